What follows belongs to an exercise in optimizing a design on an open flow for small area; a production flow would make more cautious choices. In this exercise RTL edits were held to simulation tests only and were not proved equivalent to the original. The runs stand in the order in which they began. Some may have run side by side, so a run need not build on the results above it, and the first need not be the original design. The series may have gaps, and a smaller design here may also do less where the tests do not look. The clock cells of runs 11 to 16 come from the design's own scripts or RTL, not from TritonCTS. The clock input has no modelled driver; a real chip could not lean on it and would need a root buffer or a full tree. Power is estimated from default activity; no workload was simulated.

**design/flow/run.sh**
```bash
#!/bin/bash
# synth_recipe.tcl (not shown) runs the flow's synth.tcl, then flattens the netlist and writes it again
# the make line also repeats each setting of config.mk as NAME=value (left out here)
make -C /OpenROAD-flow-scripts/flow DESIGN_CONFIG=/design/flow/config.mk WORK_HOME=/design/flow/orfs CLKGATE_MAP_FILE= SYNTH_SCRIPT=/design/flow/synth_recipe.tcl finish
```
**design/flow/config.mk**
```make
export PLATFORM = sky130hd
export DESIGN_NAME = motor_controle
export DESIGN_NICKNAME = motor_controle
export VERILOG_FILES = /design/flow/design.v
export SDC_FILE = /design/flow/constraint.sdc
export NUM_CORES = 4
export LEC_CHECK = 0
export CAP_MARGIN = 20
export CORE_MARGIN = 2
export CORE_UTILIZATION = 40
export SLEW_MARGIN = 20
```
**design/flow/constraint.sdc**
```tcl
create_clock -name core_clock -period 10.0 [get_ports {clk}]
set_input_delay 2.0000 -clock core_clock [delete_from_list [all_inputs] [get_ports {clk}]]
set_output_delay 2.0000 -clock core_clock [all_outputs]
set_load 0.01 [all_outputs]
```
**design/flow/design.v**
```verilog
module motor_controle (
    input  logic clk,              
    input  logic rst,              
    input  logic sensor,           
    output logic led_red,led_green,
    output logic pino_buzzer,      
    output logic pino_in1,
    output logic pino_in2,
    output logic pino_in3,
    output logic pino_in4,
    output logic seg_a,
    output logic seg_b,
    output logic seg_c,
    output logic seg_d,
    output logic seg_e,
    output logic seg_f,
    output logic seg_g
);
    localparam CLK_FREQ_HZ = 200_000;  
    localparam TEMPO_MOTOR = 10;
    localparam integer VELOCIDADE_HZ = 1000;
    localparam integer CONTAGEM_VELOCIDADE = CLK_FREQ_HZ / VELOCIDADE_HZ;
    localparam DEBOUNCE_MS  = 20;
    localparam DEBOUNCE_MAX = (CLK_FREQ_HZ / 1000) * DEBOUNCE_MS;
    localparam DEBOUNCE_BITS = $clog2(DEBOUNCE_MAX);
    localparam TOM_FREQ_HZ = 2000;  
    localparam TOM_MEIO_PERIODO = CLK_FREQ_HZ / (TOM_FREQ_HZ * 2);
    localparam PULSO_FREQ_HZ = 1;  
    localparam PULSO_MEIO_PERIODO = CLK_FREQ_HZ / (PULSO_FREQ_HZ * 2);
    typedef enum logic [1:0] { IDLE, CONTANDO, MOTOR_ON } state_t;
    state_t state, next_state;
    logic [2:0] cont_objetos;
    logic [31:0] tempo_motor;
    logic [$clog2(CONTAGEM_VELOCIDADE)-1:0] passo_cnt;
    logic [2:0] passo_idx;
    logic [DEBOUNCE_BITS-1:0] debounce_cnt;
    logic sensor_filtrado;
    logic sensor_antigo_filtrado;
    logic pulso_limpo;
    logic [$clog2(TOM_MEIO_PERIODO)-1:0] tom_cnt;
    logic tom_onda;
    logic [$clog2(PULSO_MEIO_PERIODO)-1:0] pulso_cnt;
    logic pulso_onda;
    always_ff @(posedge clk) begin
        if (rst) begin
            debounce_cnt <= 0;
            sensor_filtrado <= 0;
            sensor_antigo_filtrado <= 0;
        end else begin
        if (sensor != sensor_filtrado) begin
            debounce_cnt <= 0;
        end 
        else if (debounce_cnt < DEBOUNCE_MAX) begin
            debounce_cnt <= debounce_cnt + 1;
        end
        if (debounce_cnt == DEBOUNCE_MAX) begin
            sensor_filtrado <= sensor;
        end
        sensor_antigo_filtrado <= sensor_filtrado;
        end
    end
    assign pulso_limpo = sensor_filtrado & ~sensor_antigo_filtrado;
    logic [3:0] passo_atual;
    always_comb begin
        case (passo_idx)
            3'd0: passo_atual = 4'b1000;
            3'd1: passo_atual = 4'b1100;
            3'd2: passo_atual = 4'b0100;
            3'd3: passo_atual = 4'b0110;
            3'd4: passo_atual = 4'b0010;
            3'd5: passo_atual = 4'b0011;
            3'd6: passo_atual = 4'b0001;
            default: passo_atual = 4'b1001;
        endcase
    end
    always_ff @(posedge clk) begin
        if (rst) begin
            tom_cnt <= 0;
            tom_onda <= 0;
        end else if (tom_cnt == TOM_MEIO_PERIODO - 1) begin
            tom_cnt <= 0;
            tom_onda <= ~tom_onda;
        end else begin
            tom_cnt <= tom_cnt + 1;
        end
    end
    always_ff @(posedge clk) begin
        if (rst) begin
            pulso_cnt <= 0;
            pulso_onda <= 0;
        end else if (pulso_cnt == PULSO_MEIO_PERIODO - 1) begin
            pulso_cnt <= 0;
            pulso_onda <= ~pulso_onda;
        end else begin
            pulso_cnt <= pulso_cnt + 1;
        end
    end
    always_ff @(posedge clk) begin
        if (rst) begin
            state <= IDLE;
            cont_objetos <= 0;
            tempo_motor <= 0;
            passo_cnt <= 0;
            passo_idx <= 0;
        end else begin
        state <= next_state;
        if (state != MOTOR_ON && pulso_limpo) begin
            if (cont_objetos < 5)
                cont_objetos <= cont_objetos + 1;
        end
        if (state == MOTOR_ON)
            tempo_motor <= tempo_motor + 1;
        else
            tempo_motor <= 0;
        if (state == MOTOR_ON) begin
            if (passo_cnt == CONTAGEM_VELOCIDADE - 1) begin 
                passo_cnt <= 0;
                passo_idx <= passo_idx + 1;
            end else
                passo_cnt <= passo_cnt + 1;
        end else begin
            passo_idx <= 0;
            passo_cnt <= 0;
        end
        if (state == MOTOR_ON && next_state == IDLE)
            cont_objetos <= 0;
        end
    end
    always_comb begin
        next_state = state;
        case (state)
            IDLE: begin
                if (cont_objetos > 0)
                    next_state = CONTANDO;
            end
            CONTANDO: begin
                if (cont_objetos == 5)
                    next_state = MOTOR_ON;
            end
            MOTOR_ON: begin
                if (tempo_motor >= (TEMPO_MOTOR * CLK_FREQ_HZ))
                    next_state = IDLE;
            end
        endcase
    end
    assign led_red   = (state == MOTOR_ON);
    assign led_green = ~(state == MOTOR_ON);
    assign pino_buzzer = tom_onda & pulso_onda & (state == MOTOR_ON);
    logic [3:0] padrao_motor;
    assign padrao_motor = (state == MOTOR_ON) ? passo_atual : 4'b0000;
    assign pino_in1 = padrao_motor[3];
    assign pino_in2 = padrao_motor[2];
    assign pino_in3 = padrao_motor[1];
    assign pino_in4 = padrao_motor[0];
    logic [6:0] seg_vetor;
    always_comb begin
        case (cont_objetos)
            0: seg_vetor = 7'b1000000;  
            1: seg_vetor = 7'b1111001;  
            2: seg_vetor = 7'b0100100;  
            3: seg_vetor = 7'b0110000;  
            4: seg_vetor = 7'b0011001;  
            5: seg_vetor = 7'b0010010;  
            default: seg_vetor = 7'b1111111;  
        endcase
    end
    assign seg_a = seg_vetor[0];
    assign seg_b = seg_vetor[1];
    assign seg_c = seg_vetor[2];
    assign seg_d = seg_vetor[3];
    assign seg_e = seg_vetor[4];
    assign seg_f = seg_vetor[5];
    assign seg_g = seg_vetor[6];
endmodule
```
==> results.tsv, run 1 <==
stage	metric	value	unit
worst_setup_path	Reg2Reg Depth	4	
worst_setup_path	crit path launch type	flop	
floorplanning	Die Height	108	um
power	Cell Pwr Density	126	nW/um^2
routing	Vias	3527	
layout	fraction of layout cells with a size suffix above 1	4.80	%
worst_setup_path	CP Capture Type	output port	
yosys	Ys Warns	1	
yosys	Main synth FF type	dfxtp_1	
power	peak supply drop	0.0000871	V
clock_tree	CTS tree	yes	
timing	Clock Skew	0.00847	ns
power	switching part of the total power	21.2	%
clock_tree	Clk Latency, worst-skew pair	0.36	ns
layout	number of diodes	0	
yosys	Distinct cells, synth	52	
worst_setup_path	crit path capture	seg_e	
power	Psw	127	uW
power	Pint	470	uW
yosys	number of synthesized register bits	87	
global_route	vias in the first global route	3356	
min_path	Hold WC Path Type	flop to flop	
floorplanning	width of the die	108	um
layout	final net count	537	
power	combinational share of power	1.6	%
timing	Final Hold Viols	0	
routing	DRC	0	
yosys	top cell type's share of synthesized area	40.3	%
power	Clock Power Share	39.6	%
place	DPL Wire Length	5790	um
floorplanning	initial core utilization	41.5	%
global_route	initial antenna violation count	0	
worst_setup_path	crit path from	cont_objetos[2]	
yosys	Synth area leader	dfxtp_1	
worst_setup_path	critical path required time	8.00	ns
power	Leak	0.00152	uW
floorplanning	cell row count	37	
global_route	first-pass GRT wire length	14700	um
yosys	mapped cell area	4320	sq um
worst_setup_path	r2r startpoint	tempo_motor[2]	
timing	fin crit period	4.65	ns
worst_setup_path	CP max FO	11	
yosys	EDFF count, synth	0	
floorplanning	core box area	10400	sq um
floorplanning	Die Footprint	11700	sq um
outcome	status	timing/DRC/antenna clean	
global_route	total overflow reported by the global router	0	
clock_tree	setup bufs post-CTS	0	
timing	RSZ-0062 raised after global routing	false	
yosys	ys async rst share	0	%
timing	Final Cycle Share	46.5	%
global_route	largest net degree at the start of global routing	36	
yosys	syn_nets	531	
routing	initial drt markers	173	
timing	Slew Viols, Final	0	
yosys	Avg Cell Area, Syn	8.48	sq um
timing	Peak Freq	0.215	GHz
power	Flop pwr share	58.8	%
clock_tree	Hold-fix buffers, CTS	0	
place	gp weighted congestion	0.840	
timing	Post-Route Setup TNS	0	ns
routing	Via-to-Cell Ratio	5.37	
global_route	Overall Global Routing Usage	15.5	%
worst_setup_path	Reg2Reg Setup Slack	7.59	ns
layout	Layout area overhead	9.32	%
run	Max-Cap Viols	0	
timing	Worst-Margin Slew	0.817	ns
routing	Routed Antenna Nets	0	
place	port bufs	16	
clock_tree	clock sinks	87	
layout	filler cell count in the final layout	1048	
clock_tree	Root Driver	clkbuf_8	
clock_tree	post-CTS sizing	0	
clock_tree	clk buf depth	2	
routing	DRT Pass-1 Iters	4	
timing	Setup Viol. Count Final	0	
yosys	Cells after Synth	510	
yosys	post-synthesis sequential area ratio	40.3	%
worst_setup_path	r2r endpoint	tempo_motor[18]	
floorplanning	# IOs	17	
timing	Slew HR	45.4	%
clock_tree	number of buffers created by CTS	9	
worst_setup_path	Critical Path AT	2.65	ns
clock_tree	H-tree lvl count	3	
routing	WL/cell	12.7	um
routing	Total Wirelength	8330	um
worst_setup_path	worst setup path category	flop to output port	
timing	hold_ws	0.462	ns
clock_tree	Reg clk slew, reported paths	0.08	ns
yosys	dominant cells by area after synthesis	dfxtp_1 40%, nor2_1 6.4%, ha_1 5.2%, xnor2_1 4.9%, a21oi_1 3.4%	
metal layers:
metal	part of all wire, %	vias to the layer above	track usage, %
met2	48	46	26.9
met3	3.3	12	3.80
met5	0	-	0
met4	1.4	0	5.31
li1	-	1825	-
met1	48	1644	18.9
cells by family after synthesis:
group,synth area share [%]
compound gates,13.1
xor+xnor,8.10
fa+ha+maj,5.21
buf+inv,5.27
flops,40.3
mux,0.926
simple gates,27.1
worst min path at each step:
stage,startpoint,endpoint,slack [ns],depth (start not counted)
after floorplan,passo_cnt[0],passo_cnt[0],0.41,1
after global placement,passo_cnt[0],passo_cnt[0],0.42,1
after detailed placement,passo_cnt[0],passo_cnt[0],0.45,1
after CTS,passo_cnt[0],passo_cnt[0],0.46,1
after global routing,tempo_motor[0],tempo_motor[0],0.50,1
final,passo_cnt[0],passo_cnt[0],0.46,1
registers in the layout (all words and copies together) (netlist names):
| signal | cells |
|---|---|
| tempo_motor | 32 |
| pulso_cnt | 17 |
| debounce_cnt | 12 |
| passo_cnt | 8 |
| tom_cnt | 6 |
| cont_objetos | 3 |
| passo_idx | 3 |
| state | 2 |
| pulso_onda | 1 |
| sensor_antigo_filtrado | 1 |
| sensor_filtrado | 1 |
| tom_onda | 1 |
metrics by stage:
step	total power [uW]	setup WS [ns]	utilization, %	instance area [sq um]	instances
final	597	5.35	45.4	4730	657
after global routing	623	5.18	45.4	4730	657
after CTS	608	5.34	45.3	4720	657
after detailed placement	369	5.74	43.5	4530	641
after global placement	369	5.80	43.5	4530	641
after floorplan	366	6.47	-	4320	510
synthesized netlist by cell type, drive strengths merged, types with 2 or more instances:
library cell	count
nor3	11
or2	2
mux2i	4
a221oi	4
nor4	7
xnor2	24
nand3	26
a21oi	29
xor2	16
a31oi	9
or4	19
o31ai	17
nor2	74
o311a	2
a211oi	3
clkbuf	17
o22ai	2
ha	18
or3	12
nand2b	7
and4	4
nor2b	2
and3	9
nand2	29
inv	24
o211ai	2
o21ai	14
and2	3
nand4	15
dfxtp	87
buf	5
layout make-up:
type / instances / area, sq um / area share, %
clock buffer: 14 / 183 / 3.86
clock inverter: 2 / 12.5 / 0.265
inverter: 25 / 93.8 / 1.99
multi-input combinational: 376 / 2360 / 49.9
sequential: 87 / 1740 / 36.8
tap: 136 / 170 / 3.60
timing repair buffer: 17 / 168 / 3.55
worst max-delay path, stage by stage (launching register included):
cell and delay, ns:
dfxtp_1 0.51, inv_1 0.17, ha_1 0.29, or3_1 0.43, nor2_1 0.12, nor3_1 0.05, a31oi_1 0.16, clkdlybuf4s50_1 0.56
power groups by stage:
stage | clock network [uW] | registers [uW] | logic [uW]
after floorplan | 0 | 359 | 7.33
after CTS | 247 | 351 | 9.81
after global routing | 259 | 352 | 11.5
final | 236 | 351 | 9.56
after detailed placement | 0 | 359 | 9.77
after global placement | 0 | 359 | 9.45
cells in the final DEF (no fill, tap or decap), types with 3 or more instances in the layout:
cell	count
nor2_1	74
o21ai_0	14
inv_1	24
a31oi_1	9
xnor2_1	24
and4_1	4
nor3_1	11
mux2i_1	4
or4_1	18
a21oi_1	29
nand2b_1	7
dfxtp_1	87
clkdlybuf4s50_1	16
o31ai_1	17
nand2_1	29
clkbuf_8	13
a211oi_1	3
a221oi_1	4
or3_1	11
nand3_1	25
and3_1	9
xor2_1	16
nand4_1	14
ha_1	18
nor4_1	7
and2_1	3
==> run 2: changes to the inputs <==
==> design/flow/design.v (replaced) <==
module motor_controle (
    input  logic clk,
    input  logic rst,
    input  logic sensor,
    output logic led_red, led_green,
    output logic pino_buzzer,
    output logic pino_in1,
    output logic pino_in2,
    output logic pino_in3,
    output logic pino_in4,
    output logic seg_a,
    output logic seg_b,
    output logic seg_c,
    output logic seg_d,
    output logic seg_e,
    output logic seg_f,
    output logic seg_g
);
    logic [11:0] deb;
    logic sensor_filtrado, sensor_antigo_filtrado;
    wire deb_sat = deb[0] & ~deb[1] & deb[2] & deb[4] & ~deb[5] & deb[6] & ~deb[7] & deb[8] & ~deb[9] & deb[10] & ~deb[11];
    wire deb_hold = deb[0] & ~deb[1] & deb[2] & deb[4] & ~deb[5] & deb[6] & ~deb[7] & deb[8] & ~deb[9] & deb[10];
    wire deb_fb = deb_hold ? 1'b1 : ~(deb[11] ^ (deb[3] | ~deb[6]));
    wire deb_clr = rst | (sensor ^ sensor_filtrado);
    always_ff @(posedge clk) begin
        deb <= deb_clr ? 12'b100010010010 : {~deb[10:0], deb_fb};
        if (rst) sensor_filtrado <= 1'b0;
        else if (deb_sat) sensor_filtrado <= sensor;
        sensor_antigo_filtrado <= sensor_filtrado;
    end
    wire pulso_limpo = sensor_filtrado & ~sensor_antigo_filtrado;
    logic [5:0] a;        
    logic tom_onda;
    wire a_end = a[0] & ~a[2] & ~a[3] & a[5];
    always_ff @(posedge clk) begin
        a <= (rst | a_end) ? 6'b011100 : {~a[4:0], a[0] ^ a[5]};
        tom_onda <= ~rst & (tom_onda ^ a_end);
    end
    logic [9:0] b;        
    logic pulso_onda;
    wire b_end = b[0] & b[1] & b[2] & b[4] & b[5] & b[6] & b[7] & b[8];
    wire b_en = a_end & tom_onda;
    always_ff @(posedge clk) begin
        if (rst | (b_en & b_end)) b <= 10'b1111110110;
        else if (b_en) b <= {b[8:0], ~(b[2] ^ b[9])};
        pulso_onda <= ~rst & (pulso_onda ^ (b_en & b_end));
    end
    logic [2:0] st;
    localparam logic [2:0] ST_0 = 3'd0, ST_1 = 3'd1, ST_2 = 3'd2, ST_3 = 3'd3,
                           ST_4 = 3'd4, ST_5 = 3'd5, ST_M = 3'd6;
    wire motor = (st == ST_M);
    logic motor_end;
    logic [2:0] st_next;
    always_comb begin
        case (st)
            ST_0: st_next = pulso_limpo ? ST_1 : ST_0;
            ST_1: st_next = pulso_limpo ? ST_2 : ST_1;
            ST_2: st_next = pulso_limpo ? ST_3 : ST_2;
            ST_3: st_next = pulso_limpo ? ST_4 : ST_3;
            ST_4: st_next = pulso_limpo ? ST_5 : ST_4;
            ST_5: st_next = ST_M;
            ST_M: st_next = motor_end ? ST_0 : ST_M;
            default: st_next = ST_0;
        endcase
    end
    always_ff @(posedge clk) begin
        if (rst) st <= ST_0;
        else st <= st_next;
    end
    logic [7:0] c;
    logic [2:0] idx;
    wire c_end = c[0] & c[1] & c[2] & c[4] & c[5] & c[7];
    always_ff @(posedge clk) begin
        c <= (~motor | c_end) ? 8'b00001011 : {~c[6:0], c[2] ^ c[7]};
        if (~motor) idx <= 3'd0;
        else if (c_end) idx <= idx + 3'd1;
    end
    logic [10:0] u;
    wire u_end = u[0] & u[2] & ~u[3] & ~u[5] & ~u[6] & ~u[7] & ~u[9] & ~u[10];
    always_ff @(posedge clk) begin
        if (~motor) u <= 11'b10001011100;
        else if (c_end & (idx == 3'd7)) u <= {u[9:0], ~(u[0] ^ u[10])};
    end
    assign motor_end = u_end;
    logic [3:0] passo_atual;
    always_comb begin
        case (idx)
            3'd0: passo_atual = 4'b1000;
            3'd1: passo_atual = 4'b1100;
            3'd2: passo_atual = 4'b0100;
            3'd3: passo_atual = 4'b0110;
            3'd4: passo_atual = 4'b0010;
            3'd5: passo_atual = 4'b0011;
            3'd6: passo_atual = 4'b0001;
            default: passo_atual = 4'b1001;
        endcase
    end
    assign led_red = motor;
    assign led_green = ~motor;
    assign pino_buzzer = tom_onda & pulso_onda & motor;
    assign {pino_in1, pino_in2, pino_in3, pino_in4} = motor ? passo_atual : 4'b0000;
    logic [6:0] seg_vetor;
    always_comb begin
        case (st)
            ST_0: seg_vetor = 7'b1000000;
            ST_1: seg_vetor = 7'b1111001;
            ST_2: seg_vetor = 7'b0100100;
            ST_3: seg_vetor = 7'b0110000;
            ST_4: seg_vetor = 7'b0011001;
            default: seg_vetor = 7'b0010010;
        endcase
    end
    assign {seg_g, seg_f, seg_e, seg_d, seg_c, seg_b, seg_a} = seg_vetor;
endmodule
==> results.tsv, run 2 <==
stage	metric	value	unit	change
clock_tree	clk buf depth	2		unchanged
timing	RSZ-0062 raised after global routing	false		
timing	fin crit period	4.24	ns	-0.412 ns
clock_tree	H-tree lvl count	3		unchanged
yosys	ys async rst share	0	%	unchanged
layout	max FFs per register	12		-63%
yosys	top-count cell post-synth	dfxtp_1		
worst_setup_path	Reg2Reg Setup Slack	7.88	ns	+0.29 ns
clock_tree	Root Driver	clkbuf_8		
routing	Vias	1586		-55%
timing	Post-Route Setup TNS	0	ns	unchanged
yosys	Compound-Gate Fraction of Synth Area	8.36	%	-4.8 points
run	Max-Cap Viols	0		unchanged
yosys	Synth area leader	dfxtp_1		
yosys	post-synthesis sequential area ratio	52.2	%	+12 points
worst_setup_path	WP depth	5		-2
worst_setup_path	Worst path max stage delay	0.53	ns	-0.03 ns
routing	Total Wirelength	3620	um	-57%
yosys	Main synth FF type	dfxtp_1		
yosys	Avg Cell Area, Syn	9.26	sq um	+9.2%
floorplanning	width of the die	77.9	um	-28%
layout	filler cell count in the final layout	527		-50%
yosys	largest family of logic cells by synthesized area	simple AND/OR/NAND/NOR gates		
power	Cell Pwr Density	184	nW/um^2	+45%
timing	hold_ws	0.372	ns	-0.0901 ns
global_route	initial antenna violation count	0		unchanged
worst_setup_path	Critical Path AT	2.24	ns	-0.41 ns
worst_setup_path	Critical Path, Cell by Cell	nand3b_1, buf_4, inv_1, o311a_1, clkdlybuf4s50_1		
yosys	Cells after Synth	236		-54%
floorplanning	# IOs	17		unchanged
power	Leak	0.000924	uW	-39%
clock_tree	Reg clk slew, reported paths	0.07	ns	about the same
clock_tree	Clk Latency, worst-skew pair	0.33	ns	-0.03 ns
yosys	dominant cells by area after synthesis	dfxtp_1 52%, nor2_1 6.2%, nand2_1 4.1%, ha_1 4.0%, xnor2_1 3.6%		
layout	Layout area overhead	19.0	%	
timing	Clock Skew	0.00941	ns	+0.000938 ns
worst_setup_path	crit path launch type	flop		
worst_setup_path	CP max FO	25		+14
clock_tree	number of buffers created by CTS	9		unchanged
floorplanning	Die Height	77.9	um	-28%
floorplanning	core box area	5200	sq um	-50%
layout	most frequent cells in the layout	57 x dfxtp_1, 36 x nor2_1, 24 x nand2_1		
yosys	top cell type's share of synthesized area	52.2	%	+12 points
global_route	total overflow reported by the global router	0		unchanged
worst_setup_path	worst setup path category	flop to output port		
global_route	largest net degree at the start of global routing	26		-28%
clock_tree	Hold-fix buffers, CTS	0		unchanged
timing	Worst-Margin Slew	0.700	ns	-0.117 ns
floorplanning	cell row count	26		-30%
yosys	Distinct cells, synth	39		-25%
timing	Final Cycle Share	42.4	%	-4.1 points
worst_setup_path	slowest CP cell	clkdlybuf4s50_1		
routing	Via-to-Cell Ratio	4.87		-9.4%
timing	Peak Freq	0.236	GHz	+9.7%
timing	Slew HR	53.2	%	+7.8 points
yosys	XOR/XNOR Fraction of Synth Area	4.01	%	-4.1 points
layout	final net count	261		-51%
floorplanning	initial core utilization	42.0	%	+0.46 points
clock_tree	clock sinks	57		-34%
layout	number of diodes	0		unchanged
place	port bufs	16		unchanged
power	switching part of the total power	20.1	%	-1.1 points
routing	DRC	0		unchanged
power	Tot Pwr	477	uW	-20%
power	Psw	96.1	uW	-24%
worst_setup_path	crit path from	st[2]		
layout	largest registers	deb x12, u x11, b x10		
power	Clock Power Share	50.0	%	+10 points
worst_setup_path	Reg2Reg Depth	7		+3
clock_tree	CTS tree	yes		
timing	Final Hold Viols	0		unchanged
yosys	Post-Synth Adder-Cell Area	4.01	%	-1.2 points
timing	Setup Viol. Count Final	0		unchanged
yosys	Simple-Gate Fraction of Synth Area	24.0	%	-3.1 points
min_path	Hold WC Path Type	flop to flop		
clock_tree	setup bufs post-CTS	0		unchanged
layout	Final Core Density	49.9	%	+4.5 points
yosys	syn_nets	246		-54%
yosys	Ys Warns	1		unchanged
layout	most common cell after layout, fill and taps aside	dfxtp_1		
power	combinational share of power	1.3	%	-0.3 points
power	Flop pwr share	48.6	%	-10 points
routing	WL/cell	11.1	um	-12%
global_route	first-pass GRT wire length	6260	um	-57%
routing	initial drt markers	39		-77%
min_path	min-delay src	a[1]		
routing	Routed Antenna Nets	0		unchanged
yosys	number of synthesized register bits	57		-34%
floorplanning	Die Footprint	6070	sq um	-48%
place	gp weighted congestion	0.718		-15%
routing	DRT Pass-1 Iters	4		unchanged
clock_tree	post-CTS sizing	0		unchanged
yosys	post-synthesis mux area share	3.21	%	+2.3 points
outcome	status	timing/DRC/antenna clean		
timing	Slew Viols, Final	0		unchanged
worst_setup_path	CP bufs+invs	3		+1
layout	multi-input logic area	952	sq um	-60%
yosys	list of most frequent post-synthesis cells	57 x dfxtp_1, 36 x nor2_1, 24 x nand2_1		
layout	fraction of layout cells with a size suffix above 1	8.59	%	+3.8 points
power	peak supply drop	0.000107	V	+23%
yosys	EDFF count, synth	0		unchanged
layout	most flop-heavy register	deb		
worst_setup_path	CP Capture Type	output port		
layout	Sequential Area	1140	sq um	-34%
worst_setup_path	r2r startpoint	a[0]		
place	DPL Wire Length	2410	um	-58%
worst_setup_path	top cell family by delay on the critical path	buffers and inverters		
global_route	vias in the first global route	1453		-57%
yosys	mapped cell area	2180	sq um	-49%
worst_setup_path	crit path capture	pino_in1		
global_route	Overall Global Routing Usage	13.3	%	-2.3 points
worst_setup_path	r2r endpoint	pulso_onda		
power	Pint	381	uW	-19%
worst_setup_path	critical path required time	8.00	ns	about the same
## run 2: worst min path at each step
stage,to,cells past startpoint
after global routing,a[2],1
after detailed placement,a[2],1
after floorplan,a[2],1
final,a[2],1
after global placement,a[2],1
after CTS,a[2],1
## run 2: cell type report
class                   count  area share [%]
flip-flops and latches     57            43.9
multi-input cells         160            36.6
repair buffers             17            6.45
clock buffers              10            5.30
clock inverters             6            3.47
well taps                  70            3.37
inverters                   6           0.867
## run 2: per-stage QoR
step,cell area (sq um),cells,setup slack (ns)
6_report,2600,326,5.76
5_1_grt,2600,326,5.58
4_1_cts,2600,326,5.74
3_5_place_dp,2370,310,6.13
3_3_place_gp,2370,310,6.16
2_1_floorplan,2180,236,6.63
## run 2: power by group through the flow
stage	Clock (uW)	Sequential (uW)	Combinational, uW
floorplan	0	237	4.89
global placement	0	237	6.44
detailed placement	0	237	6.53
CTS	248	232	6.58
global route	257	232	7.34
finish	239	232	6.44
## run 2: logic make-up after synthesis
family,Yosys count
AND/OR/NAND/NOR,106
XOR/XNOR,10
buffers and inverters,19
adder cells (fa/ha/maj),7
AO/OA/AOI/OAI,30
multiplexers,7
flip-flops,57
## run 2: routing by layer
metal	vias up	share of wire [%]	track usage, %
met5	-	0	0
met4	0	0.72	5.79
met3	2	3.7	6.63
met2	21	48	21.8
met1	747	48	14.4
li1	816	-	-
==> run 3: changes to the inputs <==
--- a/design/flow/config.mk
+++ b/design/flow/config.mk
@@ -7,5 +7,8 @@
 export LEC_CHECK = 0
 export CAP_MARGIN = 20
 export CORE_MARGIN = 2
-export CORE_UTILIZATION = 40
+export CORE_UTILIZATION = 60
+export CTS_BUF_LIST = sky130_fd_sc_hd__clkbuf_2 sky130_fd_sc_hd__clkbuf_4
+export CTS_CLUSTER_DIAMETER = 100
+export CTS_CLUSTER_SIZE = 30
 export SLEW_MARGIN = 20
==> results.tsv, run 3 <==
stage	metric	value	unit	change
clock_tree	Reg clk slew, reported paths	0.09	ns	+0.02 ns
layout	most frequent cells in the layout	57 x dfxtp_1, 36 x nor2_1, 24 x nand2_1		
timing	Setup Viol. Count Final	0		unchanged
floorplanning	core box area	3420	sq um	-34%
min_path	Hold WC Path Type	flop to flop		
yosys	EDFF count, synth	0		unchanged
routing	Total Wirelength	3680	um	+1.9%
layout	fraction of layout cells with a size suffix above 1	7.42	%	-1.2 points
clock_tree	post-CTS sizing	0		unchanged
global_route	largest net degree at the start of global routing	26		unchanged
routing	initial drt markers	69		+77%
place	port bufs	16		unchanged
worst_setup_path	crit path launch type	flop		
layout	number of diodes	0		unchanged
worst_setup_path	CP max FO	25		unchanged
routing	Via-to-Cell Ratio	5.37		+10%
yosys	ys async rst share	0	%	unchanged
yosys	Ys Warns	1		unchanged
worst_setup_path	r2r startpoint	a[0]		
power	Leak	0.000885	uW	-4.3%
routing	DRC	0		unchanged
global_route	initial antenna violation count	0		unchanged
floorplanning	initial core utilization	64.0	%	+22 points
floorplanning	Die Footprint	4140	sq um	-32%
clock_tree	clk buf depth	2		unchanged
routing	WL/cell	12.2	um	+9.9%
yosys	Avg Cell Area, Syn	9.26	sq um	unchanged
timing	fin crit period	4.29	ns	+0.0471 ns
power	peak supply drop	0.000132	V	+23%
yosys	Synth area leader	dfxtp_1		
timing	Final Cycle Share	42.9	%	+0.47 points
clock_tree	Root Driver	clkbuf_4		
yosys	top cell type's share of synthesized area	52.2	%	unchanged
clock_tree	Clk Latency, worst-skew pair	0.37	ns	+0.04 ns
min_path	min-delay src	c[0]		
layout	most flop-heavy register	deb		
timing	RSZ-0062 raised after global routing	false		
routing	Routed Antenna Nets	0		unchanged
layout	final net count	261		unchanged
worst_setup_path	CP Capture Type	output port		
yosys	Cells after Synth	236		unchanged
yosys	mapped cell area	2180	sq um	unchanged
layout	max FFs per register	12		unchanged
global_route	total overflow reported by the global router	0		unchanged
clock_tree	setup bufs post-CTS	0		unchanged
global_route	vias in the first global route	1615		+11%
place	DPL Wire Length	2640	um	+9.6%
timing	Final Hold Viols	0		unchanged
timing	hold_ws	0.380	ns	+0.00716 ns
layout	Final Core Density	72.3	%	+22 points
layout	Layout area overhead	13.1	%	
run	Max-Cap Viols	0		unchanged
clock_tree	Hold-fix buffers, CTS	0		unchanged
floorplanning	width of the die	64.3	um	-17%
power	Cell Pwr Density	159	nW/um^2	-14%
global_route	Overall Global Routing Usage	20.7	%	+7.4 points
global_route	first-pass GRT wire length	6620	um	+5.8%
floorplanning	Die Height	64.3	um	-17%
worst_setup_path	Critical Path AT	2.29	ns	+0.05 ns
clock_tree	CTS tree	yes		
routing	Vias	1621		+2.2%
yosys	list of most frequent post-synthesis cells	57 x dfxtp_1, 36 x nor2_1, 24 x nand2_1		
yosys	syn_nets	246		unchanged
timing	Slew Viols, Final	0		unchanged
power	Tot Pwr	391	uW	-18%
timing	Clock Skew	0.0112	ns	+0.00176 ns
worst_setup_path	crit path from	st[2]		
timing	Post-Route Setup TNS	0	ns	unchanged
yosys	top-count cell post-synth	dfxtp_1		
worst_setup_path	critical path required time	8.00	ns	about the same
worst_setup_path	Reg2Reg Setup Slack	7.97	ns	+0.09 ns
timing	Peak Freq	0.233	GHz	-1.1%
yosys	number of synthesized register bits	57		unchanged
timing	Slew HR	56.5	%	+3.3 points
clock_tree	clock sinks	57		unchanged
clock_tree	H-tree lvl count	3		unchanged
clock_tree	number of buffers created by CTS	9		unchanged
timing	Worst-Margin Slew	0.651	ns	-0.0493 ns
yosys	dominant cells by area after synthesis	dfxtp_1 52%, nor2_1 6.2%, nand2_1 4.1%, ha_1 4.0%, xnor2_1 3.6%		
yosys	post-synthesis sequential area ratio	52.2	%	unchanged
routing	DRT Pass-1 Iters	6		+2
worst_setup_path	worst setup path category	flop to output port		
layout	most common cell after layout, fill and taps aside	dfxtp_1		
yosys	Distinct cells, synth	39		unchanged
outcome	status	timing/DRC/antenna clean		
floorplanning	# IOs	17		unchanged
yosys	Main synth FF type	dfxtp_1		
floorplanning	cell row count	21		-19%
place	gp weighted congestion	0.755		+5.1%
layout	largest registers	deb x12, u x11, b x10		
==> run 3: report_power, final <==
part | leakage [uW] | internal [uW] | switching, uW | total (uW)
logic | 0.000348 | 2.96 | 3.42 | 6.39
clock network | 0.0000734 | 79.2 | 74.0 | 153
registers | 0.000463 | 230 | 1.76 | 232
==> run 3: cell families (layout without fill, tap and decap cells) <==
family                   count (synthesis)  in the layout  share of synthesized area, %
AND/OR/NAND/NOR                        106            106                          24.0
flip-flops                              57             57                          52.2
AO/OA/AOI/OAI                           30             30                          8.36
buffers and inverters                   19             39                          4.18
XOR/XNOR                                10             10                          4.01
adder cells (fa/ha/maj)                  7              7                          4.01
multiplexers                             7              7                          3.21
==> run 3: metal layers <==
layer  GRT usage [%]  vias to the layer above  wire [um]
met5               0                        -          0
met4            10.6                        0         84
met3            5.81                       10         89
met2            35.3                       23       1830
met1            23.5                      760       1680
li1                -                      828          -
==> run 3: critical path, stage by stage, from the launching register on <==
cell and delay [ns]:
dfxtp_1 0.51, nand3b_1 0.11, buf_4 0.23, inv_1 0.28
o311a_1 0.24, clkdlybuf4s50_1 0.53
==> run 3: stage by stage <==
step	setup WS, ns	instance area, sq um	cells
final	5.71	2470	302
after detailed placement	6.13	2340	286
after global routing	5.58	2470	302
after global placement	6.20	2340	286
after floorplan	6.63	2180	236
after CTS	5.71	2470	302
==> run 3: cell type report <==
class	instances	area [sq um]
flip-flops and latches	57	1140
multi-input cells	160	952
fillers	253	946
repair buffers	17	168
clock buffers	11	82.6
well taps	46	57.6
clock inverters	5	46.3
inverters	6	22.5
==> run 3: final timing paths <==
kind / to / depth (start not counted)
worst max-delay path: pino_in1 / 5
worst min-delay path: c[1] / 1
worst max register to register: b[7] / 7
worst min register to register: c[1] / 1
==> run 4: changes to the inputs <==
==> design/flow/config.mk (replaced) <==
export PLATFORM = sky130hd
export DESIGN_NAME = motor_controle
export DESIGN_NICKNAME = motor_controle
export VERILOG_FILES = /design/flow/design.v
export SDC_FILE = /design/flow/constraint.sdc
export NUM_CORES = 4
export LEC_CHECK = 0
export CAP_MARGIN = 20
export CORE_MARGIN = 2
export CORE_UTILIZATION = 40
export CTS_CLUSTER_DIAMETER = 200
export CTS_CLUSTER_SIZE = 60
export SLEW_MARGIN = 20
==> results.tsv, run 4 <==
stage	metric	value	unit	change
timing	Final Hold Viols	0		unchanged
worst_setup_path	CP Capture Type	output port		
routing	WL/cell	11.1	um	-9.0%
floorplanning	Die Height	77.9	um	+21%
yosys	top-count cell post-synth	dfxtp_1		
worst_setup_path	Worst path max stage delay	0.53	ns	about the same
power	peak supply drop	0.000107	V	-19%
layout	final net count	261		unchanged
layout	most flop-heavy register	deb		
worst_setup_path	r2r endpoint	pulso_onda		
layout	Final Core Density	49.9	%	-22 points
floorplanning	# IOs	17		unchanged
layout	Layout area overhead	19.0	%	
place	gp weighted congestion	0.718		-4.9%
worst_setup_path	slowest CP cell	clkdlybuf4s50_1		
layout	most common cell after layout, fill and taps aside	dfxtp_1		
timing	Worst-Margin Slew	0.700	ns	+0.0493 ns
timing	Setup Viol. Count Final	0		unchanged
layout	largest registers	deb x12, u x11, b x10		
clock_tree	H-tree lvl count	3		unchanged
timing	RSZ-0062 raised after global routing	false		
worst_setup_path	Reg2Reg Setup Slack	7.88	ns	-0.09 ns
outcome	status	timing/DRC/antenna clean		
layout	Final Non-Filler Cells	326		+7.9%
layout	most frequent cells in the layout	57 x dfxtp_1, 36 x nor2_1, 24 x nand2_1		
routing	initial drt markers	39		-43%
place	port bufs	16		unchanged
layout	fraction of layout cells with a size suffix above 1	8.59	%	+1.2 points
min_path	Hold WC Path Type	flop to flop		
worst_setup_path	Critical Path AT	2.24	ns	-0.05 ns
timing	Final Cycle Share	42.4	%	-0.47 points
layout	filler cell count in the final layout	527		+110%
global_route	initial antenna violation count	0		unchanged
timing	fin crit period	4.24	ns	-0.0471 ns
place	DPL Wire Length	2410	um	-8.8%
floorplanning	Die Footprint	6070	sq um	+47%
routing	DRT Pass-1 Iters	4		-2
power	Leak	0.000924	uW	+4.5%
worst_setup_path	Reg2Reg Depth	7		unchanged
worst_setup_path	r2r startpoint	a[0]		
clock_tree	Reg clk slew, reported paths	0.07	ns	-0.02 ns
worst_setup_path	crit path from	st[2]		
yosys	mapped cell area	2180	sq um	unchanged
yosys	number of synthesized register bits	57		unchanged
place	Post-Place Cells	310		+8.4%
yosys	ys async rst share	0	%	unchanged
global_route	vias in the first global route	1453		-10%
worst_setup_path	crit path launch type	flop		
clock_tree	setup bufs post-CTS	0		unchanged
yosys	Ys Warns	1		unchanged
run	Max-Cap Viols	0		unchanged
min_path	min-delay src	a[1]		
yosys	top cell type's share of synthesized area	52.2	%	unchanged
power	Cell Pwr Density	184	nW/um^2	+16%
layout	max FFs per register	12		unchanged
global_route	total overflow reported by the global router	0		unchanged
floorplanning	core box area	5200	sq um	+52%
layout	number of diodes	0		unchanged
yosys	Avg Cell Area, Syn	9.26	sq um	unchanged
yosys	Cells after Synth	236		unchanged
yosys	Distinct cells, synth	39		unchanged
global_route	largest net degree at the start of global routing	26		unchanged
clock_tree	CTS tree	yes		
global_route	Overall Global Routing Usage	13.3	%	-7.4 points
clock_tree	Clk Latency, worst-skew pair	0.33	ns	-0.04 ns
yosys	post-synthesis sequential area ratio	52.2	%	unchanged
yosys	syn_nets	246		unchanged
yosys	EDFF count, synth	0		unchanged
routing	Routed Antenna Nets	0		unchanged
floorplanning	initial core utilization	42.0	%	-22 points
timing	Peak Freq	0.236	GHz	+1.1%
routing	DRC	0		unchanged
clock_tree	Root Driver	clkbuf_8		
clock_tree	clk buf depth	2		unchanged
worst_setup_path	worst setup path category	flop to output port		
worst_setup_path	Critical Path, Cell by Cell	nand3b_1, buf_4, inv_1, o311a_1, clkdlybuf4s50_1		
clock_tree	post-CTS sizing	0		unchanged
min_path	WHS Path Cells	1		unchanged
routing	Total Wirelength	3620	um	-1.8%
yosys	Synth area leader	dfxtp_1		
clock_tree	number of buffers created by CTS	9		unchanged
yosys	dominant cells by area after synthesis	dfxtp_1 52%, nor2_1 6.2%, nand2_1 4.1%, ha_1 4.0%, xnor2_1 3.6%		
worst_setup_path	critical path required time	8.00	ns	about the same
worst_setup_path	CP max FO	25		unchanged
timing	Slew HR	53.2	%	-3.3 points
floorplanning	cell row count	26		+24%
min_path	hold path endpoint	a[2]		
global_route	first-pass GRT wire length	6260	um	-5.5%
timing	Post-Route Setup TNS	0	ns	unchanged
routing	Vias	1586		-2.2%
floorplanning	width of the die	77.9	um	+21%
timing	Clock Skew	0.00941	ns	-0.00176 ns
yosys	Main synth FF type	dfxtp_1		
routing	Via-to-Cell Ratio	4.87		-9.4%
yosys	list of most frequent post-synthesis cells	57 x dfxtp_1, 36 x nor2_1, 24 x nand2_1		
clock_tree	clock sinks	57		unchanged
clock_tree	Hold-fix buffers, CTS	0		unchanged
timing	Slew Viols, Final	0		unchanged
-- run 4: cell counts after synthesis --
No cell type changed its count.
-- run 4: metrics by stage --
stage               power (uW)  hold slack [ns]  cell area (sq um)  setup WS (ns)
floorplan                  242            0.343               2180           6.63
global placement           244            0.352               2370           6.16
detailed placement         244            0.357               2370           6.13
CTS                        487            0.381               2600           5.74
global route               497            0.389               2600           5.58
finish                     477            0.372               2600           5.76
-- run 4: layout make-up --
type	instances	area (sq um)	area share [%]
tap	70	87.6	3.37
clock buffer	10	138	5.30
multi-input combinational	160	952	36.6
inverter	6	22.5	0.867
timing repair buffer	17	168	6.45
clock inverter	6	90.1	3.47
sequential	57	1140	43.9
-- run 4: power by group --
group          internal (uW)  leakage [uW]  switching [uW]  total (uW)
logic                   2.96      0.000348            3.47        6.44
registers                230      0.000463            1.68         232
clock network            148      0.000113            90.9         239
total                    381      0.000924            96.1         477
-- run 4: critical path, delay by kind of cell, from the launching register on --
family	cells	cell delay, ns
simple gates	1	0.11
flops	1	0.50
compound gates	1	0.24
buf+inv	3	1.06
-- run 4: cells by family after synthesis --
kind of cell / Yosys count / share of synthesized area [%]
muxes: 7 / 3.21
adders and majority gates: 7 / 4.01
buffers and inverters: 19 / 4.18
and+or+nand+nor: 106 / 24.0
xor gates and xnor gates: 10 / 4.01
AOI/OAI and AO/OA: 30 / 8.36
DFF: 57 / 52.2
-- run 4: worst max-delay path by stage --
stage / depth (start not counted) / to
3_3_place_gp: 5 / pino_in1
3_5_place_dp: 5 / pino_in1
6_report: 5 / pino_in1
4_1_cts: 5 / pino_in1
2_1_floorplan: 4 / pino_in4
5_1_grt: 5 / pino_in1
-- run 4: metal layers --
metal / global-route usage (%) / up-vias / share of wire, %
met5: 0 / - / 0
met4: 5.79 / 0 / 0.72
met3: 6.63 / 2 / 3.7
met2: 21.8 / 21 / 48
met1: 14.4 / 747 / 48
li1: - / 816 / -
==> run 5: changes to the inputs <==
--- a/design/flow/config.mk
+++ b/design/flow/config.mk
@@ -8,6 +8,7 @@
 export CAP_MARGIN = 20
 export CORE_MARGIN = 2
 export CORE_UTILIZATION = 40
+export CTS_BUF_LIST = sky130_fd_sc_hd__clkbuf_4
 export CTS_CLUSTER_DIAMETER = 200
 export CTS_CLUSTER_SIZE = 60
 export SLEW_MARGIN = 20
==> results.tsv, run 5 <==
stage	metric	value	unit	change
routing	WL/cell	11.0	um	-0.97%
floorplanning	Die Height	77.9	um	unchanged
layout	most flop-heavy register	deb		
timing	Peak Freq	0.233	GHz	-1.2%
min_path	Hold WC Path Type	flop to flop		
yosys	Avg Cell Area, Syn	9.26	sq um	unchanged
worst_setup_path	worst setup path category	flop to output port		
layout	Layout area overhead	15.9	%	
routing	DRT Pass-1 Iters	4		unchanged
clock_tree	CTS tree	yes		
timing	Slew Viols, Final	0		unchanged
yosys	Distinct cells, synth	39		unchanged
power	peak supply drop	0.000119	V	+11%
timing	RSZ-0062 raised after global routing	false		
worst_setup_path	r2r endpoint	pulso_onda		
global_route	first-pass GRT wire length	6220	um	-0.56%
timing	Final Hold Viols	0		unchanged
power	Cell Pwr Density	168	nW/um^2	-8.6%
yosys	Post-Synth Adder-Cell Area	4.01	%	unchanged
floorplanning	# IOs	17		unchanged
worst_setup_path	Reg2Reg Depth	7		unchanged
layout	filler cell count in the final layout	530		+0.57%
global_route	total overflow reported by the global router	0		unchanged
layout	most frequent cells in the layout	57 x dfxtp_1, 36 x nor2_1, 24 x nand2_1		
place	gp weighted congestion	0.718		unchanged
outcome	status	timing/DRC/antenna clean		
worst_setup_path	crit path from	st[2]		
floorplanning	initial core utilization	42.0	%	unchanged
place	port bufs	16		unchanged
global_route	vias in the first global route	1448		-0.34%
clock_tree	Hold-fix buffers, CTS	0		unchanged
yosys	Compound-Gate Fraction of Synth Area	8.36	%	unchanged
yosys	largest family of logic cells by synthesized area	simple AND/OR/NAND/NOR gates		
worst_setup_path	crit path capture	pino_in1		
worst_setup_path	crit path launch type	flop		
worst_setup_path	Critical Path AT	2.29	ns	+0.05 ns
worst_setup_path	Reg2Reg Setup Slack	7.87	ns	about the same
timing	fin crit period	4.29	ns	+0.0510 ns
clock_tree	clk buf depth	2		unchanged
yosys	top cell type's share of synthesized area	52.2	%	unchanged
timing	Worst-Margin Slew	0.681	ns	-0.0191 ns
global_route	initial antenna violation count	0		unchanged
yosys	syn_nets	246		unchanged
yosys	Synth area leader	dfxtp_1		
yosys	XOR/XNOR Fraction of Synth Area	4.01	%	unchanged
yosys	post-synthesis mux area share	3.21	%	unchanged
routing	DRC	0		unchanged
routing	Vias	1589		+0.19%
power	Leak	0.000896	uW	-3.1%
place	DPL Wire Length	2410	um	unchanged
yosys	Cells after Synth	236		unchanged
layout	largest registers	deb x12, u x11, b x10		
yosys	EDFF count, synth	0		unchanged
timing	Post-Route Setup TNS	0	ns	unchanged
yosys	list of most frequent post-synthesis cells	57 x dfxtp_1, 36 x nor2_1, 24 x nand2_1		
timing	Slew HR	54.4	%	+1.3 points
yosys	post-synthesis sequential area ratio	52.2	%	unchanged
worst_setup_path	CP max FO	25		unchanged
layout	max FFs per register	12		unchanged
yosys	Ys Warns	1		unchanged
clock_tree	Clk Latency, worst-skew pair	0.38	ns	+0.05 ns
timing	Clock Skew	0.0108	ns	+0.00144 ns
clock_tree	setup bufs post-CTS	0		unchanged
routing	Routed Antenna Nets	0		unchanged
worst_setup_path	CP Capture Type	output port		
clock_tree	number of buffers created by CTS	9		unchanged
timing	Final Cycle Share	42.9	%	+0.51 points
floorplanning	Die Footprint	6070	sq um	unchanged
clock_tree	Root Driver	clkbuf_4		
yosys	Main synth FF type	dfxtp_1		
clock_tree	H-tree lvl count	3		unchanged
worst_setup_path	critical path required time	8.00	ns	about the same
yosys	top-count cell post-synth	dfxtp_1		
yosys	ys async rst share	0	%	unchanged
run	Max-Cap Viols	0		unchanged
layout	most common cell after layout, fill and taps aside	dfxtp_1		
timing	Setup Viol. Count Final	0		unchanged
yosys	number of synthesized register bits	57		unchanged
floorplanning	cell row count	26		unchanged
routing	Via-to-Cell Ratio	4.87		+0.19%
floorplanning	width of the die	77.9	um	unchanged
worst_setup_path	r2r startpoint	a[0]		
yosys	Simple-Gate Fraction of Synth Area	24.0	%	unchanged
routing	Total Wirelength	3580	um	-0.97%
clock_tree	clock sinks	57		unchanged
yosys	mapped cell area	2180	sq um	unchanged
timing	hold_ws	0.384	ns	+0.0117 ns
yosys	dominant cells by area after synthesis	dfxtp_1 52%, nor2_1 6.2%, nand2_1 4.1%, ha_1 4.0%, xnor2_1 3.6%		
global_route	Overall Global Routing Usage	13.2	%	-0.046 points
layout	Sequential Area	1140	sq um	unchanged
clock_tree	Reg clk slew, reported paths	0.10	ns	+0.03 ns
clock_tree	post-CTS sizing	0		unchanged
layout	fraction of layout cells with a size suffix above 1	8.20	%	-0.39 points
global_route	largest net degree at the start of global routing	26		unchanged
routing	initial drt markers	41		+5.1%
layout	multi-input logic area	952	sq um	unchanged
layout	number of diodes	0		unchanged
layout	final net count	261		unchanged
floorplanning	core box area	5200	sq um	unchanged
run 5: worst min-delay path by stage:
stage	startpoint	to	slack (ns)	cells past startpoint
2_1_floorplan	a[1]	a[2]	0.34	1
3_3_place_gp	a[1]	a[2]	0.35	1
3_5_place_dp	a[1]	a[2]	0.36	1
4_1_cts	a[1]	a[2]	0.40	1
5_1_grt	a[1]	a[2]	0.41	1
6_report	a[1]	a[2]	0.38	1
run 5: stage by stage:
step	cells	worst slack [ns]	total power, uW	instance area, sq um	util [%]
global route	326	5.49	443	2530	48.7
floorplan	236	6.63	242	2180	-
detailed placement	310	6.13	244	2370	45.6
finish	326	5.71	425	2530	48.7
CTS	326	5.67	433	2530	48.7
global placement	310	6.16	244	2370	45.6
run 5: cell type report:
cell class / count / area share, %
inverter: 6 / 0.889
clock buffer: 9 / 2.67
clock inverter: 7 / 3.71
sequential: 57 / 45.1
tap: 70 / 3.46
timing repair buffer: 17 / 6.62
multi-input combinational: 160 / 37.6
run 5: cells by family after synthesis:
kind of cell,count (synthesis)
AO/OA/AOI/OAI,30
XOR/XNOR,10
adder cells (fa/ha/maj),7
buffers and inverters,19
flip-flops,57
multiplexers,7
AND/OR/NAND/NOR,106
run 5: routing by layer:
layer  part of all wire (%)  vias to the layer above  track usage, %
met3                    3.3                        7            6.63
met2                     46                       16            21.5
met1                     49                      745            14.4
met5                      0                        -               0
li1                       -                      821               -
met4                    1.7                        0            6.32
run 5: critical path: stages (launching register included):
cell and delay (ns):
dfxtp_1 0.51, nand3b_1 0.11, buf_4 0.22, inv_1 0.31, o311a_1 0.24, clkdlybuf4s50_1 0.53
run 5: report_power, final:
group	leakage (uW)	switching, uW	internal, uW	total, uW
logic	0.000348	3.47	2.96	6.44
clock network	0.0000839	85.1	101	186
registers	0.000463	1.66	230	232
==> run 6: changes to the inputs <==
==> design/flow/flow/run.sh (new file) <==
#!/bin/bash
set -euo pipefail
export BUFFER_PORTS_ARGS="-buffer_cell sky130_fd_sc_hd__buf_1"
export CTS_ARGS="-sink_clustering_enable -repair_clock_nets -dont_use_dummy_load -sink_clustering_size 30 -sink_clustering_max_diameter 100 -buf_list {sky130_fd_sc_hd__clkbuf_2 sky130_fd_sc_hd__clkbuf_4}"
bash standard.sh "BUFFER_PORTS_ARGS=$BUFFER_PORTS_ARGS" "CTS_ARGS=$CTS_ARGS" finish > standard.log 2>&1
==> design/flow/standard.sh (new file) <==
#!/bin/bash
# synth_recipe.tcl (not shown) runs the flow's synth.tcl, then flattens the netlist and writes it again
# the make line also repeats each setting of config.mk as NAME=value (left out here)
make -C /OpenROAD-flow-scripts/flow DESIGN_CONFIG=/design/flow/config.mk WORK_HOME=/design/flow/orfs CLKGATE_MAP_FILE= SYNTH_SCRIPT=/design/flow/synth_recipe.tcl "${@:-finish}"
==> design/flow/config.mk (replaced) <==
export PLATFORM = sky130hd
export DESIGN_NAME = motor_controle
export DESIGN_NICKNAME = motor_controle
export VERILOG_FILES = /design/flow/design.v
export SDC_FILE = /design/flow/constraint.sdc
export NUM_CORES = 4
export LEC_CHECK = 0
export CAP_MARGIN = 20
export CORE_MARGIN = 2
export CORE_UTILIZATION = 60
export SLEW_MARGIN = 20
removed: design/flow/run.sh
==> results.tsv, run 6 <==
stage	metric	value	unit	change
outcome	status	timing/DRC/antenna clean		
global_route	first-pass GRT wire length	6330	um	+1.8%
yosys	list of most frequent post-synthesis cells	57 x dfxtp_1, 36 x nor2_1, 24 x nand2_1		
floorplanning	width of the die	64.3	um	-17%
clock_tree	Reg clk slew, reported paths	0.08	ns	-0.02 ns
global_route	initial antenna violation count	0		unchanged
timing	Setup Viol. Count Final	0		unchanged
worst_setup_path	worst setup path category	flop to output port		
yosys	EDFF count, synth	0		unchanged
clock_tree	setup bufs post-CTS	0		unchanged
power	Leak	0.000815	uW	-9.0%
yosys	Ys Warns	1		unchanged
global_route	largest net degree at the start of global routing	26		unchanged
timing	fin crit period	3.86	ns	-0.435 ns
floorplanning	Die Footprint	4140	sq um	-32%
layout	largest registers	deb x12, u x11, b x10		
worst_setup_path	Critical Path AT	1.86	ns	-0.43 ns
routing	Total Wirelength	3630	um	+1.3%
clock_tree	number of buffers created by CTS	9		unchanged
yosys	top-count cell post-synth	dfxtp_1		
clock_tree	Hold-fix buffers, CTS	0		unchanged
clock_tree	post-CTS sizing	0		unchanged
floorplanning	Die Height	64.3	um	-17%
routing	Routed Antenna Nets	0		unchanged
routing	DRT Pass-1 Iters	4		unchanged
yosys	syn_nets	246		unchanged
routing	Vias	1602		+0.82%
routing	DRC	0		unchanged
floorplanning	cell row count	21		-19%
run	Max-Cap Viols	0		unchanged
clock_tree	CTS tree	yes		
power	Tot Pwr	344	uW	-19%
clock_tree	Clk Latency, worst-skew pair	0.39	ns	about the same
worst_setup_path	Critical Path, Cell by Cell	nand3b_1, buf_4, inv_1, o311a_1, buf_1		
timing	Post-Route Setup TNS	0	ns	unchanged
layout	max FFs per register	12		unchanged
worst_setup_path	CP max FO	25		unchanged
worst_setup_path	slowest CP cell	dfxtp_1		
min_path	Hold WC Path Type	flop to flop		
place	DPL Wire Length	2660	um	+10%
worst_setup_path	crit path launch type	flop		
global_route	total overflow reported by the global router	0		unchanged
place	gp weighted congestion	0.775		+8.0%
place	DP Area	2240	sq um	-5.5%
clock_tree	Root Driver	clkbuf_4		
power	Cell Pwr Density	149	nW/um^2	-11%
yosys	number of synthesized register bits	57		unchanged
yosys	Synth area leader	dfxtp_1		
floorplanning	initial core utilization	64.0	%	+22 points
layout	final design instance area without fill	2310	sq um	-8.8%
layout	Final Core Density	67.6	%	+19 points
timing	hold_ws	0.385	ns	+0.00127 ns
layout	most flop-heavy register	deb		
layout	most common cell after layout, fill and taps aside	dfxtp_1		
floorplanning	# IOs	17		unchanged
timing	Slew Viols, Final	0		unchanged
timing	Peak Freq	0.259	GHz	+11%
clock_tree	clock sinks	57		unchanged
clock_tree	H-tree lvl count	3		unchanged
worst_setup_path	critical path required time	8.00	ns	about the same
power	peak supply drop	0.000102	V	-14%
worst_setup_path	CP Capture Type	output port		
routing	initial drt markers	99		+140%
place	port bufs	16		unchanged
yosys	top cell type's share of synthesized area	52.2	%	unchanged
layout	number of diodes	0		unchanged
worst_setup_path	Worst path max stage delay	0.50	ns	-0.03 ns
layout	Layout area overhead	5.67	%	
yosys	ys async rst share	0	%	unchanged
yosys	Distinct cells, synth	39		unchanged
layout	final net count	261		unchanged
timing	RSZ-0062 raised after global routing	false		
timing	Slew HR	45.6	%	-8.8 points
routing	Via-to-Cell Ratio	5.43		+11%
timing	Final Cycle Share	38.6	%	-4.3 points
clock_tree	clk buf depth	2		unchanged
routing	WL/cell	12.3	um	+12%
timing	Final Hold Viols	0		unchanged
layout	fraction of layout cells with a size suffix above 1	6.02	%	-2.2 points
timing	Worst-Margin Slew	0.816	ns	+0.134 ns
timing	Clock Skew	0.0333	ns	+0.0224 ns
layout	most frequent cells in the layout	57 x dfxtp_1, 36 x nor2_1, 24 x nand2_1		
yosys	Cells after Synth	236		unchanged
yosys	dominant cells by area after synthesis	dfxtp_1 52%, nor2_1 6.2%, nand2_1 4.1%, ha_1 4.0%, xnor2_1 3.6%		
yosys	post-synthesis sequential area ratio	52.2	%	unchanged
global_route	Overall Global Routing Usage	20.4	%	+7.2 points
yosys	Avg Cell Area, Syn	9.26	sq um	unchanged
yosys	mapped cell area	2180	sq um	unchanged
global_route	vias in the first global route	1490		+2.9%
yosys	Main synth FF type	dfxtp_1		
floorplanning	core box area	3420	sq um	-34%
[run 6: cell counts after synthesis]
Identical to the previous run, type by type.
[run 6: through the flow]
step	worst slack (ns)	std cells
floorplan	6.63	236
global placement	6.57	286
detailed placement	6.53	286
CTS	6.10	295
global route	5.94	295
finish	6.14	295
[run 6: final cells by class]
cell class	instances	area [sq um]
sequential	57	1140
fill	272	1110
multi-input combinational	160	952
clock buffer	9	67.6
timing repair buffer	17	67.6
tap	46	57.6
inverter	6	22.5
[run 6: logic make-up (layout without fill, tap and decap cells)]
group                    Yosys count  in the layout  synth area share (%)
adder cells (fa/ha/maj)            7              7                  4.01
AO/OA/AOI/OAI                     30             30                  8.36
flip-flops                        57             57                  52.2
AND/OR/NAND/NOR                  106            106                  24.0
buffers and inverters             19             32                  4.18
XOR/XNOR                          10             10                  4.01
multiplexers                       7              7                  3.21
[run 6: path summary, 6_finish.rpt]
kind,startpoint,end,slack [ns],cells after the start
worst max-delay path,st[2],pino_in1,6.14,5
worst min-delay path,deb[0],deb[1],0.39,1
worst max register to register,a[5],pulso_onda,7.86,7
worst min register to register,deb[0],deb[1],0.39,1
[run 6: worst max-delay path: cells and delay by family (launching register included)]
family | cells | cell delay, ns
buf+inv | 3 | 0.65
flops | 1 | 0.50
compound gates | 1 | 0.23
simple gates | 1 | 0.11
[run 6: routing by layer]
metal | global-route usage [%] | part of all wire [%] | vias to the layer above
met3 | 10.7 | 3.9 | 7
met1 | 21.5 | 43 | 751
li1 | - | - | 816
met5 | 0 | 0 | -
met4 | 6.91 | 1.7 | 0
met2 | 34.9 | 52 | 28
[run 6: power breakdown]
| part | switching [uW] | internal (uW) |
|---|---|---|
| clock | 64.2 | 41.6 |
| sequential | 1.72 | 230 |
| combinational | 3.62 | 2.45 |
| total | 69.5 | 274 |
==> run 7: changes to the inputs <==
==> design/flow/flow/run.sh (replaced) <==
#!/bin/bash
set -euo pipefail
export BUFFER_PORTS_ARGS="-buffer_cell sky130_fd_sc_hd__buf_1"
export CTS_ARGS="-sink_clustering_enable -repair_clock_nets -dont_use_dummy_load -sink_clustering_size 60 -sink_clustering_max_diameter 300 -buf_list sky130_fd_sc_hd__clkbuf_8"
bash standard.sh "BUFFER_PORTS_ARGS=$BUFFER_PORTS_ARGS" "CTS_ARGS=$CTS_ARGS" finish > standard.log 2>&1
==> results.tsv, run 7 <==
stage	metric	value	unit	change
clock_tree	setup bufs post-CTS	0		unchanged
timing	Final Cycle Share	38.1	%	-0.49 points
yosys	post-synthesis sequential area ratio	52.2	%	unchanged
routing	initial drt markers	79		-20%
yosys	Synth area leader	dfxtp_1		
clock_tree	post-CTS sizing	0		unchanged
floorplanning	cell row count	21		unchanged
timing	Slew HR	45.3	%	-0.35 points
min_path	Hold WC Path Type	flop to flop		
layout	max FFs per register	12		unchanged
power	peak supply drop	0.000127	V	+25%
layout	largest registers	deb x12, u x11, b x10		
floorplanning	Die Height	64.3	um	unchanged
power	Leak	0.000838	uW	+2.9%
timing	fin crit period	3.81	ns	-0.0495 ns
clock_tree	number of buffers created by CTS	9		unchanged
worst_setup_path	Critical Path, Cell by Cell	nand3b_1, buf_4, inv_1, o311a_1, buf_1		
floorplanning	# IOs	17		unchanged
power	Pint	313	uW	+14%
global_route	Overall Global Routing Usage	20.7	%	+0.25 points
floorplanning	initial core utilization	64.0	%	unchanged
routing	Via-to-Cell Ratio	5.42		-0.12%
yosys	ys async rst share	0	%	unchanged
clock_tree	Root Driver	clkbuf_8		
place	gp weighted congestion	0.775		unchanged
global_route	initial antenna violation count	0		unchanged
timing	Final Hold Viols	0		unchanged
worst_setup_path	worst setup path category	flop to output port		
yosys	top-count cell post-synth	dfxtp_1		
worst_setup_path	Worst path max stage delay	0.50	ns	about the same
floorplanning	core box area	3420	sq um	unchanged
routing	Vias	1600		-0.12%
layout	fraction of layout cells with a size suffix above 1	6.02	%	unchanged
layout	most frequent cells in the layout	57 x dfxtp_1, 36 x nor2_1, 24 x nand2_1		
yosys	number of synthesized register bits	57		unchanged
timing	RSZ-0062 raised after global routing	false		
routing	Routed Antenna Nets	0		unchanged
routing	WL/cell	12.5	um	+2.0%
worst_setup_path	crit path launch type	flop		
clock_tree	CTS tree	yes		
worst_setup_path	CP max FO	25		unchanged
yosys	Avg Cell Area, Syn	9.26	sq um	unchanged
layout	Final Core Density	69.2	%	+1.6 points
yosys	Cells after Synth	236		unchanged
timing	Setup Viol. Count Final	0		unchanged
timing	Slew Viols, Final	0		unchanged
clock_tree	Hold-fix buffers, CTS	0		unchanged
routing	Total Wirelength	3700	um	+2.0%
clock_tree	Clk Latency, worst-skew pair	0.33	ns	-0.06 ns
global_route	vias in the first global route	1508		+1.2%
layout	final net count	261		unchanged
outcome	status	timing/DRC/antenna clean		
layout	filler cell count in the final layout	273		+0.37%
yosys	Ys Warns	1		unchanged
place	port bufs	16		unchanged
worst_setup_path	Critical Path AT	1.81	ns	-0.05 ns
power	Psw	75.3	uW	+8.3%
yosys	top cell type's share of synthesized area	52.2	%	unchanged
yosys	Distinct cells, synth	39		unchanged
worst_setup_path	top cell family by delay on the critical path	buffers and inverters		
worst_setup_path	CP bufs+invs	3		unchanged
floorplanning	Die Footprint	4140	sq um	unchanged
clock_tree	clk buf depth	2		unchanged
timing	Clock Skew	0.0219	ns	-0.0114 ns
worst_setup_path	critical path required time	8.00	ns	about the same
layout	Layout area overhead	8.25	%	
power	Cell Pwr Density	164	nW/um^2	+10%
worst_setup_path	slowest CP cell	dfxtp_1		
global_route	total overflow reported by the global router	0		unchanged
power	switching part of the total power	19.4	%	-0.81 points
clock_tree	H-tree lvl count	3		unchanged
yosys	syn_nets	246		unchanged
power	Clock Power Share	38.5	%	+7.7 points
timing	Worst-Margin Slew	0.821	ns	+0.00531 ns
layout	number of diodes	0		unchanged
yosys	Main synth FF type	dfxtp_1		
global_route	largest net degree at the start of global routing	26		unchanged
yosys	list of most frequent post-synthesis cells	57 x dfxtp_1, 36 x nor2_1, 24 x nand2_1		
power	Flop pwr share	60.0	%	-7.5 points
worst_setup_path	CP Capture Type	output port		
layout	most common cell after layout, fill and taps aside	dfxtp_1		
yosys	mapped cell area	2180	sq um	unchanged
yosys	dominant cells by area after synthesis	dfxtp_1 52%, nor2_1 6.2%, nand2_1 4.1%, ha_1 4.0%, xnor2_1 3.6%		
run	Max-Cap Viols	0		unchanged
place	DPL Wire Length	2660	um	unchanged
routing	DRC	0		unchanged
global_route	first-pass GRT wire length	6400	um	+0.98%
routing	DRT Pass-1 Iters	4		unchanged
layout	most flop-heavy register	deb		
power	combinational share of power	1.6	%	-0.2 points
clock_tree	clock sinks	57		unchanged
yosys	EDFF count, synth	0		unchanged
timing	Post-Route Setup TNS	0	ns	unchanged
floorplanning	width of the die	64.3	um	unchanged
timing	Peak Freq	0.263	GHz	+1.3%
clock_tree	Reg clk slew, reported paths	0.06	ns	-0.02 ns
[run 7: cell counts after synthesis]
Identical to the previous run, type by type.
[run 7: final cells by class]
class / instances / area (sq um) / area share, %
flip-flops and latches: 57 / 1140 / 48.3
multi-input cells: 160 / 952 / 40.3
clock buffers: 9 / 124 / 5.24
repair buffers: 17 / 67.6 / 2.86
well taps: 46 / 57.6 / 2.43
inverters: 6 / 22.5 / 0.952
[run 7: worst paths after layout]
check          endpoint  cells after the start  slack [ns]  startpoint
min reg2reg      deb[1]                      1        0.38      deb[0]
max reg2reg  pulso_onda                      7        7.85        a[5]
min              deb[1]                      1        0.38      deb[0]
max            pino_in1                      5        6.19       st[2]
[run 7: stage by stage]
| step | hold WS (ns) | setup WS [ns] | total power (uW) | cells | cell area, sq um |
|---|---|---|---|---|---|
| floorplan | 0.343 | 6.63 | 242 | 236 | 2180 |
| global placement | 0.350 | 6.57 | 243 | 286 | 2240 |
| detailed placement | 0.368 | 6.53 | 243 | 286 | 2240 |
| CTS | 0.383 | 6.18 | 393 | 295 | 2360 |
| global route | 0.394 | 6.02 | 407 | 295 | 2360 |
| finish | 0.379 | 6.19 | 388 | 295 | 2360 |
[run 7: routing by layer]
metal	share of wire (%)	track usage (%)	vias up
met5	0	0	-
met4	1.2	8.51	0
met3	4.7	10.2	4
met2	50	35.2	31
met1	44	21.7	750
li1	-	-	815
[run 7: cells by family (layout without fill, tap and decap cells)]
kind of cell | Yosys count | in the layout | share of synthesized area [%]
compound gates | 30 | 30 | 8.36
buf+inv | 19 | 32 | 4.18
xor+xnor | 10 | 10 | 4.01
mux | 7 | 7 | 3.21
simple gates | 106 | 106 | 24.0
fa+ha+maj | 7 | 7 | 4.01
flops | 57 | 57 | 52.2
[run 7: power groups by stage]
stage | clock, uW | sequential, uW | combinational (uW)
2_1_floorplan | 0 | 237 | 4.89
3_3_place_gp | 0 | 237 | 5.68
3_5_place_dp | 0 | 237 | 6.08
4_1_cts | 155 | 232 | 6.13
5_1_grt | 167 | 233 | 6.85
6_report | 149 | 233 | 6.09
[run 7: worst register-to-register path, cell delays in order (launching register included)]
cell and delay (ns):
dfxtp_1 0.35, nand2_1 0.06, nor3_1 0.29, ha_1 0.53, nand2_1 0.19, nor3_2 0.37, xnor2_1 0.16, nor2_1 0.06
==> run 8: changes to the inputs <==
==> design/flow/flow/run.sh (replaced) <==
#!/bin/bash
set -euo pipefail
here=$(pwd)
cat flow/abc_head.tcl synth_recipe.tcl > my_synth.tcl
export FLOW_ABC_SCRIPT=$here/flow/area.abc
ports="-buffer_cell sky130_fd_sc_hd__buf_1"
cts="-sink_clustering_enable -repair_clock_nets -dont_use_dummy_load -buf_list sky130_fd_sc_hd__clkbuf_4"
export BUFFER_PORTS_ARGS="$ports" CTS_ARGS="$cts"
bash standard.sh "SYNTH_SCRIPT=$here/my_synth.tcl" "ADDER_MAP_FILE=" \
  "BUFFER_PORTS_ARGS=$ports" "CTS_ARGS=$cts" finish > standard.log 2>&1
==> design/flow/flow/abc_head.tcl (new file) <==
# Map the logic with an area-oriented ABC script ($::env(FLOW_ABC_SCRIPT)) in place of
# ORFS's speed script; everything else is the standard synthesis.
proc abc {args} {
  set i [lsearch -exact $args -script]
  if {$i >= 0} { lset args [expr {$i + 1}] $::env(FLOW_ABC_SCRIPT) }
  yosys abc {*}$args
}
==> design/flow/flow/area.abc (new file) <==
strash
dch -f
amap
==> results.tsv, run 8 <==
stage	metric	value	unit	change
outcome	status	timing/DRC/antenna clean		
power	Leak	0.000737	uW	-12%
timing	Slew Viols, Final	0		unchanged
yosys	list of most frequent post-synthesis cells	57 x dfxtp_1, 50 x nor2_1, 20 x clkinv_1		
layout	most frequent cells in the layout	57 x dfxtp_1, 50 x nor2_1, 20 x clkinv_1		
timing	Final Cycle Share	43.1	%	+5.0 points
min_path	Hold WC Path Type	flop to flop		
power	Cell Pwr Density	164	nW/um^2	-0.17%
routing	initial drt markers	101		+28%
floorplanning	Die Height	60.6	um	-5.8%
yosys	post-synthesis sequential area ratio	59.4	%	+7.1 points
layout	Layout area overhead	9.51	%	
floorplanning	Die Footprint	3670	sq um	-11%
min_path	min-delay src	sensor_filtrado		
global_route	initial antenna violation count	0		unchanged
yosys	EDFF count, synth	0		unchanged
clock_tree	H-tree lvl count	3		unchanged
timing	Worst-Margin Slew	0.424	ns	-0.397 ns
routing	DRT Pass-1 Iters	4		unchanged
routing	Routed Antenna Nets	0		unchanged
worst_setup_path	most frequent CP cell	clkinv_1		
yosys	ys async rst share	0	%	unchanged
timing	hold_ws	0.359	ns	-0.0205 ns
timing	Final Hold Viols	0		unchanged
timing	RSZ-0062 raised after global routing	false		
place	port bufs	16		unchanged
yosys	dominant cells by area after synthesis	dfxtp_1 59%, nor2_1 9.8%, a221o_1 6.3%, clkinv_1 3.9%, nand2_1 2.9%		
timing	Post-Route Setup TNS	0	ns	unchanged
yosys	Avg Cell Area, Syn	9.37	sq um	+1.3%
timing	Slew HR	71.5	%	+26 points
run	Max-Cap Viols	0		unchanged
clock_tree	setup bufs post-CTS	0		unchanged
routing	DRC	0		unchanged
worst_setup_path	worst setup path category	flop to output port		
layout	most flop-heavy register	deb		
routing	WL/cell	12.2	um	-2.6%
clock_tree	Hold-fix buffers, CTS	0		unchanged
power	peak supply drop	0.0000982	V	-23%
clock_tree	CTS tree	yes		
yosys	Cells after Synth	205		-13%
yosys	Synth area leader	dfxtp_1		
place	gp weighted congestion	0.774		-0.19%
worst_setup_path	Critical Path, Cell by Cell	clkinv_1, nor2_1, clkinv_1, a221oi_1, buf_1		
worst_setup_path	CP bufs+invs	3		unchanged
global_route	largest net degree at the start of global routing	18		-31%
worst_setup_path	Worst path max stage delay	0.45	ns	-0.05 ns
floorplanning	width of the die	60.6	um	-5.8%
worst_setup_path	slowest CP cell	clkinv_1		
worst_setup_path	Critical Path AT	2.31	ns	+0.50 ns
global_route	vias in the first global route	1238		-18%
layout	final net count	235		-10%
place	DP Area	2040	sq um	-9.1%
layout	max FFs per register	12		unchanged
clock_tree	Clk Latency, worst-skew pair	0.38	ns	+0.05 ns
yosys	top-count cell post-synth	dfxtp_1		
yosys	number of synthesized register bits	57		unchanged
worst_setup_path	top cell family by delay on the critical path	buffers and inverters		
worst_setup_path	CP Capture Type	output port		
power	Tot Pwr	345	uW	-11%
floorplanning	# IOs	17		unchanged
yosys	Distinct cells, synth	28		-28%
routing	Vias	1483		-7.3%
worst_setup_path	r2r startpoint	st[2]		
floorplanning	initial core utilization	63.0	%	-1.0 points
clock_tree	Reg clk slew, reported paths	0.08	ns	+0.02 ns
global_route	total overflow reported by the global router	0		unchanged
yosys	Main synth FF type	dfxtp_1		
routing	Total Wirelength	3350	um	-9.5%
clock_tree	number of buffers created by CTS	9		unchanged
layout	final design instance area without fill	2100	sq um	-11%
timing	Peak Freq	0.232	GHz	-12%
yosys	syn_nets	208		-15%
yosys	mapped cell area	1920	sq um	-12%
layout	Final Core Density	68.9	%	-0.30 points
worst_setup_path	critical path required time	8.00	ns	about the same
yosys	top cell type's share of synthesized area	59.4	%	+7.1 points
worst_setup_path	crit path from	st[2]		
floorplanning	cell row count	20		-4.8%
routing	Via-to-Cell Ratio	5.41		-0.21%
clock_tree	Root Driver	clkbuf_4		
layout	largest registers	deb x12, u x11, b x10		
timing	Setup Viol. Count Final	0		unchanged
worst_setup_path	CP max FO	17		-32%
layout	fraction of layout cells with a size suffix above 1	4.35	%	-1.7 points
global_route	Overall Global Routing Usage	20.8	%	+0.16 points
clock_tree	clk buf depth	2		unchanged
clock_tree	clock sinks	57		unchanged
place	DPL Wire Length	2410	um	-9.5%
yosys	Ys Warns	1		unchanged
global_route	first-pass GRT wire length	5380	um	-16%
layout	number of diodes	0		unchanged
clock_tree	post-CTS sizing	0		unchanged
worst_setup_path	crit path launch type	flop		
layout	most common cell after layout, fill and taps aside	dfxtp_1		
timing	Clock Skew	0.0223	ns	+0.000404 ns
timing	fin crit period	4.31	ns	+0.503 ns
floorplanning	core box area	3050	sq um	-11%
==> run 8: through the flow <==
step                      setup WS [ns]  instances
after global placement             6.21        265
final                              5.69        274
after detailed placement           6.11        265
after global routing               5.45        274
after floorplan                    6.27        205
after CTS                          5.67        274
==> run 8: cells by family after synthesis <==
kind of cell | synth area share (%)
AND/OR/NAND/NOR | 19.7
AO/OA/AOI/OAI | 16.7
flip-flops | 59.4
buffers and inverters | 4.30
==> run 8: final timing paths <==
path | slack [ns] | end | depth (start not counted)
worst max-delay path | 5.69 | pino_in3 | 5
worst min-delay path | 0.36 | sensor_antigo_filtrado | 0
worst max register to register | 7.63 | idx[1] | 6
worst min register to register | 0.36 | sensor_antigo_filtrado | 0
==> run 8: final cells by class <==
class | instances | area (sq um)
Fill cell | 276 | 948
Inverter | 20 | 75.1
Sequential cell | 57 | 1140
Multi-Input combinational cell | 127 | 698
Clock buffer | 9 | 67.6
Tap cell | 44 | 55.1
Timing Repair Buffer | 17 | 67.6
==> run 8: layer usage <==
layer	vias to the layer above	routed length [um]	share of wire (%)	global-route usage (%)
li1	774	-	-	-
met1	675	1640	49	25.2
met2	32	1520	45	30.6
met3	2	161	4.8	8.96
met4	0	25	0.75	13.0
met5	-	0	0	0
==> run 8: report_power, final <==
part	leakage (uW)	internal, uW	switching, uW
Clock	0.0000414	41.6	65.7
Sequential	0.000463	230	1.58
Combinational	0.000232	1.80	3.66
==> run 9: changes to the inputs <==
==> design/flow/flow/area.abc (replaced) <==
&get -n
&deepsyn -T 20
&put
dch -f
amap
==> results.tsv, run 9 <==
stage	metric	value	unit	change
place	Post-Place Cells	267		+0.75%
clock_tree	setup bufs post-CTS	0		unchanged
yosys	dominant cells by area after synthesis	dfxtp_1 60%, nor2_1 7.5%, clkinv_1 5.6%, o22a_1 4.6%, nand2_1 3.6%		
clock_tree	Reg clk slew, reported paths	0.08	ns	about the same
yosys	Cells after Synth	208		+1.5%
clock_tree	CTS tree	yes		
yosys	Synth area leader	dfxtp_1		
power	switching part of the total power	20.6	%	+0.043 points
global_route	total overflow reported by the global router	0		unchanged
timing	RSZ-0062 raised after global routing	false		
layout	most flop-heavy register	deb		
yosys	mapped cell area	1890	sq um	-1.7%
layout	max FFs per register	12		unchanged
place	DPL Wire Length	2370	um	-1.3%
layout	Final Non-Filler Cells	276		+0.73%
yosys	EDFF count, synth	0		unchanged
timing	Slew Viols, Final	0		unchanged
clock_tree	Root Driver	clkbuf_4		
layout	fraction of layout cells with a size suffix above 1	3.88	%	-0.47 points
yosys	Ys Warns	1		unchanged
min_path	Hold WC Path Type	flop to flop		
layout	final design instance area without fill	2060	sq um	-1.9%
place	gp weighted congestion	0.737		-4.8%
yosys	number of synthesized register bits	57		unchanged
run	Max-Cap Viols	0		unchanged
floorplanning	cell row count	20		unchanged
routing	Vias	1426		-3.8%
routing	DRC	0		unchanged
clock_tree	post-CTS sizing	0		unchanged
power	Leak	0.000717	uW	-2.6%
yosys	syn_nets	211		+1.4%
yosys	Main synth FF type	dfxtp_1		
layout	number of diodes	0		unchanged
yosys	top-count cell post-synth	dfxtp_1		
routing	Routed Antenna Nets	0		unchanged
timing	Slew HR	45.9	%	-26 points
worst_setup_path	crit path launch type	flop		
routing	Via-to-Cell Ratio	5.17		-4.5%
global_route	initial antenna violation count	0		unchanged
timing	Final Cycle Share	47.5	%	+4.4 points
power	Psw	71.1	uW	+0.20%
routing	initial drt markers	60		-41%
clock_tree	H-tree lvl count	3		unchanged
routing	DRT Pass-1 Iters	4		unchanged
yosys	post-synthesis sequential area ratio	60.4	%	+1.0 points
timing	fin crit period	4.75	ns	+0.444 ns
power	peak supply drop	0.000129	V	+31%
floorplanning	Die Footprint	3610	sq um	-1.6%
place	DP Area	2000	sq um	-2.0%
global_route	largest net degree at the start of global routing	12		-6
power	Flop pwr share	67.3	%	about the same
clock_tree	Clk Latency, worst-skew pair	0.37	ns	about the same
layout	most common cell after layout, fill and taps aside	dfxtp_1		
yosys	Avg Cell Area, Syn	9.08	sq um	-3.1%
power	Cell Pwr Density	167	nW/um^2	+1.9%
clock_tree	clk buf depth	2		unchanged
power	Clock Power Share	31.2	%	about the same
worst_setup_path	CP max FO	8		-9
layout	Layout area overhead	9.27	%	
global_route	vias in the first global route	1324		+6.9%
yosys	list of most frequent post-synthesis cells	57 x dfxtp_1, 38 x nor2_1, 28 x clkinv_1		
outcome	status	timing/DRC/antenna clean		
layout	most frequent cells in the layout	57 x dfxtp_1, 38 x nor2_1, 28 x clkinv_1		
yosys	Distinct cells, synth	23		-18%
worst_setup_path	worst setup path category	flop to output port		
floorplanning	width of the die	60.1	um	-0.79%
yosys	top cell type's share of synthesized area	60.4	%	+1.0 points
floorplanning	core box area	3030	sq um	-0.82%
timing	Final Hold Viols	0		unchanged
clock_tree	Hold-fix buffers, CTS	0		unchanged
global_route	Overall Global Routing Usage	21.5	%	+0.61 points
routing	WL/cell	11.8	um	-3.7%
floorplanning	initial core utilization	62.4	%	-0.55 points
timing	Clock Skew	0.0211	ns	-0.00122 ns
timing	Peak Freq	0.210	GHz	-9.3%
routing	Total Wirelength	3250	um	-3.0%
floorplanning	Die Height	60.1	um	-0.79%
clock_tree	number of buffers created by CTS	9		unchanged
layout	final net count	237		+0.85%
timing	Post-Route Setup TNS	0	ns	unchanged
worst_setup_path	critical path required time	8.00	ns	about the same
timing	Worst-Margin Slew	0.806	ns	+0.381 ns
worst_setup_path	CP Capture Type	output port		
power	Pint	273	uW	about the same
floorplanning	# IOs	17		unchanged
yosys	ys async rst share	0	%	unchanged
global_route	first-pass GRT wire length	5540	um	+2.9%
place	port bufs	16		unchanged
power	combinational share of power	1.6	%	about the same
timing	Setup Viol. Count Final	0		unchanged
clock_tree	clock sinks	57		unchanged
worst_setup_path	Critical Path AT	2.75	ns	+0.44 ns
layout	largest registers	deb x12, u x11, b x10		
==> run 9: cell count changes in the layout (fill, tap and decap cells not counted), sizes merged, moves of 4 or more <==
cell and delta:
a21oi +7, a221o -12, a22oi -6, clkinv +8, nor2 -12, o22a +10, o22ai +4
==> run 9: path summary, 6_finish.rpt <==
path                         from                     end  slack [ns]  depth (start not counted)
setup / recovery            st[1]                pino_in1        5.25                          7
hold / removal    sensor_filtrado  sensor_antigo_filtrado        0.36                          0
setup reg to reg            st[1]                   u[10]        7.50                          6
hold reg to reg   sensor_filtrado  sensor_antigo_filtrado        0.36                          0
==> run 9: layout make-up <==
| type | count | area, sq um |
|---|---|---|
| clock buffers | 9 | 67.6 |
| multi-input cells | 122 | 636 |
| flip-flops and latches | 57 | 1140 |
| repair buffers | 16 | 60.1 |
| well taps | 44 | 55.1 |
| inverters | 28 | 105 |
| fillers | 265 | 963 |
==> run 9: critical path, stage by stage, from the launching register on <==
cell and delay, ns:
dfxtp_1 0.39, clkinv_1 0.17, nor3_1 0.70, clkinv_1 0.41, nor2_1 0.23, clkinv_1 0.12, o22ai_1 0.18, buf_1 0.17
==> run 9: metal layers <==
layer	global-route usage, %	wire length (um)	vias to the layer above
li1	-	-	753
met1	25.8	1550	638
met2	32.5	1470	28
met3	10.2	182	7
met4	9.84	43	0
met5	0	0	-
==> run 9: stage by stage <==
step,hold WS (ns),power [uW],setup WS (ns),util [%]
after floorplan,0.338,240,5.95,-
final,0.359,345,5.25,68.2
after detailed placement,0.346,242,5.78,66.0
after global routing,0.373,361,5.02,68.2
after CTS,0.353,348,5.32,68.2
after global placement,0.340,242,5.95,66.0
==> run 9: cells by family after synthesis <==
| group | Yosys count | share of synthesized area, % |
|---|---|---|
| AOI/OAI and AO/OA | 44 | 15.4 |
| DFF | 57 | 60.4 |
| buffers and inverters | 29 | 5.96 |
| and+or+nand+nor | 78 | 18.3 |
==> run 9: power groups by stage <==
stage / Clock, uW / Combinational (uW) / Sequential, uW
floorplan: 0 / 3.61 / 237
global placement: 0 / 5.12 / 237
detailed placement: 0 / 5.42 / 237
CTS: 111 / 5.43 / 232
global route: 122 / 6.26 / 232
finish: 107 / 5.40 / 232
==> run 10: changes to the inputs <==
--- a/design/flow/design.v
+++ b/design/flow/design.v
@@ -38,16 +38,17 @@
     end
     logic [9:0] b;        
     logic pulso_onda;
-    wire b_end = b[0] & b[1] & b[2] & b[4] & b[5] & b[6] & b[7] & b[8];
+    wire b_end = ~b[0] & ~b[1] & ~b[2] & ~b[3] & ~b[4] & ~b[5] & b[6] & ~b[7] & ~b[8] & ~b[9];
     wire b_en = a_end & tom_onda;
+    wire b_adv = b_en & ~b_end & ~rst;
+    wire b_hold = ~b_en & ~rst;
     always_ff @(posedge clk) begin
-        if (rst | (b_en & b_end)) b <= 10'b1111110110;
-        else if (b_en) b <= {b[8:0], ~(b[2] ^ b[9])};
+        b <= ({10{b_adv}} & {b[8:0], ~(b[2] ^ b[9])}) | ({10{b_hold}} & b);
         pulso_onda <= ~rst & (pulso_onda ^ (b_en & b_end));
     end
     logic [2:0] st;
     localparam logic [2:0] ST_0 = 3'd0, ST_1 = 3'd1, ST_2 = 3'd2, ST_3 = 3'd3,
-                           ST_4 = 3'd4, ST_5 = 3'd5, ST_M = 3'd6;
+                           ST_4 = 3'd5, ST_5 = 3'd7, ST_M = 3'd4;
     wire motor = (st == ST_M);
     logic motor_end;
     logic [2:0] st_next;
@@ -76,10 +77,12 @@
         else if (c_end) idx <= idx + 3'd1;
     end
     logic [10:0] u;
-    wire u_end = u[0] & u[2] & ~u[3] & ~u[5] & ~u[6] & ~u[7] & ~u[9] & ~u[10];
+    wire u_end = u[0] & u[1] & ~u[2] & u[3] & u[4] & ~u[5] & ~u[8] & ~u[10];
+    wire u_step = c_end & (idx == 3'd7);
+    wire u_adv = motor & u_step;
+    wire u_hold = motor & ~u_step;
     always_ff @(posedge clk) begin
-        if (~motor) u <= 11'b10001011100;
-        else if (c_end & (idx == 3'd7)) u <= {u[9:0], ~(u[0] ^ u[10])};
+        u <= ({11{u_adv}} & {u[9:0], ~(u[1] ^ u[10])}) | ({11{u_hold}} & u);
     end
     assign motor_end = u_end;
     logic [3:0] passo_atual;
==> design/flow/flow/area.abc (replaced) <==
&get -n
&st
&dch -f
&nf -R 1000 -p -C 32 -F 8 -A 8
&put
==> results.tsv, run 10 <==
stage	metric	value	unit	change
outcome	status	timing/DRC/antenna clean		
global_route	Overall Global Routing Usage	19.8	%	-1.6 points
yosys	top-count cell post-synth	dfxtp_1		
yosys	Post-Synth Adder-Cell Area	0	%	unchanged
layout	Final Core Density	67.6	%	-0.60 points
routing	Via-to-Cell Ratio	5.74		+11%
layout	number of diodes	0		unchanged
routing	Vias	1366		-4.2%
yosys	Simple-Gate Fraction of Synth Area	21.3	%	+3.0 points
clock_tree	clock sinks	57		unchanged
yosys	Main synth FF type	dfxtp_1		
layout	final design instance area without fill	2030	sq um	-1.7%
routing	WL/cell	12.6	um	+7.4%
global_route	first-pass GRT wire length	5110	um	-7.8%
power	Pint	274	uW	about the same
floorplanning	initial core utilization	62.0	%	-0.44 points
clock_tree	Clk Latency, worst-skew pair	0.37	ns	about the same
layout	most flop-heavy register	deb		
yosys	Avg Cell Area, Syn	10.3	sq um	+14%
layout	fraction of layout cells with a size suffix above 1	4.88	%	+1.0 points
place	DPL Wire Length	2140	um	-9.9%
floorplanning	cell row count	20		unchanged
power	Leak	0.000750	uW	+4.6%
yosys	top cell type's share of synthesized area	61.3	%	+0.93 points
clock_tree	Root Driver	clkbuf_4		
yosys	mapped cell area	1860	sq um	-1.5%
timing	Peak Freq	0.268	GHz	+28%
timing	Slew Viols, Final	0		unchanged
global_route	total overflow reported by the global router	0		unchanged
clock_tree	post-CTS sizing	0		unchanged
timing	Final Hold Viols	0		unchanged
worst_setup_path	Worst path max stage delay	0.42	ns	-0.28 ns
floorplanning	Die Footprint	3560	sq um	-1.4%
routing	Routed Antenna Nets	0		unchanged
power	Cell Pwr Density	167	nW/um^2	+0.35%
yosys	number of synthesized register bits	57		unchanged
yosys	dominant cells by area after synthesis	dfxtp_1 61%, a22o_1 9.9%, nor2_1 6.1%, nand2_1 3.0%, nor3_1 2.7%		
layout	most frequent cells in the layout	57 x dfxtp_1, 30 x nor2_1, 21 x a22o_1		
clock_tree	setup bufs post-CTS	0		unchanged
yosys	ys async rst share	0	%	unchanged
global_route	largest net degree at the start of global routing	17		+5
power	peak supply drop	0.000127	V	-1.7%
yosys	post-synthesis sequential area ratio	61.3	%	+0.93 points
worst_setup_path	Critical Path, Cell by Cell	nor2_1, nand2_1, clkinv_1, and3_1, buf_1		
yosys	Cells after Synth	180		-13%
yosys	Ys Warns	1		unchanged
timing	RSZ-0062 raised after global routing	false		
routing	DRT Pass-1 Iters	4		unchanged
worst_setup_path	Reg2Reg Setup Slack	7.92	ns	+0.42 ns
timing	Final WS setup	6.27	ns	+1.03 ns
yosys	Synth area leader	dfxtp_1		
power	Flop pwr share	68.2	%	+0.9 points
floorplanning	Die Height	59.7	um	-0.72%
place	DP Area	1960	sq um	-1.8%
worst_setup_path	CP Capture Type	output port		
routing	initial drt markers	92		+53%
layout	Layout area overhead	9.08	%	
worst_setup_path	top cell family by delay on the critical path	simple AND/OR/NAND/NOR gates		
timing	Clock Skew	0.0236	ns	+0.00245 ns
floorplanning	# IOs	17		unchanged
timing	Post-Route Setup TNS	0	ns	unchanged
worst_setup_path	crit path launch type	flop		
global_route	vias in the first global route	1208		-8.8%
layout	largest registers	deb x12, u x11, b x10		
floorplanning	width of the die	59.7	um	-0.72%
timing	hold_ws	0.367	ns	+0.00795 ns
floorplanning	core box area	3000	sq um	-0.83%
global_route	initial antenna violation count	0		unchanged
power	switching part of the total power	19.5	%	-1.1 points
timing	Final Cycle Share	37.3	%	-10 points
yosys	EDFF count, synth	0		unchanged
clock_tree	CTS tree	yes		
timing	Worst-Margin Slew	0.978	ns	+0.172 ns
timing	Slew HR	34.3	%	-12 points
clock_tree	Reg clk slew, reported paths	0.08	ns	about the same
worst_setup_path	worst setup path category	flop to output port		
worst_setup_path	slowest CP cell	dfxtp_1		
power	combinational share of power	1.5	%	about the same
layout	final net count	210		-11%
layout	max FFs per register	12		unchanged
clock_tree	H-tree lvl count	3		unchanged
worst_setup_path	CP bufs+invs	2		-2
min_path	Hold WC Path Type	flop to flop		
routing	Total Wirelength	3010	um	-7.4%
timing	fin crit period	3.73	ns	-1.03 ns
yosys	list of most frequent post-synthesis cells	57 x dfxtp_1, 30 x nor2_1, 21 x a22o_1		
clock_tree	clk buf depth	2		unchanged
worst_setup_path	CP max FO	16		+8
yosys	largest family of logic cells by synthesized area	simple AND/OR/NAND/NOR gates		
worst_setup_path	critical path required time	8.00	ns	about the same
timing	Setup Viol. Count Final	0		unchanged
clock_tree	Hold-fix buffers, CTS	0		unchanged
yosys	syn_nets	183		-13%
yosys	Distinct cells, synth	26		+13%
run	Max-Cap Viols	0		unchanged
power	Clock Power Share	30.3	%	-0.9 points
yosys	XOR/XNOR Fraction of Synth Area	2.82	%	+2.8 points
layout	most common cell after layout, fill and taps aside	dfxtp_1		
place	post-placement worst setup slack	6.57	ns	+0.792 ns
routing	DRC	0		unchanged
yosys	Compound-Gate Fraction of Synth Area	14.0	%	-1.4 points
clock_tree	number of buffers created by CTS	9		unchanged
worst_setup_path	Critical Path AT	1.73	ns	-1.02 ns
power	Psw	66.3	uW	-6.8%
place	gp weighted congestion	0.782		+6.2%
yosys	post-synthesis mux area share	0	%	unchanged
place	port bufs	16		unchanged
[run 10: cell count changes after synthesis, sizes merged, moves of 6 or more]
cell	delta
a21oi	-6
a22o	+21
clkinv	-27
nor2	-8
nor2b	+6
nor4	+6
o21ai	-7
o22a	-10
o22ai	-7
[run 10: worst reg2reg max path: stages (launching register included)]
cell     delay, ns
dfxtp_1       0.36
nand2_1       0.08
nor3_1        0.46
nand2_1       0.11
nor3_1        0.80
a22o_1        0.24
[run 10: logic make-up (layout without fill, tap and decap cells)]
group                     Yosys count  in the layout
AOI/OAI and AO/OA                  33             33
xor gates and xnor gates            6              6
buffers and inverters               2             27
DFF                                57             57
and+or+nand+nor                    82             82
[run 10: cell type report]
cell class | instances | area, sq um
Inverter | 1 | 3.75
Multi-Input combinational cell | 121 | 708
Timing Repair Buffer | 17 | 67.6
Clock buffer | 9 | 67.6
Fill cell | 266 | 973
Tap cell | 33 | 41.3
Sequential cell | 57 | 1140
[run 10: through the flow]
| stage | total power, uW | cells |
|---|---|---|
| 3_3_place_gp | 242 | 229 |
| 3_5_place_dp | 242 | 229 |
| 2_1_floorplan | 240 | 180 |
| 4_1_cts | 346 | 238 |
| 5_1_grt | 359 | 238 |
| 6_report | 340 | 238 |
[run 10: power by group through the flow]
stage | sequential, uW | combinational [uW] | clock (uW)
floorplan | 237 | 3.46 | 0
global placement | 237 | 4.98 | 0
detailed placement | 237 | 5.21 | 0
CTS | 232 | 5.21 | 109
global route | 232 | 5.86 | 120
finish | 232 | 5.07 | 103
[run 10: worst paths after layout]
check / start / to / cells after the start
max reg2reg: a[0] / b[4] / 5
min reg2reg: a[1] / a[2] / 1
max: st[0] / pino_buzzer / 5
min: a[1] / a[2] / 1
[run 10: routing by layer]
layer  global-route usage [%]  wire length [um]  vias up
met1                     23.3              1370      635
met3                     9.52               148        6
met2                     30.0              1450       25
li1                         -                 -      700
met4                     10.5                38        0
met5                        0                 0        -
==> run 11: changes to the inputs <==
==> design/flow/flow/run.sh (replaced) <==
#!/bin/bash
set -euo pipefail
here=$(pwd)
cat flow/abc_head.tcl synth_recipe.tcl > my_synth.tcl
export FLOW_ABC_SCRIPT=$here/flow/area.abc
ports="-buffer_cell sky130_fd_sc_hd__buf_1"
cts="-sink_clustering_enable -repair_clock_nets -dont_use_dummy_load -buf_list sky130_fd_sc_hd__clkbuf_4"
export BUFFER_PORTS_ARGS="$ports" CTS_ARGS="$cts"
export POST_CTS_TCL=$here/flow/clock_buffers.tcl CLOCK_BUFFERS=2 CLOCK_BUFFER_CELL=sky130_fd_sc_hd__clkbuf_16
bash standard.sh "SYNTH_SCRIPT=$here/my_synth.tcl" "ADDER_MAP_FILE=" \
  "BUFFER_PORTS_ARGS=$ports" "CTS_ARGS=$cts" "POST_CTS_TCL=$POST_CTS_TCL" finish > standard.log 2>&1
==> design/flow/flow/clock_buffers.tcl (new file) <==
set block [ord::get_db_block]
set clkbuf_master [[ord::get_db] findMaster $::env(CLOCK_BUFFER_CELL)]
set clk_net [$block findNet clk]
set sinks {}
set old_insts {}
set old_nets {}
# walk the tree from the clock port
set todo [list $clk_net]
while {[llength $todo] > 0} {
  set net [lindex $todo 0]
  set todo [lrange $todo 1 end]
  foreach it [$net getITerms] {
    set inst [$it getInst]
    if {![$it isInputSignal] && [$it getIoType] ne "INPUT"} { continue }
    set m [[$inst getMaster] getName]
    if {[string match "sky130_fd_sc_hd__clkbuf_*" $m] || [string match "sky130_fd_sc_hd__clkinv*" $m] || [string match "sky130_fd_sc_hd__buf_*" $m]} {
      if {[string match "sky130_fd_sc_hd__clkinv*" $m]} { error "unexpected clock inverter [$inst getName]" }
      lappend old_insts $inst
      foreach ot [$inst getITerms] {
        if {[$ot isOutputSignal]} {
          set on [$ot getNet]
          if {$on ne "NULL"} { lappend todo $on; lappend old_nets $on }
        }
      }
    } else {
      lappend sinks $it
    }
  }
}
puts "clock buffers: [llength $sinks] sinks, removing [llength $old_insts] buffers"
# split the sinks into K groups by position (k-means), one buffer per group
set K $::env(CLOCK_BUFFERS)
set pts {}
foreach it $sinks {
  set b [[$it getInst] getBBox]
  lappend pts [list [expr {([$b xMin] + [$b xMax]) / 2.0}] [expr {([$b yMin] + [$b yMax]) / 2.0}]]
}
set n [llength $sinks]
set cents {}
for {set k 0} {$k < $K} {incr k} {
  set p [lindex [lsort -real -index 0 $pts] [expr {int(($k + 0.5) * $n / $K)}]]
  lappend cents $p
}
for {set iter 0} {$iter < 30} {incr iter} {
  set assign {}
  foreach p $pts {
    set best 0; set bd 1e30
    for {set k 0} {$k < $K} {incr k} {
      set c [lindex $cents $k]
      set d [expr {pow([lindex $p 0] - [lindex $c 0], 2) + pow([lindex $p 1] - [lindex $c 1], 2)}]
      if {$d < $bd} { set bd $d; set best $k }
    }
    lappend assign $best
  }
  set nc {}
  for {set k 0} {$k < $K} {incr k} {
    set sx 0; set sy 0; set m 0
    foreach p $pts a $assign { if {$a == $k} { set sx [expr {$sx + [lindex $p 0]}]; set sy [expr {$sy + [lindex $p 1]}]; incr m } }
    if {$m > 0} { lappend nc [list [expr {$sx / $m}] [expr {$sy / $m}]] } else { lappend nc [lindex $cents $k] }
  }
  set cents $nc
}
foreach it $sinks { $it disconnect }
foreach inst $old_insts { odb::dbInst_destroy $inst }
foreach net $old_nets { odb::dbNet_destroy $net }
for {set k 0} {$k < $K} {incr k} {
  set buf [odb::dbInst_create $block $clkbuf_master "clkbuf_grp_$k"]
  set out_net [odb::dbNet_create $block "clknet_grp_$k"]
  $out_net setSigType CLOCK
  foreach it [$buf getITerms] {
    set mt [$it getMTerm]
    if {[$mt getName] eq "A"} { $it connect $clk_net }
    if {[$mt getName] eq "X"} { $it connect $out_net }
  }
  set m 0
  foreach it $sinks a $assign { if {$a == $k} { $it connect $out_net; incr m } }
  set c [lindex $cents $k]
  $buf setLocation [expr {int([lindex $c 0])}] [expr {int([lindex $c 1])}]
  $buf setPlacementStatus PLACED
  puts "clock buffer $k: $m sinks"
}
detailed_placement
check_placement -verbose
estimate_parasitics -placement
report_clock_skew
report_check_types -max_slew -max_capacitance
==> results.tsv, run 11 <==
stage	metric	value	unit	change
floorplanning	initial core utilization	62.0	%	unchanged
worst_setup_path	crit path launch type	flop		
yosys	list of most frequent post-synthesis cells	57 x dfxtp_1, 30 x nor2_1, 21 x a22o_1		
yosys	EDFF count, synth	0		unchanged
worst_setup_path	r2r endpoint	b[5]		
power	Cell Pwr Density	161	nW/um^2	-3.9%
routing	Vias	1340		-1.9%
layout	most common cell after layout, fill and taps aside	dfxtp_1		
min_path	Hold WC Path Type	flop to flop		
clock_tree	Reg clk slew, reported paths	0.10	ns	+0.02 ns
power	Psw	55.1	uW	-17%
floorplanning	Die Footprint	3560	sq um	unchanged
timing	Peak Freq	0.281	GHz	+4.8%
timing	Setup Viol. Count Final	0		unchanged
worst_setup_path	Reg2Reg Depth	5		unchanged
floorplanning	Die Height	59.7	um	unchanged
power	combinational share of power	1.6	%	about the same
worst_setup_path	slowest CP cell	dfxtp_1		
yosys	post-synthesis sequential area ratio	61.3	%	unchanged
worst_setup_path	top cell family by delay on the critical path	simple AND/OR/NAND/NOR gates		
worst_setup_path	Reg2Reg Setup Slack	7.90	ns	-0.02 ns
timing	Slew HR	34.9	%	+0.62 points
timing	Clock Skew	0.00512	ns	-0.0184 ns
worst_setup_path	CP Capture Type	output port		
layout	most flop-heavy register	deb		
clock_tree	Clk Latency, worst-skew pair	0.16	ns	-0.21 ns
place	DPL Wire Length	2140	um	unchanged
place	DP Area	1960	sq um	unchanged
yosys	syn_nets	183		unchanged
run	Max-Cap Viols	0		unchanged
power	Leak	0.000734	uW	-2.2%
worst_setup_path	Critical Path AT	1.55	ns	-0.18 ns
routing	initial drt markers	117		+27%
yosys	mapped cell area	1860	sq um	unchanged
power	peak supply drop	0.000159	V	+25%
timing	Post-Route Setup TNS	0	ns	unchanged
layout	Layout area overhead	8.14	%	
yosys	number of synthesized register bits	57		unchanged
power	Flop pwr share	71.6	%	+3.4 points
timing	Final Hold Viols	0		unchanged
layout	most frequent cells in the layout	57 x dfxtp_1, 30 x nor2_1, 21 x a22o_1		
timing	Slew Viols, Final	0		unchanged
global_route	vias in the first global route	1156		-4.3%
clock_tree	clock sinks	57		unchanged
outcome	status	timing/DRC/antenna clean		
min_path	WHS Path Cells	1		unchanged
worst_setup_path	Worst path max stage delay	0.43	ns	about the same
global_route	first-pass GRT wire length	4930	um	-3.4%
worst_setup_path	r2r startpoint	a[0]		
yosys	Synth area leader	dfxtp_1		
layout	Final Core Density	67.0	%	-0.58 points
min_path	hold path endpoint	a[2]		
worst_setup_path	Critical Path, Cell by Cell	nor2_1, nand2_1, clkinv_1, and3_1, buf_1		
routing	Total Wirelength	2900	um	-3.5%
min_path	min-delay src	a[1]		
yosys	Cells after Synth	180		unchanged
layout	final net count	203		-3.3%
yosys	Avg Cell Area, Syn	10.3	sq um	unchanged
yosys	ys async rst share	0	%	unchanged
yosys	top-count cell post-synth	dfxtp_1		
power	Tot Pwr	324	uW	-4.7%
timing	fin crit period	3.55	ns	-0.170 ns
yosys	dominant cells by area after synthesis	dfxtp_1 61%, a22o_1 9.9%, nor2_1 6.1%, nand2_1 3.0%, nor3_1 2.7%		
worst_setup_path	CP max FO	16		unchanged
routing	WL/cell	12.6	um	-0.53%
routing	Routed Antenna Nets	0		unchanged
worst_setup_path	worst setup path category	flop to output port		
layout	largest registers	deb x12, u x11, b x10		
global_route	largest net degree at the start of global routing	30		+13
worst_setup_path	critical path required time	8.00	ns	about the same
power	switching part of the total power	17.0	%	-2.5 points
floorplanning	# IOs	17		unchanged
global_route	Overall Global Routing Usage	17.6	%	-2.2 points
place	gp weighted congestion	0.782		unchanged
yosys	Main synth FF type	dfxtp_1		
yosys	Distinct cells, synth	26		unchanged
global_route	total overflow reported by the global router	0		unchanged
routing	DRT Pass-1 Iters	4		unchanged
floorplanning	cell row count	20		unchanged
place	port bufs	16		unchanged
layout	max FFs per register	12		unchanged
floorplanning	width of the die	59.7	um	unchanged
yosys	top cell type's share of synthesized area	61.3	%	unchanged
power	Clock Power Share	26.9	%	-3.4 points
worst_setup_path	CP bufs+invs	2		unchanged
yosys	Ys Warns	1		unchanged
floorplanning	core box area	3000	sq um	unchanged
routing	DRC	0		unchanged
layout	final design instance area without fill	2010	sq um	-0.86%
layout	number of diodes	0		unchanged
power	Pint	269	uW	-1.7%
timing	RSZ-0062 raised after global routing	false		
routing	Via-to-Cell Ratio	5.80		+1.1%
timing	Final Cycle Share	35.5	%	-1.7 points
layout	fraction of layout cells with a size suffix above 1	1.52	%	-3.4 points
timing	Worst-Margin Slew	0.969	ns	-0.00918 ns
global_route	initial antenna violation count	0		unchanged
[run 11: per-layer routing]
metal / up-vias / track usage (%) / share of wire (%)
met5: - / 0 / 0
met4: 0 / 2.86 / 0.52
met3: 3 / 3.68 / 3.2
met2: 17 / 30.0 / 48
met1: 636 / 23.5 / 49
li1: 684 / - / -
[run 11: cells by family (layout without fill, tap and decap cells)]
family          Yosys count  after routing  synth area share [%]
compound gates           33             33                  14.0
xor+xnor                  6              6                  2.82
buf+inv                   2             20                 0.605
flops                    57             57                  61.3
simple gates             82             82                  21.3
[run 11: area by class of cell]
class / count / area, sq um
Buffer: 2 / 50.0
Fill cell: 261 / 991
Inverter: 1 / 3.75
Multi-Input combinational cell: 121 / 708
Sequential cell: 57 / 1140
Tap cell: 33 / 41.3
Timing Repair Buffer: 17 / 67.6
[run 11: worst max path at each step]
stage / to / slack (ns) / cells after the start / startpoint
5_1_grt: pino_buzzer / 6.30 / 5 / st[0]
6_report: pino_buzzer / 6.45 / 5 / st[0]
3_3_place_gp: pino_buzzer / 6.68 / 5 / st[0]
2_1_floorplan: pino_buzzer / 6.75 / 4 / st[0]
3_5_place_dp: b[8] / 6.57 / 3 / rst
[run 11: power groups by stage]
stage | Combinational (uW) | Clock [uW] | Sequential (uW)
floorplan | 3.46 | 0 | 237
global placement | 4.98 | 0 | 237
detailed placement | 5.21 | 0 | 237
global route | 5.86 | 99.1 | 232
finish | 5.07 | 87.0 | 232
[run 11: through the flow]
step | setup WS (ns) | hold slack (ns) | cells
6_report | 6.45 | 0.372 | 231
5_1_grt | 6.30 | 0.381 | 231
3_3_place_gp | 6.68 | 0.351 | 229
2_1_floorplan | 6.75 | 0.343 | 180
3_5_place_dp | 6.57 | 0.350 | 229
==> run 12: changes to the inputs <==
==> design/flow/flow/run.sh (replaced) <==
#!/bin/bash
set -euo pipefail
here=$(pwd)
cat flow/abc_head.tcl synth_recipe.tcl > my_synth.tcl
export FLOW_ABC_SCRIPT=$here/flow/area.abc
ports="-buffer_cell sky130_fd_sc_hd__buf_1"
cts="-sink_clustering_enable -repair_clock_nets -dont_use_dummy_load -buf_list sky130_fd_sc_hd__clkbuf_4"
export BUFFER_PORTS_ARGS="$ports" CTS_ARGS="$cts"
export POST_CTS_TCL=$here/flow/clock_buffers.tcl CLOCK_BUFFERS=3 CLOCK_BUFFER_CELL=sky130_fd_sc_hd__clkbuf_8
bash standard.sh "SYNTH_SCRIPT=$here/my_synth.tcl" "ADDER_MAP_FILE=" \
  "BUFFER_PORTS_ARGS=$ports" "CTS_ARGS=$cts" "POST_CTS_TCL=$POST_CTS_TCL" finish > standard.log 2>&1
==> results.tsv, run 12 <==
stage	metric	value	unit	change
layout	fraction of layout cells with a size suffix above 1	2.01	%	+0.49 points
yosys	Cells after Synth	180		unchanged
routing	WL/cell	13.0	um	+3.7%
place	DP Area	1960	sq um	unchanged
worst_setup_path	crit path launch type	flop		
global_route	largest net degree at the start of global routing	24		-20%
layout	final design instance area without fill	2000	sq um	-0.44%
yosys	top-count cell post-synth	dfxtp_1		
yosys	post-synthesis mux area share	0	%	unchanged
timing	RSZ-0062 raised after global routing	false		
timing	Setup Viol. Count Final	0		unchanged
yosys	EDFF count, synth	0		unchanged
timing	Final Hold Viols	0		unchanged
floorplanning	initial core utilization	62.0	%	unchanged
power	Cell Pwr Density	158	nW/um^2	-1.6%
layout	number of diodes	0		unchanged
yosys	number of synthesized register bits	57		unchanged
yosys	list of most frequent post-synthesis cells	57 x dfxtp_1, 30 x nor2_1, 21 x a22o_1		
worst_setup_path	Critical Path, Cell by Cell	nor2_1, nand2_1, clkinv_1, and3_1, buf_1		
floorplanning	Die Height	59.7	um	unchanged
global_route	met3 usage	5.63	%	+1.9 points
layout	Final Core Density	66.7	%	-0.29 points
yosys	post-synthesis sequential area ratio	61.3	%	unchanged
yosys	Synth area leader	dfxtp_1		
timing	Slew HR	34.7	%	-0.22 points
worst_setup_path	critical path required time	8.00	ns	about the same
place	DPL Wire Length	2140	um	unchanged
yosys	Post-Synth Adder-Cell Area	0	%	unchanged
timing	Final WS setup	6.44	ns	-0.00491 ns
floorplanning	# IOs	17		unchanged
yosys	XOR/XNOR Fraction of Synth Area	2.82	%	unchanged
outcome	status	timing/DRC/antenna clean		
global_route	total overflow reported by the global router	0		unchanged
timing	Slew Viols, Final	0		unchanged
clock_tree	clock sinks	57		unchanged
layout	most frequent cells in the layout	57 x dfxtp_1, 30 x nor2_1, 21 x a22o_1		
timing	fin crit period	3.56	ns	+0.00491 ns
routing	Via-to-Cell Ratio	5.78		-0.36%
timing	Post-Route Setup TNS	0	ns	unchanged
yosys	Ys Warns	1		unchanged
global_route	vias in the first global route	1169		+1.1%
worst_setup_path	CP Capture Type	output port		
global_route	Overall Global Routing Usage	18.6	%	+1.0 points
layout	most common cell after layout, fill and taps aside	dfxtp_1		
place	port bufs	16		unchanged
worst_setup_path	Critical Path AT	1.56	ns	about the same
routing	DRT Pass-1 Iters	4		unchanged
timing	Final Cycle Share	35.6	%	+0.049 points
layout	filler cell count in the final layout	265		+1.5%
routing	Total Wirelength	3020	um	+4.1%
min_path	Hold WC Path Type	flop to flop		
layout	max FFs per register	12		unchanged
global_route	GR Layer Usage met2	30.3	%	+0.31 points
routing	DRC	0		unchanged
floorplanning	width of the die	59.7	um	unchanged
clock_tree	Clk Latency, worst-skew pair	0.17	ns	about the same
layout	final net count	204		+0.49%
worst_setup_path	CP max FO	16		unchanged
clock_tree	Reg clk slew, reported paths	0.12	ns	+0.02 ns
yosys	Main synth FF type	dfxtp_1		
yosys	largest family of logic cells by synthesized area	simple AND/OR/NAND/NOR gates		
layout	most flop-heavy register	deb		
floorplanning	core box area	3000	sq um	unchanged
power	Leak	0.000731	uW	-0.42%
worst_setup_path	slowest CP cell	dfxtp_1		
power	Tot Pwr	317	uW	-2.0%
worst_setup_path	worst setup path category	flop to output port		
yosys	top cell type's share of synthesized area	61.3	%	unchanged
global_route	most used routing layer	met2		
layout	Layout area overhead	7.67	%	
run	Max-Cap Viols	0		unchanged
worst_setup_path	Worst path max stage delay	0.41	ns	-0.02 ns
yosys	mapped cell area	1860	sq um	unchanged
yosys	ys async rst share	0	%	unchanged
floorplanning	Die Footprint	3560	sq um	unchanged
yosys	Distinct cells, synth	26		unchanged
yosys	Simple-Gate Fraction of Synth Area	21.3	%	unchanged
timing	Worst-Margin Slew	0.972	ns	+0.00324 ns
yosys	Avg Cell Area, Syn	10.3	sq um	unchanged
global_route	first-pass GRT wire length	5060	um	+2.7%
global_route	initial antenna violation count	0		unchanged
place	post-placement worst setup slack	6.57	ns	unchanged
global_route	GRT met1 Usage	24.2	%	+0.73 points
power	peak supply drop	0.000126	V	-21%
floorplanning	cell row count	20		unchanged
place	gp weighted congestion	0.782		unchanged
layout	largest registers	deb x12, u x11, b x10		
yosys	dominant cells by area after synthesis	dfxtp_1 61%, a22o_1 9.9%, nor2_1 6.1%, nand2_1 3.0%, nor3_1 2.7%		
yosys	Compound-Gate Fraction of Synth Area	14.0	%	unchanged
yosys	syn_nets	183		unchanged
routing	Vias	1341		+0.075%
timing	Peak Freq	0.281	GHz	-0.14%
routing	initial drt markers	119		+1.7%
timing	Clock Skew	0.0236	ns	+0.0185 ns
routing	Routed Antenna Nets	0		unchanged
[run 12: worst paths after layout]
kind	slack, ns	startpoint	depth (start not counted)	to
worst max-delay path	6.44	st[1]	5	pino_buzzer
worst min-delay path	0.37	a[1]	1	a[2]
worst max register to register	7.89	a[0]	5	b[5]
worst min register to register	0.37	a[1]	1	a[2]
[run 12: worst max-delay path: cells and delay by family, from the launching register on]
| family | cells | cell delay (ns) |
|---|---|---|
| simple gates | 3 | 0.69 |
| flops | 1 | 0.41 |
| buf+inv | 2 | 0.28 |
[run 12: final cells by class]
type                            instances  area [sq um]  share of cell area, %
Buffer                                  3          41.3                   2.06
Inverter                                1          3.75                  0.187
Multi-Input combinational cell        121           708                   35.4
Sequential cell                        57          1140                   57.0
Tap cell                               33          41.3                   2.06
Timing Repair Buffer                   17          67.6                   3.37
[run 12: metal layers]
| layer | up-vias | routed length [um] |
|---|---|---|
| met5 | - | 0 |
| met3 | 2 | 116 |
| li1 | 685 | - |
| met2 | 22 | 1410 |
| met1 | 632 | 1470 |
| met4 | 0 | 28 |
[run 12: where the power goes]
part           leakage, uW  internal [uW]  switching (uW)
sequential        0.000463            230            1.69
combinational     0.000246           1.80            3.29
clock            0.0000216           28.0            52.4
total             0.000731            260            57.4
[run 12: stage by stage]
| step | instances | hold slack (ns) |
|---|---|---|
| after floorplan | 180 | 0.343 |
| after global placement | 229 | 0.351 |
| after detailed placement | 229 | 0.350 |
| after global routing | 232 | 0.374 |
| final | 232 | 0.368 |
[run 12: logic make-up (layout without fill, tap and decap cells)]
kind of cell / Yosys count / count (layout)
AO/OA/AOI/OAI: 33 / 33
buffers and inverters: 2 / 21
AND/OR/NAND/NOR: 82 / 82
XOR/XNOR: 6 / 6
flip-flops: 57 / 57
==> run 13: changes to the inputs <==
--- a/design/flow/flow/run.sh
+++ b/design/flow/flow/run.sh
@@ -8,4 +8,4 @@
 export BUFFER_PORTS_ARGS="$ports" CTS_ARGS="$cts"
 export POST_CTS_TCL=$here/flow/clock_buffers.tcl CLOCK_BUFFERS=3 CLOCK_BUFFER_CELL=sky130_fd_sc_hd__clkbuf_8
 bash standard.sh "SYNTH_SCRIPT=$here/my_synth.tcl" "ADDER_MAP_FILE=" \
-  "BUFFER_PORTS_ARGS=$ports" "CTS_ARGS=$cts" "POST_CTS_TCL=$POST_CTS_TCL" finish > standard.log 2>&1
+  "MIN_BUF_CELL_AND_PORTS=sky130_fd_sc_hd__buf_1 A X" "BUFFER_PORTS_ARGS=$ports" "CTS_ARGS=$cts" "POST_CTS_TCL=$POST_CTS_TCL" finish > standard.log 2>&1
--- a/design/flow/flow/clock_buffers.tcl
+++ b/design/flow/flow/clock_buffers.tcl
@@ -28,7 +28,8 @@
   }
 }
 puts "clock buffers: [llength $sinks] sinks, removing [llength $old_insts] buffers"
-# split the sinks into K groups by position (k-means), one buffer per group
+# split the sinks into K groups of equal size by position (balanced k-means), one buffer
+# per group
 set K $::env(CLOCK_BUFFERS)
 set pts {}
 foreach it $sinks {
@@ -42,15 +43,25 @@
   lappend cents $p
 }
 for {set iter 0} {$iter < 30} {incr iter} {
-  set assign {}
+  # balanced assignment: closest (sink, group) pairs first, at most ceil(n/K) sinks a group
+  set cap [expr {($n + $K - 1) / $K}]
+  set pairs {}
+  set i 0
   foreach p $pts {
-    set best 0; set bd 1e30
     for {set k 0} {$k < $K} {incr k} {
       set c [lindex $cents $k]
-      set d [expr {pow([lindex $p 0] - [lindex $c 0], 2) + pow([lindex $p 1] - [lindex $c 1], 2)}]
-      if {$d < $bd} { set bd $d; set best $k }
+      lappend pairs [list [expr {pow([lindex $p 0] - [lindex $c 0], 2) + pow([lindex $p 1] - [lindex $c 1], 2)}] $i $k]
     }
-    lappend assign $best
+    incr i
+  }
+  set assign [lrepeat $n -1]
+  set fill [lrepeat $K 0]
+  foreach pr [lsort -real -index 0 $pairs] {
+    lassign $pr d i k
+    if {[lindex $assign $i] < 0 && [lindex $fill $k] < $cap} {
+      lset assign $i $k
+      lset fill $k [expr {[lindex $fill $k] + 1}]
+    }
   }
   set nc {}
   for {set k 0} {$k < $K} {incr k} {
==> results.tsv, run 13 <==
stage	metric	value	unit	change
outcome	status	timing/DRC/antenna clean		
global_route	initial antenna violation count	0		unchanged
layout	fraction of layout cells with a size suffix above 1	2.01	%	unchanged
yosys	post-synthesis mux area share	0	%	unchanged
power	Cell Pwr Density	160	nW/um^2	+1.0%
routing	initial drt markers	60		-50%
routing	Via-to-Cell Ratio	5.71		-1.3%
global_route	Overall Global Routing Usage	19.3	%	+0.68 points
min_path	min-delay src	a[1]		
clock_tree	Clk Latency, worst-skew pair	0.17	ns	about the same
worst_setup_path	top cell family by delay on the critical path	simple AND/OR/NAND/NOR gates		
yosys	Synth area leader	dfxtp_1		
worst_setup_path	CP Capture Type	output port		
routing	DRT Pass-1 Iters	4		unchanged
worst_setup_path	critical path required time	8.00	ns	about the same
global_route	GRT met1 Usage	24.9	%	+0.66 points
worst_setup_path	Reg2Reg Depth	5		unchanged
yosys	ys async rst share	0	%	unchanged
timing	Final Cycle Share	35.8	%	+0.20 points
timing	Slew Viols, Final	0		unchanged
yosys	Avg Cell Area, Syn	10.3	sq um	-0.20%
worst_setup_path	Worst path max stage delay	0.44	ns	+0.03 ns
worst_setup_path	CP max FO	16		unchanged
place	DP Area	1960	sq um	unchanged
floorplanning	Die Footprint	3560	sq um	-0.18%
yosys	XOR/XNOR Fraction of Synth Area	2.83	%	+0.0057 points
routing	Vias	1324		-1.3%
yosys	Distinct cells, synth	26		unchanged
yosys	EDFF count, synth	0		unchanged
yosys	syn_nets	183		unchanged
yosys	Post-Synth Adder-Cell Area	0	%	unchanged
routing	WL/cell	13.1	um	+0.66%
run	Max-Cap Viols	0		unchanged
power	Flop pwr share	72.3	%	-0.8 points
layout	Sequential Area	1140	sq um	unchanged
clock_tree	clock sinks	57		unchanged
timing	Peak Freq	0.279	GHz	-0.55%
min_path	hold path endpoint	a[2]		
yosys	top cell type's share of synthesized area	61.5	%	+0.12 points
worst_setup_path	Critical Path, Cell by Cell	nor2_1, nand2_1, clkinv_1, and3_1, buf_1		
layout	multi-input logic area	708	sq um	unchanged
yosys	mapped cell area	1860	sq um	-0.20%
worst_setup_path	Reg2Reg Setup Slack	7.90	ns	about the same
power	Tot Pwr	321	uW	+1.0%
yosys	Main synth FF type	dfxtp_1		
yosys	Simple-Gate Fraction of Synth Area	21.3	%	+0.043 points
timing	Worst-Margin Slew	0.983	ns	+0.0109 ns
power	switching part of the total power	18.9	%	+0.81 points
floorplanning	cell row count	20		unchanged
routing	DRC	0		unchanged
global_route	largest net degree at the start of global routing	20		-17%
power	peak supply drop	0.000110	V	-12%
power	combinational share of power	1.6	%	about the same
layout	Layout area overhead	7.88	%	
global_route	met3 usage	5.02	%	-0.61 points
timing	Setup Viol. Count Final	0		unchanged
timing	Clock Skew	0.0126	ns	-0.0109 ns
layout	max FFs per register	12		unchanged
power	Psw	60.6	uW	+5.6%
worst_setup_path	slowest CP cell	dfxtp_1		
power	Pint	260	uW	about the same
global_route	most used routing layer	met2		
worst_setup_path	r2r startpoint	a[0]		
layout	final design instance area without fill	2000	sq um	unchanged
yosys	Ys Warns	1		unchanged
layout	most common cell after layout, fill and taps aside	dfxtp_1		
yosys	list of most frequent post-synthesis cells	57 x dfxtp_1, 30 x nor2_1, 21 x a22o_1		
routing	Routed Antenna Nets	0		unchanged
worst_setup_path	worst setup path category	flop to output port		
yosys	post-synthesis sequential area ratio	61.5	%	+0.12 points
worst_setup_path	crit path launch type	flop		
yosys	Cells after Synth	180		unchanged
layout	most frequent cells in the layout	57 x dfxtp_1, 30 x nor2_1, 21 x a22o_1		
global_route	first-pass GRT wire length	5140	um	+1.5%
floorplanning	width of the die	59.6	um	about the same
floorplanning	initial core utilization	61.8	%	-0.12 points
global_route	total overflow reported by the global router	0		unchanged
layout	largest registers	deb x12, u x11, b x10		
layout	final net count	204		unchanged
place	DPL Wire Length	2100	um	-1.8%
worst_setup_path	crit path from	st[0]		
global_route	vias in the first global route	1184		+1.3%
global_route	GR Layer Usage met2	31.4	%	+1.1 points
clock_tree	Reg clk slew, reported paths	0.12	ns	about the same
floorplanning	Die Height	59.6	um	about the same
timing	Final WS setup	6.42	ns	-0.0198 ns
min_path	Hold WC Path Type	flop to flop		
worst_setup_path	CP bufs+invs	2		unchanged
timing	Final Hold Viols	0		unchanged
yosys	top-count cell post-synth	dfxtp_1		
place	gp weighted congestion	0.781		-0.15%
timing	fin crit period	3.58	ns	+0.0198 ns
layout	number of diodes	0		unchanged
yosys	Compound-Gate Fraction of Synth Area	14.0	%	+0.028 points
yosys	dominant cells by area after synthesis	dfxtp_1 61%, a22o_1 9.9%, nor2_1 6.1%, nand2_1 3.0%, nor3_1 2.7%		
yosys	number of synthesized register bits	57		unchanged
layout	most flop-heavy register	deb		
yosys	largest family of logic cells by synthesized area	simple AND/OR/NAND/NOR gates		
place	post-placement worst setup slack	6.58	ns	+0.00886 ns
timing	Slew HR	34.0	%	-0.73 points
timing	Post-Route Setup TNS	0	ns	unchanged
floorplanning	# IOs	17		unchanged
place	port bufs	16		unchanged
min_path	WHS Path Cells	1		unchanged
worst_setup_path	Critical Path AT	1.58	ns	+0.02 ns
power	Clock Power Share	26.1	%	+0.8 points
timing	RSZ-0062 raised after global routing	false		
worst_setup_path	r2r endpoint	b[8]		
layout	filler cell count in the final layout	244		-7.9%
power	Leak	0.000731	uW	unchanged
floorplanning	core box area	3000	sq um	unchanged
routing	Total Wirelength	3040	um	+0.66%
run 13: cell counts in the layout (fill, tap and decap cells not counted):
Identical to the previous run, type by type.
run 13: power groups by stage:
stage	clock network, uW	logic [uW]	registers (uW)
after floorplan	0	3.46	237
final	83.7	5.12	232
after global placement	0	4.98	237
after global routing	94.1	6.08	233
after detailed placement	0	5.28	237
run 13: worst max-delay path by stage:
stage | to | cells past startpoint
after floorplan | pino_buzzer | 4
after global placement | pino_buzzer | 5
after detailed placement | b[8] | 3
after global routing | pino_buzzer | 5
final | pino_buzzer | 5
run 13: stage by stage:
step	std cells	hold slack [ns]	util, %
2_1_floorplan	180	0.343	-
3_3_place_gp	229	0.351	65.3
3_5_place_dp	229	0.360	65.3
5_1_grt	232	0.415	66.7
6_report	232	0.381	66.7
run 13: per-layer routing:
| metal | part of all wire, % | wire length, um |
|---|---|---|
| met4 | 1.3 | 41 |
| met1 | 49 | 1500 |
| met2 | 46 | 1410 |
| met3 | 3.1 | 94 |
| met5 | 0 | 0 |
run 13: cell families (layout without fill, tap and decap cells):
family / count (synthesis) / after routing
AOI/OAI and AO/OA: 33 / 33
xor gates and xnor gates: 6 / 6
DFF: 57 / 57
buffers and inverters: 2 / 21
and+or+nand+nor: 82 / 82
run 13: area by class of cell:
| class | instances | area share [%] |
|---|---|---|
| Multi-Input combinational cell | 121 | 35.4 |
| Buffer | 3 | 2.06 |
| Inverter | 1 | 0.187 |
| Tap cell | 33 | 2.06 |
| Sequential cell | 57 | 57.0 |
| Timing Repair Buffer | 17 | 3.37 |
==> run 14: changes to the inputs <==
==> design/flow/flow/run.sh (replaced) <==
#!/bin/bash
set -euo pipefail
here=$(pwd)
cat flow/abc_head.tcl synth_recipe.tcl > my_synth.tcl
export FLOW_ABC_SCRIPT=$here/flow/area.abc
ports="-buffer_cell sky130_fd_sc_hd__buf_1"
cts="-sink_clustering_enable -repair_clock_nets -dont_use_dummy_load -buf_list sky130_fd_sc_hd__clkbuf_4"
export BUFFER_PORTS_ARGS="$ports" CTS_ARGS="$cts"
export POST_CTS_TCL=$here/flow/clock_buffers.tcl CLOCK_BUFFERS=2 CLOCK_BUFFER_CELL=sky130_fd_sc_hd__buf_12
bash standard.sh "SYNTH_SCRIPT=$here/my_synth.tcl" "ADDER_MAP_FILE=" \
  "MIN_BUF_CELL_AND_PORTS=sky130_fd_sc_hd__buf_1 A X" "BUFFER_PORTS_ARGS=$ports" "CTS_ARGS=$cts" "POST_CTS_TCL=$POST_CTS_TCL" finish > standard.log 2>&1
==> results.tsv, run 14 <==
stage	metric	value	unit	change
outcome	status	timing/DRC/antenna clean		
power	Cell Pwr Density	163	nW/um^2	+1.8%
timing	hold_ws	0.379	ns	-0.00214 ns
timing	Setup Viol. Count Final	0		unchanged
global_route	first-pass GRT wire length	5050	um	-1.8%
timing	Post-Route Setup TNS	0	ns	unchanged
global_route	initial antenna violation count	0		unchanged
global_route	largest net degree at the start of global routing	30		+50%
worst_setup_path	Reg2Reg Setup Slack	7.88	ns	-0.02 ns
run	Max-Cap Viols	0		unchanged
yosys	dominant cells by area after synthesis	dfxtp_1 61%, a22o_1 9.9%, nor2_1 6.1%, nand2_1 3.0%, nor3_1 2.7%		
worst_setup_path	r2r startpoint	a[0]		
worst_setup_path	r2r endpoint	b[8]		
timing	Final WS setup	6.46	ns	+0.0392 ns
min_path	WHS Path Cells	1		unchanged
routing	Total Wirelength	2990	um	-1.8%
worst_setup_path	CP bufs+invs	2		unchanged
routing	Vias	1295		-2.2%
layout	final net count	203		-0.49%
yosys	mapped cell area	1860	sq um	unchanged
routing	Via-to-Cell Ratio	5.61		-1.8%
worst_setup_path	critical path required time	8.00	ns	about the same
worst_setup_path	top cell family by delay on the critical path	simple AND/OR/NAND/NOR gates		
layout	most common cell after layout, fill and taps aside	dfxtp_1		
yosys	top cell type's share of synthesized area	61.5	%	unchanged
layout	fraction of layout cells with a size suffix above 1	1.52	%	-0.49 points
yosys	syn_nets	183		unchanged
layout	most flop-heavy register	deb		
layout	Final Non-Filler Cells	231		-0.43%
worst_setup_path	Critical Path AT	1.54	ns	-0.04 ns
layout	max FFs per register	12		unchanged
routing	Routed Antenna Nets	0		unchanged
layout	most frequent cells in the layout	57 x dfxtp_1, 30 x nor2_1, 21 x a22o_1		
place	DPL Wire Length	2100	um	unchanged
worst_setup_path	slowest CP cell	dfxtp_1		
worst_setup_path	Worst path max stage delay	0.44	ns	about the same
yosys	list of most frequent post-synthesis cells	57 x dfxtp_1, 30 x nor2_1, 21 x a22o_1		
timing	Clock Skew	0.00860	ns	-0.00402 ns
timing	Peak Freq	0.282	GHz	+1.1%
worst_setup_path	Reg2Reg Depth	5		unchanged
global_route	total overflow reported by the global router	0		unchanged
layout	Layout area overhead	7.82	%	about the same
layout	largest registers	deb x12, u x11, b x10		
floorplanning	# IOs	17		unchanged
worst_setup_path	CP max FO	16		unchanged
power	Leak	0.000728	uW	-0.38%
global_route	Overall Global Routing Usage	18.2	%	-1.1 points
place	Post-Place Cells	229		unchanged
floorplanning	Die Footprint	3560	sq um	unchanged
yosys	EDFF count, synth	0		unchanged
yosys	Main synth FF type	dfxtp_1		
place	port bufs	16		unchanged
timing	Worst-Margin Slew	0.984	ns	+0.000520 ns
floorplanning	core box area	3000	sq um	unchanged
routing	DRC	0		unchanged
routing	DRT Pass-1 Iters	4		unchanged
clock_tree	Reg clk slew, reported paths	0.11	ns	about the same
global_route	vias in the first global route	1171		-1.1%
routing	initial drt markers	57		-5.0%
timing	RSZ-0062 raised after global routing	false		
worst_setup_path	Critical Path, Cell by Cell	nor2_1, nand2_1, clkinv_1, and3_1, buf_1		
timing	Final Cycle Share	35.4	%	-0.39 points
worst_setup_path	crit path launch type	flop		
place	gp weighted congestion	0.781		unchanged
yosys	Ys Warns	1		unchanged
worst_setup_path	CP Capture Type	output port		
yosys	ys async rst share	0	%	unchanged
yosys	Avg Cell Area, Syn	10.3	sq um	unchanged
min_path	hold path endpoint	a[2]		
routing	WL/cell	12.9	um	-1.4%
timing	fin crit period	3.54	ns	-0.0392 ns
yosys	top-count cell post-synth	dfxtp_1		
min_path	min-delay src	a[1]		
clock_tree	clock sinks	57		unchanged
floorplanning	Die Height	59.6	um	unchanged
timing	Slew Viols, Final	0		unchanged
timing	Final Hold Viols	0		unchanged
floorplanning	cell row count	20		unchanged
place	post-placement worst setup slack	6.58	ns	unchanged
clock_tree	Clk Latency, worst-skew pair	0.14	ns	-0.03 ns
min_path	Hold WC Path Type	flop to flop		
yosys	Synth area leader	dfxtp_1		
power	Tot Pwr	326	uW	+1.7%
timing	Slew HR	33.9	%	-0.035 points
floorplanning	initial core utilization	61.8	%	unchanged
yosys	Cells after Synth	180		unchanged
worst_setup_path	worst setup path category	flop to output port		
yosys	Distinct cells, synth	26		unchanged
power	peak supply drop	0.0000726	V	-34%
layout	number of diodes	0		unchanged
yosys	post-synthesis sequential area ratio	61.5	%	unchanged
floorplanning	width of the die	59.6	um	unchanged
yosys	number of synthesized register bits	57		unchanged
run 14: cell type report:
| class | instances | area [sq um] |
|---|---|---|
| buffer | 2 | 40.0 |
| fill | 244 | 1000 |
| inverter | 1 | 3.75 |
| multi-input combinational | 121 | 708 |
| sequential | 57 | 1140 |
| tap | 33 | 41.3 |
| timing repair buffer | 17 | 67.6 |
run 14: per-stage QoR:
step | instance area [sq um] | util (%)
after floorplan | 1860 | -
after global placement | 1960 | 65.3
after detailed placement | 1960 | 65.3
after global routing | 2000 | 66.7
final | 2000 | 66.7
run 14: worst max path at each step:
stage | startpoint | endpoint | slack, ns | depth (start not counted)
after global routing | st[0] | pino_buzzer | 6.33 | 5
after floorplan | st[0] | pino_buzzer | 6.75 | 4
after global placement | st[0] | pino_buzzer | 6.68 | 5
final | st[0] | pino_buzzer | 6.46 | 5
after detailed placement | rst | b[8] | 6.58 | 3
run 14: power by group:
group | internal, uW | total (uW) | switching, uW
Sequential | 230 | 232 | 1.65
Clock | 32.7 | 89.3 | 56.6
Combinational | 1.80 | 5.15 | 3.34
run 14: cell families (layout without fill, tap and decap cells):
family / Yosys count / count (layout) / share of synthesized area [%]
simple gates: 82 / 82 / 21.3
flops: 57 / 57 / 61.5
compound gates: 33 / 33 / 14.0
xor+xnor: 6 / 6 / 2.83
buf+inv: 2 / 20 / 0.404
run 14: layer usage:
metal  global-route usage, %  part of all wire [%]
met2                    30.5                    45
met5                       0                     0
met1                    25.3                    51
met4                    2.86                  0.74
met3                    3.06                   2.5
run 14: worst register-to-register path, stage by stage, from the launching register on:
cell     delay [ns]
dfxtp_1        0.37
nand2_1        0.07
nor3_1         0.46
nand2_1        0.11
nor3_1         0.81
a22o_1         0.25
==> run 15: changes to the inputs <==
--- a/design/flow/config.mk
+++ b/design/flow/config.mk
@@ -5,7 +5,8 @@
 export SDC_FILE = /design/flow/constraint.sdc
 export NUM_CORES = 4
 export LEC_CHECK = 0
-export CAP_MARGIN = 20
+export CAP_MARGIN = 0
 export CORE_MARGIN = 2
 export CORE_UTILIZATION = 60
-export SLEW_MARGIN = 20
+export GPL_TIMING_DRIVEN = 0
+export SLEW_MARGIN = 0
==> results.tsv, run 15 <==
stage	metric	value	unit	change
outcome	status	timing/DRC/antenna clean		
floorplanning	cell row count	20		unchanged
worst_setup_path	CP Capture Type	output port		
place	port bufs	16		unchanged
worst_setup_path	Critical Path, Cell by Cell	nor2_1, nand2_1, clkinv_1, and3_1, buf_1		
layout	most frequent cells in the layout	57 x dfxtp_1, 30 x nor2_1, 21 x a22o_1		
yosys	post-synthesis sequential area ratio	61.5	%	unchanged
floorplanning	width of the die	59.6	um	unchanged
timing	Peak Freq	0.278	GHz	-1.5%
layout	Layout area overhead	7.95	%	
clock_tree	Clk Latency, worst-skew pair	0.13	ns	about the same
yosys	syn_nets	183		unchanged
routing	Vias	1307		+0.93%
place	Post-Place Cells	229		unchanged
yosys	ys async rst share	0	%	unchanged
timing	Setup Viol. Count Final	0		unchanged
global_route	total overflow reported by the global router	0		unchanged
layout	Final Non-Filler Cells	231		unchanged
worst_setup_path	Worst path max stage delay	0.45	ns	about the same
global_route	initial antenna violation count	0		unchanged
global_route	Overall Global Routing Usage	17.5	%	-0.71 points
layout	largest registers	deb x12, u x11, b x10		
yosys	number of synthesized register bits	57		unchanged
clock_tree	Reg clk slew, reported paths	0.10	ns	about the same
worst_setup_path	CP max FO	16		unchanged
routing	DRC	0		unchanged
yosys	list of most frequent post-synthesis cells	57 x dfxtp_1, 30 x nor2_1, 21 x a22o_1		
yosys	top-count cell post-synth	dfxtp_1		
yosys	Distinct cells, synth	26		unchanged
min_path	Hold WC Path Type	flop to flop		
timing	Final WS setup	6.40	ns	-0.0554 ns
yosys	Avg Cell Area, Syn	10.3	sq um	unchanged
layout	most common cell after layout, fill and taps aside	dfxtp_1		
layout	final net count	203		unchanged
timing	Worst-Margin Slew	0.954	ns	-0.0300 ns
min_path	WHS Path Cells	1		unchanged
layout	Final Core Density	66.8	%	+0.083 points
layout	final design instance area without fill	2000	sq um	+0.12%
yosys	Cells after Synth	180		unchanged
layout	number of diodes	0		unchanged
timing	Final Cycle Share	36.0	%	+0.55 points
timing	Final Hold Viols	0		unchanged
routing	Total Wirelength	2890	um	-3.4%
timing	Clock Skew	0.00272	ns	-0.00588 ns
timing	fin crit period	3.60	ns	+0.0554 ns
routing	DRT Pass-1 Iters	4		unchanged
worst_setup_path	crit path launch type	flop		
layout	most flop-heavy register	deb		
timing	RSZ-0062 raised after global routing	false		
place	DP Area	1960	sq um	+0.13%
floorplanning	initial core utilization	61.8	%	unchanged
layout	fraction of layout cells with a size suffix above 1	1.52	%	unchanged
timing	Slew HR	35.9	%	+2.0 points
floorplanning	Die Height	59.6	um	unchanged
place	DPL Wire Length	2090	um	-0.73%
yosys	top cell type's share of synthesized area	61.5	%	unchanged
place	gp weighted congestion	0.778		-0.37%
yosys	dominant cells by area after synthesis	dfxtp_1 61%, a22o_1 9.9%, nor2_1 6.1%, nand2_1 3.0%, nor3_1 2.7%		
clock_tree	clock sinks	57		unchanged
worst_setup_path	critical path required time	8.00	ns	about the same
timing	Slew Viols, Final	0		unchanged
yosys	mapped cell area	1860	sq um	unchanged
yosys	Synth area leader	dfxtp_1		
worst_setup_path	worst setup path category	flop to output port		
run	Max-Cap Viols	0		unchanged
yosys	Ys Warns	1		unchanged
yosys	Main synth FF type	dfxtp_1		
worst_setup_path	Critical Path AT	1.60	ns	+0.06 ns
worst_setup_path	Reg2Reg Depth	4		-1
floorplanning	# IOs	17		unchanged
floorplanning	Die Footprint	3560	sq um	unchanged
routing	Routed Antenna Nets	0		unchanged
routing	initial drt markers	68		+19%
place	post-placement worst setup slack	6.55	ns	-0.0292 ns
layout	max FFs per register	12		unchanged
routing	Via-to-Cell Ratio	5.66		+0.93%
power	peak supply drop	0.000161	V	+120%
global_route	vias in the first global route	1100		-6.1%
power	Cell Pwr Density	160	nW/um^2	-1.9%
power	Leak	0.000724	uW	-0.58%
routing	WL/cell	12.5	um	-3.4%
yosys	EDFF count, synth	0		unchanged
global_route	largest net degree at the start of global routing	30		unchanged
global_route	first-pass GRT wire length	4830	um	-4.4%
floorplanning	core box area	3000	sq um	unchanged
timing	Post-Route Setup TNS	0	ns	unchanged
worst_setup_path	slowest CP cell	dfxtp_1		
## run 15: cell count changes in the layout (fill, tap and decap cells not counted)
cell / previous run / this run
buf_1: 16 / 17
buf_4: 1 / 0
nor4_1: 6 / 5
nor4_2: 0 / 1
## run 15: metrics by stage
step	hold WS (ns)	power [uW]
global route	0.400	334
detailed placement	0.361	242
global placement	0.350	242
floorplan	0.343	240
finish	0.379	320
## run 15: final timing paths
path | from | endpoint | slack (ns)
hold reg to reg | a[1] | a[2] | 0.38
setup / recovery | st[0] | pino_buzzer | 6.40
setup reg to reg | st[0] | u[3] | 7.88
hold / removal | a[1] | a[2] | 0.38
## run 15: report_power, final
part | internal (uW) | total (uW) | switching, uW
Combinational | 1.80 | 5.14 | 3.34
Clock | 32.6 | 83.4 | 50.8
Sequential | 230 | 232 | 1.64
## run 15: kinds of logic (layout without fill, tap and decap cells)
group                  count (synthesis)  count (layout)  share of synthesized area [%]
AO/OA/AOI/OAI                         33              33                           14.0
XOR/XNOR                               6               6                           2.83
buffers and inverters                  2              20                          0.404
flip-flops                            57              57                           61.5
AND/OR/NAND/NOR                       82              82                           21.3
## run 15: final cells by class
cell class	count	area (sq um)
sequential	57	1140
fill	252	998
timing repair buffer	16	60.1
tap	33	41.3
buffer	3	43.8
multi-input combinational	121	714
inverter	1	3.75
## run 15: per-layer routing
metal | global-route usage (%) | up-vias | part of all wire (%)
li1 | - | 677 | -
met1 | 23.1 | 609 | 48
met4 | 2.86 | 0 | 0.73
met3 | 3.71 | 2 | 3.3
met5 | 0 | - | 0
met2 | 30.0 | 19 | 48
## run 15: critical path: cells and delay by family (launching register included)
family / cells / cell delay, ns
simple gates: 3 / 0.73
buf+inv: 2 / 0.29
flops: 1 / 0.45
==> run 16: changes to the inputs <==
--- a/design/flow/design.v
+++ b/design/flow/design.v
@@ -46,39 +46,37 @@
         b <= ({10{b_adv}} & {b[8:0], ~(b[2] ^ b[9])}) | ({10{b_hold}} & b);
         pulso_onda <= ~rst & (pulso_onda ^ (b_en & b_end));
     end
-    logic [2:0] st;
-    localparam logic [2:0] ST_0 = 3'd0, ST_1 = 3'd1, ST_2 = 3'd2, ST_3 = 3'd3,
-                           ST_4 = 3'd5, ST_5 = 3'd7, ST_M = 3'd4;
-    wire motor = (st == ST_M);
+    logic motor;
+    logic [2:0] cnt;
+    logic [7:0] c;
+    wire c_end = c[0] & c[1] & c[2] & c[4] & c[5] & c[7];
+    wire motor_start = ~motor & (cnt == 3'd5);
+    wire cnt_inc = motor ? c_end : pulso_limpo;
     logic motor_end;
-    logic [2:0] st_next;
+    logic [2:0] cnt_next;    
     always_comb begin
-        case (st)
-            ST_0: st_next = pulso_limpo ? ST_1 : ST_0;
-            ST_1: st_next = pulso_limpo ? ST_2 : ST_1;
-            ST_2: st_next = pulso_limpo ? ST_3 : ST_2;
-            ST_3: st_next = pulso_limpo ? ST_4 : ST_3;
-            ST_4: st_next = pulso_limpo ? ST_5 : ST_4;
-            ST_5: st_next = ST_M;
-            ST_M: st_next = motor_end ? ST_0 : ST_M;
-            default: st_next = ST_0;
+        case (cnt)
+            3'd0: cnt_next = 3'd1;
+            3'd1: cnt_next = 3'd2;
+            3'd2: cnt_next = 3'd3;
+            3'd3: cnt_next = 3'd4;
+            3'd4: cnt_next = 3'd5;
+            3'd5: cnt_next = 3'd6;
+            3'd6: cnt_next = 3'd7;
+            default: cnt_next = 3'd0;
         endcase
     end
     always_ff @(posedge clk) begin
-        if (rst) st <= ST_0;
-        else st <= st_next;
-    end
-    logic [7:0] c;
-    logic [2:0] idx;
-    wire c_end = c[0] & c[1] & c[2] & c[4] & c[5] & c[7];
-    always_ff @(posedge clk) begin
+        if (rst) motor <= 1'b0;
+        else if (motor_start) motor <= 1'b1;
+        else if (motor_end) motor <= 1'b0;
+        if (rst | motor_start) cnt <= 3'd0;
+        else if (cnt_inc) cnt <= cnt_next;
         c <= (~motor | c_end) ? 8'b00001011 : {~c[6:0], c[2] ^ c[7]};
-        if (~motor) idx <= 3'd0;
-        else if (c_end) idx <= idx + 3'd1;
     end
     logic [10:0] u;
     wire u_end = u[0] & u[1] & ~u[2] & u[3] & u[4] & ~u[5] & ~u[8] & ~u[10];
-    wire u_step = c_end & (idx == 3'd7);
+    wire u_step = c_end & (cnt == 3'd7);
     wire u_adv = motor & u_step;
     wire u_hold = motor & ~u_step;
     always_ff @(posedge clk) begin
@@ -87,7 +85,7 @@
     assign motor_end = u_end;
     logic [3:0] passo_atual;
     always_comb begin
-        case (idx)
+        case (cnt)
             3'd0: passo_atual = 4'b1000;
             3'd1: passo_atual = 4'b1100;
             3'd2: passo_atual = 4'b0100;
@@ -104,12 +102,13 @@
     assign {pino_in1, pino_in2, pino_in3, pino_in4} = motor ? passo_atual : 4'b0000;
     logic [6:0] seg_vetor;
     always_comb begin
-        case (st)
-            ST_0: seg_vetor = 7'b1000000;
-            ST_1: seg_vetor = 7'b1111001;
-            ST_2: seg_vetor = 7'b0100100;
-            ST_3: seg_vetor = 7'b0110000;
-            ST_4: seg_vetor = 7'b0011001;
+        if (motor) seg_vetor = 7'b0010010;
+        else case (cnt)
+            3'd0: seg_vetor = 7'b1000000;
+            3'd1: seg_vetor = 7'b1111001;
+            3'd2: seg_vetor = 7'b0100100;
+            3'd3: seg_vetor = 7'b0110000;
+            3'd4: seg_vetor = 7'b0011001;
             default: seg_vetor = 7'b0010010;
         endcase
     end
==> design/flow/flow/area.abc (replaced) <==
&get -n
&st
&dch -f
&nf -R 1000 -p -C 32 -F 8 -A 8
&put
&get -n
&st
&dch -f
&nf -R 1000 -p -C 32 -F 8 -A 8
&put
==> design/flow/config.mk (replaced) <==
export PLATFORM = sky130hd
export DESIGN_NAME = motor_controle
export DESIGN_NICKNAME = motor_controle
export VERILOG_FILES = /design/flow/design.v
export SDC_FILE = /design/flow/constraint.sdc
export NUM_CORES = 4
export LEC_CHECK = 0
export CAP_MARGIN = 20
export CORE_MARGIN = 2
export CORE_UTILIZATION = 45
export SLEW_MARGIN = 20
==> results.tsv, run 16 <==
stage	metric	value	unit	change
yosys	syn_nets	181		-1.1%
yosys	top cell type's share of synthesized area	61.2	%	-0.26 points
yosys	Synth area leader	dfxtp_1		
floorplanning	Die Footprint	4520	sq um	+27%
timing	fin crit period	3.32	ns	-0.277 ns
worst_setup_path	CP Capture Type	output port		
layout	most frequent cells in the layout	55 x dfxtp_1, 27 x nor2_1, 21 x a22o_1		
yosys	Simple-Gate Fraction of Synth Area	19.6	%	-1.7 points
timing	Final Cycle Share	33.2	%	-2.8 points
global_route	initial antenna violation count	0		unchanged
routing	DRC	0		unchanged
layout	number of diodes	0		unchanged
routing	WL/cell	12.0	um	-3.7%
timing	RSZ-0062 raised after global routing	false		
timing	Setup Viol. Count Final	0		unchanged
global_route	first-pass GRT wire length	5150	um	+6.7%
yosys	Avg Cell Area, Syn	10.1	sq um	-2.0%
timing	Final Hold Viols	0		unchanged
min_path	Hold WC Path Type	flop to flop		
clock_tree	clock sinks	55		-3.5%
layout	fraction of layout cells with a size suffix above 1	2.05	%	+0.54 points
yosys	post-synthesis sequential area ratio	61.2	%	-0.26 points
place	gp weighted congestion	0.725		-6.9%
layout	largest registers	deb x12, u x11, b x10		
yosys	Main synth FF type	dfxtp_1		
layout	max FFs per register	12		unchanged
floorplanning	Die Height	67.2	um	+13%
timing	Slew HR	48.0	%	+12 points
yosys	Compound-Gate Fraction of Synth Area	15.6	%	+1.6 points
floorplanning	initial core utilization	48.1	%	-14 points
timing	Slew Viols, Final	0		unchanged
routing	initial drt markers	97		+43%
place	DPL Wire Length	2080	um	-0.29%
global_route	total overflow reported by the global router	0		unchanged
clock_tree	Reg clk slew, reported paths	0.10	ns	about the same
floorplanning	cell row count	22		+10%
layout	final net count	200		-1.5%
timing	Clock Skew	0.00729	ns	+0.00457 ns
routing	Vias	1290		-1.3%
timing	Post-Route Setup TNS	0	ns	unchanged
yosys	Ys Warns	1		unchanged
yosys	top-count cell post-synth	dfxtp_1		
yosys	ys async rst share	0	%	unchanged
floorplanning	core box area	3740	sq um	+25%
yosys	Cells after Synth	178		-1.1%
routing	Routed Antenna Nets	0		unchanged
routing	Total Wirelength	2920	um	+1.3%
yosys	mapped cell area	1800	sq um	-3.1%
yosys	dominant cells by area after synthesis	dfxtp_1 61%, a22o_1 10%, nor2_1 5.6%, nand2_1 4.0%, nor3_1 3.1%		
yosys	Post-Synth Adder-Cell Area	0	%	unchanged
place	Post-Place Cells	241		+5.2%
outcome	status	timing/DRC/antenna clean		
worst_setup_path	critical path required time	8.00	ns	about the same
layout	Final Non-Filler Cells	243		+5.2%
power	Leak	0.000704	uW	-2.6%
worst_setup_path	worst setup path category	flop to output port		
layout	filler cell count in the final layout	378		+50%
global_route	largest net degree at the start of global routing	29		-3.3%
worst_setup_path	Critical Path AT	1.32	ns	-0.28 ns
yosys	post-synthesis mux area share	0	%	unchanged
layout	Layout area overhead	9.25	%	
worst_setup_path	crit path launch type	flop		
worst_setup_path	CP max FO	13		-3
yosys	largest family of logic cells by synthesized area	simple AND/OR/NAND/NOR gates		
routing	Via-to-Cell Ratio	5.31		-6.2%
layout	most flop-heavy register	deb		
timing	Peak Freq	0.301	GHz	+8.3%
yosys	XOR/XNOR Fraction of Synth Area	2.92	%	+0.091 points
global_route	vias in the first global route	1167		+6.1%
floorplanning	width of the die	67.2	um	+13%
clock_tree	Clk Latency, worst-skew pair	0.13	ns	about the same
power	Cell Pwr Density	159	nW/um^2	-0.71%
floorplanning	# IOs	17		unchanged
yosys	Distinct cells, synth	25		-3.8%
run	Max-Cap Viols	0		unchanged
yosys	number of synthesized register bits	55		-3.5%
yosys	list of most frequent post-synthesis cells	55 x dfxtp_1, 27 x nor2_1, 21 x a22o_1		
global_route	Overall Global Routing Usage	14.6	%	-2.9 points
yosys	EDFF count, synth	0		unchanged
place	port bufs	16		unchanged
timing	Worst-Margin Slew	0.779	ns	-0.174 ns
routing	DRT Pass-1 Iters	4		unchanged
layout	most common cell after layout, fill and taps aside	dfxtp_1		
power	peak supply drop	0.000165	V	+2.6%
run 16: cell types whose count changed in the layout (fill, tap and decap cells not counted), moves of 3 or more:
cell,delta
nor2_1,-3
o21ai_0,+4
nor4_1,-4
nand2_1,+4
run 16: cells by family after synthesis:
logic type	count (synthesis)
compound gates	38
xor+xnor	6
buf+inv	3
flops	55
simple gates	76
run 16: power breakdown:
| group | switching, uW | internal [uW] |
|---|---|---|
| sequential | 1.71 | 222 |
| clock | 49.9 | 32.6 |
| combinational | 3.56 | 2.00 |
run 16: area by class of cell:
cell class	count	area [sq um]	share of cell area (%)
Buffer	2	40.0	2.04
Inverter	2	7.51	0.382
Multi-Input combinational cell	120	697	35.5
Sequential cell	55	1100	56.0
Tap cell	48	60.1	3.06
Timing Repair Buffer	16	60.1	3.06
run 16: path summary, 6_finish.rpt:
| kind | start | end | slack, ns | depth (start not counted) |
|---|---|---|---|---|
| worst max-delay path | motor | seg_b | 6.68 | 3 |
| worst min-delay path | a[1] | a[2] | 0.38 | 1 |
| worst min register to register | a[1] | a[2] | 0.38 | 1 |
| worst max register to register | motor | u[4] | 8.11 | 3 |
run 16: through the flow:
stage	instance area [sq um]	worst slack, ns	hold WS, ns	total power [uW]	utilization (%)
finish	1970	6.68	0.379	312	52.5
global route	1970	6.54	0.399	322	52.5
detailed placement	1920	6.65	0.360	234	51.2
global placement	1920	6.72	0.359	234	51.2
floorplan	1800	6.93	0.343	232	-
run 16: layer usage:
layer | wire length, um | global-route usage [%] | up-vias
met4 | 24 | 3.06 | 0
li1 | - | - | 670
met2 | 1300 | 24.4 | 26
met1 | 1490 | 20.0 | 592
met5 | 0 | 0 | -
met3 | 110 | 2.50 | 2
run 16: critical path, stage by stage (launching register included):
cell and delay [ns]:
dfxtp_1 0.61, clkinv_1 0.30, nand2_1 0.13, buf_1 0.15

-- port drivers added, routing unchanged --
The results above use ideal ports. As a check the final layouts listed here were re-extracted and re-timed, cells and wires unchanged.
Step 1 sets driving cells, clkbuf_16 on the clock port and buf_2 on the other inputs (assumed; they add their load-dependent delay and slew).
Step 2, shift: input delay + t, output delay - t, t = (earliest + latest rising clock arrival at the registers) / 2. This alone moves slack from input paths to output paths.
Three values: no drivers, after step 1, after step 2; two values: the first two.
| run | t (ns) | setup WS [ns] | clock arrival spread, ns |
|---|---|---|---|
| run 1 | 0.385 | 5.349 / 5.318 / 5.703 | 0.008 / 0.008 |
| run 2 | 0.348 | 5.761 / 5.735 / 6.083 | 0.010 / 0.010 |
| run 3 | 0.391 | 5.714 / 5.690 / 6.081 | 0.011 / 0.011 |
| run 4 | 0.348 | 5.761 / 5.735 / 6.083 | 0.010 / 0.010 |
| run 5 | 0.402 | 5.710 / 5.685 / 6.087 | 0.013 / 0.013 |
| run 6 | 0.400 | 6.145 / 6.122 / 6.522 | 0.034 / 0.033 |
| run 7 | 0.345 | 6.194 / 6.170 / 6.515 | 0.022 / 0.022 |
| run 8 | 0.389 | 5.691 / 5.669 / 6.058 | 0.025 / 0.025 |
| run 9 | 0.383 | 5.247 / 5.225 / 5.608 | 0.025 / 0.025 |
| run 10 | 0.382 | 6.275 / 6.253 / 6.589 | 0.024 / 0.024 |
| run 11 | 0.197 | 6.445 / 6.403 / 6.592 | 0.006 / 0.006 |
| run 12 | 0.207 | 6.440 / 6.396 / 6.581 | 0.024 / 0.025 |
| run 13 | 0.209 | 6.421 / 6.375 / 6.580 | 0.014 / 0.015 |
| run 14 | 0.184 | 6.460 / 6.414 / 6.569 | 0.009 / 0.009 |
| run 15 | 0.178 | 6.404 / 6.357 / 6.535 | 0.003 / 0.004 |
| run 16 | 0.175 | 6.681 / 6.635 / 6.791 | 0.008 / 0.008 |
After both steps every run listed still meets setup and hold.
